Source: an optimization exercise on an open RTL-to-GDS flow (aim: a short achievable clock period and few clock cycles). Production flows keep margins and buffers that such runs may drop.
RTL that was checked went through simulation tests only; none was proved equivalent to the original.
Runs are listed by start time; runs that overlapped did not see each other's results, and the first one shown may already differ from the original design.
The series may have gaps, and a smaller design here may also do less where the tests do not look.
Function not checked in runs 2 and 3: the RTL went through the layout flow alone.
Power is estimated from default activity; no workload was simulated.

==> flow/design.v <==
module alu #(
    parameter DATA_WIDTH = 32,
    parameter ALU_CTRL_WIDTH = 4,
    parameter SHIFT_WIDTH = 5
)(
    input  logic [DATA_WIDTH-1:0]     SrcA,
    input  logic [DATA_WIDTH-1:0]     SrcB,
    input  logic [ALU_CTRL_WIDTH-1:0] ALUControl,
    output logic [DATA_WIDTH-1:0]     ALUResult,
    output logic                      Zero,
    output logic                      N,
    output logic                      C,  
    output logic                      V  
);
logic [1:0] signs;
assign signs = {SrcA[DATA_WIDTH-1], SrcB[DATA_WIDTH-1]};
always_comb begin
    case(ALUControl)
        4'b0000:  {C, ALUResult} = SrcA + SrcB;
        4'b0001:  {C, ALUResult} = SrcA - SrcB;
        4'b0010:  begin ALUResult = (SrcA<<SrcB[SHIFT_WIDTH-1:0]); C = 0; end
        4'b0011:  case(signs)
                    2'b00: begin ALUResult = (SrcA < SrcB) ? {{DATA_WIDTH-1{1'b0}}, {1'b1}} : {DATA_WIDTH{1'b0}}; C = 0; end
                    2'b01: begin ALUResult = {DATA_WIDTH{1'b0}}; C = 0; end
                    2'b10: begin ALUResult = {{DATA_WIDTH-1{1'b0}}, {1'b1}}; C = 0; end
                    2'b11: begin ALUResult = (SrcA[DATA_WIDTH-2:0] < SrcB[DATA_WIDTH-2:0]) ? {{DATA_WIDTH-1{1'b0}}, {1'b1}} : {DATA_WIDTH{1'b0}}; C = 0; end
                    default: begin ALUResult = (SrcA < SrcB) ? {{DATA_WIDTH-1{1'b0}}, {1'b1}} : {DATA_WIDTH{1'b0}}; C = 0; end
                endcase
        4'b0100:  begin ALUResult = (SrcA < SrcB) ? {{DATA_WIDTH-1{1'b0}}, {1'b1}} : {DATA_WIDTH{1'b0}}; C = 0; end
        4'b0101:  begin ALUResult = SrcA ^ SrcB; C = 0; end
        4'b0110:  begin ALUResult = (SrcA>>SrcB[SHIFT_WIDTH-1:0]); C = 0; end
        4'b0111:  begin ALUResult = SrcA[31] ? ~({32{1'b1}}>>SrcB[SHIFT_WIDTH-1:0])| SrcA>>SrcB[SHIFT_WIDTH-1:0]: SrcA>>SrcB[SHIFT_WIDTH-1:0]; C = 0; end
        4'b1000:  begin ALUResult = SrcA | SrcB; C = 0; end
        4'b1001:  begin ALUResult = SrcA & SrcB; C = 0; end
        4'b1011:  begin ALUResult = SrcB;  C = 0; end
        default:  begin ALUResult = {32{1'b0}}; C = 0; end
    endcase
    Zero = ({DATA_WIDTH{1'b0}} == ALUResult) ? 1'b1 : 1'b0;
    N = ALUResult[DATA_WIDTH-1];
    if (ALUControl == 4'b0001)
        V = (SrcA[DATA_WIDTH-1] != SrcB[DATA_WIDTH-1]) && (SrcA[DATA_WIDTH-1] != ALUResult[DATA_WIDTH-1]);
    else
        V = (SrcA[DATA_WIDTH-1] == SrcB[DATA_WIDTH-1]) && (SrcA[DATA_WIDTH-1] != ALUResult[DATA_WIDTH-1]);
end
endmodule
module alu_decoder #(
    parameter                         OP_WIDTH       = 7,
    parameter                         FUNCT3_WIDTH   = 3,
    parameter                         ALU_OP_WIDTH   = 3,
    parameter                         ALU_CTRL_WIDTH = 4
) (
    input logic  [OP_WIDTH-1:0]       op,
    input logic  [FUNCT3_WIDTH-1:0]   funct3,
    input logic                       funct7_5,
    input logic  [ALU_OP_WIDTH-1:0]   ALUOp,
    output logic [ALU_CTRL_WIDTH-1:0] ALUControl
);
    logic [1:0]                       op_5_funct_5_5;
    assign op_5_funct_5_5 = {op[5], funct7_5};
    always_comb
        case (ALUOp)
            3'b000:                                       
                ALUControl = 4'b0000;                     
            3'b001:                                       
                ALUControl = 4'b0001;                     
            3'b100:
                ALUControl = 4'b1011;                     
            3'b010:                                       
                case (funct3)
                    3'b000:
                        if (op_5_funct_5_5 == 2'b11)
                            ALUControl = 4'b0001;            
                        else
                            ALUControl = 4'b0000;            
                    3'b001:
                            ALUControl = 4'b0010;            
                    3'b010:
                        ALUControl = 4'b0011;                
                    3'b011:
                        ALUControl = 4'b0100;                
                    3'b100:
                        ALUControl = 4'b0101;                
                    3'b101: 
                        if (funct7_5)
                            ALUControl = 4'b0111;             
                        else
                            ALUControl = 4'b0110;             
                    3'b110:
                        ALUControl = 4'b1000;                 
                    3'b111:
                        ALUControl = 4'b1001;                 
                    default:
                        ALUControl = 4'b000;                 
                endcase
            3'b011:
                ALUControl = 4'b0000;                         
            default:
                ALUControl = 4'b000;                         
        endcase
endmodule
module main_decoder #(
    parameter                         IMM_SRC_WIDTH = 3,
    parameter                         ALU_OP_WIDTH = 3,
    parameter                         OP_WIDTH = 7
) (
    input logic [OP_WIDTH-1:0]        op,
    output logic                      RegWrite,
    output logic [IMM_SRC_WIDTH-1:0]  ImmSrc,
    output logic                      ALUSrc,
    output logic                      MemWrite, MemRead,
    output logic [1:0]                ResultSrc,
    output logic                      Branch,
    output logic [ALU_OP_WIDTH-1:0]   ALUOp,
    output logic                      Jump
);
    always_comb begin
        case (op)
            7'b0000011:  
                begin
                    RegWrite  = 1'b1;
                    ImmSrc    = 3'b000;
                    ALUSrc    = 1'b1;
                    MemWrite  = 1'b0;
                    MemRead   = 1'b1;
                    ResultSrc = 2'b01;
                    Branch    = 1'b0;
                    ALUOp     = 3'b000;
                    Jump      = 1'b0;
                end
            7'b0100011:  
                begin
                    RegWrite  = 1'b0;
                    ImmSrc    = 3'b001;
                    ALUSrc    = 1'b1;
                    MemWrite  = 1'b1;
                    MemRead   = 1'b0;
                    ResultSrc = 2'b00;  
                    Branch    = 1'b0;
                    ALUOp     = 3'b000;
                    Jump      = 1'b0;
                end
            7'b0110011:  
                begin
                    RegWrite  = 1'b1;
                    ImmSrc    = 3'b000;
                    ALUSrc    = 1'b0;  
                    MemWrite  = 1'b0;
                    MemRead   = 1'b0;
                    ResultSrc = 2'b00;
                    Branch    = 1'b0;
                    ALUOp     = 3'b010;
                    Jump      = 1'b0;
                end
            7'b0010011:  
                begin
                    RegWrite  = 1'b1;
                    ImmSrc    = 3'b000;
                    ALUSrc    = 1'b1;
                    MemWrite  = 1'b0;
                    MemRead   = 1'b0;
                    ResultSrc = 2'b00;
                    Branch    = 1'b0;
                    ALUOp     = 3'b010;
                    Jump      = 1'b0;
                end
            7'b1100011:  
                begin
                    RegWrite  = 1'b0;
                    ImmSrc    = 3'b010;
                    ALUSrc    = 1'b0;
                    MemWrite  = 1'b0;
                    MemRead   = 1'b0;
                    ResultSrc = 2'b00;  
                    Branch    = 1'b1;
                    ALUOp     = 3'b001;
                    Jump      = 1'b0;
                end
            7'b0010111:  
                begin
                    RegWrite  = 1'b1;
                    ImmSrc    = 3'b011;
                    ALUSrc    = 1'b1;
                    MemWrite  = 1'b0;
                    MemRead   = 1'b0;
                    ResultSrc = 2'b00;
                    Branch    = 1'b0;
                    ALUOp     = 3'b100;
                    Jump      = 1'b0;
                end
            7'b0110111:  
                begin
                    RegWrite  = 1'b1;
                    ImmSrc    = 3'b011;
                    ALUSrc    = 1'b1;
                    MemWrite  = 1'b0;
                    MemRead   = 1'b0;
                    ResultSrc = 2'b00;
                    Branch    = 1'b0;
                    ALUOp     = 3'b100;
                    Jump      = 1'b0;
                end
            7'b01100111:  
                begin
                    RegWrite  = 1'b1;
                    ImmSrc    = 3'b000;
                    ALUSrc    = 1'b1;
                    MemWrite  = 1'b0;
                    MemRead   = 1'b0;
                    ResultSrc = 2'b10;
                    Branch    = 1'b1;
                    ALUOp     = 3'b011;
                    Jump      = 1'b1;
                end
            7'b1101111:  
                begin
                    RegWrite  = 1'b1;
                    ImmSrc    = 3'b100;
                    ALUSrc    = 1'b0;
                    MemWrite  = 1'b0;
                    MemRead   = 1'b0;
                    ResultSrc = 2'b10;
                    Branch    = 1'b1;
                    ALUOp     = 3'b100;
                    Jump      = 1'b0;
                end
            default:
                begin
                    RegWrite  = 0;
                    ImmSrc    = 3'b000;
                    ALUSrc    = 0;
                    MemWrite  = 0;
                    MemRead   = 1'b0;
                    ResultSrc = 2'b00;
                    Branch    = 0;
                    ALUOp     = 3'b000;
                    Jump      = 1;
                end
        endcase
    end
endmodule
module control_unit #(
    parameter                         OP_WIDTH       = 7,
    parameter                         FUNCT3_WIDTH   = 3,
    parameter                         ALU_CTRL_WIDTH = 4,
    parameter                         IMM_SRC_WIDTH  = 3,
    parameter                         ALU_OP_WIDTH   = 3
) (
    input logic [OP_WIDTH-1:0]        op,
    input logic [FUNCT3_WIDTH-1:0]    funct3,
    input logic                       funct7_5,
    output logic [1:0]                ResultSrc,
    output logic                      MemWrite,
    output logic                      MemRead,
    output logic [ALU_CTRL_WIDTH-1:0] ALUControl,
    output logic                      ALUSrc,
    output logic [IMM_SRC_WIDTH-1:0]  ImmSrc,
    output logic                      RegWrite,
    output logic                      Jump,
    output logic                      Branch
);
    logic [ALU_OP_WIDTH-1:0]          ALUOp;
    main_decoder  #(
        .IMM_SRC_WIDTH  (IMM_SRC_WIDTH),
        .ALU_OP_WIDTH   (ALU_OP_WIDTH)
    ) 
    main_decoder (
        .op             (op),
        .Branch         (Branch),
        .ResultSrc      (ResultSrc),
        .MemWrite       (MemWrite),
        .MemRead        (MemRead),
        .ALUSrc         (ALUSrc),
        .ImmSrc         (ImmSrc),
        .RegWrite       (RegWrite),
        .ALUOp          (ALUOp),
        .Jump           (Jump)
    );
    alu_decoder #(
        .OP_WIDTH       (OP_WIDTH),
        .FUNCT3_WIDTH   (FUNCT3_WIDTH),
        .ALU_OP_WIDTH   (ALU_OP_WIDTH),
        .ALU_CTRL_WIDTH (ALU_CTRL_WIDTH)
    ) alu_decoder (
        .op             (op),
        .funct3         (funct3),
        .funct7_5       (funct7_5),
        .ALUOp          (ALUOp),
        .ALUControl     (ALUControl)
    );
endmodule
module flags #(
    parameter                      OP_WIDTH       = 7,
    parameter                      FUNCT3_WIDTH   = 3
)(
    input logic                       Zero,
    input logic                       N,
    input logic                       C,
    input logic                       V,
    input logic                       Branch,
    input logic [OP_WIDTH-1:0]        op,
    input logic [FUNCT3_WIDTH-1:0]    funct3,
    output logic                      PCSrc
);
    logic signed_greater_than;
    always_comb begin
        signed_greater_than = ((~N & ~V) |  Zero | (N & V));
        if({op[6:5], op[2:0]} == 5'b11111)  
            PCSrc = 1;
        else if ({op[6:5], op[1:0]} == 4'b1111)  
            case (funct3)
                3'b000:  
                    PCSrc = Branch & Zero;
                3'b001:  
                    PCSrc = Branch & ~Zero;
                3'b100:  
                    PCSrc = Branch &  ~signed_greater_than;
                3'b101:  
                    PCSrc = Branch & signed_greater_than;
                3'b110:  
                    PCSrc = Branch & C;
                3'b111:  
                    PCSrc = Branch & ~C;
                default: PCSrc = 0;
            endcase
        else
            PCSrc = 0;
    end  
endmodule
module forward #(
    parameter ADDRESS_WIDTH = 5,
    parameter FORWARD_WIDTH = 2
) (
    input logic [ADDRESS_WIDTH-1:0] RdM,
    input logic [ADDRESS_WIDTH-1:0] RsE,
    input logic [ADDRESS_WIDTH-1:0] RdW,
    input logic                     RegWriteM,
    input logic                     RegWriteW,
    output logic [FORWARD_WIDTH-1:0] ForwardE
);
always_comb begin
    if ((RsE == RdM) & (RegWriteM) & (RsE != 0)) begin
        ForwardE = 2'b10;
    end else if (((RsE == RdW) & RegWriteW) & (RsE != 0)) begin
        ForwardE = 2'b01;
    end else begin
        ForwardE = 2'b00;
    end
end
endmodule
module lwstall #(
    parameter ADDRESS_WIDTH = 5
) (
    input logic [ADDRESS_WIDTH-1:0] RdE,
    input logic [ADDRESS_WIDTH-1:0] Rs1D,
    input logic [ADDRESS_WIDTH-1:0] Rs2D,
    input logic                     ResultSrcE0,
    output logic                    lwstall
);
assign lwstall = ResultSrcE0 & ((RdE == Rs1D) | (RdE == Rs2D));
endmodule
module hazard_unit #(
    parameter ADDRESS_WIDTH = 5,
    parameter FORWARD_WIDTH = 2
) (
    input logic [ADDRESS_WIDTH-1:0] Rs1D,
    input logic [ADDRESS_WIDTH-1:0] Rs2D,
    input logic [ADDRESS_WIDTH-1:0] RdE,
    input logic [ADDRESS_WIDTH-1:0] Rs1E,
    input logic [ADDRESS_WIDTH-1:0] Rs2E,
    input logic                     PCSrcE,
    input logic                     ResultSrcE0,
    input logic [ADDRESS_WIDTH-1:0] RdM,
    input logic                     RegWriteM,
    input logic [ADDRESS_WIDTH-1:0] RdW,
    input logic                     RegWriteW,
    input logic                     MemReadM,
    input logic                     HitM,
    output logic                    StallF, StallD, StallE, StallM, StallW,
    output logic                    FlushD,
    output logic                    FlushE,
    output logic [FORWARD_WIDTH-1:0] ForwardAE,
    output logic [FORWARD_WIDTH-1:0] ForwardBE
);
    logic lwstall;
    logic CacheStall;
    lwstall # (
        .ADDRESS_WIDTH (ADDRESS_WIDTH)
    )
    riscHazardLwstall (
        .RdE (RdE),
        .Rs1D (Rs1D),
        .Rs2D (Rs2D),
        .ResultSrcE0 (ResultSrcE0),
        .lwstall (lwstall)
    );
    forward # (
        .ADDRESS_WIDTH (ADDRESS_WIDTH),
        .FORWARD_WIDTH (FORWARD_WIDTH)
    )
    forwarda (
        .RdM (RdM),
        .RsE (Rs1E),
        .RdW (RdW),
        .RegWriteM (RegWriteM),
        .RegWriteW (RegWriteW),
        .ForwardE (ForwardAE)
    );
    forward # (
        .ADDRESS_WIDTH (ADDRESS_WIDTH),
        .FORWARD_WIDTH (FORWARD_WIDTH)
    )
    forwardb (
        .RdM (RdM),
        .RsE (Rs2E),
        .RdW (RdW),
        .RegWriteM (RegWriteM),
        .RegWriteW (RegWriteW),
        .ForwardE (ForwardBE)
    );
assign CacheStall = MemReadM & !HitM;
assign FlushD = PCSrcE;
assign FlushE = PCSrcE | lwstall;
assign StallF = lwstall | CacheStall;
assign StallD = lwstall | CacheStall;
assign StallE = CacheStall;
assign StallM = CacheStall;
assign StallW = CacheStall;
endmodule
module ld_decoder #(
    parameter DATA_WIDTH = 32
) (
    input  logic [DATA_WIDTH-1:0] RD,
    input  logic [           2:0] funct3,
    output logic [DATA_WIDTH-1:0] RDOut
);
  always_comb
    case (funct3)
      3'b000: RDOut = {{(DATA_WIDTH - 8){RD[7]}}, RD[7:0]};
      3'b001: RDOut = {{(DATA_WIDTH - 16){RD[15]}}, RD[15:8], RD[7:0]};
      3'b010: RDOut = {RD[31:24], RD[23:16], RD[15:8], RD[7:0]};
      3'b100: RDOut = {{(DATA_WIDTH - 8){1'b0}}, RD[7:0]};
      3'b101: RDOut = {{(DATA_WIDTH - 16){1'b0}}, RD[15:8], RD[7:0]};
      default: RDOut = {DATA_WIDTH{1'b0}};
    endcase
endmodule
module we_decoder #()
(
    input  logic [2:0]               funct3,
    input  logic                   MemWrite, 
    output logic                        WE0,
    output logic                        WE1,
    output logic                        WE2,
    output logic                        WE3
);
always_comb
    if (MemWrite) begin
        case (funct3)
            3'b000:
                begin
                    WE3 = 1'b0;
                    WE2 = 1'b0;
                    WE1 = 1'b0;
                    WE0 = 1'b1;
                end
            3'b001: 
                begin
                    WE3 = 1'b0;
                    WE2 = 1'b0;
                    WE1 = 1'b1;
                    WE0 = 1'b1;
                end
            3'b010: 
                begin
                    WE3 = 1'b1;
                    WE2 = 1'b1;
                    WE1 = 1'b1;
                    WE0 = 1'b1;
                end
            default:
                begin
                    WE3 = 1'b0;
                    WE2 = 1'b0;
                    WE1 = 1'b0;
                    WE0 = 1'b0;
                end
        endcase
    end
    else begin
        WE3 = 1'b0;
        WE2 = 1'b0;
        WE1 = 1'b0;
        WE0 = 1'b0;
    end
endmodule
module pc #(
    parameter DATA_WIDTH = 32
) (
    input  logic                  CLK,
    input  logic                  RST,
    input  logic                  EN,
    input  logic [DATA_WIDTH-1:0] PCNext,
    output logic [DATA_WIDTH-1:0] PC
);
    always_ff @ (posedge CLK) begin
        if (RST) PC <= 32'h0;
        else if (!EN) PC <= PCNext;
    end
endmodule
module reg_file #(
    parameter ADDRESS_WIDTH = 5,
    parameter DATA_WIDTH = 32
)(
    input  logic                     CLK,
    input  logic [ADDRESS_WIDTH-1:0] A1,   
    input  logic [ADDRESS_WIDTH-1:0] A2,   
    input  logic [ADDRESS_WIDTH-1:0] A3,   
    input logic  [ADDRESS_WIDTH-1:0] address_to_view,
    input  logic                     WE3,  
    input  logic [DATA_WIDTH-1:0]    WD3,  
    output logic [DATA_WIDTH-1:0]    RD1,  
    output logic [DATA_WIDTH-1:0]    RD2,  
    output logic [DATA_WIDTH-1:0]    reg_output,    
    output logic [DATA_WIDTH-1:0]    a0
);
logic [DATA_WIDTH-1:0] registers [2**ADDRESS_WIDTH-1:0];
always_ff @(negedge CLK) begin
    if(WE3 == 1'b1 && A3 != 0) registers[A3] <= WD3;
end
always_comb begin
    RD1 = (A1 == 0) ? {DATA_WIDTH{1'b0}} : registers[A1];
    RD2 = (A2 == 0) ? {DATA_WIDTH{1'b0}} : registers[A2];
    reg_output = (address_to_view == 0) ? {DATA_WIDTH{1'b0}} : registers[address_to_view];
    a0 = registers[5'hA];
end
endmodule
module reg_file_d #(
    parameter DATA_WIDTH = 32
)(
    input  logic                            CLK,
    input  logic                            CLR, 
    input  logic                            EN,
    input  logic [DATA_WIDTH-1:0]           RD,
    input  logic [DATA_WIDTH-1:0]           PCF,
    input  logic [DATA_WIDTH-1:0]           PCPlus4F,
    output  logic [DATA_WIDTH-1:0]          InstrD,
    output  logic [DATA_WIDTH-1:0]          PCD, 
    output  logic [DATA_WIDTH-1:0]          PCPlus4D
);
always_ff @(posedge CLK) begin
    if(CLR)  begin
        InstrD <= 32'b0;
        PCD <= 32'b0;
        PCPlus4D <= 32'b0;
    end
    else if(!EN) begin
        InstrD <= RD;
        PCD <= PCF;
        PCPlus4D <= PCPlus4F;
    end
end
endmodule
module reg_file_e #(
    parameter ADDRESS_WIDTH = 5,
    parameter DATA_WIDTH = 32,
    parameter ALU_CTRL_WIDTH = 4,
    parameter FUNCT3_WIDTH = 3,
    parameter OP_WIDTH = 7
)(
    input  logic                            CLK,
    input  logic                            CLR,
    input  logic                            EN,
    input  logic                            RegWriteD,
    input  logic [1:0]                      ResultSrcD, 
    input  logic                            MemWriteD, MemReadD, 
    input  logic                            JumpD, 
    input  logic                            BranchD, 
    input  logic [ALU_CTRL_WIDTH-1:0]       ALUControlD, 
    input  logic                            ALUSrcD, 
    input  logic [DATA_WIDTH-1:0]           RD1, 
    input  logic [DATA_WIDTH-1:0]           RD2,
    input  logic [DATA_WIDTH-1:0]           PCD, 
    input  logic [ADDRESS_WIDTH-1:0]        Rs1D, 
    input  logic [ADDRESS_WIDTH-1:0]        Rs2D,
    input  logic [ADDRESS_WIDTH-1:0]        RdD,
    input  logic [DATA_WIDTH-1:0]           ImmExtD,
    input  logic [DATA_WIDTH-1:0]           PCPlus4D, 
    input  logic [FUNCT3_WIDTH-1:0]         funct3D,
    input  logic [OP_WIDTH-1:0]             opD,
    output  logic                            RegWriteE,
    output  logic [1:0]                      ResultSrcE, 
    output  logic                            MemWriteE, MemReadE,
    output  logic                            JumpE, 
    output  logic                            BranchE, 
    output  logic [ALU_CTRL_WIDTH-1:0]       ALUControlE, 
    output  logic                            ALUSrcE, 
    output  logic [DATA_WIDTH-1:0]           RD1E, 
    output  logic [DATA_WIDTH-1:0]           RD2E,
    output  logic [DATA_WIDTH-1:0]           PCE, 
    output  logic [ADDRESS_WIDTH-1:0]        Rs1E, 
    output  logic [ADDRESS_WIDTH-1:0]        Rs2E,
    output  logic [ADDRESS_WIDTH-1:0]        RdE,
    output  logic [DATA_WIDTH-1:0]           ImmExtE,
    output  logic [DATA_WIDTH-1:0]           PCPlus4E,
    output  logic [FUNCT3_WIDTH-1:0]         funct3E,
    output  logic [OP_WIDTH-1:0]             opE   
);
always_ff @(posedge CLK) begin
    if(CLR)  begin
        RegWriteE     <= 0;
        ResultSrcE    <= 0;
        MemWriteE     <= 0;
        MemReadE      <= 0;
        JumpE         <= 0;
        BranchE       <= 0;
        ALUControlE   <= 0;
        ALUSrcE       <= 0;
        RD1E          <= 0;
        RD2E          <= 0;
        PCE           <= 0;
        Rs1E          <= 0;
        Rs2E          <= 0;
        RdE           <= 0;
        ImmExtE       <= 0;
        PCPlus4E      <= 0;
        funct3E       <= 0;
        opE           <= 0;
    end
    else if (!EN) begin
        RegWriteE    <= RegWriteD;
        ResultSrcE   <= ResultSrcD;
        MemWriteE    <= MemWriteD;
        MemReadE     <= MemReadD;
        JumpE        <= JumpD;
        BranchE      <= BranchD;
        ALUControlE  <= ALUControlD;
        ALUSrcE      <= ALUSrcD;
        RD1E         <= RD1;
        RD2E         <= RD2;
        PCE          <= PCD;
        Rs1E         <= Rs1D;
        Rs2E         <= Rs2D;
        RdE          <= RdD;
        ImmExtE      <= ImmExtD;
        PCPlus4E     <= PCPlus4D;
        funct3E      <= funct3D;
        opE          <= opD;
    end
end
endmodule
module reg_file_m #(
    parameter ADDRESS_WIDTH = 5,
    parameter DATA_WIDTH = 32,
    parameter FUNCT3_WIDTH = 3
)(
    input  logic                            CLK,
    input  logic                            RST,
    input  logic                            EN,
    input  logic                            RegWriteE,
    input  logic [1:0]                      ResultSrcE,
    input  logic                            MemWriteE, MemReadE,
    input  logic [DATA_WIDTH-1:0]           ALUResultE,
    input  logic [DATA_WIDTH-1:0]           WriteDataE,
    input  logic [ADDRESS_WIDTH-1:0]        RdE,
    input  logic [DATA_WIDTH-1:0]           PCPlus4E, 
    input  logic [FUNCT3_WIDTH-1:0]         funct3E,
    output  logic                            RegWriteM,
    output  logic [1:0]                      ResultSrcM, 
    output  logic                            MemWriteM, MemReadM,
    output  logic [DATA_WIDTH-1:0]           ALUResultM,
    output  logic [DATA_WIDTH-1:0]           WriteDataM,
    output  logic [ADDRESS_WIDTH-1:0]        RdM,
    output  logic [DATA_WIDTH-1:0]           PCPlus4M, 
    output  logic [FUNCT3_WIDTH-1:0]         funct3M
);
always_ff @(posedge CLK) begin
    if (RST) begin
    RegWriteM    <= 0;
    ResultSrcM   <= 0;
    MemWriteM    <= 0;
    MemReadM     <= 0;
    end
    else if (!EN) begin
    RegWriteM    <= RegWriteE;
    ResultSrcM   <= ResultSrcE;
    MemWriteM    <= MemWriteE;
    MemReadM     <= MemReadE;
    ALUResultM   <= ALUResultE;
    WriteDataM   <= WriteDataE;
    RdM          <= RdE;
    PCPlus4M     <= PCPlus4E;
    funct3M      <= funct3E;
    end
end
endmodule
module reg_file_w #(
    parameter ADDRESS_WIDTH = 5,
    parameter DATA_WIDTH = 32,
    parameter FUNCT3_WIDTH = 3
)(
    input  logic                            CLK, 
    input  logic                            RST,
    input  logic                            EN,
    input  logic                            RegWriteM,
    input  logic [1:0]                      ResultSrcM, 
    input  logic [DATA_WIDTH-1:0]           ALUResultM,
    input  logic [DATA_WIDTH-1:0]           RD,
    input  logic [ADDRESS_WIDTH-1:0]        RdM,
    input  logic [DATA_WIDTH-1:0]           PCPlus4M, 
    input  logic [FUNCT3_WIDTH-1:0]         funct3M,
    output  logic                            RegWriteW,
    output  logic [1:0]                      ResultSrcW, 
    output  logic [DATA_WIDTH-1:0]           ALUResultW,
    output  logic [DATA_WIDTH-1:0]           ReadDataW,
    output  logic [ADDRESS_WIDTH-1:0]        RdW,
    output  logic [DATA_WIDTH-1:0]           PCPlus4W,
    output  logic [FUNCT3_WIDTH-1:0]         funct3W
);
always_ff @(posedge CLK) begin
    if (RST) begin
    RegWriteW <= 0;
    ResultSrcW <= 0;
    end
    else if (!EN) begin
    RegWriteW <= RegWriteM;
    ResultSrcW <= ResultSrcM;
    ALUResultW <= ALUResultM;
    ReadDataW <= RD;
    RdW <= RdM;
    PCPlus4W <= PCPlus4M;
    funct3W <= funct3M;
    end
end
endmodule
module sign_extend #(
    parameter DATA_WIDTH = 32,
    parameter IMM_SRC_WIDTH = 3
) (
    input  logic [DATA_WIDTH-1:0]    Instr,
    input  logic [IMM_SRC_WIDTH-1:0] ImmSrc,
    output logic [DATA_WIDTH-1:0]    ImmOp
);
    always_comb
        case (ImmSrc)
            3'b000:   ImmOp = {{20{Instr[31]}}, Instr[31:20]};
            3'b001:   ImmOp = {{20{Instr[31]}}, Instr[31:25], Instr[11:7]};
            3'b010:   ImmOp = {{20{Instr[31]}}, Instr[7], Instr[30:25], Instr[11:8], 1'b0};
            3'b011:   ImmOp = {Instr[31:12], 12'b0};
            3'b100:   ImmOp = {{12{Instr[31]}}, Instr[19:12], Instr[20], Instr[30:21], 1'b0};
            default:  ImmOp = {{20{Instr[31]}}, Instr[31:20]};
        endcase
endmodule
module risc_v #(
    parameter                      DATA_WIDTH     = 32,
    parameter                      OP_WIDTH       = 7,
    parameter                      FUNCT3_WIDTH   = 3,
    parameter                      ADDRESS_WIDTH = 5,
    parameter                      IMM_SRC_WIDTH  = 3,
    parameter                      ALU_CTRL_WIDTH = 4,
    parameter                      RES_SRC_WIDTH = 2,
    parameter                      FORWARD_WIDTH = 2,
    parameter                      MEM_ADDRESS_WIDTH = 17,
    parameter                      BYTE_WIDTH = 8
)(
    input  logic                   CLK, RST, 
    input  logic [ADDRESS_WIDTH-1:0]  address_to_view,
    output logic [DATA_WIDTH-1:0]  a0, reg_output,
    output logic [DATA_WIDTH-1:0]  pc_viewer,
    input  logic [DATA_WIDTH-1:0]  instr,
    output logic [MEM_ADDRESS_WIDTH-1:0] dmem_addr,
    output logic [DATA_WIDTH-1:0]  dmem_wdata,
    output logic [3:0]             dmem_we,
    input  logic [DATA_WIDTH-1:0]  dmem_rdata
);
    logic                          StallF, StallD, StallE, StallM, StallW;
    logic                          FlushD, FlushE;
    logic [FORWARD_WIDTH-1:0]      ForwardAE, ForwardBE;
    logic [DATA_WIDTH-1:0]         PCF, PCNextF, PCPlus4F;
    logic [DATA_WIDTH-1:0]         InstrF;
    logic [DATA_WIDTH-1:0]         InstrD, PCD, PCPlus4D;
    logic [OP_WIDTH-1:0]           op;
    logic [FUNCT3_WIDTH-1:0]       funct3D;
    logic [RES_SRC_WIDTH-1:0]      ResultSrcD;
    logic [ALU_CTRL_WIDTH-1:0]     ALUControlD;
    logic [IMM_SRC_WIDTH-1:0]      ImmSrcD;
    logic                          MemWriteD, MemReadD, ALUSrcD, RegWriteD, BranchD, JumpD;
    logic                          funct7_5D;
    logic [ADDRESS_WIDTH-1:0]     A1, A2, RdD;
    logic [DATA_WIDTH-1:0]        RD1, RD2; 
    logic [DATA_WIDTH-1:0]         ImmExtD;
    logic                          RegWriteE, MemWriteE, MemReadE, JumpE, BranchE, ALUSrcE;
    logic [ALU_CTRL_WIDTH-1:0]     ALUControlE;
    logic [RES_SRC_WIDTH-1:0]      ResultSrcE;
    logic [DATA_WIDTH-1:0]         RD1E, RD2E, PCE, ImmExtE, PCPlus4E;
    logic [ADDRESS_WIDTH-1:0]      Rs1E, Rs2E, RdE;
    logic [FUNCT3_WIDTH-1:0]       funct3E;
    logic [OP_WIDTH-1:0]           opE;
    logic [DATA_WIDTH-1:0]         JumpMux;
    logic [DATA_WIDTH-1:0]         WriteDataE;
    logic [DATA_WIDTH-1:0]         PCTargetE;
    logic [DATA_WIDTH-1:0]         ExResultE;
    logic                          PCSrcE;
    logic [DATA_WIDTH-1:0]         SrcA;
    logic [DATA_WIDTH-1:0]         SrcB;
    logic [DATA_WIDTH-1:0]         ALUResultE;
    logic                          Zero, N, C, V;
    logic [DATA_WIDTH-1:0]         ResultW;
    logic                          RegWriteM, MemWriteM, MemReadM;
    logic [RES_SRC_WIDTH-1:0]      ResultSrcM;
    logic [DATA_WIDTH-1:0]         ALUResultM, WriteDataM, ReadDataM, PCPlus4M;
    logic [ADDRESS_WIDTH-1:0]      RdM;
    logic [FUNCT3_WIDTH-1:0]       funct3M;
    logic WE0, WE1, WE2, WE3;
    logic [DATA_WIDTH-1:0] FoundData;
    logic [DATA_WIDTH-1:0]         RDMem;
    logic                          RegWriteW;
    logic [RES_SRC_WIDTH-1:0]      ResultSrcW;
    logic [DATA_WIDTH-1:0]         ALUResultW, PCPlus4W, ReadDataW;
    logic [ADDRESS_WIDTH-1:0]      RdW;
    logic [FUNCT3_WIDTH-1:0]       funct3W;
    assign PCNextF   = PCSrcE     ? PCTargetE  : PCPlus4F;
    hazard_unit #(
        .ADDRESS_WIDTH(5),
        .FORWARD_WIDTH(2)
    ) 
    risc_HazardUnit (
        .Rs1D        (A1),
        .Rs2D        (A2),
        .RdE         (RdE),
        .Rs1E        (Rs1E),
        .Rs2E        (Rs2E),
        .PCSrcE      (PCSrcE),
        .ResultSrcE0 (ResultSrcE[0]),
        .RdM         (RdM),
        .RegWriteM   (RegWriteM),
        .RdW         (RdW),
        .RegWriteW   (RegWriteW),
        .StallF      (StallF),
        .StallD      (StallD),
        .StallE      (StallE),
        .StallM      (StallM),
        .StallW      (StallW),
        .FlushD      (FlushD),
        .FlushE      (FlushE),
        .ForwardAE   (ForwardAE),
        .ForwardBE   (ForwardBE),
        .HitM        (1'b1),
        .MemReadM     (MemReadM)
    );
    pc #(
        .DATA_WIDTH (32)
    )
    riscPC (
        .CLK        (CLK),
        .RST        (RST),
        .PCNext     (PCNextF),
        .PC         (PCF),
        .EN         (StallF)        
    );
    assign InstrF = instr;
    assign PCPlus4F  = PCF + 4;
    reg_file_d #(
        .DATA_WIDTH    (32)
    )
    risc_reg_file_d (
        .CLK(CLK),
        .CLR(FlushD | RST), 
        .EN (StallD),
        .RD(InstrF),
        .PCF(PCF),
        .PCPlus4F(PCPlus4F),
        .InstrD(InstrD),
        .PCD(PCD), 
        .PCPlus4D(PCPlus4D)
    );
    assign op         = InstrD[6:0];
    assign funct3D    = InstrD[14:12];
    assign funct7_5D   = InstrD[30];
    assign A1         = InstrD[19:15];
    assign A2         = InstrD[24:20];
    assign RdD         = InstrD[11:7];
    control_unit #(
        .OP_WIDTH       (7),
        .FUNCT3_WIDTH   (3),
        .ALU_CTRL_WIDTH (4),
        .IMM_SRC_WIDTH  (3),
        .ALU_OP_WIDTH   (3)
    )
    riscControlUnit (
        .op         (op),
        .funct3     (funct3D),
        .funct7_5   (funct7_5D),
        .ResultSrc  (ResultSrcD),
        .MemWrite   (MemWriteD),
        .MemRead    (MemReadD),
        .ALUControl (ALUControlD),
        .ALUSrc     (ALUSrcD),
        .ImmSrc     (ImmSrcD),
        .RegWrite   (RegWriteD),
        .Jump       (JumpD),
        .Branch     (BranchD)
    );
    reg_file #(
        .ADDRESS_WIDTH (5),
        .DATA_WIDTH    (32)
    )
    riscRegFile (
        .CLK        (CLK),
        .A1         (A1),
        .A2         (A2),
        .address_to_view (address_to_view),
        .A3         (RdW), 
        .WE3        (RegWriteW), 
        .RD1        (RD1),
        .RD2        (RD2),
        .WD3        (ResultW),
        .a0         (a0),
        .reg_output (reg_output)
    );
    sign_extend # (
        .DATA_WIDTH    (32),
        .IMM_SRC_WIDTH (3)
    )
    riscSignExtend (
        .Instr      (InstrD),
        .ImmSrc     (ImmSrcD),
        .ImmOp      (ImmExtD)
    );
    reg_file_e #(
        .ADDRESS_WIDTH (5),
        .DATA_WIDTH    (32),
        .ALU_CTRL_WIDTH (4),
        .OP_WIDTH       (7)
    )
    reg_file_e (
        .CLK(CLK),
        .CLR(FlushE | RST), 
        .EN(StallE),
        .RegWriteD(RegWriteD),
        .ResultSrcD(ResultSrcD), 
        .MemWriteD(MemWriteD),
        .MemReadD(MemReadD),
        .JumpD(JumpD), 
        .BranchD(BranchD), 
        .ALUControlD(ALUControlD), 
        .ALUSrcD(ALUSrcD),
        .RD1(RD1), 
        .RD2(RD2),
        .PCD(PCD), 
        .Rs1D(A1), 
        .Rs2D(A2),
        .RdD(RdD),
        .ImmExtD(ImmExtD),
        .PCPlus4D(PCPlus4D), 
        .funct3D(funct3D),
        .opD(op),
        .RegWriteE(RegWriteE),
        .ResultSrcE(ResultSrcE),
        .MemWriteE(MemWriteE), 
        .MemReadE(MemReadE),
        .JumpE(JumpE), 
        .BranchE(BranchE), 
        .ALUControlE(ALUControlE), 
        .ALUSrcE(ALUSrcE), 
        .RD1E(RD1E), 
        .RD2E(RD2E),
        .PCE(PCE), 
        .Rs1E(Rs1E), 
        .Rs2E(Rs2E),
        .RdE(RdE),
        .ImmExtE(ImmExtE),
        .PCPlus4E(PCPlus4E),
        .funct3E(funct3E),
        .opE(opE)
    );
    assign SrcA = ForwardAE[1] ? ALUResultM : (ForwardAE[0] ? ResultW : RD1E);
    assign WriteDataE = ForwardBE[1] ? ALUResultM : (ForwardBE[0] ? ResultW : RD2E);
    assign SrcB     = ALUSrcE ? ImmExtE : WriteDataE; 
    assign JumpMux  = JumpE      ? SrcA : PCE;
    assign PCTargetE = JumpE ? ((JumpMux + ImmExtE) & ~32'd1) : (JumpMux + ImmExtE);
    assign ExResultE = (ResultSrcE == 2'b10) ? PCPlus4E :
                       ((opE == 7'b0010111) ? PCTargetE : ALUResultE);
    flags #(
        .OP_WIDTH     (7),
        .FUNCT3_WIDTH (3)
    ) 
    riscflags (
        .op (opE),
        .funct3 (funct3E),
        .Zero(Zero),
        .N(N),
        .C(C),
        .V(V),
        .Branch(BranchE),
        .PCSrc(PCSrcE)
    );
    alu #(
        .DATA_WIDTH     (32),
        .ALU_CTRL_WIDTH (4)
    )
    riscALU (
        .SrcA        (SrcA),
        .SrcB        (SrcB),
        .ALUControl  (ALUControlE),
        .ALUResult   (ALUResultE),
        .Zero        (Zero),
        .N           (N),
        .C           (C),
        .V           (V)
    );
    reg_file_m #(
        .ADDRESS_WIDTH (5),
        .DATA_WIDTH    (32)
    )
    reg_file_m (
        .CLK(CLK),
        .RST(RST),
        .EN(StallM),
        .RegWriteE(RegWriteE),
        .ResultSrcE(ResultSrcE),
        .MemWriteE(MemWriteE),
        .MemReadE(MemReadE),
        .ALUResultE(ExResultE),
        .WriteDataE(WriteDataE), 
        .RdE(RdE),
        .PCPlus4E(PCPlus4E),
        .funct3E(funct3E),
        .RegWriteM(RegWriteM),
        .ResultSrcM(ResultSrcM),
        .MemWriteM(MemWriteM),
        .MemReadM(MemReadM),
        .ALUResultM(ALUResultM),
        .WriteDataM(WriteDataM),
        .RdM(RdM),
        .PCPlus4M(PCPlus4M),
        .funct3M(funct3M)
    );
    we_decoder #()
    we_decoder (
        .funct3(funct3M),
        .MemWrite(MemWriteM),
        .WE0(WE0),
        .WE1(WE1),
        .WE2(WE2),
        .WE3(WE3)
    );
    assign dmem_addr  = ALUResultM[MEM_ADDRESS_WIDTH-1:0];
    assign dmem_wdata = WriteDataM;
    assign dmem_we    = {WE3, WE2, WE1, WE0};
    assign RDMem      = dmem_rdata;
    ld_decoder #(
        .DATA_WIDTH(DATA_WIDTH)
    )
    ld_decoder(
        .RD(FoundData),
        .funct3(funct3M),
        .RDOut(ReadDataM)
    );
    reg_file_w #(
        .ADDRESS_WIDTH (5),
        .DATA_WIDTH    (32)
    )
    reg_file_w (
        .CLK(CLK),
        .RST(RST),
        .EN(StallW),
        .RegWriteM(RegWriteM),
        .ResultSrcM(ResultSrcM),
        .ALUResultM(ALUResultM),
        .RD(ReadDataM),
        .RdM(RdM),
        .PCPlus4M(PCPlus4M),
        .funct3M(funct3M),
        .RegWriteW(RegWriteW),
        .ResultSrcW(ResultSrcW),
        .ALUResultW(ALUResultW),
        .ReadDataW(ReadDataW),
        .RdW(RdW),
        .PCPlus4W(PCPlus4W),
        .funct3W(funct3W)
    );
    assign ResultW  = ResultSrcW[1] ? PCPlus4W : (ResultSrcW[0] ? ReadDataW : ALUResultW);
    assign FoundData = RDMem;
    assign pc_viewer = PCF;
endmodule
==> flow/run.sh <==
#!/bin/bash
# synth_recipe.tcl (not shown) runs the flow's synth.tcl, then flattens the netlist and writes it again
# the make line also repeats each setting of config.mk as NAME=value (left out here)
make -C /OpenROAD-flow-scripts/flow DESIGN_CONFIG=/design/flow/config.mk WORK_HOME=/design/flow/orfs CLKGATE_MAP_FILE= SYNTH_SCRIPT=/design/flow/synth_recipe.tcl finish
==> flow/config.mk <==
export PLATFORM = sky130hd
export DESIGN_NAME = risc_v
export DESIGN_NICKNAME = risc_v
export VERILOG_FILES = /design/flow/design.v
export SDC_FILE = /design/flow/constraint.sdc
export NUM_CORES = 4
export LEC_CHECK = 0
export CAP_MARGIN = 20
export CORE_MARGIN = 2
export CORE_UTILIZATION = 40
export SETUP_SLACK_MARGIN = 0.2
export SLEW_MARGIN = 20
==> flow/constraint.sdc <==
create_clock -name core_clock -period 10.5 [get_ports {CLK}]
set_input_delay 2.1000 -clock core_clock [delete_from_list [all_inputs] [get_ports {CLK}]]
set_output_delay 2.1000 -clock core_clock [all_outputs]
set_load 0.01 [all_outputs]
==> results_dict.tcl, run 1 <==
set metrics [dict create \
    layout-drive-gt1-share_pct 25.2 \
    holdPathStages 0 \
    placedCellCount 9157 \
    finalNonFillerCells 10500 \
    gp_congestion 1.03 \
    drt_wl_total_mm 360 \
    portBuffers 219 \
    cts_tree "yes" \
    first_pass_iters 10 \
    p_leak_nw 39.3 \
    synth.most_common_cell "edfxtp_1" \
    start_kind "register" \
    start_util_pct 40.2 \
    path_clk_slew_ps 60 \
    final_hold_viol_count 0 \
    finalPower_mw 17.8 \
    grt-ovfl-total 0 \
    n_fill_cell 19300 \
    yosysTopAreaCellShare_pct 41.8 \
    drc 0 \
    finalCoreUtilization_pct 48.0 \
    grt_pass1_wl_mm 503 \
    syn_area_um2 88200 \
    core_um2 220000 \
    synth.area.top_cells "edfxtp_1 (42%), mux4_2 (25%), dfxtp_1 (7.4%)" \
    grtUsageTotal_pct 31.6 \
    grt_max_degree 120 \
    crit_chain "mux4_2 -> mux4_2 -> mux2i_1 -> nor2_1 -> dlygate4sd2_1" \
    setup_viol 0 \
    p_int_mw 12.1 \
    syn-instance-count 6251 \
    area_delta_synth_final_pct 19.5 \
    regToRegStartpoint "reg_file_w.RdW[2]" \
    grt_antenna_before_repair 36 \
    drtIter0Drc 8601 \
    synth_top_cell_by_area "edfxtp_1" \
    numCtsBuffers 177 \
    tightest_slew_ps 1370 \
    hold_path.class "register to register" \
    drv_cap 0 \
    num_vias 67800 \
    path_class "register to primary output" \
    synthTopCellsByCount "edfxtp_1 (1229), mux4_2 (964), clkbuf_1 (359)" \
    die_area_um2 224000 \
    wl_per_cell_um 34.2 \
    power_density_nw_per_um2 169 \
    r2r_cells 31 \
    hp-start "reg_file_m.PCPlus4M[21]" \
    worstPathArrival_ps 8180 \
    synth-edff-count 1229 \
    fin_skew_ps 89.9 \
    grt_pass1_vias 68200 \
    cts_sinks 1556 \
    synthDistinctLibCells 103 \
    maxSlewHeadroom_pct 8.01 \
    path_common_cell "mux4_2" \
    ant_nets 0 \
    hpwl_mm 246 \
    cts_root_buf "clkbuf_16" \
    min_to "reg_file_w.PCPlus4W[21]" \
    clock_latency_ps 880 \
    r2r_setup_slack_ps 370 \
    placementRows 172 \
    worstSetupEndpointType "primary output" \
    outcome "complete, no violations" \
    ios 220 \
    drv_slew 0 \
    dieHeight_um 474 \
    whs_ps 393 \
    cp-startpoint "riscRegFile.registers[31][11]" \
    cp_data_required_time_ps 8400 \
    switching_power_mw 5.70 \
    seq_area_frac_synth_pct 49.3 \
    clkPwrFrac_pct 44.6 \
    yosysWarnings 14 \
    rsz0062_at_grt "false" \
    synth_seq_cells 1556 \
    viasPerCell 6.43 \
    fin_tns_setup_ps 0 \
    die_w_um 474 \
    clock_path_buffers 3 \
    power.share.combinational_pct 15.8 \
    pwr-share-seq_pct 39.6 \
    cts_hold_buf 0 \
    p_sw_share_pct 32.1 \
    avgSynthCellArea_um2 14.1 \
    r2r_end "reg_file_e.ImmExtE[10]" \
    ir_worst_vdd_mv 0.179 \
    postSynth.asyncResetShare_pct 0 \
    htree_num_levels 4 \
    cp_slowest_stage_delay_ps 600 \
    cp_slowest_cell "mux4_2" \
    ys.flop_type "edfxtp_1" \
    fin_nets 7703 \
    cp_max_fo 3 \
]
## layout by cell type, fill, tap and decap left out, types with 37 or more instances in the layout
master,count
a31oi_1,46
dfxtp_1,315
nor2_4,37
a211oi_1,48
a21oi_1,251
o211ai_1,54
mux2_2,107
nor3_1,193
edfxtp_1,1229
inv_1,1168
nand3_1,162
nand2_1,291
and3_1,106
clkdlybuf4s50_1,181
mux4_2,964
nor2_1,311
and2_1,102
xnor2_1,78
ha_1,129
mux2i_1,168
nand4_1,40
clkbuf_16,182
o21ai_0,189
buf_4,331
## through the flow
step / setup slack (ps) / cell area, um2
after floorplan: 1130 / 88300
after global placement: 659 / 95200
after detailed placement: 661 / 95200
after CTS: 184 / 105000
after global routing: 197 / 105000
final: 220 / 105000
## power by group through the flow
stage,Combinational (mW),Clock (mW),Sequential (mW)
after floorplan,1.59,0.577,7.06
after global placement,2.72,0.577,7.12
after detailed placement,2.72,0.577,7.12
after CTS,2.74,8.08,7.03
after global routing,2.90,8.62,7.03
final,2.81,7.92,7.03
## what timing repair did
item                       in CTS  in global routing
setup endpoints to repair      32                  6
buffers inserted                7                  4
pin swaps                       0                  0
gates resized for setup        64                  8
## layer usage
layer / up-vias / wire length, um / GRT usage (%)
met2: 4226 / 167000 / 48.7
met4: 20 / 18500 / 16.2
met5: - / 136 / 0
met3: 750 / 35700 / 7.73
met1: 34900 / 139000 / 41.7
li1: 27900 / - / -
## cell families after synthesis
logic type	Yosys count	share of synthesized area, %
xor gates and xnor gates	108	1.07
buffers and inverters	681	3.22
AOI/OAI and AO/OA	1073	8.31
other	1	0.00425
DFF	1556	49.3
and+or+nand+nor	1439	8.10
muxes	1261	28.1
adders and majority gates	132	1.90
## worst max-delay path by stage
stage	end	slack (ps)	depth (start not counted)
global placement	reg_output[31]	660	5
floorplan	reg_file_m.ALUResultM[0]	1130	5
CTS	reg_output[31]	180	5
finish	reg_output[11]	220	5
global route	reg_output[22]	200	5
detailed placement	reg_output[31]	660	5
## sequential cells by signal, indices dropped and copies added (netlist names), 7 cells and up
name,cells
reg_file_e.ImmExtE,32
reg_file_e.PCE,30
reg_file_e.PCPlus4E,32
reg_file_e.RD1E,32
reg_file_e.RD2E,32
reg_file_e.opE,7
reg_file_m.ALUResultM,32
reg_file_m.PCPlus4M,32
reg_file_m.WriteDataM,32
reg_file_w.ALUResultW,32
reg_file_w.PCPlus4W,32
reg_file_w.ReadDataW,32
riscPC.PC,32
riscRegFile.registers,1024
risc_reg_file_d.InstrD,32
risc_reg_file_d.PCD,30
risc_reg_file_d.PCPlus4D,32
## area by class of cell
cell class | count | area, um2 | share of cell area (%)
Antenna cell | 12 | 30.0 | 0.0285
Clock buffer | 211 | 4750 | 4.51
Clock inverter | 1142 | 5130 | 4.86
Inverter | 121 | 462 | 0.438
Multi-Input combinational cell | 4045 | 42800 | 40.6
Sequential cell | 1556 | 43500 | 41.3
Tap cell | 2871 | 3590 | 3.41
Timing Repair Buffer | 575 | 5170 | 4.91
## critical path, delay by kind of cell (launching register included)
kind	cells	cell delay, ps
simple gates	1	70
flops	1	410
buf+inv	1	310
mux	3	1320
Testbench counts, summed over its fixed seeds: cycles 54,471.
==> run 2, diff against run 1 <==
==> flow/design.v (replaced) <==
module risc_v #(
    parameter                      DATA_WIDTH     = 32,
    parameter                      OP_WIDTH       = 7,
    parameter                      FUNCT3_WIDTH   = 3,
    parameter                      ADDRESS_WIDTH = 5,
    parameter                      IMM_SRC_WIDTH  = 3,
    parameter                      ALU_CTRL_WIDTH = 4,
    parameter                      RES_SRC_WIDTH = 2,
    parameter                      FORWARD_WIDTH = 2,
    parameter                      MEM_ADDRESS_WIDTH = 17,
    parameter                      BYTE_WIDTH = 8
)(
    input  logic                   CLK, RST,
    input  logic [ADDRESS_WIDTH-1:0]  address_to_view,
    output logic [DATA_WIDTH-1:0]  a0, reg_output,
    output logic [DATA_WIDTH-1:0]  pc_viewer,
    input  logic [DATA_WIDTH-1:0]  instr,
    output logic [MEM_ADDRESS_WIDTH-1:0] dmem_addr,
    output logic [DATA_WIDTH-1:0]  dmem_wdata,
    output logic [3:0]             dmem_we,
    input  logic [DATA_WIDTH-1:0]  dmem_rdata
);
    logic [31:0] PCF;
    logic        validD;
    logic [31:0] InstrD, PCD, PCPlus4D;
    logic        regwriteE, isLoadE, isStoreE, isBrE, isJalrE, predTE, k1E;
    logic [4:0]  rdE;
    logic [2:0]  f3E;
    logic        fAME, fAWE, fBME, fBWE, fSME, fSWE;
    logic [31:0] RD1E, OpBE, SDataE, ConstE, AltPCE;
    logic        rAddE, rSubE, rSllE, rSrE, rSltE, rSltuE, rXorE, rOrE, rAndE, rConstE, sraE;
    logic        regwriteM, isLoadM;
    logic [4:0]  rdM;
    logic [2:0]  f3M;
    logic [3:0]  weM;
    logic [31:0] ResultM, WdataM;
    logic        regwriteW;
    logic [4:0]  rdW;
    logic [31:0] ResultW;
    logic [31:0] regs [1:31];
    logic [4:0]  viewA;
    logic [31:0] viewR;
    logic [31:0] PCPlus4F, PCNextF;
    assign PCPlus4F  = PCF + 32'd4;
    assign pc_viewer = PCF;
    logic [4:0]  op;
    logic [2:0]  f3D;
    logic [4:0]  rs1, rs2, rdD;
    logic        isLUI, isAUIPC, isJAL, isJALR, isBR, isLD, isST, isOPI, isOP;
    logic [31:0] immI, immS, immB, immU, immJ;
    assign op  = InstrD[6:2];
    assign f3D = InstrD[14:12];
    assign rs1 = InstrD[19:15];
    assign rs2 = InstrD[24:20];
    assign rdD = InstrD[11:7];
    assign isLUI   = (op == 5'b01101);
    assign isAUIPC = (op == 5'b00101);
    assign isJAL   = (op == 5'b11011);
    assign isJALR  = (op == 5'b11001);
    assign isBR    = (op == 5'b11000);
    assign isLD    = (op == 5'b00000);
    assign isST    = (op == 5'b01000);
    assign isOPI   = (op == 5'b00100);
    assign isOP    = (op == 5'b01100);
    assign immI = {{20{InstrD[31]}}, InstrD[31:20]};
    assign immS = {{20{InstrD[31]}}, InstrD[31:25], InstrD[11:7]};
    assign immB = {{19{InstrD[31]}}, InstrD[31], InstrD[7], InstrD[30:25], InstrD[11:8], 1'b0};
    assign immU = {InstrD[31:12], 12'b0};
    assign immJ = {{11{InstrD[31]}}, InstrD[31], InstrD[19:12], InstrD[20], InstrD[30:21], 1'b0};
    logic usesRs1, usesRs2, writesRd, regwriteD, useImm;
    assign usesRs1  = ~(isLUI | isAUIPC | isJAL);
    assign usesRs2  = isBR | isST | isOP;
    assign writesRd = ~(isBR | isST) & (rdD != 5'd0);
    assign regwriteD = validD & writesRd;
    assign useImm   = ~(isOP | isBR);
    logic [31:0] RD1D, RD2D;
    assign RD1D = (rs1 == 5'd0) ? 32'd0 :
                  (regwriteW && rdW == rs1) ? ResultW : regs[rs1];
    assign RD2D = (rs2 == 5'd0) ? 32'd0 :
                  (regwriteW && rdW == rs2) ? ResultW : regs[rs2];
    logic loadUse;
    assign loadUse = validD & isLoadE &
                     ((usesRs1 & (rs1 == rdE)) | (usesRs2 & (rs2 == rdE)));
    logic [31:0] ConstD;
    assign ConstD = isLUI ? immU : (isAUIPC ? PCD + immU : PCPlus4D);
    logic        jalrFuse, predTD, redirRawD;
    logic [31:0] baseD, offD, TargetD;
    assign jalrFuse  = isJALR & ((rs1 == 5'd0) | (rConstE & regwriteE & (rdE == rs1)));
    assign predTD    = isBR & InstrD[31];
    assign redirRawD = validD & (isJAL | jalrFuse | predTD);
    assign baseD     = isJALR ? ((rs1 == 5'd0) ? 32'd0 : ConstE) : PCD;
    assign offD      = isJAL ? immJ : (isBR ? immB : immI);
    assign TargetD   = (baseD + offD) & ~32'd1;
    logic brTrivD, k1D;
    assign brTrivD = (immB == 32'd4);
    assign k1D     = (immB == 32'd8);
    logic [31:0] A, B, SD;
    assign A  = fAME ? ResultM : (fAWE ? ResultW : RD1E);
    assign B  = fBME ? ResultM : (fBWE ? ResultW : OpBE);
    assign SD = fSME ? ResultM : (fSWE ? ResultW : SDataE);
    logic [31:0] sum, diff, sll, sr;
    logic        borrow, eq, ltu, lt;
    assign sum = A + B;
    assign {borrow, diff} = {1'b0, A} - {1'b0, B};
    assign eq  = (A == B);
    assign ltu = borrow;
    assign lt  = (A[31] ^ B[31]) ? A[31] : borrow;
    assign sll = A << B[4:0];
    assign sr  = $unsigned($signed({sraE & A[31], A}) >>> B[4:0]);
    logic [31:0] ExResultE;
    assign ExResultE = ({32{rAddE}}  & sum)
                     | ({32{rSubE}}  & diff)
                     | ({32{rSllE}}  & sll)
                     | ({32{rSrE}}   & sr)
                     | ({32{rSltE}}  & {31'd0, lt})
                     | ({32{rSltuE}} & {31'd0, ltu})
                     | ({32{rXorE}}  & (A ^ B))
                     | ({32{rOrE}}   & (A | B))
                     | ({32{rAndE}}  & (A & B))
                     | ({32{rConstE}} & ConstE);
    logic taken, redirE, killD;
    logic [31:0] redirPC;
    assign taken  = f3E[2] ? ((f3E[1] ? ltu : lt) ^ f3E[0]) : (eq ^ f3E[0]);
    assign redirE = (isBrE & (taken ^ predTE) & ~(k1E & taken)) | isJalrE;
    assign killD  = isBrE & k1E & taken;
    assign redirPC = isJalrE ? {sum[31:1], 1'b0} : AltPCE;
    logic [3:0] weE;
    assign weE = ~isStoreE ? 4'b0000 :
                 (f3E[1:0] == 2'b00) ? 4'b0001 :
                 (f3E[1:0] == 2'b01) ? 4'b0011 : 4'b1111;
    logic [31:0] LoadData;
    always_comb
        case (f3M)
            3'b000:  LoadData = {{24{dmem_rdata[7]}}, dmem_rdata[7:0]};
            3'b001:  LoadData = {{16{dmem_rdata[15]}}, dmem_rdata[15:0]};
            3'b100:  LoadData = {24'd0, dmem_rdata[7:0]};
            3'b101:  LoadData = {16'd0, dmem_rdata[15:0]};
            default: LoadData = dmem_rdata;
        endcase
    assign dmem_addr  = ResultM[MEM_ADDRESS_WIDTH-1:0];
    assign dmem_wdata = WdataM;
    assign dmem_we    = weM;
    logic redirD, bubbleE;
    assign redirD  = redirRawD & ~loadUse & ~redirE & ~killD;
    assign bubbleE = redirE | killD | loadUse | ~validD;
    assign PCNextF = redirE  ? redirPC :
                     loadUse ? PCF :
                     redirD  ? TargetD : PCPlus4F;
    always_ff @(posedge CLK) begin
        if (RST) PCF <= 32'd0;
        else     PCF <= PCNextF;
        if (RST | redirE | redirD) validD <= 1'b0;
        else if (!loadUse)         validD <= 1'b1;
        if (!loadUse) begin
            InstrD   <= instr;
            PCD      <= PCF;
            PCPlus4D <= PCPlus4F;
        end
        if (RST | bubbleE) begin
            regwriteE <= 1'b0;
            isLoadE   <= 1'b0;
            isStoreE  <= 1'b0;
            isBrE     <= 1'b0;
            isJalrE   <= 1'b0;
            rConstE   <= 1'b0;
        end else begin
            regwriteE <= writesRd;
            isLoadE   <= isLD & writesRd;
            isStoreE  <= isST;
            isBrE     <= isBR & ~brTrivD;
            isJalrE   <= isJALR & ~jalrFuse;
            rConstE   <= isLUI | isAUIPC | isJAL | isJALR;
        end
        rdE    <= rdD;
        f3E    <= f3D;
        predTE <= predTD;
        k1E    <= k1D;
        fAME   <= regwriteE & (rdE == rs1);
        fAWE   <= regwriteM & (rdM == rs1);
        fBME   <= ~useImm & regwriteE & (rdE == rs2);
        fBWE   <= ~useImm & regwriteM & (rdM == rs2);
        fSME   <= regwriteE & (rdE == rs2);
        fSWE   <= regwriteM & (rdM == rs2);
        RD1E   <= RD1D;
        OpBE   <= useImm ? (isST ? immS : immI) : RD2D;
        SDataE <= RD2D;
        ConstE <= ConstD;
        AltPCE <= predTD ? PCPlus4D : TargetD;
        rAddE  <= isLD | isST | ((isOP | isOPI) & f3D == 3'b000 & ~(isOP & InstrD[30]));
        rSubE  <= isOP & f3D == 3'b000 & InstrD[30];
        rSllE  <= (isOP | isOPI) & f3D == 3'b001;
        rSltE  <= (isOP | isOPI) & f3D == 3'b010;
        rSltuE <= (isOP | isOPI) & f3D == 3'b011;
        rXorE  <= (isOP | isOPI) & f3D == 3'b100;
        rSrE   <= (isOP | isOPI) & f3D == 3'b101;
        rOrE   <= (isOP | isOPI) & f3D == 3'b110;
        rAndE  <= (isOP | isOPI) & f3D == 3'b111;
        sraE   <= InstrD[30];
        if (RST) begin
            regwriteM <= 1'b0;
            weM       <= 4'b0000;
        end else begin
            regwriteM <= regwriteE;
            weM       <= weE;
        end
        isLoadM <= isLoadE;
        rdM     <= rdE;
        f3M     <= f3E;
        ResultM <= ExResultE;
        WdataM  <= SD;
        if (RST) regwriteW <= 1'b0;
        else     regwriteW <= regwriteM;
        rdW     <= rdM;
        ResultW <= isLoadM ? LoadData : ResultM;
        if (regwriteW) regs[rdW] <= ResultW;
        viewA <= address_to_view;
        viewR <= (viewA == 5'd0) ? 32'd0 : regs[viewA];
    end
    assign a0         = regs[10];
    assign reg_output = viewR;
endmodule
--- a/flow/config.mk
+++ b/flow/config.mk
@@ -5,6 +5,7 @@
 export SDC_FILE = /design/flow/constraint.sdc
 export NUM_CORES = 4
 export LEC_CHECK = 0
+export ABC_CLOCK_PERIOD_IN_PS = 2500
 export CAP_MARGIN = 20
 export CORE_MARGIN = 2
 export CORE_UTILIZATION = 40
==> run 2 against run 1 <==
Against the previous run: sequential share of layout area is 2.2 points higher; critical path depth is 13 higher; area after synthesis is 7.1% lower; total power is 15% lower; sequential power is 4.8% lower; utilization is 2.7 points lower; clock power is 26% lower; final area is 12% lower; count of clock-buffer cells in the layout is 15 higher; synthesized cell count is 0.30% higher; non-clock buffer count is 188 lower.
==> results_dict.tcl, run 2 <==
set metrics [dict create \
    outcome "complete, no violations" \
    final_common_cell "edfxtp_1" \
    finalNonFillerCells 9126 \
    ios 220 \
    setup_viol 0 \
    drv_cap 0 \
    r2r_setup_slack_ps 3260 \
    path_clk_slew_ps 60 \
    hpwl_mm 204 \
    path_class "register to register" \
    wl_per_cell_um 34.5 \
    power_density_nw_per_um2 163 \
    pwr-share-seq_pct 44.4 \
    portBuffers 217 \
    maxSlewHeadroom_pct 20.0 \
    synth.area.top_cells "edfxtp_1 (40%), mux4_2 (20%), dfxtp_1 (9.3%)" \
    dieHeight_um 457 \
    placementRows 166 \
    rsz0062_at_grt "false" \
    cts_sinks 1466 \
    switching_power_mw 4.35 \
    fin_tns_setup_ps 0 \
    yosysTopAreaCellShare_pct 39.7 \
    viasPerCell 6.61 \
    clock_path_buffers 3 \
    power.share.combinational_pct 16.6 \
    grt_max_degree 121 \
    regMostFlops "regs" \
    grt_antenna_before_repair 12 \
    cts_root_buf "clkbuf_16" \
    fin_nets 6513 \
    timing.fmax_mhz 138 \
    synth_seq_cells 1466 \
    fin_skew_ps 61.4 \
    postSynth.asyncResetShare_pct 0 \
    whs_ps 379 \
    die_w_um 457 \
    seq_area_frac_synth_pct 49.1 \
    ant_nets 0 \
    ir_worst_vdd_mv 0.170 \
    cp_max_fo 32 \
    hold_path.class "register to register" \
    p_sw_share_pct 28.8 \
    finalCoreUtilization_pct 45.4 \
    drt_wl_total_mm 314 \
    cts_hold_buf 0 \
    grt-ovfl-total 0 \
    num_vias 60300 \
    cts_tree "yes" \
    drc 0 \
    ys.flop_type "edfxtp_1" \
    gp_congestion 0.989 \
    synthDistinctLibCells 92 \
    syn-instance-count 6270 \
    period_share_pct 68.9 \
    drv_slew 0 \
    p_int_mw 10.7 \
    cts_resized 0 \
    numCtsBuffers 164 \
    layout_common_cells "edfxtp_1 (1084), mux4_2 (739), nand2_1 (481), nor2_1 (390), mux2i_1 (369)" \
    clkPwrFrac_pct 39.0 \
    p_leak_nw 32.0 \
    grt_pass1_vias 58700 \
    avgSynthCellArea_um2 13.1 \
    synthTopCellsByCount "edfxtp_1 (1084), mux4_2 (739), nand2_1 (482)" \
    grtUsageTotal_pct 29.5 \
    drtIter0Drc 8414 \
    fin_crit_ps 7240 \
    cts_setup_buffers 0 \
    die_area_um2 208000 \
    start_util_pct 40.1 \
    synth_top_cell_by_area "edfxtp_1" \
    yosysWarnings 1 \
    clock_latency_ps 850 \
    grt_pass1_wl_mm 439 \
    largest_register_ff_count 992 \
    worstSetupEndpointType "register" \
    placedCellCount 8813 \
    synth.most_common_cell "edfxtp_1" \
    final_hold_viol_count 0 \
    core_um2 204000 \
    syn_area_um2 81900 \
    synth-edff-count 1084 \
    layout-drive-gt1-share_pct 20.9 \
    start_kind "register" \
    tightest_slew_ps 1190 \
    first_pass_iters 6 \
    htree_num_levels 4 \
    cp_data_required_time_ps 11180 \
    area_delta_synth_final_pct 13.0 \
    worstPathArrival_ps 7920 \
]
## run 2: cell families after synthesis
kind of cell    after synthesis  synth area share, %
fa+ha+maj                   151                 2.34
xor+xnor                    134                 1.43
compound gates             1425                 11.4
mux                        1200                 26.1
simple gates               1221                 6.45
buf+inv                     673                 3.20
flops                      1466                 49.1
## run 2: through the flow
step / area, um2 / power (mW) / setup WS, ps
after floorplan: 81900 / 8.20 / 4980
after global placement: 87000 / 9.24 / 3500
after detailed placement: 87100 / 9.26 / 3470
after CTS: 92600 / 15.1 / 3400
after global routing: 92600 / 15.5 / 2980
final: 92600 / 15.1 / 3260
## run 2: worst max-delay path, stage by stage, from the launching register on
cell       delay [ps]
dfxtp_2           320
buf_4             480
mux2i_1           250
o21a_2            440
clkinv_1          790
fa_1              750
a21oi_1           200
o21bai_1          190
a2111oi_0         490
o21bai_1          260
a221o_1           500
a211oi_1          350
o31ai_1           130
buf_4             180
a41o_1            350
a311oi_1          360
xnor2_1           370
a221oi_1          530
nand3_1           130
## run 2: area by class of cell
class                      instances  area [um2]
inverter                         141         532
antenna                           11        27.5
fill                           18200      112000
tap                             2688        3360
sequential                      1466       40300
clock inverter                    76         918
clock buffer                     226        4550
timing repair buffer             387        3560
multi-input combinational       4131       39400
## run 2: power by group through the flow
| stage | logic [mW] | clock network (mW) | registers (mW) |
|---|---|---|---|
| after floorplan | 1.41 | 0 | 6.78 |
| after detailed placement | 2.45 | 0 | 6.81 |
| after global routing | 2.62 | 6.18 | 6.70 |
| after CTS | 2.46 | 5.95 | 6.69 |
| after global placement | 2.43 | 0 | 6.81 |
| final | 2.51 | 5.89 | 6.69 |
## run 2: final timing paths
path,startpoint,to,cells after the start
worst min-delay path,isLoadE,isLoadM,0
worst max-delay path,fBWE,ResultM[30],18
worst min register to register,isLoadE,isLoadM,0
worst max register to register,fBWE,ResultM[30],18
## run 2: per-layer routing
layer	global-route usage, %	vias to the layer above	wire [um]
met2	46.5	3885	146000
met1	38.3	30900	116000
met5	0	-	17
met4	17.0	2	20500
li1	-	24900	-
met3	5.38	673	32800
==> run 3, diff against run 2 <==
==> flow/design.v (replaced) <==
module risc_v #(
    parameter                      DATA_WIDTH     = 32,
    parameter                      OP_WIDTH       = 7,
    parameter                      FUNCT3_WIDTH   = 3,
    parameter                      ADDRESS_WIDTH = 5,
    parameter                      IMM_SRC_WIDTH  = 3,
    parameter                      ALU_CTRL_WIDTH = 4,
    parameter                      RES_SRC_WIDTH = 2,
    parameter                      FORWARD_WIDTH = 2,
    parameter                      MEM_ADDRESS_WIDTH = 17,
    parameter                      BYTE_WIDTH = 8
)(
    input  logic                   CLK, RST,
    input  logic [ADDRESS_WIDTH-1:0]  address_to_view,
    output logic [DATA_WIDTH-1:0]  a0, reg_output,
    output logic [DATA_WIDTH-1:0]  pc_viewer,
    input  logic [DATA_WIDTH-1:0]  instr,
    output logic [MEM_ADDRESS_WIDTH-1:0] dmem_addr,
    output logic [DATA_WIDTH-1:0]  dmem_wdata,
    output logic [3:0]             dmem_we,
    input  logic [DATA_WIDTH-1:0]  dmem_rdata
);
    localparam BHT_BITS = 7;
    logic [31:0] PCF;
    logic [1:0]  bht [0:(1<<BHT_BITS)-1];
    logic        validD, predTD, jalrDoneD, fRedirD;
    logic [31:0] InstrD, PCD, PCPlus4D, ConstD;
    logic        regwriteE, isLoadE, isStoreE, isBrE, isJalrE, predTE, k1E;
    logic [4:0]  rdE;
    logic [2:0]  f3E;
    logic [BHT_BITS-1:0] bhtIdxE;
    logic        fAME, fBME, fSME;
    logic [31:0] RD1E, OpBE, SDataE, ConstE, AltPCE;
    logic        rAddE, rSubE, rSllE, rSrE, rSltE, rSltuE, rXorE, rOrE, rAndE, rConstE, sraE;
    logic        regwriteM, isLoadM, isJalrM, bhtUpdM, takenM;
    logic [BHT_BITS-1:0] bhtIdxM;
    logic [4:0]  rdM;
    logic [2:0]  f3M;
    logic [3:0]  weM;
    logic [31:0] ResultM, WdataM, TargetM;
    logic        regwriteW;
    logic [4:0]  rdW;
    logic [31:0] ResultW;
    logic [31:0] regs [1:31];
    logic [4:0]  viewA;
    logic [31:0] viewR;
    logic [4:0]  op;
    logic [2:0]  f3D;
    logic [4:0]  rs1, rs2, rdD;
    logic        isLUI, isAUIPC, isJAL, isJALR, isBR, isLD, isST, isOPI, isOP;
    logic [31:0] immI, immS, immB, immU;
    assign op  = InstrD[6:2];
    assign f3D = InstrD[14:12];
    assign rs1 = InstrD[19:15];
    assign rs2 = InstrD[24:20];
    assign rdD = InstrD[11:7];
    assign isLUI   = (op == 5'b01101);
    assign isAUIPC = (op == 5'b00101);
    assign isJAL   = (op == 5'b11011);
    assign isJALR  = (op == 5'b11001);
    assign isBR    = (op == 5'b11000);
    assign isLD    = (op == 5'b00000);
    assign isST    = (op == 5'b01000);
    assign isOPI   = (op == 5'b00100);
    assign isOP    = (op == 5'b01100);
    assign immI = {{20{InstrD[31]}}, InstrD[31:20]};
    assign immS = {{20{InstrD[31]}}, InstrD[31:25], InstrD[11:7]};
    assign immB = {{19{InstrD[31]}}, InstrD[31], InstrD[7], InstrD[30:25], InstrD[11:8], 1'b0};
    assign immU = {InstrD[31:12], 12'b0};
    logic usesRs1, usesRs2, writesRd, useImm, isConstD;
    assign usesRs1  = ~(isLUI | isAUIPC | isJAL);
    assign usesRs2  = isBR | isST | isOP;
    assign writesRd = ~(isBR | isST) & (rdD != 5'd0);
    assign useImm   = ~(isOP | isBR);
    assign isConstD = isLUI | isAUIPC | isJAL | isJALR;
    logic [31:0] RD1D, RD2D, ResultWNext;
    assign RD1D = (rs1 == 5'd0) ? 32'd0 :
                  (regwriteM && rdM == rs1) ? ResultWNext :
                  (regwriteW && rdW == rs1) ? ResultW : regs[rs1];
    assign RD2D = (rs2 == 5'd0) ? 32'd0 :
                  (regwriteM && rdM == rs2) ? ResultWNext :
                  (regwriteW && rdW == rs2) ? ResultW : regs[rs2];
    logic loadUse;
    assign loadUse = validD & isLoadE &
                     ((usesRs1 & (rs1 == rdE)) | (usesRs2 & (rs2 == rdE)));
    logic brTrivD, k1D;
    assign brTrivD = (immB == 32'd4);
    assign k1D     = (immB == 32'd8);
    logic [31:0] A, B, SD;
    assign A  = fAME ? ResultM : RD1E;
    assign B  = fBME ? ResultM : OpBE;
    assign SD = fSME ? ResultM : SDataE;
    logic [31:0] sum, diff, sll, sr;
    logic        borrow, eq, ltu, lt;
    assign sum = A + B;
    assign {borrow, diff} = {1'b0, A} - {1'b0, B};
    assign eq  = (A == B);
    assign ltu = borrow;
    assign lt  = (A[31] ^ B[31]) ? A[31] : borrow;
    assign sll = A << B[4:0];
    assign sr  = $unsigned($signed({sraE & A[31], A}) >>> B[4:0]);
    logic [31:0] ExResultE;
    assign ExResultE = ({32{rAddE}}  & sum)
                     | ({32{rSubE}}  & diff)
                     | ({32{rSllE}}  & sll)
                     | ({32{rSrE}}   & sr)
                     | ({32{rSltE}}  & {31'd0, lt})
                     | ({32{rSltuE}} & {31'd0, ltu})
                     | ({32{rXorE}}  & (A ^ B))
                     | ({32{rOrE}}   & (A | B))
                     | ({32{rAndE}}  & (A & B))
                     | ({32{rConstE}} & ConstE);
    logic taken, mispE, redirE, killD;
    assign taken   = f3E[2] ? ((f3E[1] ? ltu : lt) ^ f3E[0]) : (eq ^ f3E[0]);
    assign mispE   = isBrE & (taken ^ predTE);
    assign killD   = mispE & taken & k1E & ~fRedirD;
    assign redirE  = mispE & ~killD;
    logic [3:0] weE;
    assign weE = ~isStoreE ? 4'b0000 :
                 (f3E[1:0] == 2'b00) ? 4'b0001 :
                 (f3E[1:0] == 2'b01) ? 4'b0011 : 4'b1111;
    logic [31:0] PCPlus4F, PCNextF;
    assign PCPlus4F  = PCF + 32'd4;
    assign pc_viewer = PCF;
    logic [4:0]  opF, rs1F;
    logic        isJALF, isJALRF, isBRF, isLUIF, isAUIPCF, bhtT, predTF, fuseF, redirF;
    logic [31:0] immIF, immBF, immJF, tgtJ, tgtB, tgtR, TargetF, ConstF;
    assign opF   = instr[6:2];
    assign rs1F  = instr[19:15];
    assign isJALF   = (opF == 5'b11011);
    assign isJALRF  = (opF == 5'b11001);
    assign isBRF    = (opF == 5'b11000);
    assign isLUIF   = (opF == 5'b01101);
    assign isAUIPCF = (opF == 5'b00101);
    assign immIF = {{20{instr[31]}}, instr[31:20]};
    assign immBF = {{19{instr[31]}}, instr[31], instr[7], instr[30:25], instr[11:8], 1'b0};
    assign immJF = {{11{instr[31]}}, instr[31], instr[19:12], instr[20], instr[30:21], 1'b0};
    assign ConstF = isLUIF   ? {instr[31:12], 12'd0} :
                    isAUIPCF ? {PCF[31:12] + instr[31:12], PCF[11:0]} : PCPlus4F;
    assign bhtT   = bht[PCF[BHT_BITS+1:2]][1];
    assign predTF = isBRF & (instr[31] | bhtT);
    assign fuseF  = isJALRF & ((rs1F == 5'd0) |
                    (validD & isConstD & writesRd & (rdD == rs1F) & ~(isBrE & k1E)));
    assign redirF = isJALF | predTF | fuseF;
    logic [21:0] loJ;
    logic [13:0] loB;
    logic [12:0] loR;
    logic [10:0] hiJ;
    logic [18:0] hiB;
    logic [19:0] hiR;
    assign loJ = {1'b0, PCF[20:0]} + {1'b0, immJF[20:0]};
    assign loB = {1'b0, PCF[12:0]} + {1'b0, immBF[12:0]};
    assign loR = {1'b0, ConstD[11:0]} + {1'b0, immIF[11:0]};
    assign hiJ = (loJ[21] == instr[31]) ? PCF[31:21] :
                 loJ[21] ? PCF[31:21] + 11'd1 : PCF[31:21] - 11'd1;
    assign hiB = (loB[13] == instr[31]) ? PCF[31:13] :
                 loB[13] ? PCF[31:13] + 19'd1 : PCF[31:13] - 19'd1;
    assign hiR = (loR[12] == instr[31]) ? ConstD[31:12] :
                 loR[12] ? ConstD[31:12] + 20'd1 : ConstD[31:12] - 20'd1;
    assign tgtJ = {hiJ, loJ[20:0]};
    assign tgtB = {hiB, loB[12:0]};
    assign tgtR = (rs1F == 5'd0) ? immIF : {hiR, loR[11:0]};
    assign TargetF = isJALF ? tgtJ : (isBRF ? tgtB : {tgtR[31:1], 1'b0});
    logic [31:0] LoadData;
    always_comb
        case (f3M)
            3'b000:  LoadData = {{24{dmem_rdata[7]}}, dmem_rdata[7:0]};
            3'b001:  LoadData = {{16{dmem_rdata[15]}}, dmem_rdata[15:0]};
            3'b100:  LoadData = {24'd0, dmem_rdata[7:0]};
            3'b101:  LoadData = {16'd0, dmem_rdata[15:0]};
            default: LoadData = dmem_rdata;
        endcase
    assign ResultWNext = isLoadM ? LoadData : ResultM;
    assign dmem_addr  = ResultM[MEM_ADDRESS_WIDTH-1:0];
    assign dmem_wdata = WdataM;
    assign dmem_we    = weM;
    logic bubbleE;
    assign bubbleE = mispE | isJalrE | isJalrM | loadUse | ~validD;
    assign PCNextF = isJalrM ? TargetM :
                     redirE  ? AltPCE :
                     loadUse ? PCF :
                     redirF  ? TargetF : PCPlus4F;
    always_ff @(posedge CLK) begin
        if (RST) PCF <= 32'd0;
        else     PCF <= PCNextF;
        for (int i = 0; i < (1<<BHT_BITS); i++)
            if (RST)
                bht[i] <= 2'b01;
            else if (bhtUpdM && bhtIdxM == i[BHT_BITS-1:0]) begin
                if (takenM && bht[i] != 2'b11)       bht[i] <= bht[i] + 2'b01;
                else if (!takenM && bht[i] != 2'b00) bht[i] <= bht[i] - 2'b01;
            end
        if (RST | redirE | isJalrM) validD <= 1'b0;
        else if (!loadUse) validD <= 1'b1;
        if (!loadUse) begin
            InstrD    <= instr;
            PCD       <= PCF;
            PCPlus4D  <= PCPlus4F;
            ConstD    <= ConstF;
            predTD    <= predTF;
            jalrDoneD <= fuseF;
            fRedirD   <= redirF;
        end
        if (RST | bubbleE) begin
            regwriteE <= 1'b0;
            isLoadE   <= 1'b0;
            isStoreE  <= 1'b0;
            isBrE     <= 1'b0;
            isJalrE   <= 1'b0;
            rConstE   <= 1'b0;
        end else begin
            regwriteE <= writesRd;
            isLoadE   <= isLD & writesRd;
            isStoreE  <= isST;
            isBrE     <= isBR & ~brTrivD;
            isJalrE   <= isJALR & ~jalrDoneD;
            rConstE   <= isConstD;
        end
        rdE     <= rdD;
        f3E     <= f3D;
        predTE  <= predTD;
        k1E     <= k1D;
        bhtIdxE <= PCD[BHT_BITS+1:2];
        fAME    <= regwriteE & (rdE == rs1);
        fBME    <= ~useImm & regwriteE & (rdE == rs2);
        fSME    <= regwriteE & (rdE == rs2);
        RD1E    <= RD1D;
        OpBE    <= useImm ? (isST ? immS : immI) : RD2D;
        SDataE  <= RD2D;
        ConstE  <= ConstD;
        AltPCE  <= predTD ? PCPlus4D : PCD + immB;
        rAddE   <= isLD | isST | ((isOP | isOPI) & f3D == 3'b000 & ~(isOP & InstrD[30]));
        rSubE   <= isOP & f3D == 3'b000 & InstrD[30];
        rSllE   <= (isOP | isOPI) & f3D == 3'b001;
        rSltE   <= (isOP | isOPI) & f3D == 3'b010;
        rSltuE  <= (isOP | isOPI) & f3D == 3'b011;
        rXorE   <= (isOP | isOPI) & f3D == 3'b100;
        rSrE    <= (isOP | isOPI) & f3D == 3'b101;
        rOrE    <= (isOP | isOPI) & f3D == 3'b110;
        rAndE   <= (isOP | isOPI) & f3D == 3'b111;
        sraE    <= InstrD[30];
        if (RST) begin
            regwriteM <= 1'b0;
            weM       <= 4'b0000;
            isJalrM   <= 1'b0;
            bhtUpdM   <= 1'b0;
        end else begin
            bhtUpdM   <= isBrE;
            regwriteM <= regwriteE;
            weM       <= weE;
            isJalrM   <= isJalrE;
        end
        TargetM <= {sum[31:1], 1'b0};
        takenM  <= taken;
        bhtIdxM <= bhtIdxE;
        isLoadM <= isLoadE;
        rdM     <= rdE;
        f3M     <= f3E;
        ResultM <= ExResultE;
        WdataM  <= SD;
        if (RST) regwriteW <= 1'b0;
        else     regwriteW <= regwriteM;
        rdW     <= rdM;
        ResultW <= ResultWNext;
        if (regwriteW) regs[rdW] <= ResultW;
        viewA <= address_to_view;
        viewR <= (viewA == 5'd0) ? 32'd0 : regs[viewA];
    end
    assign a0         = regs[10];
    assign reg_output = viewR;
endmodule
==> flow/flow/run.sh (new file) <==
#!/bin/bash
set -euo pipefail
bash standard.sh SETUP_SLACK_MARGIN=7.0 finish > standard_flow.log 2>&1
==> flow/standard.sh (new file) <==
#!/bin/bash
# synth_recipe.tcl (not shown) runs the flow's synth.tcl, then flattens the netlist and writes it again
# the make line also repeats each setting of config.mk as NAME=value (left out here)
make -C /OpenROAD-flow-scripts/flow DESIGN_CONFIG=/design/flow/config.mk WORK_HOME=/design/flow/orfs CLKGATE_MAP_FILE= SYNTH_SCRIPT=/design/flow/synth_recipe.tcl "${@:-finish}"
--- a/flow/config.mk
+++ b/flow/config.mk
@@ -9,5 +9,4 @@
 export CAP_MARGIN = 20
 export CORE_MARGIN = 2
 export CORE_UTILIZATION = 40
-export SETUP_SLACK_MARGIN = 0.2
 export SLEW_MARGIN = 20
removed: flow/run.sh
==> run 3 against run 2 <==
Against the previous run: still clean on timing, DRC and antenna; final area is 36% higher; cell count is 40% higher; setup slack better by 1500 ps; total power is 32% higher; count of clock-buffer cells in the layout is 35 higher; combinational power is 62% higher; critical path depth is 5 higher; die area is 25% higher; via count is 40% higher; clock skew is 60 ps higher; critical path type is now primary input to register; largest power group unchanged.
==> results_dict.tcl, run 3 <==
set metrics [dict create \
    grt_pass1_wl_mm 578 \
    timing.fmax_mhz 175 \
    fin_skew_ps 121 \
    power.share.combinational_pct 20.5 \
    p_leak_nw 45.0 \
    clkPwrFrac_pct 37.2 \
    finalNonFillerCells 12800 \
    die_area_um2 261000 \
    synth.most_common_cell "edfxtp_1" \
    setup_viol 0 \
    syn_area_um2 103000 \
    outcome "complete, no violations" \
    first_pass_iters 8 \
    drt_wl_total_mm 412 \
    synthTopCellsByCount "edfxtp_1 (1119), mux4_2 (864), nor2_1 (817)" \
    maxSlewHeadroom_pct 20.6 \
    htree_num_levels 4 \
    postSynth.asyncResetShare_pct 0 \
    grt_antenna_before_repair 22 \
    dieHeight_um 511 \
    r2r_cells 22 \
    synth.area.top_cells "edfxtp_1 (33%), mux4_2 (19%), dfxtp_1 (13%)" \
    worstSetupEndpointType "register" \
    grtUsageTotal_pct 30.2 \
    switching_power_mw 6.01 \
    largest_register_ff_count 992 \
    fin_tns_setup_ps 0 \
    drc 0 \
    yosysWarnings 2 \
    crit_chain "buf_12 -> inv_12 -> fa_2 -> nor2b_4 -> o2111ai_2 -> a21bo_2 -> a211o_1 -> nand2_4 -> clkinv_4 -> buf_4 -> ha_4 -> a211oi_2 -> o21a_1 -> o31ai_4 -> a211o_1 -> a21oi_2 -> xor2_1 -> o21ai_1 -> a21oi_2 -> a211o_1 -> a221oi_2 -> a21oi_1 -> o32ai_1" \
    final_hold_viol_count 0 \
    placedCellCount 11800 \
    num_vias 84200 \
    min_to "bhtIdxM[6]" \
    layout_common_cells "edfxtp_1 (1119), mux4_2 (864), nor2_1 (745), dfxtp_1 (590), o21ai_0 (575)" \
    power_density_nw_per_um2 158 \
    hp-start "bhtIdxE[6]" \
    core_um2 256000 \
    path_clk_slew_ps 60 \
    highest_layer "met5" \
    rsz0062_at_grt "true" \
    cp_data_required_time_ps 11320 \
    synth_top_cell_by_area "edfxtp_1" \
    place_area_um2 109000 \
    grt_pass1_vias 79900 \
    whs_ps 329 \
    cp_slowest_stage_delay_ps 420 \
    finalCoreUtilization_pct 49.2 \
    crit_family "compound AO/OA/AOI/OAI gates" \
    cp_slowest_cell "fa_2" \
    area_delta_synth_final_pct 22.5 \
    cp_max_fo 5 \
    placementRows 186 \
    path_buf_inv 4 \
    cts_root_buf "clkbuf_16" \
    grt-ovfl-total 0 \
    hpwl_mm 249 \
    start_kind "primary input" \
    worst_slack_ps 4780 \
    p_int_mw 13.9 \
    ir_worst_vdd_mv 0.181 \
    n_fill_cell 22100 \
    hold_path.class "register to register" \
    layout-drive-gt1-share_pct 30.9 \
    drv_cap 0 \
    grt_max_degree 359 \
    design_area_um2 126000 \
    synth-edff-count 1119 \
    worstPathArrival_ps 6540 \
    ios 220 \
    die_w_um 511 \
    yosysTopAreaCellShare_pct 32.7 \
    avgSynthCellArea_um2 11.7 \
    r2r_setup_slack_ps 5540 \
    clock_latency_ps 930 \
    seq_area_frac_synth_pct 46.1 \
    met3_length_mm 43.4 \
    p_sw_share_pct 30.3 \
    regMostFlops "regs" \
    dpl_worst_slack_ps 2660 \
    r2r_end "PCF[27]" \
    met2_length_mm 187 \
    drv_slew 0 \
    finalPower_mw 19.9 \
    fin_crit_ps 5720 \
    synthDistinctLibCells 105 \
    numCtsBuffers 199 \
    fin_nets 9518 \
    start_util_pct 40.1 \
    cts_hold_buf 0 \
    holdPathStages 0 \
    regToRegStartpoint "ConstD[0]" \
    reg_top3 "regs: 992 flops, bht: 256 flops" \
    tightest_slew_ps 1190 \
    ys.flop_type "edfxtp_1" \
    path_class "primary input to register" \
    gp_congestion 0.981 \
    pwr-share-seq_pct 42.3 \
    clock_path_buffers 3 \
    cts_sinks 1807 \
    drtIter0Drc 10800 \
    portBuffers 217 \
    m1WireLength_mm 152 \
    ant_nets 0 \
    syn-instance-count 8777 \
    path_common_cell "a211o_1" \
    viasPerCell 6.59 \
    period_share_pct 54.4 \
    synth_seq_cells 1807 \
    cts_tree "yes" \
    wl_per_cell_um 32.3 \
    final_common_cell "edfxtp_1" \
]
-- run 3: changes by cell type in the layout (fill, tap and decap cells not counted), sizes merged, moves of 105 or more --
| cell | previous run | this run |
|---|---|---|
| nor2 | 424 | 819 |
| dfxtp | 382 | 688 |
| a21oi | 367 | 633 |
| mux4 | 739 | 864 |
| o21ai | 317 | 667 |
| clkdlybuf4s50 | 217 | 43 |
| buf | 170 | 841 |
| inv | 141 | 246 |
-- run 3: how the worst max path moves through the flow --
stage          cells after the start       to  startpoint  slack (ps)
4_1_cts                           22  PCF[28]   instr[20]        4810
5_1_grt                           21  PCF[28]   instr[21]        4740
2_1_floorplan                     21  PCF[28]   instr[21]        4580
6_report                          23  PCF[27]   instr[21]        4780
3_3_place_gp                      22  PCF[28]   instr[20]        2660
3_5_place_dp                      22  PCF[28]   instr[20]        2660
-- run 3: kinds of logic (layout without fill, tap and decap cells) --
group	Yosys count	count (layout)	synth area share [%]
compound gates	2170	2172	13.2
fa+ha+maj	233	233	2.91
flops	1807	1807	46.1
simple gates	2180	2182	9.80
other cells	0	8	0
xor+xnor	210	210	1.79
mux	1235	1235	22.6
buf+inv	942	1548	3.69
-- run 3: final cells by class --
| class | count | area, um2 | area share (%) |
|---|---|---|---|
| diodes | 8 | 20.0 | 0.0159 |
| clock buffers | 261 | 5610 | 4.45 |
| clock inverters | 113 | 1290 | 1.02 |
| inverters | 243 | 1050 | 0.834 |
| multi-input cells | 6032 | 56400 | 44.8 |
| flip-flops and latches | 1807 | 47700 | 37.8 |
| well taps | 3384 | 4230 | 3.36 |
| repair buffers | 925 | 9680 | 7.68 |
| repair inverters | 6 | 55.1 | 0.0437 |
-- run 3: repair_timing --
item,4_1_cts,5_1_grt
gates cloned,35,9
resized for setup,1594,312
pin swaps,229,214
buffers inserted,363,140
setup endpoints to repair,491,406
-- run 3: layer usage --
metal	GRT usage (%)	up-vias
met1	38.7	42500
met3	6.63	1250
li1	-	34900
met2	46.9	5536
met5	0	-
met4	18.1	12
-- run 3: power groups by stage --
stage / sequential [mW] / clock [mW] / combinational (mW)
after floorplan: 8.28 / 0 / 2.15
after global placement: 8.55 / 0 / 3.06
after detailed placement: 8.57 / 0 / 3.09
after CTS: 8.40 / 7.43 / 3.72
after global routing: 8.45 / 7.71 / 4.25
final: 8.41 / 7.38 / 4.07
==> run 4, diff against run 3 <==
==> flow/design.v (replaced) <==
module risc_v #(
    parameter                      DATA_WIDTH     = 32,
    parameter                      OP_WIDTH       = 7,
    parameter                      FUNCT3_WIDTH   = 3,
    parameter                      ADDRESS_WIDTH = 5,
    parameter                      IMM_SRC_WIDTH  = 3,
    parameter                      ALU_CTRL_WIDTH = 4,
    parameter                      RES_SRC_WIDTH = 2,
    parameter                      FORWARD_WIDTH = 2,
    parameter                      MEM_ADDRESS_WIDTH = 17,
    parameter                      BYTE_WIDTH = 8
)(
    input  logic                   CLK, RST,
    input  logic [ADDRESS_WIDTH-1:0]  address_to_view,
    output logic [DATA_WIDTH-1:0]  a0, reg_output,
    output logic [DATA_WIDTH-1:0]  pc_viewer,
    input  logic [DATA_WIDTH-1:0]  instr,
    output logic [MEM_ADDRESS_WIDTH-1:0] dmem_addr,
    output logic [DATA_WIDTH-1:0]  dmem_wdata,
    output logic [3:0]             dmem_we,
    input  logic [DATA_WIDTH-1:0]  dmem_rdata
);
    localparam TGT_BITS = 10;   
    localparam BTB_BITS = 5;    
    localparam TAG_BITS = 2;    
    logic [31:0] PCF;
    logic [1:0]  btbCtr [0:(1<<BTB_BITS)-1];
    logic        btbV   [0:(1<<BTB_BITS)-1];
    logic        btbC   [0:(1<<BTB_BITS)-1];
    logic [TAG_BITS-1:0] btbTag [0:(1<<BTB_BITS)-1];
    logic [TGT_BITS+1:2] btbTgt [0:(1<<BTB_BITS)-1];
    logic        validD, predTD;
    logic [31:0] InstrD, PCD, PCPlus4D;
    logic        regwriteE, isLoadE, isStoreE, isBrE, isJalrE, predTE, k1E, nonSeqE;
    logic [4:0]  rdE;
    logic [2:0]  f3E;
    logic [11:2] pcE;
    logic        fAME, fBME, fSME;
    logic [31:0] RD1E, OpBE, SDataE, ConstE, TgtE, Plus4E, PredE;
    logic        btbChkE;
    logic        rSllE, rSrE, rSltE, rSltuE, rXorE, rOrE, rAndE, rConstE, sraE;
    logic [3:0]  fwdE, rAddE;    
    logic        negBE, rSub01E;
    logic [31:0] OpBNE;
    logic        regwriteM, isLoadM, isBrM, isJalrM, k1M, predTM, eqM, ltM, ltuM;
    logic [4:0]  rdM;
    logic [2:0]  f3M;
    logic [11:2] pcM;
    logic [3:0]  weM;
    logic [31:0] ResultM, WdataM, RedirPCM, JalrTgtM;
    logic [MEM_ADDRESS_WIDTH-1:0] AddrM;
    logic        regwriteW;
    logic [4:0]  rdW;
    logic [31:0] ResultW;
    logic [31:0] regs [1:31];
    logic [4:0]  viewA;
    logic [31:0] viewR, a0R;
    logic [31:0] PCPlus4F, PCNextF;
    assign PCPlus4F  = PCF + 32'd4;
    assign pc_viewer = PCF;
    logic        rV [0:(1<<BTB_BITS)-1];
    logic        rC [0:(1<<BTB_BITS)-1];
    logic [1:0]  rCtr [0:(1<<BTB_BITS)-1];
    logic [TAG_BITS-1:0] rTag [0:(1<<BTB_BITS)-1];
    logic [TGT_BITS+1:2] rTgt [0:(1<<BTB_BITS)-1];
    always_comb
        for (int i = 0; i < (1<<BTB_BITS); i++) begin
            rV[i]   = btbV[(i + 1) % (1<<BTB_BITS)];
            rC[i]   = btbC[(i + 1) % (1<<BTB_BITS)];
            rCtr[i] = btbCtr[(i + 1) % (1<<BTB_BITS)];
            rTag[i] = btbTag[(i + 1) % (1<<BTB_BITS)];
            rTgt[i] = btbTgt[(i + 1) % (1<<BTB_BITS)];
        end
    logic [BTB_BITS-1:0] biF;
    logic [TAG_BITS-1:0] tagN;
    logic        btbHitN, predN, predTF;
    logic [31:0] btbTgtN, btbTgtF;
    assign biF     = PCF[BTB_BITS+1:2];
    assign tagN    = PCF[BTB_BITS+TAG_BITS+1:BTB_BITS+2] + {{(TAG_BITS-1){1'b0}}, &biF};
    assign btbHitN = rV[biF] & (rTag[biF] == tagN);
    assign predN   = btbHitN & (~rC[biF] | rCtr[biF][1]);
    assign btbTgtN = {PCPlus4F[31:TGT_BITS+2], rTgt[biF], 2'b00};
    logic [4:0]  op;
    logic [2:0]  f3D;
    logic [4:0]  rs1, rs2, rdD;
    logic        isLUI, isAUIPC, isJAL, isJALR, isBR, isLD, isST, isOPI, isOP;
    logic [31:0] immI, immS, immB, immU, immJ;
    assign op  = InstrD[6:2];
    assign f3D = InstrD[14:12];
    assign rs1 = InstrD[19:15];
    assign rs2 = InstrD[24:20];
    assign rdD = InstrD[11:7];
    logic [8:0]  opF9, opD9;
    logic        bneFwdF, bneFwdD;
    assign bneFwdF = (instr[6:0] == 7'b1100011) & (instr[14:12] == 3'b001) & ~instr[31] &
                     ~({instr[7], instr[30:25], instr[11:8]} == 11'd2);
    assign opF9 = {instr[6:2] == 5'b01101, instr[6:2] == 5'b00101,
                   instr[6:2] == 5'b11011, instr[6:2] == 5'b11001,
                   instr[6:2] == 5'b11000, instr[6:2] == 5'b00000,
                   instr[6:2] == 5'b01000, instr[6:2] == 5'b00100,
                   instr[6:2] == 5'b01100};
    assign {isLUI, isAUIPC, isJAL, isJALR, isBR, isLD, isST, isOPI, isOP} = opD9;
    assign immI = {{20{InstrD[31]}}, InstrD[31:20]};
    assign immS = {{20{InstrD[31]}}, InstrD[31:25], InstrD[11:7]};
    assign immB = {{19{InstrD[31]}}, InstrD[31], InstrD[7], InstrD[30:25], InstrD[11:8], 1'b0};
    assign immU = {InstrD[31:12], 12'b0};
    assign immJ = {{11{InstrD[31]}}, InstrD[31], InstrD[19:12], InstrD[20], InstrD[30:21], 1'b0};
    logic usesRs1, usesRs2, writesRd, useImm, isConstD;
    assign usesRs1  = ~(isLUI | isAUIPC | isJAL);
    assign usesRs2  = isBR | isST | isOP;
    assign writesRd = ~(isBR | isST) & (rdD != 5'd0);
    assign useImm   = ~(isOP | isBR);
    assign isConstD = isLUI | isAUIPC | isJAL | isJALR;
    logic killE;
    logic [31:0] RD1D, RD2D, ResultWNext;
    assign RD1D = (rs1 == 5'd0) ? 32'd0 :
                  (regwriteM && rdM == rs1) ? ResultWNext :
                  (regwriteW && rdW == rs1) ? ResultW : regs[rs1];
    assign RD2D = (rs2 == 5'd0) ? 32'd0 :
                  (regwriteM && rdM == rs2) ? ResultWNext :
                  (regwriteW && rdW == rs2) ? ResultW : regs[rs2];
    logic loadUse;
    assign loadUse = validD & isLoadE &
                     ((usesRs1 & (rs1 == rdE)) | (usesRs2 & (rs2 == rdE)));
    logic [31:0] ConstD;
    assign ConstD = isLUI ? immU : (isAUIPC ? PCD + immU : PCPlus4D);
    logic        jalrFuse, wantTD;
    logic [31:0] tgtJD, tgtBD, tgtRD, TargetD;
    assign jalrFuse = isJALR & ((rs1 == 5'd0) |
                      (rConstE & regwriteE & ~killE & (rdE == rs1)));
    assign wantTD   = isJAL | jalrFuse | (isBR & (predTD | InstrD[31])) | bneFwdD;
    assign tgtJD    = PCD + immJ;
    assign tgtBD    = PCD + immB;
    assign tgtRD    = ConstE + immI;
    assign TargetD  = isJAL ? tgtJD : isBR ? tgtBD :
                      {((rs1 == 5'd0) ? immI[31:1] : tgtRD[31:1]), 1'b0};
    logic redirRawD, lateJalrD;
    assign lateJalrD = isJALR & ~jalrFuse;
    assign redirRawD = validD & ~lateJalrD & (wantTD ^ predTD);
    logic fwdAD, fwdBD, addD, subD;
    assign fwdAD = regwriteE & ~killE & (rdE == rs1);
    assign fwdBD = ~useImm & regwriteE & ~killE & (rdE == rs2);
    assign addD  = isLD | isST | ((isOP | isOPI) & f3D == 3'b000 & ~(isOP & InstrD[30]));
    assign subD  = isOP & f3D == 3'b000 & InstrD[30];
    logic negBD;
    assign negBD = subD | isBR | ((isOP | isOPI) & (f3D == 3'b010 | f3D == 3'b011));
    logic brTrivD, k1D;
    assign brTrivD = (immB == 32'd4);
    assign k1D     = (immB == 32'd8);
    logic [31:0] A, B, SD;
    assign A  = fAME ? ResultM : RD1E;
    assign B  = fBME ? ResultM : OpBE;
    assign SD = fSME ? ResultM : SDataE;
    logic [31:0] s00, s10, s01, d01, s11;
    logic        c00, c10, c01, e00, e10, e01;
    assign {c00, s00} = {1'b0, RD1E}    + {1'b0, OpBNE}    + {32'd0, negBE};
    assign {c10, s10} = {1'b0, ResultM} + {1'b0, OpBNE}    + {32'd0, negBE};
    assign {c01, d01} = {1'b0, RD1E}    + {1'b0, ~ResultM} + 33'd1;
    assign s01 = RD1E + ResultM;
    assign s11 = {ResultM[30:0], 1'b0};
    assign e00 = (RD1E == OpBE);
    assign e10 = (ResultM == OpBE);
    assign e01 = (RD1E == ResultM);
    logic [31:0] sum, sll, sr;
    logic        eq, ltu, lt;
    assign sum = fAME ? s10 : s00;      
    assign eq  = (fwdE[0] & e00) | (fwdE[1] & e10) | (fwdE[2] & e01) | fwdE[3];
    assign ltu = (fwdE[0] & ~c00) | (fwdE[1] & ~c10) | (fwdE[2] & ~c01);
    assign lt  = (A[31] ^ B[31]) ? A[31] : ltu;
    assign sll = A << B[4:0];
    assign sr  = (A >> B[4:0]) | ({32{sraE & A[31]}} & ~(32'hFFFFFFFF >> B[4:0]));
    logic [31:0] ExResultE;
    assign ExResultE = ({32{rAddE[0]}} & s00)
                     | ({32{rAddE[1]}} & s10)
                     | ({32{rAddE[2]}} & s01)
                     | ({32{rAddE[3]}} & s11)
                     | ({32{rSub01E}}  & d01)
                     | ({32{rSllE}}  & sll)
                     | ({32{rSrE}}   & sr)
                     | ({32{rSltE}}  & {31'd0, lt})
                     | ({32{rSltuE}} & {31'd0, ltu})
                     | ({32{rXorE}}  & (A ^ B))
                     | ({32{rOrE}}   & (A | B))
                     | ({32{rAndE}}  & (A & B))
                     | ({32{rConstE}} & ConstE);
    logic [3:0] weE;
    assign weE = ~isStoreE ? 4'b0000 :
                 (f3E[1:0] == 2'b00) ? 4'b0001 :
                 (f3E[1:0] == 2'b01) ? 4'b0011 : 4'b1111;
    logic redirE;
    assign redirE = btbChkE & (TgtE[31:1] != PredE[31:1]);
    logic redirM, takenM, mispM;
    assign takenM = f3M[2] ? ((f3M[1] ? ltuM : ltM) ^ f3M[0]) : (eqM ^ f3M[0]);
    assign mispM  = isBrM & (takenM ^ predTM);
    assign killE  = mispM & takenM & k1M & ~nonSeqE;
    assign redirM = (mispM & ~killE) | isJalrM;
    logic [31:0] LoadData;
    always_comb
        case (f3M)
            3'b000:  LoadData = {{24{dmem_rdata[7]}}, dmem_rdata[7:0]};
            3'b001:  LoadData = {{16{dmem_rdata[15]}}, dmem_rdata[15:0]};
            3'b100:  LoadData = {24'd0, dmem_rdata[7:0]};
            3'b101:  LoadData = {16'd0, dmem_rdata[15:0]};
            default: LoadData = dmem_rdata;
        endcase
    assign ResultWNext = isLoadM ? LoadData : ResultM;
    assign dmem_addr  = AddrM;
    assign dmem_wdata = WdataM;
    assign dmem_we    = weM;
    logic redirD, bubbleE, squashM;
    assign redirD  = redirRawD & ~loadUse & ~redirE & ~redirM;
    assign bubbleE = redirM | redirE | loadUse | ~validD;
    assign squashM = redirM | killE;
    logic        overF, holdF;
    logic [31:0] guessF, overPCF;
    assign guessF  = predTF ? btbTgtF : PCPlus4F;
    assign overF   = redirM | redirE | loadUse | redirD;
    assign holdF   = loadUse & ~redirM & ~redirE;
    assign overPCF = redirM  ? (isJalrM ? JalrTgtM : RedirPCM) :
                     redirE  ? TgtE :
                     loadUse ? PCF :
                     wantTD  ? TargetD : PCPlus4D;
    assign PCNextF = overF ? overPCF : guessF;
    logic                btbWr, btbWrV, btbWrC, btbWrQ, btbWrVQ, btbWrCQ;
    logic [BTB_BITS-1:0] btbWrI, btbWrIQ;
    logic [TAG_BITS-1:0] btbWrTag, btbWrTagQ;
    logic [TGT_BITS+1:2] btbWrTgt, btbWrTgtQ;
    always_comb begin
        if (mispM & takenM) begin
            btbWr    = 1'b1;
            btbWrV   = 1'b1;
            btbWrC   = 1'b1;
            btbWrI   = pcM[BTB_BITS+1:2];
            btbWrTag = pcM[BTB_BITS+TAG_BITS+1:BTB_BITS+2];
            btbWrTgt = RedirPCM[TGT_BITS+1:2];
        end else begin
            btbWr    = redirD;
            btbWrV   = wantTD;
            btbWrC   = isBR;
            btbWrI   = PCD[BTB_BITS+1:2];
            btbWrTag = PCD[BTB_BITS+TAG_BITS+1:BTB_BITS+2];
            btbWrTgt = TargetD[TGT_BITS+1:2];
        end
    end
    always_ff @(posedge CLK) begin
        if (RST) PCF <= 32'd0;
        else     PCF <= PCNextF;
        if (RST | (overF & ~holdF) | (~overF & predTF)) predTF <= 1'b0;
        else if (!overF)                                 predTF <= predN;
        if (!overF) btbTgtF <= btbTgtN;
        for (int i = 0; i < (1<<BTB_BITS); i++) begin
            if (RST)
                btbV[i] <= 1'b0;
            else if (btbWrQ && btbWrIQ == i[BTB_BITS-1:0])
                btbV[i] <= btbWrVQ;
            if (btbWrQ && btbWrIQ == i[BTB_BITS-1:0]) begin
                btbC[i]   <= btbWrCQ;
                btbTag[i] <= btbWrTagQ;
                btbTgt[i] <= btbWrTgtQ;
                btbCtr[i] <= 2'b10;
            end else if (isBrM && pcM[BTB_BITS+1:2] == i[BTB_BITS-1:0]) begin
                if (takenM && btbCtr[i] != 2'b11)       btbCtr[i] <= btbCtr[i] + 2'b01;
                else if (!takenM && btbCtr[i] != 2'b00) btbCtr[i] <= btbCtr[i] - 2'b01;
            end
        end
        if (RST) btbWrQ <= 1'b0;
        else     btbWrQ <= btbWr;
        btbWrVQ   <= btbWrV;
        btbWrCQ   <= btbWrC;
        btbWrIQ   <= btbWrI;
        btbWrTagQ <= btbWrTag;
        btbWrTgtQ <= btbWrTgt;
        if (RST | redirM | redirE | redirD) validD <= 1'b0;
        else if (!loadUse)                  validD <= 1'b1;
        if (!loadUse) begin
            InstrD   <= instr;
            opD9     <= opF9;
            bneFwdD  <= bneFwdF;
            PCD      <= PCF;
            PCPlus4D <= PCPlus4F;
            predTD   <= predTF;
        end
        if (RST | bubbleE) begin
            regwriteE <= 1'b0;
            isLoadE   <= 1'b0;
            isStoreE  <= 1'b0;
            isBrE     <= 1'b0;
            isJalrE   <= 1'b0;
            rConstE   <= 1'b0;
            btbChkE   <= 1'b0;
        end else begin
            regwriteE <= writesRd;
            isLoadE   <= isLD & writesRd;
            isStoreE  <= isST;
            isBrE     <= isBR & ~brTrivD;
            isJalrE   <= lateJalrD;
            rConstE   <= isConstD;
            btbChkE   <= wantTD & predTD;
        end
        rdE     <= rdD;
        f3E     <= f3D;
        pcE     <= PCD[11:2];
        predTE  <= wantTD;
        k1E     <= k1D;
        nonSeqE <= wantTD | predTD;
        fAME    <= fwdAD;
        fBME    <= fwdBD;
        fwdE    <= {fwdAD & fwdBD, ~fwdAD & fwdBD, fwdAD & ~fwdBD, ~fwdAD & ~fwdBD};
        rAddE   <= {addD & fwdAD & fwdBD, addD & ~fwdAD & fwdBD,
                    (addD | subD) & fwdAD & ~fwdBD, (addD | subD) & ~fwdAD & ~fwdBD};
        rSub01E <= subD & ~fwdAD & fwdBD;
        negBE   <= negBD;
        fSME    <= regwriteE & ~killE & (rdE == rs2);
        RD1E    <= RD1D;
        OpBE    <= useImm ? (isST ? immS : immI) : RD2D;
        OpBNE   <= (useImm ? (isST ? immS : immI) : RD2D) ^ {32{negBD}};
        SDataE  <= RD2D;
        ConstE  <= ConstD;
        TgtE    <= TargetD;
        PredE   <= PCF;
        Plus4E  <= PCPlus4D;
        rSllE   <= (isOP | isOPI) & f3D == 3'b001;
        rSltE   <= (isOP | isOPI) & f3D == 3'b010;
        rSltuE  <= (isOP | isOPI) & f3D == 3'b011;
        rXorE   <= (isOP | isOPI) & f3D == 3'b100;
        rSrE    <= (isOP | isOPI) & f3D == 3'b101;
        rOrE    <= (isOP | isOPI) & f3D == 3'b110;
        rAndE   <= (isOP | isOPI) & f3D == 3'b111;
        sraE    <= InstrD[30];
        if (RST | squashM) begin
            regwriteM <= 1'b0;
            weM       <= 4'b0000;
            isBrM     <= 1'b0;
            isJalrM   <= 1'b0;
        end else begin
            regwriteM <= regwriteE;
            weM       <= weE;
            isBrM     <= isBrE;
            isJalrM   <= isJalrE;
        end
        eqM      <= eq;
        ltM      <= lt;
        ltuM     <= ltu;
        predTM   <= predTE;
        k1M      <= k1E;
        pcM      <= pcE;
        isLoadM  <= isLoadE;
        rdM      <= rdE;
        f3M      <= f3E;
        ResultM  <= ExResultE;
        WdataM   <= SD;
        JalrTgtM <= {sum[31:1], 1'b0};
        AddrM    <= sum[MEM_ADDRESS_WIDTH-1:0];
        RedirPCM <=
                    predTE  ? Plus4E : TgtE;
        if (RST) regwriteW <= 1'b0;
        else     regwriteW <= regwriteM;
        rdW     <= rdM;
        ResultW <= ResultWNext;
        if (regwriteW) regs[rdW] <= ResultW;
        viewA <= address_to_view;
        viewR <= (viewA == 5'd0) ? 32'd0 : regs[viewA];
        a0R   <= regs[10];
    end
    assign a0         = a0R;      
    assign reg_output = viewR;
endmodule
==> flow/flow/run.sh (replaced) <==
#!/bin/bash
# The standard layout (standard.sh, all ORFS steps unchanged) with
# three settings changed:
# - repair may swap a cell for one of another size (the platform restricts
#   it to cells of the same footprint);
# - the port buffers are buf_4 cells.
# make's output goes to standard_flow.log; each ORFS step keeps its own log
# under orfs/logs.
set -euo pipefail
bash standard.sh SETUP_SLACK_MARGIN=7.0 MATCH_CELL_FOOTPRINT=0 \
    "BUFFER_PORTS_ARGS=-buffer_cell sky130_fd_sc_hd__buf_4" finish > standard_flow.log 2>&1
==> run 4 against run 3 <==
Against the previous run: critical path depth fell by 10; synthesized cell count rose by 5.4%; final area rose by 11%; die area rose by 15%; hold slack got worse by 0.78 ps; highest routed layer unchanged.
==> results_dict.tcl, run 4 <==
set metrics [dict create \
    pwr-share-seq_pct 44.3 \
    multiInputGateArea_um2 56700 \
    cp_slowest_stage_delay_ps 460 \
    drv_slew 0 \
    worstSetupEndpointType "register" \
    cp_max_fo 68 \
    cts_hold_buf 0 \
    hold_path.class "register to register" \
    rsz0062_at_grt "true" \
    path_buf_inv 4 \
    drtIter0Drc 12800 \
    syn_area_um2 118000 \
    timing.fmax_mhz 270 \
    clock_path_buffers 4 \
    start_kind "register" \
    synth-edff-count 1536 \
    n_fill_cell 25800 \
    syn-instance-count 9253 \
    numCtsBuffers 245 \
    tightest_slew_ps 1140 \
    worstPathArrival_ps 4460 \
    synth_top_cell_by_area "edfxtp_1" \
    ios 220 \
    crit_chain "mux2i_4 -> buf_4 -> a211o_1 -> and2_2 -> buf_12 -> a311oi_2 -> buf_4 -> nand2_2 -> o32ai_2 -> nor3_4 -> buf_4 -> a221oi_1 -> a211oi_2" \
    grtUsageTotal_pct 31.2 \
    cp_slowest_cell "o32ai_2" \
    num_vias 90300 \
    fin_tns_setup_ps 0 \
    layout-drive-gt1-share_pct 28.5 \
    htree_num_levels 4 \
    cts_root_buf "clkbuf_16" \
    grt_pass1_vias 86800 \
    cts_sinks 2259 \
    grt_pass1_wl_mm 669 \
    layout_common_cells "edfxtp_1 (1536), mux4_2 (772), nor2_1 (609), nand2_1 (522), dfxtp_1 (520)" \
    fin_skew_ps 88.3 \
    p_int_mw 17.1 \
    drc 0 \
    outcome "complete, no violations" \
    switching_power_mw 7.45 \
    seqCellArea_um2 61100 \
    grt_antenna_before_repair 36 \
    synth.most_common_cell "edfxtp_1" \
    p_leak_nw 49.3 \
    ys.flop_type "edfxtp_1" \
    regMostFlops "regs" \
    seq_area_frac_synth_pct 51.3 \
    reg_top3 "regs: 992 flops, btbTgt: 320 flops" \
    power.share.combinational_pct 18.6 \
    cts_tree "yes" \
    period_share_pct 35.3 \
    drt_wl_total_mm 485 \
    synthDistinctLibCells 104 \
    p_sw_share_pct 30.3 \
    gp_congestion 0.998 \
    first_pass_iters 19 \
    final_common_cell "edfxtp_1" \
    setup_viol 0 \
    grt-ovfl-total 0 \
    placedCellCount 13000 \
    area_delta_synth_final_pct 18.1 \
    portBuffers 219 \
    fin_nets 9934 \
    final_hold_viol_count 0 \
    finalNonFillerCells 13700 \
    largest_register_ff_count 992 \
    viasPerCell 6.58 \
    fin_crit_ps 3700 \
    path_common_cell "buf_4" \
    synth.area.top_cells "edfxtp_1 (39%), mux4_2 (15%), dfxtp_1 (12%)" \
    whs_ps 329 \
    ir_worst_vdd_mv 0.171 \
    path_clk_slew_ps 60 \
    synthTopCellsByCount "edfxtp_1 (1536), mux4_2 (772), dfxtp_1 (723)" \
    wl_per_cell_um 35.3 \
    power_density_nw_per_um2 176 \
    grt_max_degree 115 \
    cp_data_required_time_ps 11260 \
    dieHeight_um 547 \
    die_area_um2 300000 \
    synth_seq_cells 2259 \
    crit_family "compound AO/OA/AOI/OAI gates" \
    avgSynthCellArea_um2 12.8 \
    maxSlewHeadroom_pct 23.9 \
    placementRows 199 \
    yosysTopAreaCellShare_pct 39.1 \
    drv_cap 0 \
    path_class "register to register" \
    postSynth.asyncResetShare_pct 0 \
    die_w_um 547 \
    finalPower_mw 24.6 \
    core_um2 294000 \
    clock_latency_ps 970 \
    hpwl_mm 305 \
    clkPwrFrac_pct 37.1 \
    start_util_pct 40.2 \
    yosysWarnings 11 \
    ant_nets 0 \
]
run 4: layer usage:
layer / track usage (%) / vias up / wire [um]
li1: - / 37100 / -
met1: 41.2 / 45900 / 184000
met2: 47.7 / 6075 / 215000
met3: 6.25 / 1235 / 50200
met4: 18.7 / 10 / 35600
met5: 0 / - / 68
run 4: power groups by stage:
stage          sequential [mW]  combinational [mW]  clock (mW)
3_3_place_gp              11.1                3.88           0
3_5_place_dp              11.1                3.90           0
6_report                  10.9                4.57        9.11
4_1_cts                   10.9                4.32        9.19
5_1_grt                   10.9                4.78        9.51
2_1_floorplan             10.6                2.51           0
run 4: layout make-up:
cell class,instances,share of cell area [%]
Timing Repair Buffer,747,5.29
Tap cell,3919,3.51
Timing Repair inverter,3,0.0197
Inverter,237,0.687
Sequential cell,2259,43.8
Clock inverter,147,1.17
Antenna cell,21,0.0377
Clock buffer,313,4.86
Multi-Input combinational cell,6077,40.6
run 4: per-stage QoR:
step           area, um2  setup slack (ps)  util (%)
2_1_floorplan     118000              6690         -
3_3_place_gp      125000              4130      42.4
3_5_place_dp      125000              4100      42.4
4_1_cts           138000              6860      46.9
5_1_grt           139000              6680      47.5
6_report          140000              6800      47.5
run 4: path summary, 6_finish.rpt:
check / cells past startpoint / to / slack, ps / from
worst min-delay path: 0 / pcM[1] / 330 / pcE[1]
worst max register to register: 13 / PCF[22] / 6800 / f3M[1]
worst max-delay path: 13 / PCF[22] / 6800 / f3M[1]
worst min register to register: 0 / pcM[1] / 330 / pcE[1]
run 4: cell families (layout without fill, tap and decap cells):
logic type,Yosys count,in the layout,synth area share (%)
adders and majority gates,293,293,3.17
AOI/OAI and AO/OA,2144,2144,12.3
muxes,1413,1413,20.4
xor gates and xnor gates,326,326,2.42
DFF,2259,2259,51.3
buffers and inverters,921,1447,3.08
and+or+nand+nor,1897,1901,7.39
other,0,21,0
run 4: timing repair:
item                                    in CTS  in global routing
pin swaps                                   88                111
resized for setup                          784                232
setup buffers                              180                 70
endpoints found under the hold margin        0                  0
endpoints found under the setup margin     512                282
gates cloned                                21                  9
Testbench counts for the RTL of run 4, summed over its fixed seeds: cycles 47,728.
==> run 5, diff against run 4 <==
--- a/flow/config.mk
+++ b/flow/config.mk
@@ -8,5 +8,5 @@
 export ABC_CLOCK_PERIOD_IN_PS = 2500
 export CAP_MARGIN = 20
 export CORE_MARGIN = 2
-export CORE_UTILIZATION = 40
+export CORE_UTILIZATION = 55
 export SLEW_MARGIN = 20
==> run 5 against run 4 <==
Against the previous run: still clean on timing, DRC and antenna; cell count decreased by 7.6%; via count increased by 1.4%; routed wire length decreased by 0.41%; non-clock buffer count increased by 56; sequential power about the same; largest cell class unchanged.
==> results_dict.tcl, run 5 <==
set metrics [dict create \
    outcome "complete, no violations" \
    r2r_end "predTF" \
    numCtsBuffers 231 \
    regToRegStartpoint "PCF[5]" \
    hp-start "f3E[2]" \
    fin_skew_ps 83.4 \
    ios 220 \
    final_hold_viol_count 0 \
    avgSynthCellArea_um2 12.8 \
    final_common_cell "edfxtp_1" \
    syn_area_um2 118000 \
    drt_wl_total_mm 483 \
    regMostFlops "regs" \
    htree_num_levels 4 \
    cts_tree "yes" \
    cts_hold_buf 0 \
    ir_worst_vdd_mv 0.201 \
    min_to "f3M[2]" \
    crit_family "simple AND/OR/NAND/NOR gates" \
    power.share.combinational_pct 20.1 \
    grtUsageTotal_pct 43.2 \
    hold_path.class "register to register" \
    synth.most_common_cell "edfxtp_1" \
    gp_congestion 1.02 \
    grt-ovfl-total 0 \
    wl_per_cell_um 38.1 \
    grt_max_degree 87 \
    cp_slowest_cell "a222oi_1" \
    syn-instance-count 9253 \
    yosysWarnings 11 \
    power_density_nw_per_um2 178 \
    cp-startpoint "PCF[5]" \
    area_delta_synth_final_pct 16.9 \
    multiInputGateArea_um2 56600 \
    core_um2 214000 \
    synthDistinctLibCells 104 \
    fin_crit_ps 3700 \
    maxSlewHeadroom_pct 12.1 \
    hpwl_mm 304 \
    die_area_um2 218000 \
    grt_pass1_wl_mm 664 \
    placementRows 170 \
    drv_slew 0 \
    drtIter0Drc 13900 \
    portBuffers 219 \
    worstSetupEndpointType "register" \
    ant_nets 0 \
    finalCoreUtilization_pct 64.5 \
    path_class "register to register" \
    cts_root_buf "clkbuf_16" \
    path_clk_slew_ps 70 \
    ys.flop_type "edfxtp_1" \
    timing.fmax_mhz 270 \
    layout_common_cells "edfxtp_1 (1536), mux4_2 (772), nor2_1 (610), buf_4 (603), dfxtp_1 (586)" \
    pwr-share-seq_pct 43.8 \
    start_util_pct 55.2 \
    die_w_um 467 \
    synth_top_cell_by_area "edfxtp_1" \
    postSynth.asyncResetShare_pct 0 \
    fin_nets 9978 \
    synthTopCellsByCount "edfxtp_1 (1536), mux4_2 (772), dfxtp_1 (723)" \
    p_sw_share_pct 30.8 \
    worstPathArrival_ps 4540 \
    drv_cap 0 \
    tightest_slew_ps 1300 \
    r2r_cells 13 \
    r2r_setup_slack_ps 6800 \
    cp_data_required_time_ps 11340 \
    worst_slack_ps 6800 \
    path_common_cell "buf_12" \
    first_pass_iters 10 \
    n_fill_cell 16000 \
    fin_tns_setup_ps 0 \
    setup_viol 0 \
    rsz0062_at_grt "true" \
    p_leak_nw 49.4 \
    cp_num_cells 13 \
    clkPwrFrac_pct 36.1 \
    dpl_worst_slack_ps 4630 \
    switching_power_mw 7.56 \
    path_buf_inv 3 \
    cp_slowest_stage_delay_ps 890 \
    drc 0 \
    cp_max_fo 6 \
    yosysTopAreaCellShare_pct 39.1 \
    synth.area.top_cells "edfxtp_1 (39%), mux4_2 (15%), dfxtp_1 (12%)" \
    num_vias 91600 \
    dieHeight_um 467 \
    synth-edff-count 1536 \
    start_kind "register" \
    clock_path_buffers 3 \
    synth_seq_cells 2259 \
    largest_register_ff_count 992 \
    holdPathStages 0 \
    reg_top3 "regs: 992 flops, btbTgt: 320 flops" \
    clock_latency_ps 930 \
    crit_chain "buf_12 -> buf_12 -> buf_12 -> and3_4 -> ha_4 -> a222oi_1 -> nand3_1 -> nor4_4 -> or3_4 -> a31oi_4 -> nor4_2 -> mux2i_1 -> nor3_1" \
    grt_antenna_before_repair 34 \
    viasPerCell 7.22 \
    cts_sinks 2259 \
    period_share_pct 35.3 \
    p_int_mw 17.0 \
    layout-drive-gt1-share_pct 27.7 \
    grt_pass1_vias 87300 \
    seqCellArea_um2 61000 \
    seq_area_frac_synth_pct 51.3 \
]
-- run 5: worst max path at each step --
stage               endpoint  slack [ps]
floorplan            PCF[22]        6690
global placement     PCF[22]        4540
detailed placement   PCF[22]        4630
CTS                  PCF[22]        6860
global route          predTF        6710
finish                predTF        6800
-- run 5: power by group through the flow --
stage               combinational (mW)  sequential [mW]  clock [mW]
finish                            4.93             10.7        8.84
global route                      5.07             10.8        9.20
CTS                               4.57             10.7        8.86
detailed placement                4.15             11.0           0
global placement                  4.14             11.0           0
floorplan                         2.51             10.6           0
-- run 5: stage by stage --
step                instances  total power [mW]  hold slack [ps]  area (um2)
floorplan                9253              13.1              310      118000
global placement        11900              15.1              314      123000
detailed placement      11900              15.1              314      123000
CTS                     12600              24.1              327      136000
global route            12700              25.0              340      138000
finish                  12700              24.5              324      138000
-- run 5: cell type report --
type	count	area share, %
clock inverters	143	1.31
repair buffers	803	5.60
clock buffers	298	4.62
diodes	15	0.0272
repair inverters	6	0.0372
multi-input cells	6076	41.0
well taps	2838	2.57
flip-flops and latches	2259	44.2
inverters	237	0.709
-- run 5: logic make-up (layout without fill, tap and decap cells) --
| logic type | Yosys count | after routing | share of synthesized area [%] |
|---|---|---|---|
| flip-flops | 2259 | 2259 | 51.3 |
| XOR/XNOR | 326 | 326 | 2.42 |
| AO/OA/AOI/OAI | 2144 | 2144 | 12.3 |
| adder cells (fa/ha/maj) | 293 | 293 | 3.17 |
| buffers and inverters | 921 | 1487 | 3.08 |
| AND/OR/NAND/NOR | 1897 | 1900 | 7.39 |
| other | 0 | 15 | 0 |
| multiplexers | 1413 | 1413 | 20.4 |
-- run 5: what timing repair did --
item                       4_1_cts  5_1_grt
gates resized for setup        624      268
setup endpoints to repair      460      236
gates cloned                    24       16
pin swaps                       82      101
setup buffers                  189       65
-- run 5: worst reg2reg max path: stages, from the launching register on --
cell and delay (ps):
dfxtp_4 350, buf_12 130, buf_12 130, buf_12 120, and3_4 190, ha_4 200
a222oi_1 890, nand3_1 260, nor4_4 490, or3_4 250, a31oi_4 100, nor4_2 260
mux2i_1 100, nor3_1 140
-- run 5: routing by layer --
metal	vias to the layer above	wire length (um)	track usage (%)
met1	45800	171000	56.0
met2	6966	208000	62.7
met4	14	41700	30.4
li1	37200	-	-
met5	-	92	0
met3	1624	61600	12.4
==> run 6, diff against run 5 <==
--- a/flow/design.v
+++ b/flow/design.v
@@ -43,6 +43,7 @@
     logic        negBE, rSub01E;
     logic [31:0] OpBNE;
     logic        regwriteM, isLoadM, isBrM, isJalrM, k1M, predTM, eqM, ltM, ltuM;
+    logic        sEqM, sLtM, sLtuM, invM;
     logic [4:0]  rdM;
     logic [2:0]  f3M;
     logic [11:2] pcM;
@@ -80,6 +81,13 @@
     assign btbHitN = rV[biF] & (rTag[biF] == tagN);
     assign predN   = btbHitN & (~rC[biF] | rCtr[biF][1]);
     assign btbTgtN = {PCPlus4F[31:TGT_BITS+2], rTgt[biF], 2'b00};
+    logic [BTB_BITS-1:0] biT;
+    logic        btbHitT, predT;
+    logic [31:0] btbTgtT;
+    assign biT     = btbTgtF[BTB_BITS+1:2];
+    assign btbHitT = btbV[biT] & (btbTag[biT] == btbTgtF[BTB_BITS+TAG_BITS+1:BTB_BITS+2]);
+    assign predT   = btbHitT & (~btbC[biT] | btbCtr[biT][1]);
+    assign btbTgtT = {btbTgtF[31:TGT_BITS+2], btbTgt[biT], 2'b00};
     logic [4:0]  op;
     logic [2:0]  f3D;
     logic [4:0]  rs1, rs2, rdD;
@@ -111,7 +119,7 @@
     assign writesRd = ~(isBR | isST) & (rdD != 5'd0);
     assign useImm   = ~(isOP | isBR);
     assign isConstD = isLUI | isAUIPC | isJAL | isJALR;
-    logic killE;
+    logic killE, killPossM;
     logic [31:0] RD1D, RD2D, ResultWNext;
     assign RD1D = (rs1 == 5'd0) ? 32'd0 :
                   (regwriteM && rdM == rs1) ? ResultWNext :
@@ -127,7 +135,7 @@
     logic        jalrFuse, wantTD;
     logic [31:0] tgtJD, tgtBD, tgtRD, TargetD;
     assign jalrFuse = isJALR & ((rs1 == 5'd0) |
-                      (rConstE & regwriteE & ~killE & (rdE == rs1)));
+                      (rConstE & regwriteE & ~killPossM & (rdE == rs1)));
     assign wantTD   = isJAL | jalrFuse | (isBR & (predTD | InstrD[31])) | bneFwdD;
     assign tgtJD    = PCD + immJ;
     assign tgtBD    = PCD + immB;
@@ -166,7 +174,9 @@
     assign sum = fAME ? s10 : s00;      
     assign eq  = (fwdE[0] & e00) | (fwdE[1] & e10) | (fwdE[2] & e01) | fwdE[3];
     assign ltu = (fwdE[0] & ~c00) | (fwdE[1] & ~c10) | (fwdE[2] & ~c01);
-    assign lt  = (A[31] ^ B[31]) ? A[31] : ltu;
+    assign lt  = (fwdE[0] & ((RD1E[31] ^ OpBE[31])    ? RD1E[31]    : ~c00))
+               | (fwdE[1] & ((ResultM[31] ^ OpBE[31]) ? ResultM[31] : ~c10))
+               | (fwdE[2] & ((RD1E[31] ^ ResultM[31]) ? RD1E[31]    : ~c01));
     assign sll = A << B[4:0];
     assign sr  = (A >> B[4:0]) | ({32{sraE & A[31]}} & ~(32'hFFFFFFFF >> B[4:0]));
     logic [31:0] ExResultE;
@@ -189,10 +199,12 @@
                  (f3E[1:0] == 2'b01) ? 4'b0011 : 4'b1111;
     logic redirE;
     assign redirE = btbChkE & (TgtE[31:1] != PredE[31:1]);
-    logic redirM, takenM, mispM;
-    assign takenM = f3M[2] ? ((f3M[1] ? ltuM : ltM) ^ f3M[0]) : (eqM ^ f3M[0]);
-    assign mispM  = isBrM & (takenM ^ predTM);
+    logic redirM, rawM, takenM, mispM;
+    assign rawM   = (sEqM & eqM) | (sLtM & ltM) | (sLtuM & ltuM);
+    assign takenM = rawM ^ f3M[0];
+    assign mispM  = isBrM & (rawM ^ invM);
     assign killE  = mispM & takenM & k1M & ~nonSeqE;
+    assign killPossM = isBrM & k1M & ~predTM & ~nonSeqE;
     assign redirM = (mispM & ~killE) | isJalrM;
     logic [31:0] LoadData;
     always_comb
@@ -207,20 +219,22 @@
     assign dmem_addr  = AddrM;
     assign dmem_wdata = WdataM;
     assign dmem_we    = weM;
-    logic redirD, bubbleE, squashM;
-    assign redirD  = redirRawD & ~loadUse & ~redirE & ~redirM;
+    logic redirD0, redirD, bubbleE, squashM;
+    assign redirD0 = redirRawD & ~loadUse & ~redirE;
+    assign redirD  = redirD0 & ~redirM;
     assign bubbleE = redirM | redirE | loadUse | ~validD;
     assign squashM = redirM | killE;
-    logic        overF, holdF;
-    logic [31:0] guessF, overPCF;
-    assign guessF  = predTF ? btbTgtF : PCPlus4F;
-    assign overF   = redirM | redirE | loadUse | redirD;
-    assign holdF   = loadUse & ~redirM & ~redirE;
-    assign overPCF = redirM  ? (isJalrM ? JalrTgtM : RedirPCM) :
-                     redirE  ? TgtE :
-                     loadUse ? PCF :
-                     wantTD  ? TargetD : PCPlus4D;
-    assign PCNextF = overF ? overPCF : guessF;
+    logic        overF0, overF, holdF;
+    logic [31:0] guessF, overPCF0, restPCF;
+    assign guessF   = predTF ? btbTgtF : PCPlus4F;
+    assign overF0   = redirE | loadUse | redirD0;
+    assign overF    = redirM | overF0;
+    assign holdF    = loadUse & ~redirM & ~redirE;
+    assign overPCF0 = redirE  ? TgtE :
+                      loadUse ? PCF :
+                      wantTD  ? TargetD : PCPlus4D;
+    assign restPCF  = overF0 ? overPCF0 : guessF;
+    assign PCNextF  = redirM ? (isJalrM ? JalrTgtM : RedirPCM) : restPCF;
     logic                btbWr, btbWrV, btbWrC, btbWrQ, btbWrVQ, btbWrCQ;
     logic [BTB_BITS-1:0] btbWrI, btbWrIQ;
     logic [TAG_BITS-1:0] btbWrTag, btbWrTagQ;
@@ -245,9 +259,9 @@
     always_ff @(posedge CLK) begin
         if (RST) PCF <= 32'd0;
         else     PCF <= PCNextF;
-        if (RST | (overF & ~holdF) | (~overF & predTF)) predTF <= 1'b0;
-        else if (!overF)                                 predTF <= predN;
-        if (!overF) btbTgtF <= btbTgtN;
+        if (RST | (overF & ~holdF)) predTF <= 1'b0;
+        else if (!overF)            predTF <= predTF ? predT : predN;
+        if (!overF) btbTgtF <= predTF ? btbTgtT : btbTgtN;
         for (int i = 0; i < (1<<BTB_BITS); i++) begin
             if (RST)
                 btbV[i] <= 1'b0;
@@ -342,6 +356,10 @@
         ltM      <= lt;
         ltuM     <= ltu;
         predTM   <= predTE;
+        sEqM     <= ~f3E[2];
+        sLtM     <= f3E[2] & ~f3E[1];
+        sLtuM    <= f3E[2] & f3E[1];
+        invM     <= f3E[0] ^ predTE;
         k1M      <= k1E;
         pcM      <= pcE;
         isLoadM  <= isLoadE;
--- a/flow/config.mk
+++ b/flow/config.mk
@@ -8,5 +8,5 @@
 export ABC_CLOCK_PERIOD_IN_PS = 2500
 export CAP_MARGIN = 20
 export CORE_MARGIN = 2
-export CORE_UTILIZATION = 55
+export CORE_UTILIZATION = 40
 export SLEW_MARGIN = 20
==> run 6 against run 5 <==
Against the previous run: clock power increased by 9.2%; die area up 41%; total power is 8.0% higher; sequential share of layout area fell by 1.7 points; synthesized cell count is 5.7% higher; largest power group unchanged.
==> results_dict.tcl, run 6 <==
set metrics [dict create \
    synth.area.top_cells "edfxtp_1 (38%), mux4_2 (15%), dfxtp_1 (12%)" \
    largest_register_ff_count 992 \
    synth.most_common_cell "edfxtp_1" \
    finalNonFillerCells 14300 \
    setup_viol 0 \
    synthTopCellsByCount "edfxtp_1 (1536), mux4_2 (782), nor2_1 (741)" \
    grt_pass1_vias 93300 \
    avgSynthCellArea_um2 12.4 \
    synth-edff-count 1536 \
    clock_path_buffers 4 \
    dieHeight_um 554 \
    cts_tree "yes" \
    ios 220 \
    layout-drive-gt1-share_pct 28.2 \
    hold_path.class "register to register" \
    ant_nets 0 \
    regToRegStartpoint "RD1E[6]" \
    path_clk_slew_ps 60 \
    ir_worst_vdd_mv 0.130 \
    portBuffers 219 \
    fin_skew_ps 67.3 \
    ys.flop_type "edfxtp_1" \
    drc 0 \
    synthDistinctLibCells 90 \
    p_sw_share_pct 32.0 \
    path_class "register to register" \
    yosysTopAreaCellShare_pct 38.1 \
    place_area_um2 128000 \
    start_util_pct 40.1 \
    yosysWarnings 11 \
    timing.fmax_mhz 271 \
    multiInputGateArea_um2 60400 \
    cts_root_buf "clkbuf_16" \
    worstSetupEndpointType "register" \
    wl_per_cell_um 38.3 \
    grt_pass1_wl_mm 748 \
    switching_power_mw 8.48 \
    viasPerCell 6.88 \
    power_density_nw_per_um2 184 \
    placedCellCount 13500 \
    crit_chain "ha_1 -> a21o_1 -> a21o_1 -> a22oi_1 -> o21ai_2 -> a221o_1 -> a41o_1 -> a211o_1 -> a221o_1 -> a221oi_2 -> xor2_2 -> buf_4 -> o2111ai_1" \
    gp_congestion 1.03 \
    postSynth.asyncResetShare_pct 0 \
    worstPathArrival_ps 4460 \
    cp_data_required_time_ps 11270 \
    drt_wl_total_mm 549 \
    period_share_pct 35.1 \
    p_leak_nw 50.9 \
    reg_top3 "regs: 992 flops, btbTgt: 320 flops" \
    clkPwrFrac_pct 36.5 \
    num_vias 98800 \
    synth_seq_cells 2263 \
    fin_tns_setup_ps 0 \
    start_kind "register" \
    layout_common_cells "edfxtp_1 (1536), mux4_2 (782), nor2_1 (656), dfxtp_1 (591), buf_4 (586)" \
    grtUsageTotal_pct 34.4 \
    hpwl_mm 347 \
    fin_crit_ps 3680 \
    maxSlewHeadroom_pct 15.1 \
    pwr-share-seq_pct 42.2 \
    drtIter0Drc 16300 \
    tightest_slew_ps 1270 \
    dpl_worst_slack_ps 4470 \
    grt_antenna_before_repair 43 \
    fin_nets 10500 \
    htree_num_levels 5 \
    p_int_mw 18.0 \
    placementRows 202 \
    power.share.combinational_pct 21.4 \
    die_w_um 554 \
    die_area_um2 307000 \
    cts_sinks 2263 \
    rsz0062_at_grt "true" \
    drv_cap 0 \
    cp-startpoint "RD1E[6]" \
    cp_slowest_stage_delay_ps 410 \
    first_pass_iters 10 \
    n_fill_cell 26400 \
    outcome "complete, no violations" \
    whs_ps 332 \
    final_hold_viol_count 0 \
    drv_slew 0 \
    final_common_cell "edfxtp_1" \
    core_um2 302000 \
    regMostFlops "regs" \
    design_area_um2 144000 \
    cts_hold_buf 0 \
    numCtsBuffers 264 \
    area_delta_synth_final_pct 18.8 \
    seqCellArea_um2 61100 \
    hp-start "pcE[2]" \
    seq_area_frac_synth_pct 50.1 \
    clock_latency_ps 910 \
    cp_max_fo 5 \
    cp_slowest_cell "dfxtp_2" \
    synth_top_cell_by_area "edfxtp_1" \
    grt_max_degree 80 \
    syn-instance-count 9784 \
    worst_slack_ps 6820 \
    grt-ovfl-total 0 \
    syn_area_um2 121000 \
]
==> run 6: logic make-up after synthesis <==
logic type | Yosys count | share of synthesized area [%]
adders and majority gates | 293 | 3.09
DFF | 2263 | 50.1
xor gates and xnor gates | 323 | 2.34
and+or+nand+nor | 2032 | 7.56
muxes | 1379 | 19.7
buffers and inverters | 996 | 3.22
AOI/OAI and AO/OA | 2498 | 14.0
==> run 6: final timing paths <==
| path | to | slack, ps | cells past startpoint |
|---|---|---|---|
| worst max-delay path | ResultM[31] | 6820 | 13 |
| worst max register to register | ResultM[31] | 6820 | 13 |
| worst min-delay path | pcM[2] | 330 | 0 |
| worst min register to register | pcM[2] | 330 | 0 |
==> run 6: critical path, delay by kind of cell, from the launching register on <==
kind,cells,cell delay [ps]
AO/OA/AOI/OAI,10,2490
adder cells (fa/ha/maj),1,300
buffers and inverters,1,140
XOR/XNOR,1,220
flip-flops,1,410
==> run 6: layer usage <==
layer,GRT usage (%),wire length (um),part of all wire [%],up-vias
li1,-,-,-,39400
met1,45.6,206000,37,50000
met2,49.7,232000,42,7758
met3,10.4,71300,13,1616
met4,20.2,40000,7.3,32
met5,0.188,315,0.057,-
==> run 6: repair_timing <==
item,in CTS,in global routing
buffers inserted,169,101
pin swaps,81,114
setup endpoints to repair,459,175
gates cloned,16,7
resized for setup,762,321
==> run 6: area by class of cell <==
cell class / count / share of cell area (%)
clock buffer: 355 / 5.20
sequential: 2263 / 42.5
antenna: 28 / 0.0487
tap: 3978 / 3.46
clock inverter: 127 / 1.01
multi-input combinational: 6528 / 41.9
timing repair inverter: 2 / 0.00870
timing repair buffer: 781 / 5.09
inverter: 286 / 0.768
==> run 6: power groups by stage <==
stage          combinational, mW  clock (mW)  sequential, mW
2_1_floorplan               2.91           0            10.8
3_3_place_gp                4.67           0            11.3
3_5_place_dp                4.66           0            11.4
4_1_cts                     5.19        9.68            11.1
5_1_grt                     5.85        10.0            11.2
6_report                    5.66        9.65            11.2
==> run 6: through the flow <==
step	util, %	power [mW]
6_report	47.6	26.5
5_1_grt	47.6	27.1
4_1_cts	46.8	26.0
3_5_place_dp	42.4	16.0
3_3_place_gp	42.4	16.0
2_1_floorplan	-	13.7
Testbench counts for the RTL of run 6, summed over its fixed seeds: cycles 47,423.
==> run 7, diff against run 6 <==
--- a/flow/config.mk
+++ b/flow/config.mk
@@ -8,5 +8,5 @@
 export ABC_CLOCK_PERIOD_IN_PS = 2500
 export CAP_MARGIN = 20
 export CORE_MARGIN = 2
-export CORE_UTILIZATION = 40
+export CORE_UTILIZATION = 55
 export SLEW_MARGIN = 20
==> run 7 against run 6 <==
Against the previous run: maximum frequency fell by 2.7%; final area decreased by 0.99%; cell count down 7.9%; highest routed layer unchanged; still clean; non-clock buffer count grew 13; combinational power grew 1%; count of clock-buffer cells in the layout down 37; sequential share of layout area is 0.45 points higher; register-to-register slack got worse by 100 ps; critical path depth rose by 1.
==> results_dict.tcl, run 7 <==
set metrics [dict create \
    outcome "complete, no violations" \
    fin_skew_ps 92.1 \
    regMostFlops "regs" \
    yosysTopAreaCellShare_pct 38.1 \
    die_w_um 473 \
    rsz0062_at_grt "true" \
    switching_power_mw 8.39 \
    ant_nets 0 \
    avgSynthCellArea_um2 12.4 \
    synth-edff-count 1536 \
    cts_sinks 2263 \
    layout-drive-gt1-share_pct 28.2 \
    numCtsBuffers 234 \
    period_share_pct 36.1 \
    power.share.combinational_pct 22.0 \
    min_to "pcM[4]" \
    clock_latency_ps 940 \
    num_vias 101000 \
    n_fill_cell 16200 \
    portBuffers 219 \
    grt-ovfl-total 0 \
    dieHeight_um 473 \
    hpwl_mm 347 \
    place_area_um2 127000 \
    r2r_setup_slack_ps 6710 \
    worstSetupEndpointType "register" \
    drv_slew 0 \
    hold_path.class "register to register" \
    grt_antenna_before_repair 36 \
    cts_tree "yes" \
    grtUsageTotal_pct 47.4 \
    finalNonFillerCells 13200 \
    yosysWarnings 11 \
    grt_max_degree 111 \
    placedCellCount 12400 \
    fin_crit_ps 3790 \
    setup_viol 0 \
    holdPathStages 0 \
    path_clk_slew_ps 70 \
    synth_top_cell_by_area "edfxtp_1" \
    seq_area_frac_synth_pct 50.1 \
    placementRows 172 \
    drtIter0Drc 17500 \
    pwr-share-seq_pct 42.7 \
    ys.flop_type "edfxtp_1" \
    clkPwrFrac_pct 35.3 \
    timing.fmax_mhz 264 \
    cts_root_buf "clkbuf_16" \
    syn-instance-count 9784 \
    postSynth.asyncResetShare_pct 0 \
    htree_num_levels 4 \
    final_common_cell "edfxtp_1" \
    final_hold_viol_count 0 \
    path_class "register to register" \
    grt_pass1_wl_mm 741 \
    drv_cap 0 \
    regToRegStartpoint "RD1E[7]" \
    wl_per_cell_um 41.3 \
    layout_common_cells "edfxtp_1 (1536), mux4_2 (782), nor2_1 (643), nand2_1 (585), buf_4 (566)" \
    cts_hold_buf 0 \
    hp-start "pcE[4]" \
    clock_path_buffers 3 \
    fin_nets 10500 \
    drt_wl_total_mm 546 \
    die_area_um2 224000 \
    r2r_cells 14 \
    reg_top3 "regs: 992 flops, btbTgt: 320 flops" \
    start_util_pct 55.2 \
    syn_area_um2 121000 \
    area_delta_synth_final_pct 17.6 \
    worstPathArrival_ps 4510 \
    first_pass_iters 10 \
    ir_worst_vdd_mv 0.221 \
    start_kind "register" \
    synth.most_common_cell "edfxtp_1" \
    drc 0 \
    synth_seq_cells 2263 \
    largest_register_ff_count 992 \
    core_um2 219000 \
    synthTopCellsByCount "edfxtp_1 (1536), mux4_2 (782), nor2_1 (741)" \
    p_int_mw 17.7 \
    cp_max_fo 6 \
    grt_pass1_vias 94100 \
    r2r_end "ResultM[31]" \
    fin_tns_setup_ps 0 \
    p_leak_nw 50.8 \
    viasPerCell 7.61 \
    synthDistinctLibCells 90 \
    power_density_nw_per_um2 183 \
    p_sw_share_pct 32.2 \
    ios 220 \
    design_area_um2 142000 \
    synth.area.top_cells "edfxtp_1 (38%), mux4_2 (15%), dfxtp_1 (12%)" \
    maxSlewHeadroom_pct 14.2 \
    cp_data_required_time_ps 11230 \
    tightest_slew_ps 1290 \
    gp_congestion 1.05 \
]
## run 7: worst max-delay path by stage
stage	start	slack (ps)	end
2_1_floorplan	InstrD[16]	6650	PCF[28]
3_3_place_gp	InstrD[17]	5300	PCF[28]
3_5_place_dp	InstrD[16]	5260	PCF[28]
4_1_cts	RD1E[0]	6600	ResultM[31]
5_1_grt	RD1E[0]	6710	ResultM[31]
6_report	RD1E[7]	6710	ResultM[31]
## run 7: kinds of logic after synthesis
family	Yosys count	share of synthesized area (%)
mux	1379	19.7
buf+inv	996	3.22
fa+ha+maj	293	3.09
compound gates	2498	14.0
xor+xnor	323	2.34
simple gates	2032	7.56
flops	2263	50.1
## run 7: power by group through the flow
stage | clock (mW) | sequential (mW) | combinational, mW
after floorplan | 0 | 10.8 | 2.91
after global placement | 0 | 11.3 | 4.67
after detailed placement | 0 | 11.3 | 4.66
after CTS | 9.16 | 11.1 | 5.20
after global routing | 9.51 | 11.2 | 5.86
final | 9.20 | 11.1 | 5.73
## run 7: final cells by class
class | count | area, um2 | share of cell area [%]
Tap cell | 2871 | 3590 | 2.52
Timing Repair Buffer | 794 | 7680 | 5.39
Sequential cell | 2263 | 61100 | 42.9
Inverter | 286 | 1110 | 0.777
Multi-Input combinational cell | 6530 | 60400 | 42.4
Clock inverter | 131 | 1860 | 1.30
Clock buffer | 318 | 6640 | 4.66
Antenna cell | 26 | 65.1 | 0.0457
## run 7: routing by layer
| layer | track usage [%] | up-vias | share of wire, % |
|---|---|---|---|
| met1 | 62.0 | 49800 | 35 |
| met5 | 0.238 | - | 0.048 |
| met2 | 66.5 | 9064 | 41 |
| met3 | 16.4 | 2345 | 15 |
| met4 | 32.2 | 30 | 8.7 |
| li1 | - | 39300 | - |
## run 7: what timing repair did
item / 4_1_cts / 5_1_grt
endpoints found under the setup margin: 460 / 222
gates cloned: 19 / 7
pin swaps: 90 / 150
setup buffers: 185 / 99
resized for setup: 788 / 301
## run 7: metrics by stage
stage	hold slack, ps	worst slack (ps)	util (%)	total power, mW
2_1_floorplan	310	6650	-	13.7
3_3_place_gp	311	5300	57.7	16.0
3_5_place_dp	315	5260	57.7	16.0
4_1_cts	326	6600	63.8	25.5
5_1_grt	334	6710	64.9	26.5
6_report	327	6710	65.0	26.1
## run 7: worst max-delay path: stages (launching register included)
cell       delay, ps
dfxtp_2          330
buf_12           140
ha_2             330
a21o_1           170
a21o_1           200
a22oi_2          200
o21ai_2          110
a221o_1          380
a41o_1           280
a211o_1          290
a221o_2          400
a221oi_4         300
xor2_2           220
buf_4            150
o2111ai_1         90
==> run 8, diff against run 7 <==
--- a/flow/flow/run.sh
+++ b/flow/flow/run.sh
@@ -7,5 +7,5 @@
 # make's output goes to standard_flow.log; each ORFS step keeps its own log
 # under orfs/logs.
 set -euo pipefail
-bash standard.sh SETUP_SLACK_MARGIN=7.0 MATCH_CELL_FOOTPRINT=0 \
+bash standard.sh SETUP_SLACK_MARGIN=7.5 MATCH_CELL_FOOTPRINT=0 \
     "BUFFER_PORTS_ARGS=-buffer_cell sky130_fd_sc_hd__buf_4" finish > standard_flow.log 2>&1
==> run 8 against run 7 <==
Against the previous run: routed wire length rose by 1.7%; critical path depth fell by 2; hold slack better by 1.5 ps; largest cell class is now multi-input combinational cells; still clean.
==> results_dict.tcl, run 8 <==
set metrics [dict create \
    outcome "complete, no violations" \
    start_kind "register" \
    num_vias 103000 \
    gp_congestion 1.05 \
    reg_top3 "regs: 992 flops, btbTgt: 320 flops" \
    regToRegStartpoint "RD1E[8]" \
    synth-edff-count 1536 \
    ir_worst_vdd_mv 0.193 \
    tightest_slew_ps 1290 \
    setup_viol 0 \
    htree_num_levels 4 \
    start_util_pct 55.2 \
    area_delta_synth_final_pct 24.0 \
    muxShareOfSynthArea_pct 19.7 \
    cp_max_fo 6 \
    syn_area_um2 121000 \
    worstPathArrival_ps 4540 \
    finalPower_mw 26.5 \
    postSynth.asyncResetShare_pct 0 \
    layout_common_cells "edfxtp_1 (1536), mux4_2 (782), buf_4 (687), nor2_1 (634), nand2_1 (562)" \
    seq_area_frac_synth_pct 50.1 \
    whs_ps 329 \
    cp-endpoint "ResultM[31]" \
    fin_tns_setup_ps 0 \
    met3_length_mm 85.0 \
    cts_tree "yes" \
    synth_top_cell_by_area "edfxtp_1" \
    r2r_cells 12 \
    ys.flop_type "edfxtp_1" \
    grt-ovfl-total 0 \
    drt_wl_total_mm 555 \
    timing.fmax_mhz 264 \
    cp-startpoint "RD1E[8]" \
    viasPerCell 7.60 \
    drc 0 \
    m1WireLength_mm 191 \
    cts_hold_buf 0 \
    fin_nets 10900 \
    avgSynthCellArea_um2 12.4 \
    die_area_um2 224000 \
    synth.area.top_cells "edfxtp_1 (38%), mux4_2 (15%), dfxtp_1 (12%)" \
    r2r_end "ResultM[31]" \
    dieHeight_um 473 \
    largest_register_ff_count 992 \
    clock_latency_ps 950 \
    grt_pass1_vias 96200 \
    die_w_um 473 \
    drv_cap 0 \
    synthDistinctLibCells 90 \
    worstSetupEndpointType "register" \
    final_common_cell "edfxtp_1" \
    synth_simple_gate_area_share_pct 7.56 \
    maxSlewHeadroom_pct 13.6 \
    period_share_pct 36.1 \
    numCtsBuffers 231 \
    power_density_nw_per_um2 176 \
    synth_compound_area_share_pct 14.0 \
    cts_root_buf "clkbuf_16" \
    first_pass_iters 10 \
    synth_top_family_by_area "multiplexers" \
    grt_pass1_wl_mm 750 \
    synthXorXnorAreaFrac_pct 2.34 \
    drv_slew 0 \
    final_hold_viol_count 0 \
    fin_crit_ps 3790 \
    regMostFlops "regs" \
    synth.most_common_cell "edfxtp_1" \
    met2_length_mm 227 \
    holdPathStages 0 \
    synthAdderAreaFrac_pct 3.09 \
    dpl_worst_slack_ps 4790 \
    drtIter0Drc 18500 \
    core_um2 219000 \
    hold_path.class "register to register" \
    ios 220 \
    grt_antenna_before_repair 37 \
    p_leak_nw 53.8 \
    cts_sinks 2263 \
    path_class "register to register" \
    grtUsageTotal_pct 47.8 \
    worst_slack_ps 6710 \
    ant_nets 0 \
    fin_skew_ps 79.7 \
    cp_data_required_time_ps 11250 \
    grt_max_degree 76 \
    highest_layer "met5" \
    yosysTopAreaCellShare_pct 38.1 \
    syn-instance-count 9784 \
    layout-drive-gt1-share_pct 34.5 \
    yosysWarnings 11 \
    rsz0062_at_grt "true" \
    path_clk_slew_ps 60 \
    r2r_setup_slack_ps 6710 \
    wl_per_cell_um 40.8 \
    clock_path_buffers 3 \
    synthTopCellsByCount "edfxtp_1 (1536), mux4_2 (782), nor2_1 (741)" \
    placementRows 172 \
    synth_seq_cells 2263 \
    hpwl_mm 338 \
    portBuffers 219 \
]
==> run 8: cell counts after synthesis <==
No cell type changed its count.
==> run 8: per-layer routing <==
layer  track usage, %  vias up
met3             17.4     2528
met5            0.649        -
li1                 -    40100
met2             66.9     9911
met1             61.8    50800
met4             33.1       41
==> run 8: power breakdown <==
part	switching [mW]	leakage, nW	internal (mW)
Clock	3.81	3.91	4.96
Sequential	0.926	20.4	10.2
Combinational	3.95	29.4	2.57
==> run 8: cell families (layout without fill, tap and decap cells) <==
logic type                 after synthesis  in the layout
AOI/OAI and AO/OA                     2498           2498
xor gates and xnor gates               323            323
adders and majority gates              293            293
buffers and inverters                  996           1905
DFF                                   2263           2263
muxes                                 1379           1379
other                                    0             29
and+or+nand+nor                       2032           2037
==> run 8: how the worst min path moves through the flow <==
stage            from     end  slack [ps]
2_1_floorplan     k1E     k1M         310
3_3_place_gp   pcE[6]  pcM[6]         310
3_5_place_dp   pcE[6]  pcM[6]         310
4_1_cts        pcE[6]  pcM[6]         330
5_1_grt        pcE[6]  pcM[6]         330
6_report       pcE[4]  pcM[4]         330
==> run 8: critical path, cell delays in order, from the launching register on <==
cell	delay, ps
dfxtp_4	490
ha_2	400
a21o_1	240
a22oi_2	210
o21ai_2	130
a221o_1	430
a41o_4	270
a211o_1	290
a221o_1	390
a221oi_2	350
xor2_1	180
buf_4	150
o2111ai_1	100
==> run 8: area by class of cell <==
type	count	area, um2
Fill cell	15300	69100
Multi-Input combinational cell	6530	63400
Sequential cell	2263	61300
Timing Repair Buffer	1174	12600
Clock buffer	321	6560
Tap cell	2871	3590
Clock inverter	120	1480
Inverter	286	1150
Antenna cell	29	72.6
Timing Repair inverter	4	46.3
==> run 8: timing repair <==
| action | 4_1_cts | 5_1_grt |
|---|---|---|
| pin swaps | 267 | 321 |
| cloned | 39 | 24 |
| setup endpoints to repair | 674 | 431 |
| setup buffers | 391 | 237 |
| resized for setup | 1464 | 540 |
==> run 8: through the flow <==
stage | util [%] | cells | instance area, um2
2_1_floorplan | - | 9784 | 122000
3_3_place_gp | 57.9 | 12400 | 127000
3_5_place_dp | 57.9 | 12400 | 127000
4_1_cts | 66.1 | 13300 | 145000
5_1_grt | 68.5 | 13600 | 150000
6_report | 68.5 | 13600 | 150000

==> port drivers added, routing unchanged <==
The results above use ideal ports. As a check the final layouts listed here were re-extracted and re-timed, cells and wires unchanged.
Step 1 (the two cells are an assumption about what drives the block):
set clk [get_ports {CLK}]
set_driving_cell -lib_cell sky130_fd_sc_hd__clkbuf_16 $clk
set_driving_cell -lib_cell sky130_fd_sc_hd__buf_2 [delete_from_list [all_inputs] $clk]
Step 2 also shifts input and output timing later by t, the mid clock arrival at the registers, as if the neighbouring blocks saw the same clock.
a / b / c = ideal / step 1 / step 2; a / b = the first two.
| run | t, ns | setup slack, ns | worst setup path after step 2 | clock arrival spread, ns |
|---|---|---|---|---|
| run 2 | 0.912 | 3.264 / 3.264 / 3.264 | register to register | 0.065 / 0.066 |
| run 3 | 0.957 | 4.785 / 4.802 / 3.845 | input to register | 0.129 / 0.128 |
| run 4 | 1.026 | 6.799 / 6.799 / 5.933 | input to register | 0.095 / 0.095 |
| run 5 | 0.984 | 6.795 / 6.788 / 6.164 | input to register | 0.088 / 0.089 |
| run 6 | 0.990 | 6.816 / 6.722 / 6.161 | input to register | 0.074 / 0.074 |
| run 7 | 1.000 | 6.713 / 6.713 / 6.132 | input to register | 0.094 / 0.093 |
| run 8 | 1.008 | 6.712 / 6.712 / 6.515 | input to register | 0.089 / 0.090 |
After both steps setup and hold are still met in every run listed. For run 3, which loses most, drivers alone change the setup slack by +0.017 ns; drivers and shift together by -0.940 ns.
